Background: an optimization exercise with open tools, aiming at small area. Do not read the settings as production practice.
At most, simulation tests tie the RTL to the original design; equivalence was not proved.
Order is by start time. A run may have started before the one above it ended, and the first run may already hold edits.
Some runs may be left out. An edit can pass the tests and still lose a function that they never use.
Function not checked in runs 2 to 4 and 7: the RTL went through the layout flow alone.
No driver is modelled on the clock port, so clocking that relies on it looks cheaper here than on a real chip.
Power and IR drop assume default switching activity.

==> design.v <==
`timescale 1ns/1ps
module sentinel_core (
    input  logic        aclk,
    input  logic        aresetn,
    input  logic [63:0] s_axis_tdata,
    input  logic        s_axis_tvalid,
    input  logic        s_axis_tlast,
    output logic        s_axis_tready,
    output logic [63:0] m_axis_tdata,
    output logic        m_axis_tvalid,
    output logic        m_axis_tlast,
    input  logic        m_axis_tready,
    input  logic [31:0] s_axil_awaddr,
    input  logic        s_axil_awvalid,
    output logic        s_axil_awready,
    input  logic [31:0] s_axil_wdata,
    input  logic        s_axil_wvalid,
    output logic        s_axil_wready,
    output logic [1:0]  s_axil_bresp,
    output logic        s_axil_bvalid,
    input  logic        s_axil_bready,
    input  logic [31:0] s_axil_araddr,
    input  logic        s_axil_arvalid,
    output logic        s_axil_arready,
    output logic [31:0] s_axil_rdata,
    output logic [1:0]  s_axil_rresp,
    output logic        s_axil_rvalid,
    input  logic        s_axil_rready
);
    logic [31:0] reg_control;
    logic [31:0] reg_limit_shadow; 
    logic [31:0] reg_violation_count;
    logic [63:0] reg_dropped_snapshot;  
    logic [39:0] active_limit; 
    logic aw_en;
    always_ff @(posedge aclk or negedge aresetn) begin
        if (!aresetn) begin
            s_axil_awready <= 0;
            s_axil_wready  <= 0;
            s_axil_bvalid  <= 0;
            s_axil_bresp   <= 0;
            reg_control    <= 1;  
            reg_limit_shadow <= 1000;  
            aw_en          <= 1;
        end else begin
            if (~s_axil_awready && s_axil_awvalid && s_axil_wvalid && aw_en) begin
                s_axil_awready <= 1;
                s_axil_wready  <= 1;
            end else begin
                s_axil_awready <= 0;
                s_axil_wready  <= 0;
            end
            if (s_axil_awready && s_axil_wready && s_axil_awvalid && s_axil_wvalid) begin
                case (s_axil_awaddr[4:0]) 
                    5'h00: reg_control      <= s_axil_wdata;
                    5'h04: reg_limit_shadow <= s_axil_wdata;
                    default: ;  
                endcase
            end
            if (s_axil_awready && s_axil_wready && s_axil_awvalid && s_axil_wvalid) begin
                s_axil_bvalid <= 1;
                s_axil_bresp  <= 2'b00;  
            end else if (s_axil_bready && s_axil_bvalid) begin
                s_axil_bvalid <= 0;
            end
        end
    end
    always_ff @(posedge aclk or negedge aresetn) begin
        if (!aresetn) begin
            s_axil_arready <= 0;
            s_axil_rvalid  <= 0;
            s_axil_rdata   <= 0;
            s_axil_rresp   <= 0;
        end else begin
            if (~s_axil_arready && s_axil_arvalid) begin
                s_axil_arready <= 1;
            end else begin
                s_axil_arready <= 0;
            end
            if (s_axil_arready && s_axil_arvalid && ~s_axil_rvalid) begin
                s_axil_rvalid <= 1;
                s_axil_rresp  <= 2'b00; 
                case (s_axil_araddr[4:0])
                    5'h00: s_axil_rdata <= reg_control;
                    5'h04: s_axil_rdata <= reg_limit_shadow;
                    5'h08: s_axil_rdata <= reg_violation_count;
                    5'h0C: s_axil_rdata <= reg_dropped_snapshot[31:0];   
                    5'h10: s_axil_rdata <= reg_dropped_snapshot[63:32];  
                    default: s_axil_rdata <= 0;
                endcase
            end else if (s_axil_rvalid && s_axil_rready) begin
                s_axil_rvalid <= 0;
            end
        end
    end
    always_ff @(posedge aclk or negedge aresetn) begin
        if (!aresetn) begin
            active_limit <= 40'd1000;
        end else begin
            if ((s_axis_tlast && s_axis_tvalid && m_axis_tready) || !s_axis_tvalid || reg_control[0] == 0) begin
                active_limit <= {8'b0, reg_limit_shadow}; 
            end
        end
    end
    logic pass_check;
    logic [63:0] data_reg;
    logic valid_reg;
    logic last_reg;
    logic violation_detected;
    logic [39:0] amount;
    logic [15:0] dest_id; 
    assign amount  = s_axis_tdata[39:0];
    assign dest_id = s_axis_tdata[55:40];
    always_comb begin
        if ((amount > active_limit) && reg_control[0]) begin
            pass_check = 1'b0; 
            violation_detected = 1'b1;
        end else begin
            pass_check = 1'b1;
            violation_detected = 1'b0;
        end
    end
    always_ff @(posedge aclk or negedge aresetn) begin
        if (!aresetn) begin
            valid_reg <= 0;
            data_reg  <= 0;
            last_reg  <= 0;
            reg_violation_count <= 0;
            reg_dropped_snapshot <= 0;
        end else begin
            if (m_axis_tready || !valid_reg) begin
                valid_reg <= s_axis_tvalid && pass_check;
                data_reg  <= s_axis_tdata;
                last_reg  <= s_axis_tlast;
                if (s_axis_tvalid && violation_detected) begin
                    reg_violation_count <= reg_violation_count + 1;
                    reg_dropped_snapshot <= s_axis_tdata;  
                end
            end
        end
    end
    assign m_axis_tvalid = valid_reg;
    assign m_axis_tdata  = data_reg;
    assign m_axis_tlast  = last_reg;
    assign s_axis_tready = m_axis_tready; 
endmodule
==> run.sh <==
#!/bin/bash
# synth_recipe.tcl (not shown) runs the flow's synth.tcl, then flattens the netlist and writes it again
# the make line also repeats each setting of config.mk as NAME=value (left out here)
make -C /OpenROAD-flow-scripts/flow DESIGN_CONFIG=/design/flow/config.mk WORK_HOME=/design/flow/orfs CLKGATE_MAP_FILE= SYNTH_SCRIPT=/design/flow/synth_recipe.tcl finish
==> config.mk <==
export PLATFORM = sky130hd
export DESIGN_NAME = sentinel_core
export DESIGN_NICKNAME = sentinel_core
export VERILOG_FILES = /design/flow/design.v
export SDC_FILE = /design/flow/constraint.sdc
export NUM_CORES = 4
export LEC_CHECK = 0
export CAP_MARGIN = 20
export CORE_MARGIN = 2
export CORE_UTILIZATION = 40
export SLEW_MARGIN = 20
==> constraint.sdc <==
create_clock -name core_clock -period 4.0 [get_ports {aclk}]
set_input_delay 0.8000 -clock core_clock [delete_from_list [all_inputs] [get_ports {aclk}]]
set_output_delay 0.8000 -clock core_clock [all_outputs]
set_load 0.01 [all_outputs]
==> flow_metrics.py, run 1 <==
metrics = {
    "status": {
        "status": "no timing/DRC/antenna violations",
    },
    "place": {
        "place_congestion": 0.7382,
        "hpwl_mm": 22.45,
        "placed_area_mm2": 0.01572,
        "io_buffers": 219,
    },
    "clocking": {
        "cts_resized": 0,
        "h-tree-depth": 2,
        "path_clk_slew_ns": 0.06,
        "cts.sinks": 294,
        "cts_made_buffers": 35,
        "hold_buffers": 0,
        "clk_latency_ns": 0.50,
        "cts_buffer_depth": 3,
        "cts_root_buf": "clkbuf_16",
        "cts_setup_buffers": 0,
        "cts_tree": "built",
    },
    "setup_path": {
        "path_class": "input pin to flop",
        "start_kind": "input pin",
        "critPathSlowestCell": "or4b_1",
        "cp_max_fo": 6,
        "r2r_slack_ns": 1.15,
        "cp.required_ns": 4.38,
        "worstRegToRegCells": 11,
        "path_common_cell": "nor2_1",
        "reg2reg_to": "reg_violation_count[21]$_DFFE_PN0P_",
        "slowest_delay_ns": 0.58,
        "rr_startpoint": "active_limit[13]$_DFFE_PN0P_",
        "critPathLaunch": "s_axis_tdata[21]",
        "crit_family": "simple AND/OR/NAND/NOR gates",
        "crit_chain": "clkdlybuf4s50_1, ha_1, a21oi_1, nor2b_1, o21ai_0, or4b_1, nor2_1, o21a_1, buf_4, nor2_1, xor2_1",
        "cp_num_buf_inv": 2,
        "cp_num_cells": 11,
        "endpoint": "reg_violation_count[21]$_DFFE_PN0P_",
        "cp-end-kind": "flop",
        "arrival_ns": 3.65,
    },
    "power_and_ir_drop": {
        "p_leak_uw": 0.007731,
        "vdd_drop_max_uv": 288.9,
        "power_density_mw_per_mm2": 436.7,
    },
    "logic_synthesis": {
        "ys_ff_latch": 294,
        "synth_top_area_share": 0.5425,
        "synth_cells": 956,
        "yosysTopAreaCell": "dfrtp_1",
        "synthArstFlopShare": 1.000,
        "synth-xor-area-share": 0.02095,
        "yosysUniqueCellTypes": 49,
        "synth.most_common_cell": "dfrtp_1",
        "yosys_warnings": 1,
        "seq_area_frac_synth": 0.5689,
        "synth-compound-area-share": 0.09084,
        "synth_mux_area_frac": 0.2033,
        "synthTopCellsByArea": "dfrtp_1 (54%), mux2_2 (14%), mux2_1 (3.3%), ha_1 (3.2%), mux2_4 (3.1%)",
        "synth_ff_type": "dfrtp_1",
        "synthSimpleGateAreaFrac": 0.05136,
        "avgSynthCellArea_um2": 13.56,
        "ys_top_cells_by_count": "dfrtp_1 (281), mux2_2 (160), a21oi_1 (43)",
        "synth_edf_count": 0,
        "netlist_area_mm2": 0.01296,
        "yosys.area_share.adder": 0.03186,
        "synth_top_family_by_area": "multiplexers",
    },
    "timing": {
        "max_freq_ghz": 0.3057,
        "slew_violations": 0,
        "worst_slew_margin_rel": 0.3155,
        "finalSetupViolations": 0,
        "tns_ns": 0,
        "tightest_slew_ns": 1.027,
        "finClkSkew_ns": 0.01238,
        "period_needed_ns": 3.271,
        "rsz0062_at_grt": "no",
        "min_period_over_period": 0.8178,
        "hold_violations": 0,
    },
    "global_route": {
        "grt_usage": 0.2056,
        "grt_pass1_vias": 9032,
        "overflow": 0,
        "grt_pass1_wl_mm": 53.61,
        "grt_max_degree": 126,
        "antenna_found_initial": 0,
    },
    "detailed_routing": {
        "vias": 8817,
        "dr.first_iter.drc_count": 657,
        "dr_wl_met2_mm": 15.75,
        "highest_layer": "met4",
        "met3_length_mm": 1.732,
        "drcViolationCount": 0,
        "dr.pass1.iters": 9,
        "wl_per_cell_um": 21.26,
        "wirelength_met1_mm": 16.24,
        "via_per_inst": 5.466,
        "wl_mm": 34.29,
        "ant_nets": 0,
    },
    "floorplan": {
        "start_util": 0.4086,
        "dieArea_mm2": 0.03386,
        "die_y_um": 184.0,
        "rows": 65,
        "core_area_mm2": 0.03172,
        "ios": 278,
        "die_w_um": 184.0,
    },
    "layout": {
        "final_net_count": 1390,
        "fill_cells": 2737,
        "diodes": 0,
        "fin_area_mm2": 0.01689,
        "area_growth_pct": 30.33,
        "drive_gt1_frac": 0.2510,
    },
    "worst_hold_path": {
        "hp-class": "input pin to asynchronous set/reset pin",
    },
    "flow_run": {
        "maxCapViolCount": 0,
    },
}
[layer usage]
| layer | vias to the layer above | track usage |
|---|---|---|
| li1 | 3983 | - |
| met2 | 255 | 0.3191 |
| met1 | 4536 | 0.3034 |
| met4 | 0 | 0.04768 |
| met5 | - | 0 |
| met3 | 43 | 0.03150 |
[final cells by class]
class / count / area, um^2 / area share
Clock inverter: 8 / 90.09 / 0.005333
Inverter: 34 / 127.6 / 0.007555
Multi-Input combinational cell: 573 / 5228 / 0.3095
Sequential cell: 294 / 7373 / 0.4365
Timing Repair Buffer: 249 / 2485 / 0.1471
Tap cell: 402 / 503.0 / 0.02978
Clock buffer: 53 / 1086 / 0.06429
[where the power goes]
group	leakage [uW]	internal (uW)	switching [uW]
Clock	0.000587	2000	1230
Combinational	0.00329	472	335
Sequential	0.00385	3220	133
[layout by cell type, fill, tap and decap left out, types with 22 or more instances in the layout]
cell / synthesis / final
mux2_4: 27 / 27
a21oi_1: 43 / 42
buf_4: 6 / 25
mux2_1: 38 / 38
a21o_1: 35 / 35
clkbuf_16: 0 / 37
a222oi_1: 32 / 32
dfrtp_1: 281 / 281
a22oi_1: 32 / 32
inv_1: 34 / 34
nand2_1: 22 / 22
ha_1: 33 / 33
mux2_2: 160 / 160
clkdlybuf4s50_1: 0 / 218
[worst reg2reg max path, delay by kind of cell, from the launching register on]
| kind | cells | cell delay (ns) |
|---|---|---|
| fa+ha+maj | 1 | 0.28 |
| buf+inv | 2 | 0.26 |
| simple gates | 4 | 1.07 |
| flops | 1 | 0.34 |
| compound gates | 3 | 0.63 |
| xor+xnor | 1 | 0.14 |
[metrics by stage]
step | setup slack, ns | hold WS (ns) | utilization | instances | power (uW)
2_1_floorplan | 1.106 | 0.4418 | - | 959 | 3744
3_3_place_gp | 0.1923 | 0.4568 | 0.4955 | 1552 | 4198
3_5_place_dp | 0.1968 | 0.4647 | 0.4955 | 1552 | 4215
4_1_cts | 0.7215 | 0.4591 | 0.5326 | 1613 | 7473
5_1_grt | 0.6097 | 0.4877 | 0.5326 | 1613 | 7696
6_report | 0.7288 | 0.3826 | 0.5326 | 1613 | 7377
[logic make-up after synthesis]
kind of cell	Yosys count
adder cells (fa/ha/maj)	33
buffers and inverters	92
AND/OR/NAND/NOR	119
AO/OA/AOI/OAI	161
multiplexers	225
other	1
XOR/XNOR	31
flip-flops	294
[how the worst min path moves through the flow]
| stage | startpoint | endpoint | cells after the start |
|---|---|---|---|
| after detailed placement | s_axil_rdata[8]$_DFFE_PN0P_ | s_axil_rdata[8]$_DFFE_PN0P_ | 1 |
| after global routing | s_axil_rdata[8]$_DFFE_PN0P_ | s_axil_rdata[8]$_DFFE_PN0P_ | 1 |
| final | aresetn | active_limit[15]$_DFFE_PN0P_ | 1 |
| after floorplan | reg_violation_count[31]$_DFFE_PN0P_ | reg_violation_count[31]$_DFFE_PN0P_ | 1 |
| after global placement | reg_violation_count[31]$_DFFE_PN0P_ | reg_violation_count[31]$_DFFE_PN0P_ | 1 |
| after CTS | aresetn | data_reg[15]$_DFFE_PN0P_ | 1 |
==> inputs of run 2 (changes only) <==
==> design.v (replaced) <==
`timescale 1ns/1ps
module sentinel_core (
    input  logic        aclk,
    input  logic        aresetn,
    input  logic [63:0] s_axis_tdata,
    input  logic        s_axis_tvalid,
    input  logic        s_axis_tlast,
    output logic        s_axis_tready,
    output logic [63:0] m_axis_tdata,
    output logic        m_axis_tvalid,
    output logic        m_axis_tlast,
    input  logic        m_axis_tready,
    input  logic [31:0] s_axil_awaddr,
    input  logic        s_axil_awvalid,
    output logic        s_axil_awready,
    input  logic [31:0] s_axil_wdata,
    input  logic        s_axil_wvalid,
    output logic        s_axil_wready,
    output logic [1:0]  s_axil_bresp,
    output logic        s_axil_bvalid,
    input  logic        s_axil_bready,
    input  logic [31:0] s_axil_araddr,
    input  logic        s_axil_arvalid,
    output logic        s_axil_arready,
    output logic [31:0] s_axil_rdata,
    output logic [1:0]  s_axil_rresp,
    output logic        s_axil_rvalid,
    input  logic        s_axil_rready
);
    localparam logic [31:0] LIMIT_RST = 32'd1000;
    logic [31:0] ctrl_q;       
    logic        ctrl_f;
    logic [31:0] shadow_q;     
    logic        shadow_f;
    logic [31:0] alim_q;       
    logic        alim_f;
    logic [31:0] vcount;
    logic [63:0] snap_q;       
    logic        snap_f;
    logic        awr;          
    logic        bvalid;
    logic        arr;
    logic        rvalid;
    logic [31:0] rdata;
    logic        valid_reg;
    logic        last_reg;
    logic [63:0] data_reg;
    wire wr      = awr & s_axil_awvalid & s_axil_wvalid;
    wire wr_ctrl = wr & (s_axil_awaddr[4:0] == 5'h00);
    wire wr_lim  = wr & (s_axil_awaddr[4:0] == 5'h04);
    always_ff @(posedge aclk or negedge aresetn) begin
        if (!aresetn) begin
            awr      <= 1'b0;
            bvalid   <= 1'b0;
            ctrl_f   <= 1'b0;
            shadow_f <= 1'b0;
        end else begin
            awr    <= ~awr & s_axil_awvalid & s_axil_wvalid;
            bvalid <= wr | (bvalid & ~s_axil_bready);
            if (wr_ctrl) ctrl_f   <= 1'b1;
            if (wr_lim)  shadow_f <= 1'b1;
        end
    end
    always_ff @(posedge aclk) begin
        if (wr_ctrl) ctrl_q   <= s_axil_wdata;
        if (wr_lim)  shadow_q <= s_axil_wdata;
    end
    wire enable = ~ctrl_f | ctrl_q[0];
    wire [4:0] ra = s_axil_araddr[4:0];
    wire ld_r  = ~rvalid;
    wire sel_c = ld_r & (ra == 5'h00);
    wire sel_l = ld_r & (ra == 5'h04);
    wire sel_v = ld_r & (ra == 5'h08);
    wire sel_s = ld_r & snap_f & (ra == 5'h0C);
    wire sel_h = ld_r & snap_f & (ra == 5'h10);
    wire [31:0] ctrl_e   = ctrl_f   ? ctrl_q   : 32'd1;
    wire [31:0] shadow_e = shadow_f ? shadow_q : LIMIT_RST;
    wire [31:0] rnext = ({32{rvalid}} & rdata)
                      | ({32{sel_c}} & ctrl_e)
                      | ({32{sel_l}} & shadow_e)
                      | ({32{sel_v}} & vcount)
                      | ({32{sel_s}} & snap_q[31:0])
                      | ({32{sel_h}} & snap_q[63:32]);
    always_ff @(posedge aclk or negedge aresetn) begin
        if (!aresetn) begin
            arr    <= 1'b0;
            rvalid <= 1'b0;
        end else begin
            arr    <= ~arr & s_axil_arvalid;
            rvalid <= (arr & s_axil_arvalid & ~rvalid) | (rvalid & ~s_axil_rready);
        end
    end
    always_ff @(posedge aclk) rdata <= rnext;
    wire upd = (s_axis_tlast & s_axis_tvalid & m_axis_tready) | ~s_axis_tvalid | ~enable;
    always_ff @(posedge aclk or negedge aresetn) begin
        if (!aresetn) alim_f <= 1'b0;
        else if (upd) alim_f <= shadow_f;
    end
    always_ff @(posedge aclk) begin
        if (upd) alim_q <= shadow_q;
    end
    wire [39:0] amount = s_axis_tdata[39:0];
    wire hi_nz   = |amount[39:32];
    wire gt_q    = hi_nz | (amount[31:0] > alim_q);
    wire gt_rst  = hi_nz | (amount[31:0] > LIMIT_RST);
    wire viol    = enable & (alim_f ? gt_q : gt_rst);
    wire ld      = m_axis_tready | ~valid_reg;
    wire snap_we = ld & s_axis_tvalid & viol;
    always_ff @(posedge aclk or negedge aresetn) begin
        if (!aresetn) begin
            valid_reg <= 1'b0;
            vcount    <= 32'd0;
            snap_f    <= 1'b0;
        end else begin
            if (ld) valid_reg <= s_axis_tvalid & ~viol;
            vcount <= vcount + {31'd0, snap_we};
            if (snap_we) snap_f <= 1'b1;
        end
    end
    always_ff @(posedge aclk) begin
        if (ld) begin
            data_reg <= s_axis_tdata;
            last_reg <= s_axis_tlast;
        end
        if (snap_we) snap_q <= s_axis_tdata;
    end
    assign s_axis_tready  = m_axis_tready;
    assign m_axis_tvalid  = valid_reg;
    assign m_axis_tdata   = data_reg;
    assign m_axis_tlast   = last_reg;
    assign s_axil_awready = awr;
    assign s_axil_wready  = awr;
    assign s_axil_bvalid  = bvalid;
    assign s_axil_bresp   = 2'b00;
    assign s_axil_arready = arr;
    assign s_axil_rvalid  = rvalid;
    assign s_axil_rdata   = rdata;
    assign s_axil_rresp   = 2'b00;
endmodule
==> flow_metrics.py, run 2 <==
metrics = {
    "status": {
        "status": "no timing/DRC/antenna violations",
    },
    "timing": {
        "min_period_over_period": 0.9415,
        "slew_violations": 0,
        "hold_violations": 0,
        "finClkSkew_ns": 0.02167,
        "max_freq_ghz": 0.2655,
        "rsz0062_at_grt": "no",
        "worst_slew_margin_rel": 0.3401,
        "period_needed_ns": 3.766,
        "tns_ns": 0,
        "tightest_slew_ns": 0.9899,
        "worst_slack_ns": 0.2341,
        "finalSetupViolations": 0,
        "whs_ns": 0.2940,
    },
    "logic_synthesis": {
        "yosys.area_share.adder": 0.03822,
        "netlist_area_mm2": 0.01113,
        "synthTopCellsByArea": "edfxtp_1 (61%), dfrtp_1 (9.2%), dfxtp_1 (5.8%), ha_1 (3.8%), a222oi_1 (3.5%)",
        "synth_ff_type": "edfxtp_1",
        "yosysUniqueCellTypes": 50,
        "synth_edf_count": 225,
        "ys_top_cells_by_count": "edfxtp_1 (225), nand2_1 (52), nand3_1 (43)",
        "synth.most_common_cell": "edfxtp_1",
        "synth_cells": 698,
        "synth_top_area_share": 0.6070,
        "synthArstFlopShare": 0.1376,
        "yosys_warnings": 1,
        "synthSimpleGateAreaFrac": 0.07992,
        "synth_top_family_by_area": "simple AND/OR/NAND/NOR gates",
        "synth-xor-area-share": 0.02361,
        "synth-compound-area-share": 0.07295,
        "yosysTopAreaCell": "edfxtp_1",
        "seq_area_frac_synth": 0.7567,
        "synth_mux_area_frac": 0.001911,
        "avgSynthCellArea_um2": 15.95,
        "ys_ff_latch": 298,
    },
    "detailed_routing": {
        "ant_nets": 0,
        "wl_per_cell_um": 20.36,
        "wl_mm": 28.47,
        "via_per_inst": 5.129,
        "drcViolationCount": 0,
        "vias": 7170,
        "dr.pass1.iters": 8,
        "dr.first_iter.drc_count": 534,
    },
    "place": {
        "io_buffers": 219,
        "place_ws_ns": -0.3077,
        "place_congestion": 0.7935,
        "placed_area_mm2": 0.01427,
        "hpwl_mm": 19.13,
    },
    "floorplan": {
        "die_w_um": 170.8,
        "die_y_um": 170.8,
        "ios": 278,
        "rows": 61,
        "start_util": 0.4040,
        "core_area_mm2": 0.02755,
        "dieArea_mm2": 0.02918,
    },
    "clocking": {
        "path_clk_slew_ns": 0.06,
        "cts_root_buf": "clkbuf_16",
        "cts_buffer_depth": 3,
        "cts_tree": "built",
        "hold_buffers": 0,
        "cts_made_buffers": 34,
        "h-tree-depth": 2,
        "cts.sinks": 298,
        "clk_latency_ns": 0.50,
    },
    "global_route": {
        "grt_pass1_wl_mm": 42.78,
        "grt_pass1_vias": 7422,
        "antenna_found_initial": 0,
        "grt_usage": 0.1981,
        "overflow": 0,
        "grt_max_degree": 67,
    },
    "flow_run": {
        "maxCapViolCount": 0,
    },
    "setup_path": {
        "crit_chain": "clkdlybuf4s50_1, ha_1, nand4_1, a2111oi_2, o31a_1, a311oi_2, buf_4, nor2_4, ha_4, nand3_1, nor2_2, nand4_1, nor2_1, nand4_1, xnor2_1",
        "crit_family": "simple AND/OR/NAND/NOR gates",
        "slowest_delay_ns": 0.46,
        "arrival_ns": 4.14,
        "cp_num_buf_inv": 2,
        "cp.required_ns": 4.38,
        "cp-end-kind": "flop",
        "cp_max_fo": 4,
        "start_kind": "input pin",
        "path_common_cell": "nand4_1",
        "path_class": "input pin to flop",
        "critPathSlowestCell": "clkdlybuf4s50_1",
    },
    "layout": {
        "diodes": 0,
        "multi_input_area_mm2": 0.002577,
        "final_common_cell": "edfxtp_1",
        "final_cell_mix": "edfxtp_1 (225), clkdlybuf4s50_1 (218), buf_4 (67), nand2_1 (51), dfrtp_1 (41)",
        "fill_cells": 2229,
        "drive_gt1_frac": 0.1480,
        "area_growth_pct": 38.19,
        "fin_area_mm2": 0.01538,
        "regArea_mm2": 0.008423,
        "final_net_count": 1199,
    },
    "power_and_ir_drop": {
        "p_leak_uw": 0.005907,
        "power_density_mw_per_mm2": 460.8,
        "power.switching_uw": 1546,
        "p_sw_frac": 0.2181,
        "seqPwrFrac": 0.505,
        "power_frac_comb": 0.078,
        "clkPwrFrac": 0.417,
        "internal_power_uw": 5541,
        "vdd_drop_max_uv": 367.8,
    },
    "worst_hold_path": {
        "hp-class": "input pin to asynchronous set/reset pin",
    },
}
run 2: cell count changes in the layout (fill, tap and decap cells not counted), moves of 10 or more:
cell	change
a21o_1	-31
a21oi_1	-31
buf_4	+42
dfrtp_1	-240
dfstp_2	-13
dfxtp_1	+32
edfxtp_1	+225
mux2_1	-38
mux2_2	-159
mux2_4	-27
nand2_1	+29
nand3_1	+29
nor3_1	-12
xor2_1	-10
run 2: worst reg2reg max path, cell delays in order (launching register included):
cell	delay (ns)
edfxtp_1	0.32
inv_1	0.05
ha_1	0.32
nand4_1	0.31
a2111oi_2	0.44
o31a_1	0.19
a311oi_2	0.06
buf_4	0.16
nor2_4	0.13
ha_4	0.16
nand3_1	0.11
nor2_2	0.27
nand4_1	0.19
nor2_1	0.22
nand4_1	0.14
xnor2_1	0.14
run 2: area by class of cell:
class	count	share of cell area
Clock inverter	16	0.005694
Inverter	37	0.009030
Timing Repair Buffer	285	0.1746
Multi-Input combinational cell	339	0.1676
Tap cell	378	0.03075
Sequential cell	298	0.5476
Clock buffer	45	0.06475
run 2: final timing paths:
kind / startpoint / endpoint / slack, ns / cells past startpoint
min: aresetn / rvalid$_DFF_PN0_ / 0.29 / 1
max in group asynchronous: aresetn / vcount[12]$_DFF_PN0_ / 3.27 / 1
min reg2reg: ctrl_q[11]$_DFFE_PP_ / rdata[11]$_DFF_P_ / 0.44 / 2
min in group core_clock: ctrl_q[11]$_DFFE_PP_ / rdata[11]$_DFF_P_ / 0.44 / 2
max: s_axis_tdata[27] / vcount[19]$_DFF_PN0_ / 0.23 / 15
max reg2reg: alim_q[27]$_DFFE_PP_ / vcount[19]$_DFF_PN0_ / 0.67 / 15
run 2: logic make-up (layout without fill, tap and decap cells):
logic type      count (synthesis)  after routing
compound gates                 97             97
mux                             2              2
xor+xnor                       30             30
simple gates                  172            172
flops                         298            298
other cells                     1              4
buf+inv                        64            383
fa+ha+maj                      34             34
run 2: metrics by stage:
step | total power (uW) | std cells | utilization
2_1_floorplan | 3811 | 701 | -
3_3_place_gp | 4185 | 1336 | 0.5181
3_5_place_dp | 4201 | 1336 | 0.5181
4_1_cts | 7160 | 1397 | 0.5574
5_1_grt | 7340 | 1398 | 0.5582
6_report | 7087 | 1398 | 0.5582
run 2: what timing repair did:
item | in CTS | in global routing
setup endpoints to repair | 0 | 4
gates resized for setup | 0 | 2
buffers inserted | 0 | 1
run 2: per-layer routing:
layer / vias to the layer above / global-route usage / share of wire
met2: 262 / 0.3383 / 0.49
li1: 3337 / - / -
met3: 44 / 0.05205 / 0.080
met5: - / 0 / 0
met1: 3527 / 0.2478 / 0.41
met4: 0 / 0.06006 / 0.021
run 2: power groups by stage:
stage / sequential (uW) / combinational, uW / clock (uW)
after floorplan: 3640 / 169 / 0
after global placement: 3640 / 547 / 0
after detailed placement: 3640 / 559 / 0
after CTS: 3580 / 563 / 3020
after global routing: 3590 / 604 / 3140
final: 3580 / 553 / 2960
==> inputs of run 3 (changes only) <==
==> flow/run.sh (new file) <==
#!/bin/bash
# Standard ORFS layout, with the port buffers made of the smallest buffer cell.
set -euo pipefail
export BUFFER_PORTS_ARGS="-buffer_cell sky130_fd_sc_hd__buf_1"
bash standard.sh finish > make_finish.log 2>&1
==> standard.sh (new file) <==
#!/bin/bash
# synth_recipe.tcl (not shown) runs the flow's synth.tcl, then flattens the netlist and writes it again
# the make line also repeats each setting of config.mk as NAME=value (left out here)
make -C /OpenROAD-flow-scripts/flow DESIGN_CONFIG=/design/flow/config.mk WORK_HOME=/design/flow/orfs CLKGATE_MAP_FILE= SYNTH_SCRIPT=/design/flow/synth_recipe.tcl "${@:-finish}"
removed: run.sh
==> flow_metrics.py, run 3 <==
metrics = {
    "floorplan": {
        "die_y_um": 170.8,
        "ios": 278,
        "start_util": 0.4040,
        "core_area_mm2": 0.02755,
        "dieArea_mm2": 0.02918,
        "rows": 61,
        "die_w_um": 170.8,
    },
    "power_and_ir_drop": {
        "power.total_uw": 7039,
        "power_density_mw_per_mm2": 509.8,
        "vdd_drop_max_uv": 356.2,
        "p_leak_uw": 0.005162,
    },
    "global_route": {
        "grt_pass1_vias": 7263,
        "grt_pass1_wl_mm": 41.39,
        "overflow": 0,
        "grt_max_degree": 67,
        "grt_usage": 0.1899,
        "antenna_found_initial": 0,
    },
    "layout": {
        "final_util": 0.5011,
        "area_growth_pct": 24.04,
        "regArea_mm2": 0.008423,
        "final_net_count": 1164,
        "stdcell_count": 1363,
        "diodes": 0,
        "drive_gt1_frac": 0.1147,
        "final_cell_mix": "edfxtp_1 (225), buf_1 (218), nand2_1 (51), dfrtp_1 (41), nand3_1 (40)",
        "fin_area_mm2": 0.01381,
        "final_common_cell": "edfxtp_1",
        "multi_input_area_mm2": 0.002564,
        "fill_cells": 2380,
    },
    "clocking": {
        "hold_buffers": 0,
        "cts_resized": 0,
        "cts.sinks": 298,
        "cts_made_buffers": 34,
        "cts_root_buf": "clkbuf_16",
        "h-tree-depth": 2,
        "path_clk_slew_ns": 0.06,
        "cts_tree": "built",
        "cts_setup_buffers": 0,
        "clk_latency_ns": 0.50,
        "cts_buffer_depth": 3,
    },
    "timing": {
        "hold_violations": 0,
        "max_freq_ghz": 0.2927,
        "finClkSkew_ns": 0.01375,
        "min_period_over_period": 0.8543,
        "worst_slack_ns": 0.5830,
        "tightest_slew_ns": 1.000,
        "period_needed_ns": 3.417,
        "slew_violations": 0,
        "worst_slew_margin_rel": 0.3333,
        "finalSetupViolations": 0,
        "rsz0062_at_grt": "no",
    },
    "detailed_routing": {
        "vias": 7009,
        "wl_per_cell_um": 20.01,
        "dr.first_iter.drc_count": 576,
        "dr.pass1.iters": 6,
        "drcViolationCount": 0,
        "ant_nets": 0,
        "via_per_inst": 5.142,
        "wl_mm": 27.28,
    },
    "logic_synthesis": {
        "seq_area_frac_synth": 0.7567,
        "synth_edf_count": 225,
        "yosys_warnings": 1,
        "synth_cells": 698,
        "avgSynthCellArea_um2": 15.95,
        "synthArstFlopShare": 0.1376,
        "ys_ff_latch": 298,
        "ys_top_cells_by_count": "edfxtp_1 (225), nand2_1 (52), nand3_1 (43)",
        "yosysTopAreaCell": "edfxtp_1",
        "synth_ff_type": "edfxtp_1",
        "synth_top_area_share": 0.6070,
        "synthTopCellsByArea": "edfxtp_1 (61%), dfrtp_1 (9.2%), dfxtp_1 (5.8%), ha_1 (3.8%), a222oi_1 (3.5%)",
        "synth.most_common_cell": "edfxtp_1",
        "yosysUniqueCellTypes": 50,
        "netlist_area_mm2": 0.01113,
    },
    "setup_path": {
        "cp_num_buf_inv": 1,
        "crit_chain": "buf_1, ha_1, nand4_1, nor4_2, a21boi_0, o31a_1, a311oi_2, nor2_4, ha_4, ha_4, nand2_4, nor2_4, and4_4, nor2b_4, xor2_1",
        "rr_startpoint": "alim_q[31]$_DFFE_PP_",
        "crit_family": "simple AND/OR/NAND/NOR gates",
        "reg2reg_to": "vcount[14]$_DFF_PN0_",
        "critPathSlowestCell": "nor4_2",
        "cp_max_fo": 5,
        "slowest_delay_ns": 0.46,
        "arrival_ns": 3.79,
        "cp.required_ns": 4.37,
        "cp-end-kind": "flop",
        "worstRegToRegCells": 15,
        "path_class": "input pin to flop",
        "start_kind": "input pin",
        "r2r_slack_ns": 0.62,
    },
    "place": {
        "placed_area_mm2": 0.01266,
        "hpwl_mm": 18.22,
        "place_ws_ns": 0.03082,
        "io_buffers": 219,
        "place_congestion": 0.8218,
        "placed_cells": 1301,
    },
    "worst_hold_path": {
        "hp-class": "input pin to asynchronous set/reset pin",
    },
    "status": {
        "status": "no timing/DRC/antenna violations",
    },
    "flow_run": {
        "maxCapViolCount": 0,
    },
}
[run 3: cell counts after synthesis]
No cell type changed its count.
[run 3: layout make-up]
cell class,count,area share
Inverter,37,0.01006
Clock buffer,49,0.07087
Clock inverter,12,0.01024
Multi-Input combinational cell,339,0.1857
Timing Repair Buffer,250,0.07884
Sequential cell,298,0.6101
Tap cell,378,0.03425
[run 3: report_power, final]
part           internal, uW  total, uW  switching, uW
logic                   147        385            238
clock network          1850       3070           1220
registers              3480       3580           99.6
[run 3: stage by stage]
step	TNS (ns)	hold WS (ns)
finish	0	0.3673
global route	0	0.4067
CTS	0	0.3873
detailed placement	0	0.4272
global placement	0	0.4252
floorplan	-2.379	0.4168
[run 3: cells by family (layout without fill, tap and decap cells)]
| family | count (synthesis) | in the layout | synth area share |
|---|---|---|---|
| adder cells (fa/ha/maj) | 34 | 34 | 0.03822 |
| multiplexers | 2 | 2 | 0.001911 |
| AND/OR/NAND/NOR | 172 | 172 | 0.07993 |
| other | 1 | 4 | 0.0003369 |
| buffers and inverters | 64 | 348 | 0.02630 |
| flip-flops | 298 | 298 | 0.7567 |
| XOR/XNOR | 30 | 30 | 0.02361 |
| AO/OA/AOI/OAI | 97 | 97 | 0.07296 |
[run 3: worst reg2reg max path, delay by kind of cell (launching register included)]
kind | cells | cell delay (ns)
and+or+nand+nor | 7 | 1.28
adders and majority gates | 3 | 0.66
AOI/OAI and AO/OA | 3 | 0.77
buffers and inverters | 1 | 0.05
xor gates and xnor gates | 1 | 0.14
DFF | 1 | 0.34
[run 3: worst max path at each step]
stage | startpoint | end | cells past startpoint
final | s_axis_tdata[30] | vcount[14]$_DFF_PN0_ | 15
after global routing | s_axis_tdata[1] | vcount[19]$_DFF_PN0_ | 15
after CTS | s_axis_tdata[30] | vcount[18]$_DFF_PN0_ | 16
after detailed placement | s_axis_tdata[30] | vcount[14]$_DFF_PN0_ | 15
after global placement | s_axis_tdata[31] | vcount[14]$_DFF_PN0_ | 15
after floorplan | s_axis_tdata[1] | vcount[16]$_DFF_PN0_ | 15
[run 3: metal layers]
layer  wire length [um]  track usage  vias up
met5                  0            0        -
met4                466      0.04716        0
met3               1852      0.03840       37
met2              13540       0.3300      247
met1              11420       0.2446     3474
li1                   -            -     3251
==> inputs of run 4 (changes only) <==
==> flow/run.sh (replaced) <==
#!/bin/bash
# Standard ORFS layout, with the port buffers made of the smallest buffer cell
# and a clock tree of small clock buffers without dummy loads.
set -euo pipefail
export BUFFER_PORTS_ARGS="-buffer_cell sky130_fd_sc_hd__buf_1"
export CTS_ARGS="-sink_clustering_enable -repair_clock_nets -dont_use_dummy_load -buf_list sky130_fd_sc_hd__clkbuf_4"
bash standard.sh finish > make_finish.log 2>&1
==> flow_metrics.py, run 4 <==
metrics = {
    "clocking": {
        "cts_setup_buffers": 0,
        "h-tree-depth": 3,
        "cts_root_buf": "clkbuf_4",
        "cts.sinks": 298,
        "hold_buffers": 0,
        "path_clk_slew_ns": 0.06,
        "clk_latency_ns": 0.65,
        "cts_buffer_depth": 3,
        "cts_tree": "built",
        "cts_made_buffers": 77,
        "cts_resized": 0,
    },
    "logic_synthesis": {
        "ys_top_cells_by_count": "edfxtp_1 (225), nand2_1 (52), nand3_1 (43)",
        "seq_area_frac_synth": 0.7567,
        "synth_ff_type": "edfxtp_1",
        "synth_cells": 698,
        "ys_ff_latch": 298,
        "yosysUniqueCellTypes": 50,
        "synthTopCellsByArea": "edfxtp_1 (61%), dfrtp_1 (9.2%), dfxtp_1 (5.8%), ha_1 (3.8%), a222oi_1 (3.5%)",
        "yosys_warnings": 1,
        "synth_top_area_share": 0.6070,
        "netlist_area_mm2": 0.01113,
        "synth_edf_count": 225,
        "synthArstFlopShare": 0.1376,
        "avgSynthCellArea_um2": 15.95,
        "synth.most_common_cell": "edfxtp_1",
        "yosysTopAreaCell": "edfxtp_1",
    },
    "floorplan": {
        "dieArea_mm2": 0.02918,
        "ios": 278,
        "die_w_um": 170.8,
        "rows": 61,
        "start_util": 0.4040,
        "core_area_mm2": 0.02755,
        "die_y_um": 170.8,
    },
    "global_route": {
        "grt_pass1_wl_mm": 41.80,
        "antenna_found_initial": 1,
        "grt_use_met2": 0.3269,
        "grt_max_degree": 67,
        "overflow": 0,
        "grt_busiest_layer": "met2",
        "met3_usage": 0.04650,
        "grtUsageMet1": 0.2422,
        "grt_pass1_vias": 7587,
        "grt_usage": 0.1928,
    },
    "detailed_routing": {
        "vias": 7177,
        "ant_nets": 0,
        "drcViolationCount": 0,
        "via_per_inst": 5.197,
        "dr.pass1.iters": 6,
        "dr.first_iter.drc_count": 622,
        "wl_per_cell_um": 19.83,
        "wl_mm": 27.39,
    },
    "place": {
        "place_congestion": 0.8218,
        "placed_cells": 1301,
        "hpwl_mm": 18.22,
        "io_buffers": 219,
        "place_ws_ns": 0.03082,
        "placed_area_mm2": 0.01266,
    },
    "power_and_ir_drop": {
        "power_frac_comb": 0.065,
        "clkPwrFrac": 0.325,
        "power_density_mw_per_mm2": 442.6,
        "seqPwrFrac": 0.610,
        "internal_power_uw": 4503,
        "vdd_drop_max_uv": 237.0,
        "power.switching_uw": 1371,
        "p_sw_frac": 0.2334,
        "p_leak_uw": 0.004975,
    },
    "layout": {
        "final_cell_mix": "edfxtp_1 (225), buf_1 (218), clkbuf_4 (77), nand2_1 (51), dfrtp_1 (41)",
        "fill_cells": 2474,
        "regArea_mm2": 0.008423,
        "multi_input_area_mm2": 0.002564,
        "drive_gt1_frac": 0.1379,
        "fin_area_mm2": 0.01327,
        "stdcell_count": 1381,
        "final_net_count": 1207,
        "area_growth_pct": 19.22,
        "final_common_cell": "edfxtp_1",
    },
    "timing": {
        "finClkSkew_ns": 0.05883,
        "period_needed_ns": 3.385,
        "rsz0062_at_grt": "no",
        "finalSetupViolations": 0,
        "max_freq_ghz": 0.2954,
        "hold_violations": 0,
        "tightest_slew_ns": 1.007,
        "slew_violations": 0,
        "worst_slack_ns": 0.6153,
        "tns_ns": 0,
        "worst_slew_margin_rel": 0.3287,
        "min_period_over_period": 0.8462,
    },
    "setup_path": {
        "path_class": "flop to flop",
        "start_kind": "flop",
        "cp_num_cells": 15,
        "slowest_delay_ns": 0.47,
        "worstRegToRegCells": 15,
        "cp_num_buf_inv": 1,
        "cp-end-kind": "flop",
        "crit_family": "simple AND/OR/NAND/NOR gates",
        "arrival_ns": 3.87,
        "critPathSlowestCell": "nor4_2",
        "crit_chain": "inv_1, ha_1, nand4_1, nor4_2, a21boi_0, o31a_1, a311oi_2, nor2_4, ha_4, ha_4, nand2_4, nor2_4, and4_4, nor2b_4, xor2_1",
        "cp.required_ns": 4.48,
        "cp_max_fo": 5,
    },
    "flow_run": {
        "maxCapViolCount": 0,
    },
    "worst_hold_path": {
        "hp-class": "input pin to asynchronous set/reset pin",
    },
    "status": {
        "status": "no timing/DRC/antenna violations",
    },
}
run 4: cell counts after synthesis:
No cell type changed its count.
run 4: through the flow:
| stage | utilization | total power [uW] | hold slack (ns) |
|---|---|---|---|
| after floorplan | - | 3811 | 0.4168 |
| after global placement | 0.4595 | 4016 | 0.4252 |
| after detailed placement | 0.4595 | 4032 | 0.4272 |
| after CTS | 0.4805 | 5963 | 0.1775 |
| after global routing | 0.4816 | 6170 | 0.2319 |
| final | 0.4816 | 5873 | 0.2397 |
run 4: cells by family after synthesis:
logic type | synth area share
AOI/OAI and AO/OA | 0.07296
muxes | 0.001911
adders and majority gates | 0.03822
DFF | 0.7567
buffers and inverters | 0.02630
and+or+nand+nor | 0.07993
xor gates and xnor gates | 0.02361
other | 0.0003369
run 4: cell type report:
type	count	share of cell area
antenna	2	0.0003771
clock buffer	77	0.04356
inverter	37	0.01047
multi-input combinational	339	0.1932
sequential	298	0.6347
tap	378	0.03564
timing repair buffer	250	0.08203
run 4: layer usage:
layer,vias to the layer above,routed length [um]
met1,3501,11340
met2,291,13480
met4,0,550
met3,51,2021
met5,-,0
li1,3334,-
run 4: power groups by stage:
stage / Sequential, uW / Clock, uW / Combinational (uW)
floorplan: 3640 / 0 / 169
global placement: 3640 / 0 / 377
detailed placement: 3640 / 0 / 390
CTS: 3580 / 1990 / 391
global route: 3600 / 2140 / 435
finish: 3580 / 1910 / 384
run 4: final timing paths:
| kind | to | slack [ns] | from |
|---|---|---|---|
| worst max-delay path | vcount[14]$_DFF_PN0_ | 0.62 | alim_q[30]$_DFFE_PP_ |
| worst min-delay path | vcount[5]$_DFF_PN0_ | 0.24 | aresetn |
| worst max register to register | vcount[14]$_DFF_PN0_ | 0.62 | alim_q[30]$_DFFE_PP_ |
| worst min register to register | rdata[1]$_DFF_P_ | 0.40 | ctrl_q[1]$_DFFE_PP_ |
| max in group asynchronous | vcount[10]$_DFF_PN0_ | 3.33 | aresetn |
| min in group core_clock | ctrl_q[3]$_DFFE_PP_ | 0.35 | s_axil_wdata[3] |
==> inputs of run 5 (changes only) <==
--- a/design.v
+++ b/design.v
@@ -73,14 +73,16 @@
     wire sel_v = ld_r & (ra == 5'h08);
     wire sel_s = ld_r & snap_f & (ra == 5'h0C);
     wire sel_h = ld_r & snap_f & (ra == 5'h10);
-    wire [31:0] ctrl_e   = ctrl_f   ? ctrl_q   : 32'd1;
-    wire [31:0] shadow_e = shadow_f ? shadow_q : LIMIT_RST;
+    wire sel_cq = sel_c & ctrl_f;
+    wire sel_lq = sel_l & shadow_f;
+    wire [31:0] rst_val = ({32{sel_c & ~ctrl_f}} & 32'd1) | ({32{sel_l & ~shadow_f}} & LIMIT_RST);
     wire [31:0] rnext = ({32{rvalid}} & rdata)
-                      | ({32{sel_c}} & ctrl_e)
-                      | ({32{sel_l}} & shadow_e)
+                      | ({32{sel_cq}} & ctrl_q)
+                      | ({32{sel_lq}} & shadow_q)
                       | ({32{sel_v}} & vcount)
                       | ({32{sel_s}} & snap_q[31:0])
-                      | ({32{sel_h}} & snap_q[63:32]);
+                      | ({32{sel_h}} & snap_q[63:32])
+                      | rst_val;
     always_ff @(posedge aclk or negedge aresetn) begin
         if (!aresetn) begin
             arr    <= 1'b0;
@@ -101,7 +103,32 @@
     end
     wire [39:0] amount = s_axis_tdata[39:0];
     wire hi_nz   = |amount[39:32];
-    wire gt_q    = hi_nz | (amount[31:0] > alim_q);
+    logic [31:0] g0, l0;
+    logic [15:0] g1, l1;
+    logic [7:0]  g2, l2;
+    logic [3:0]  g3, l3;
+    logic [1:0]  g4, l4;
+    always_comb begin
+        g0 = amount[31:0] & ~alim_q;
+        l0 = ~amount[31:0] & alim_q;
+        for (int i = 0; i < 16; i++) begin
+            g1[i] = g0[2*i+1] | (~l0[2*i+1] & g0[2*i]);
+            l1[i] = l0[2*i+1] | (~g0[2*i+1] & l0[2*i]);
+        end
+        for (int i = 0; i < 8; i++) begin
+            g2[i] = g1[2*i+1] | (~l1[2*i+1] & g1[2*i]);
+            l2[i] = l1[2*i+1] | (~g1[2*i+1] & l1[2*i]);
+        end
+        for (int i = 0; i < 4; i++) begin
+            g3[i] = g2[2*i+1] | (~l2[2*i+1] & g2[2*i]);
+            l3[i] = l2[2*i+1] | (~g2[2*i+1] & l2[2*i]);
+        end
+        for (int i = 0; i < 2; i++) begin
+            g4[i] = g3[2*i+1] | (~l3[2*i+1] & g3[2*i]);
+            l4[i] = l3[2*i+1] | (~g3[2*i+1] & l3[2*i]);
+        end
+    end
+    wire gt_q    = hi_nz | g4[1] | (~l4[1] & g4[0]);
     wire gt_rst  = hi_nz | (amount[31:0] > LIMIT_RST);
     wire viol    = enable & (alim_f ? gt_q : gt_rst);
     wire ld      = m_axis_tready | ~valid_reg;
==> flow/run.sh (replaced) <==
#!/bin/bash
# Standard ORFS layout, with the port buffers made of the smallest buffer cell
# and a clock tree of small clock buffers without dummy loads.
set -euo pipefail
export BUFFER_PORTS_ARGS="-buffer_cell sky130_fd_sc_hd__buf_1"
export CTS_ARGS="-sink_clustering_enable -repair_clock_nets -dont_use_dummy_load -buf_list sky130_fd_sc_hd__clkbuf_4 -sink_clustering_size 10 -sink_clustering_max_diameter 50"
bash standard.sh finish > make_finish.log 2>&1
==> flow_metrics.py, run 5 <==
metrics = {
    "layout": {
        "final_net_count": 1199,
        "regArea_mm2": 0.008423,
        "final_cell_mix": "edfxtp_1 (225), buf_1 (218), buf_4 (83), nand2_1 (48), dfrtp_1 (41)",
        "area_growth_pct": 19.00,
        "final_common_cell": "edfxtp_1",
        "drive_gt1_frac": 0.1483,
        "multi_input_area_mm2": 0.002467,
        "final_util": 0.4874,
        "fill_cells": 2391,
    },
    "place": {
        "io_buffers": 219,
        "place_congestion": 0.7948,
        "hpwl_mm": 19.29,
    },
    "logic_synthesis": {
        "synth_edf_count": 225,
        "synth.most_common_cell": "edfxtp_1",
        "synth_ff_type": "edfxtp_1",
        "synthTopCellsByArea": "edfxtp_1 (61%), dfrtp_1 (9.3%), dfxtp_1 (5.8%), a222oi_1 (3.4%), nand3_1 (1.9%)",
        "avgSynthCellArea_um2": 15.61,
        "seq_area_frac_synth": 0.7609,
        "yosysUniqueCellTypes": 62,
        "synth_top_area_share": 0.6104,
        "yosys_warnings": 1,
        "netlist_area_mm2": 0.01107,
        "yosysTopAreaCell": "edfxtp_1",
        "synthArstFlopShare": 0.1376,
        "ys_top_cells_by_count": "edfxtp_1 (225), nand2_1 (48), dfrtp_1 (41), nand3_1 (41), a222oi_1 (38)",
        "ys_ff_latch": 298,
        "synth_cells": 709,
    },
    "setup_path": {
        "cp_max_fo": 4,
        "critPathSlowestCell": "edfxtp_1",
        "cp-end-kind": "flop",
        "cp_num_cells": 18,
        "crit_family": "simple AND/OR/NAND/NOR gates",
        "worstRegToRegCells": 18,
        "rr_startpoint": "alim_q[29]$_DFFE_PP_",
        "arrival_ns": 4.18,
        "slowest_delay_ns": 0.40,
        "crit_chain": "nor2b_1, o21ai_0, a21oi_1, o311ai_0, a31oi_1, o211ai_1, a21oi_2, and3_4, ha_4, ha_1, nand4_1, nor2_2, nand4_1, nor2_2, nand4_1, buf_4, nor4_2, xor2_1",
        "cp.required_ns": 4.57,
        "cp_num_buf_inv": 1,
        "critPathLaunch": "alim_q[29]$_DFFE_PP_",
        "path_common_cell": "nand4_1",
        "path_class": "flop to flop",
        "start_kind": "flop",
    },
    "timing": {
        "rsz0062_at_grt": "no",
        "max_freq_ghz": 0.2771,
        "whs_ns": 0.2407,
        "finalSetupViolations": 0,
        "min_period_over_period": 0.9021,
        "slew_violations": 0,
        "hold_violations": 0,
        "finClkSkew_ns": 0.04432,
        "period_needed_ns": 3.609,
        "tightest_slew_ns": 0.9757,
        "worst_slew_margin_rel": 0.3496,
    },
    "clocking": {
        "cts_tree": "built",
        "cts.sinks": 298,
        "cts_made_buffers": 39,
        "hold_buffers": 0,
        "cts_buffer_depth": 3,
        "cts_root_buf": "clkbuf_4",
        "h-tree-depth": 2,
        "clk_latency_ns": 0.64,
        "path_clk_slew_ns": 0.11,
    },
    "global_route": {
        "grt_pass1_wl_mm": 42.19,
        "antenna_found_initial": 3,
        "grt_pass1_vias": 7211,
        "grt_usage": 0.1969,
        "grt_max_degree": 68,
        "overflow": 0,
    },
    "floorplan": {
        "dieArea_mm2": 0.02902,
        "die_y_um": 170.4,
        "rows": 60,
        "start_util": 0.4096,
        "core_area_mm2": 0.02703,
        "ios": 278,
        "die_w_um": 170.4,
    },
    "power_and_ir_drop": {
        "power.switching_uw": 1274,
        "seqPwrFrac": 0.664,
        "vdd_drop_max_uv": 220.0,
        "p_sw_frac": 0.2374,
        "p_leak_uw": 0.004835,
        "power.total_uw": 5366,
        "clkPwrFrac": 0.259,
        "power_density_mw_per_mm2": 407.4,
        "internal_power_uw": 4092,
        "power_frac_comb": 0.077,
    },
    "detailed_routing": {
        "vias": 7233,
        "dr.first_iter.drc_count": 681,
        "dr.pass1.iters": 6,
        "ant_nets": 0,
        "drcViolationCount": 0,
        "wl_mm": 28.63,
        "wl_per_cell_um": 20.91,
        "via_per_inst": 5.283,
    },
    "worst_hold_path": {
        "hp-class": "input pin to asynchronous set/reset pin",
    },
    "status": {
        "status": "no timing/DRC/antenna violations",
    },
    "flow_run": {
        "maxCapViolCount": 0,
    },
}
run 5: cell count changes in the layout (fill, tap and decap cells not counted), moves of 5 or more:
cell | previous run | this run
buf_4 | 29 | 83
clkbuf_4 | 77 | 39
ha_1 | 31 | 1
nand2b_1 | 7 | 25
nor2b_1 | 2 | 16
nand4_1 | 17 | 6
inv_1 | 37 | 29
maj3_1 | 0 | 8
nor2_1 | 10 | 17
a31oi_1 | 0 | 5
nor3_1 | 0 | 5
o21ai_0 | 3 | 8
run 5: per-stage QoR:
stage | TNS (ns) | cell area [um^2] | cells | setup WS [ns]
4_1_cts | 0 | 13160 | 1365 | 0.1217
6_report | 0 | 13170 | 1369 | 0.3915
3_3_place_gp | -2.808 | 12860 | 1326 | -0.4219
5_1_grt | 0 | 13170 | 1367 | 0.09204
2_1_floorplan | -3.264 | 11110 | 712 | -0.05036
3_5_place_dp | -2.939 | 12860 | 1326 | -0.4684
run 5: routing by layer:
metal / share of wire / track usage
met3: 0.066 / 0.04372
met4: 0.017 / 0.04980
met1: 0.43 / 0.2673
met2: 0.48 / 0.3226
met5: 0 / 0
run 5: cell families (layout without fill, tap and decap cells):
logic type | after synthesis | count (layout) | share of synthesized area
simple gates | 196 | 196 | 0.09721
other cells | 1 | 7 | 0.0003388
mux | 2 | 2 | 0.001922
fa+ha+maj | 10 | 10 | 0.009495
xor+xnor | 30 | 30 | 0.02374
buf+inv | 57 | 370 | 0.02159
flops | 298 | 298 | 0.7609
compound gates | 115 | 115 | 0.08477
run 5: worst paths after layout:
kind | endpoint | slack [ns]
setup / recovery | vcount[28]$_DFF_PN0_ | 0.39
hold / removal | vcount[31]$_DFF_PN0_ | 0.24
setup reg to reg | vcount[28]$_DFF_PN0_ | 0.39
hold reg to reg | alim_q[7]$_DFFE_PP_ | 0.44
max in group asynchronous | vcount[14]$_DFF_PN0_ | 3.31
min in group core_clock | data_reg[54]$_DFFE_PN_ | 0.35
run 5: area by class of cell:
type                            instances  area share
Timing Repair Buffer                  302      0.1098
Antenna cell                            3   0.0005699
Clock buffer                           39     0.02223
Tap cell                              341     0.03239
Sequential cell                       298      0.6394
Multi-Input combinational cell        357      0.1873
Inverter                               29    0.008264
run 5: what timing repair did:
| action | in CTS | in global routing |
|---|---|---|
| buffers inserted | 0 | 1 |
| hold endpoints to repair | 0 | 0 |
| endpoints found under the setup margin | 0 | 4 |
| gates resized for setup | 0 | 1 |
run 5: power groups by stage:
| stage | Clock [uW] | Combinational [uW] | Sequential [uW] |
|---|---|---|---|
| 2_1_floorplan | 0 | 162 | 3640 |
| 3_3_place_gp | 0 | 408 | 3630 |
| 3_5_place_dp | 0 | 418 | 3630 |
| 4_1_cts | 1450 | 419 | 3560 |
| 5_1_grt | 1560 | 456 | 3580 |
| 6_report | 1390 | 412 | 3560 |
==> inputs of run 6 (changes only) <==
--- a/config.mk
+++ b/config.mk
@@ -8,4 +8,5 @@
 export CAP_MARGIN = 20
 export CORE_MARGIN = 2
 export CORE_UTILIZATION = 40
+export GPL_TIMING_DRIVEN = 0
 export SLEW_MARGIN = 20
==> flow_metrics.py, run 6 <==
metrics = {
    "place": {
        "io_buffers": 219,
        "hpwl_mm": 20.08,
        "placed_area_mm2": 0.01249,
        "place_congestion": 0.7986,
    },
    "logic_synthesis": {
        "ys_top_cells_by_count": "edfxtp_1 (225), nand2_1 (48), dfrtp_1 (41), nand3_1 (41), a222oi_1 (38)",
        "synth_edf_count": 225,
        "synth_cells": 709,
        "yosys_warnings": 1,
        "avgSynthCellArea_um2": 15.61,
        "seq_area_frac_synth": 0.7609,
        "synthTopCellsByArea": "edfxtp_1 (61%), dfrtp_1 (9.3%), dfxtp_1 (5.8%), a222oi_1 (3.4%), nand3_1 (1.9%)",
        "synth_top_area_share": 0.6104,
        "yosysTopAreaCell": "edfxtp_1",
        "synthArstFlopShare": 0.1376,
        "synth.most_common_cell": "edfxtp_1",
        "ys_ff_latch": 298,
        "synth_ff_type": "edfxtp_1",
        "netlist_area_mm2": 0.01107,
        "yosysUniqueCellTypes": 62,
    },
    "setup_path": {
        "arrival_ns": 4.31,
        "rr_startpoint": "alim_q[9]$_DFFE_PP_",
        "reg2reg_to": "vcount[31]$_DFF_PN0_",
        "cp.required_ns": 4.56,
        "cp-end-kind": "flop",
        "worstRegToRegCells": 17,
        "path_class": "flop to flop",
        "r2r_slack_ns": 0.24,
        "start_kind": "flop",
        "cp_max_fo": 5,
    },
    "global_route": {
        "grt_usage": 0.2024,
        "overflow": 0,
        "antenna_found_initial": 4,
        "grt_pass1_vias": 7206,
        "grt_pass1_wl_mm": 43.37,
        "grt_max_degree": 71,
    },
    "floorplan": {
        "die_y_um": 170.4,
        "core_area_mm2": 0.02703,
        "die_w_um": 170.4,
        "ios": 278,
        "rows": 60,
        "dieArea_mm2": 0.02902,
        "start_util": 0.4096,
    },
    "clocking": {
        "hold_buffers": 0,
        "h-tree-depth": 2,
        "path_clk_slew_ns": 0.11,
        "cts.sinks": 298,
        "cts_buffer_depth": 3,
        "clk_latency_ns": 0.66,
        "cts_tree": "built",
        "cts_root_buf": "clkbuf_4",
        "cts_made_buffers": 38,
    },
    "layout": {
        "fill_cells": 2441,
        "fin_area_mm2": 0.01287,
        "area_growth_pct": 16.24,
        "final_net_count": 1161,
        "multi_input_area_mm2": 0.002504,
        "final_cell_mix": "edfxtp_1 (225), buf_1 (216), nand2_1 (48), dfrtp_1 (41), nand3_1 (40)",
        "drive_gt1_frac": 0.09828,
        "final_common_cell": "edfxtp_1",
        "final_util": 0.4761,
        "regArea_mm2": 0.008423,
    },
    "timing": {
        "worst_slew_margin_rel": 0.3109,
        "finClkSkew_ns": 0.06435,
        "slew_violations": 0,
        "whs_ns": 0.1302,
        "rsz0062_at_grt": "no",
        "min_period_over_period": 0.9394,
        "finalSetupViolations": 0,
        "tns_ns": 0,
        "tightest_slew_ns": 1.034,
        "period_needed_ns": 3.758,
        "hold_violations": 0,
        "max_freq_ghz": 0.2661,
    },
    "power_and_ir_drop": {
        "power.total_uw": 5340,
        "vdd_drop_max_uv": 238.9,
        "power_density_mw_per_mm2": 415.0,
        "p_leak_uw": 0.004595,
    },
    "detailed_routing": {
        "dr.first_iter.drc_count": 686,
        "ant_nets": 0,
        "wl_per_cell_um": 21.91,
        "drcViolationCount": 0,
        "vias": 7137,
        "wl_mm": 29.16,
        "dr.pass1.iters": 6,
        "via_per_inst": 5.362,
    },
    "flow_run": {
        "maxCapViolCount": 0,
    },
    "status": {
        "status": "no timing/DRC/antenna violations",
    },
    "worst_hold_path": {
        "hp-class": "input pin to asynchronous set/reset pin",
    },
}
[run 6: where the power goes]
group	internal, uW	switching [uW]	total [uW]
combinational	139	248	387
clock	440	954	1390
sequential	3470	84.4	3560
total	4050	1290	5340
[run 6: kinds of logic (layout without fill, tap and decap cells)]
| logic type | after synthesis | after routing | synth area share |
|---|---|---|---|
| mux | 2 | 2 | 0.001922 |
| flops | 298 | 298 | 0.7609 |
| compound gates | 115 | 115 | 0.08477 |
| other cells | 1 | 7 | 0.0003388 |
| buf+inv | 57 | 330 | 0.02159 |
| simple gates | 196 | 198 | 0.09721 |
| fa+ha+maj | 10 | 10 | 0.009495 |
| xor+xnor | 30 | 30 | 0.02374 |
[run 6: worst max path at each step]
stage / endpoint / depth (start not counted) / start
floorplan: ctrl_q[0]$_DFFE_PP_ / 2 / s_axil_awaddr[1]
global placement: ctrl_f$_DFFE_PN0P_ / 4 / s_axil_awaddr[1]
detailed placement: vcount[28]$_DFF_PN0_ / 18 / s_axis_tdata[29]
CTS: vcount[28]$_DFF_PN0_ / 20 / s_axis_tdata[29]
global route: vcount[28]$_DFF_PN0_ / 19 / alim_q[9]$_DFFE_PP_
finish: vcount[31]$_DFF_PN0_ / 17 / alim_q[9]$_DFFE_PP_
[run 6: per-stage QoR]
step	cells	worst slack, ns
6_report	1331	0.2423
3_3_place_gp	1272	-2.562
2_1_floorplan	712	-0.05036
4_1_cts	1327	0.1547
5_1_grt	1329	0.008053
3_5_place_dp	1282	-1.861
[run 6: layer usage]
metal / routed length [um] / global-route usage
met1: 11950 / 0.2652
met2: 14050 / 0.3358
met3: 2450 / 0.04837
met4: 704 / 0.06057
met5: 13 / 0
[run 6: what timing repair did]
item	4_1_cts	5_1_grt
gates resized for setup	1	7
gates cloned	2	0
endpoints found under the setup margin	19	5
buffers inserted	5	1
pin swaps	1	2
[run 6: cell type report]
class / instances / share of cell area
Sequential cell: 298 / 0.6546
Inverter: 29 / 0.008460
Antenna cell: 3 / 0.0005834
Tap cell: 341 / 0.03316
Buffer: 28 / 0.01011
Multi-Input combinational cell: 359 / 0.1946
Clock buffer: 38 / 0.02217
Timing Repair Buffer: 235 / 0.07633
[run 6: worst max-delay path: stages (launching register included)]
cell	delay (ns)
edfxtp_1	0.37
nor2b_1	0.15
o31ai_1	0.21
o211ai_1	0.12
or3b_4	0.26
a221oi_1	0.13
a22o_1	0.28
a21oi_2	0.14
and3_4	0.24
ha_4	0.15
and3_4	0.21
nand3_4	0.10
nor2_4	0.23
and4_4	0.30
and3_4	0.21
nand4_4	0.19
nor3_2	0.25
xor2_1	0.16
==> inputs of run 7 (changes only) <==
--- a/design.v
+++ b/design.v
@@ -34,7 +34,17 @@
     logic        shadow_f;
     logic [31:0] alim_q;       
     logic        alim_f;
-    logic [31:0] vcount;
+    logic [31:0] vcount;       
+    logic        vpend;        
+    logic [31:0] vcount_now;
+    logic [32:0] vcarry;
+    always_comb begin
+        vcarry[0] = vpend;
+        for (int i = 0; i < 32; i++) begin
+            vcount_now[i] = vcount[i] ^ vcarry[i];
+            vcarry[i+1]   = vcount[i] & vcarry[i];
+        end
+    end
     logic [63:0] snap_q;       
     logic        snap_f;
     logic        awr;          
@@ -79,7 +89,7 @@
     wire [31:0] rnext = ({32{rvalid}} & rdata)
                       | ({32{sel_cq}} & ctrl_q)
                       | ({32{sel_lq}} & shadow_q)
-                      | ({32{sel_v}} & vcount)
+                      | ({32{sel_v}} & vcount_now)
                       | ({32{sel_s}} & snap_q[31:0])
                       | ({32{sel_h}} & snap_q[63:32])
                       | rst_val;
@@ -137,10 +147,12 @@
         if (!aresetn) begin
             valid_reg <= 1'b0;
             vcount    <= 32'd0;
+            vpend     <= 1'b0;
             snap_f    <= 1'b0;
         end else begin
             if (ld) valid_reg <= s_axis_tvalid & ~viol;
-            vcount <= vcount + {31'd0, snap_we};
+            vcount <= vcount_now;
+            vpend  <= snap_we;
             if (snap_we) snap_f <= 1'b1;
         end
     end
==> flow_metrics.py, run 7 <==
metrics = {
    "status": {
        "status": "complete, but fails checks",
        "so_faults": "negative setup slack",
    },
    "logic_synthesis": {
        "synth_cells": 647,
        "synth_top_area_share": 0.6228,
        "ys_top_cells_by_count": "edfxtp_1 (225), a222oi_1 (50), dfrtp_1 (42)",
        "ys_ff_latch": 299,
        "synth_edf_count": 225,
        "synthTopCellsByArea": "edfxtp_1 (62%), dfrtp_1 (9.7%), dfxtp_1 (5.9%), a222oi_1 (4.6%), ha_1 (3.6%)",
        "synth_ff_type": "edfxtp_1",
        "yosysTopAreaCell": "edfxtp_1",
        "seq_area_frac_synth": 0.7788,
        "netlist_area_mm2": 0.01085,
        "yosys_warnings": 1,
        "synthArstFlopShare": 0.1405,
        "yosysUniqueCellTypes": 52,
        "synth.most_common_cell": "edfxtp_1",
        "avgSynthCellArea_um2": 16.77,
    },
    "clocking": {
        "path_clk_slew_ns": 0.11,
        "cts_root_buf": "clkbuf_4",
        "cts_tree": "built",
        "clk_latency_ns": 0.67,
        "cts.sinks": 299,
        "cts_made_buffers": 37,
        "cts_buffer_depth": 3,
        "hold_buffers": 0,
        "h-tree-depth": 2,
    },
    "detailed_routing": {
        "wl_mm": 26.66,
        "wl_per_cell_um": 21.17,
        "drcViolationCount": 0,
        "vias": 6728,
        "via_per_inst": 5.344,
        "dr.first_iter.drc_count": 711,
        "ant_nets": 0,
        "dr.pass1.iters": 6,
    },
    "layout": {
        "final_cell_mix": "edfxtp_1 (225), buf_1 (218), a222oi_1 (50), dfrtp_1 (42)",
        "final_net_count": 1120,
        "area_growth_pct": 20.16,
        "drive_gt1_frac": 0.1167,
        "fill_cells": 2322,
        "stdcell_count": 1259,
        "final_common_cell": "edfxtp_1",
    },
    "setup_path": {
        "start_kind": "flop",
        "path_common_cell": "ha_4",
        "cp-end-kind": "flop",
        "path_class": "flop to flop",
        "arrival_ns": 6.47,
        "cp_max_fo": 2,
        "slowest_delay_ns": 0.39,
        "cp.required_ns": 4.48,
        "critPathSlowestCell": "dfrtp_1",
    },
    "place": {
        "io_buffers": 219,
        "hpwl_mm": 19.44,
        "place_ws_ns": -1.936,
        "place_congestion": 0.7981,
        "placed_cells": 1220,
    },
    "timing": {
        "period_needed_ns": 5.990,
        "tightest_slew_ns": 0.8592,
        "finalSetupViolations": 25,
        "max_freq_ghz": 0.1670,
        "hold_violations": 0,
        "finClkSkew_ns": 0.07783,
        "slew_violations": 0,
        "min_period_over_period": 1.497,
        "worst_slack_ns": -1.990,
        "whs_ns": 0.1173,
        "worst_slew_margin_rel": 0.4219,
        "rsz0062_at_grt": "yes",
    },
    "floorplan": {
        "die_w_um": 168.7,
        "dieArea_mm2": 0.02845,
        "die_y_um": 168.7,
        "core_area_mm2": 0.02680,
        "ios": 278,
        "rows": 60,
        "start_util": 0.4048,
    },
    "power_and_ir_drop": {
        "clkPwrFrac": 0.253,
        "power_density_mw_per_mm2": 408.2,
        "p_sw_frac": 0.2319,
        "power.total_uw": 5321,
        "power.switching_uw": 1234,
        "seqPwrFrac": 0.670,
        "power_frac_comb": 0.077,
        "internal_power_uw": 4087,
        "vdd_drop_max_uv": 247.2,
        "p_leak_uw": 0.004662,
    },
    "flow_run": {
        "maxCapViolCount": 0,
    },
    "global_route": {
        "grt_pass1_vias": 6762,
        "overflow": 0,
        "grt_pass1_wl_mm": 39.23,
        "grt_max_degree": 50,
        "antenna_found_initial": 2,
        "grt_usage": 0.1858,
    },
    "worst_hold_path": {
        "hp-class": "input pin to asynchronous set/reset pin",
    },
}
run 7: changes by cell type after synthesis, sizes merged, moves of 4 or more:
cell,previous run,this run
a21oi,11,20
a222oi,38,50
a22oi,25,15
and3,8,0
ha,2,31
nand2,48,38
nand2b,26,16
nand3,42,13
nand4,7,3
nor2,21,10
xnor2,18,0
xor2,12,1
run 7: layer usage:
layer,global-route usage,vias up,share of wire
met5,0,-,0.00049
met4,0.05022,2,0.021
met3,0.04325,47,0.072
met2,0.3097,272,0.48
met1,0.2460,3306,0.43
li1,-,3101,-
run 7: path summary, 6_finish.rpt:
path	cells past startpoint	slack [ns]	to	from
worst max register to register	34	-1.99	rdata[31]$_DFF_P_	vpend$_DFF_PN0_
min in group core_clock	2	0.33	bvalid$_DFF_PN0_	s_axil_bready
worst min register to register	0	0.41	alim_q[17]$_DFFE_PP_	shadow_q[17]$_DFFE_PP_
worst min-delay path	1	0.12	vcount[6]$_DFF_PN0_	aresetn
max in group asynchronous	2	3.26	valid_reg$_DFFE_PN0N_	aresetn
worst max-delay path	34	-1.99	rdata[31]$_DFF_P_	vpend$_DFF_PN0_
run 7: cell families (layout without fill, tap and decap cells):
kind of cell / count (synthesis) / count (layout) / synth area share
xor gates and xnor gates: 1 / 1 / 0.0008075
buffers and inverters: 55 / 322 / 0.02134
AOI/OAI and AO/OA: 126 / 126 / 0.09377
and+or+nand+nor: 124 / 124 / 0.05963
other: 1 / 5 / 0.0003457
muxes: 2 / 2 / 0.001961
DFF: 299 / 299 / 0.7788
adders and majority gates: 39 / 39 / 0.04337
run 7: area by class of cell:
class                           instances  area [um^2]  area share
Sequential cell                       299         8448      0.6481
Buffer                                 27        126.4    0.009695
Clock buffer                           37        277.8     0.02131
Multi-Input combinational cell        296         2597      0.1993
Tap cell                              341        426.7     0.03273
Inverter                               28        107.6    0.008255
Timing Repair Buffer                  230         1049     0.08044
Antenna cell                            1        2.502   0.0001920
run 7: per-stage QoR:
step	instance area (um^2)	TNS (ns)	utilization
2_1_floorplan	11250	-17.35	-
3_3_place_gp	12500	-73.19	0.4665
3_5_place_dp	12740	-22.44	0.4754
4_1_cts	13030	-24.40	0.4863
5_1_grt	13040	-26.90	0.4864
6_report	13040	-23.82	0.4864
run 7: repair_timing:
action	4_1_cts	5_1_grt
buffers inserted	1	0
pin swaps	7	5
resized for setup	1	0
endpoints found under the setup margin	25	26
run 7: critical path: cells and delay by family (launching register included):
family	cells	cell delay, ns
adders and majority gates	31	4.87
DFF	1	0.39
AOI/OAI and AO/OA	1	0.29
xor gates and xnor gates	1	0.15
and+or+nand+nor	1	0.08
run 7: power groups by stage:
stage               registers (uW)  logic, uW  clock network (uW)
global route                  3580        462                1510
global placement              3630        387                   0
floorplan                     3650        173                   0
detailed placement            3630        419                   0
finish                        3560        412                1350
CTS                           3560        419                1410
==> inputs of run 8 (changes only) <==
--- a/design.v
+++ b/design.v
@@ -34,19 +34,10 @@
     logic        shadow_f;
     logic [31:0] alim_q;       
     logic        alim_f;
-    logic [31:0] vcount;       
-    logic        vpend;        
-    logic [31:0] vcount_now;
-    logic [32:0] vcarry;
-    always_comb begin
-        vcarry[0] = vpend;
-        for (int i = 0; i < 32; i++) begin
-            vcount_now[i] = vcount[i] ^ vcarry[i];
-            vcarry[i+1]   = vcount[i] & vcarry[i];
-        end
-    end
     logic [63:0] snap_q;       
     logic        snap_f;
+    logic [31:0] vcount;
+    logic        vpend;
     logic        awr;          
     logic        bvalid;
     logic        arr;
@@ -55,6 +46,22 @@
     logic        valid_reg;
     logic        last_reg;
     logic [63:0] data_reg;
+    logic [31:0] vcount_now;
+    logic [3:0]  vbyte_ones;
+    logic [3:0]  vbyte_cin;
+    logic [8:0]  vcarry [4];
+    always_comb begin
+        for (int k = 0; k < 4; k++) vbyte_ones[k] = &vcount[8*k +: 8];
+        vbyte_cin[0] = vpend;
+        for (int k = 1; k < 4; k++) vbyte_cin[k] = vbyte_cin[k-1] & vbyte_ones[k-1];
+        for (int k = 0; k < 4; k++) begin
+            vcarry[k][0] = vbyte_cin[k];
+            for (int i = 0; i < 8; i++) begin
+                vcount_now[8*k+i] = vcount[8*k+i] ^ vcarry[k][i];
+                vcarry[k][i+1]    = vcount[8*k+i] & vcarry[k][i];
+            end
+        end
+    end
     wire wr      = awr & s_axil_awvalid & s_axil_wvalid;
     wire wr_ctrl = wr & (s_axil_awaddr[4:0] == 5'h00);
     wire wr_lim  = wr & (s_axil_awaddr[4:0] == 5'h04);
--- a/config.mk
+++ b/config.mk
@@ -9,4 +9,5 @@
 export CORE_MARGIN = 2
 export CORE_UTILIZATION = 40
 export GPL_TIMING_DRIVEN = 0
+export PLACE_DENSITY = 0.75
 export SLEW_MARGIN = 20
==> flow_metrics.py, run 8 <==
metrics = {
    "status": {
        "status": "no timing/DRC/antenna violations",
    },
    "timing": {
        "rsz0062_at_grt": "no",
        "hold_violations": 0,
        "tns_ns": 0,
        "whs_ns": 0.1407,
        "worst_slew_margin_rel": 0.3303,
        "finalSetupViolations": 0,
        "tightest_slew_ns": 1.005,
        "max_freq_ghz": 0.3034,
        "slew_violations": 0,
        "min_period_over_period": 0.8240,
        "period_needed_ns": 3.296,
        "finClkSkew_ns": 0.04452,
    },
    "logic_synthesis": {
        "synth_cells": 668,
        "synth_top_area_share": 0.6138,
        "netlist_area_mm2": 0.01101,
        "seq_area_frac_synth": 0.7674,
        "avgSynthCellArea_um2": 16.48,
        "yosys_warnings": 2,
        "ys_ff_latch": 299,
        "synth.most_common_cell": "edfxtp_1",
        "yosysUniqueCellTypes": 64,
        "yosysTopAreaCell": "edfxtp_1",
        "synthTopCellsByArea": "edfxtp_1 (61%), dfrtp_1 (9.5%), dfxtp_1 (5.8%), ha_1 (3.2%), a222oi_1 (2.5%)",
        "synth_edf_count": 225,
        "synth_ff_type": "edfxtp_1",
        "synthArstFlopShare": 0.1405,
        "ys_top_cells_by_count": "edfxtp_1 (225), nand2_1 (45), dfrtp_1 (42)",
    },
    "layout": {
        "fill_cells": 2337,
        "final_util": 0.4748,
        "final_net_count": 1143,
        "final_cell_mix": "edfxtp_1 (225), buf_1 (218), nand2_1 (45), dfrtp_1 (42), clkbuf_4 (37)",
        "area_growth_pct": 16.24,
        "fin_area_mm2": 0.01280,
        "final_common_cell": "edfxtp_1",
        "stdcell_count": 1287,
        "drive_gt1_frac": 0.1018,
    },
    "clocking": {
        "hold_buffers": 0,
        "cts.sinks": 299,
        "cts_buffer_depth": 3,
        "clk_latency_ns": 0.64,
        "cts_resized": 0,
        "cts_tree": "built",
        "h-tree-depth": 2,
        "cts_made_buffers": 37,
        "path_clk_slew_ns": 0.10,
        "cts_setup_buffers": 0,
        "cts_root_buf": "clkbuf_4",
    },
    "place": {
        "placed_area_mm2": 0.01251,
        "place_congestion": 0.8532,
        "placed_cells": 1247,
        "hpwl_mm": 20.23,
        "io_buffers": 219,
    },
    "detailed_routing": {
        "dr.pass1.iters": 6,
        "wl_mm": 28.08,
        "via_per_inst": 5.413,
        "wl_per_cell_um": 21.82,
        "ant_nets": 0,
        "dr.first_iter.drc_count": 641,
        "drcViolationCount": 0,
        "vias": 6967,
    },
    "power_and_ir_drop": {
        "p_sw_frac": 0.2355,
        "vdd_drop_max_uv": 247.9,
        "power.switching_uw": 1253,
        "power_density_mw_per_mm2": 415.7,
        "internal_power_uw": 4066,
        "p_leak_uw": 0.004792,
        "clkPwrFrac": 0.254,
        "seqPwrFrac": 0.668,
        "power_frac_comb": 0.078,
    },
    "setup_path": {
        "cp.required_ns": 4.33,
        "start_kind": "flop",
        "r2r_slack_ns": 0.70,
        "arrival_ns": 3.62,
        "path_class": "flop to flop",
        "cp-end-kind": "flop",
        "cp_max_fo": 67,
    },
    "floorplan": {
        "die_w_um": 169.9,
        "ios": 278,
        "rows": 60,
        "die_y_um": 169.9,
        "dieArea_mm2": 0.02886,
        "start_util": 0.4084,
        "core_area_mm2": 0.02695,
    },
    "global_route": {
        "grt_usage": 0.1930,
        "overflow": 0,
        "grt_pass1_wl_mm": 41.63,
        "grt_max_degree": 68,
        "antenna_found_initial": 3,
        "grt_pass1_vias": 7157,
    },
    "worst_hold_path": {
        "hp-class": "input pin to asynchronous set/reset pin",
    },
    "flow_run": {
        "maxCapViolCount": 0,
    },
}
run 8: cell count changes after synthesis, moves of 4 or more:
| cell | change |
|---|---|
| a21oi_1 | -14 |
| a221o_1 | +4 |
| a222oi_1 | -23 |
| a22oi_1 | +18 |
| a31oi_1 | -4 |
| buf_2 | +8 |
| clkbuf_1 | -12 |
| inv_1 | -5 |
| maj3_2 | +5 |
| nand2_1 | +7 |
| nand3_1 | +20 |
| nand4_1 | +4 |
| nor4_1 | -4 |
| or4_1 | +4 |
run 8: kinds of logic after synthesis:
kind of cell	after synthesis	share of synthesized area
and+or+nand+nor	160	0.07684
muxes	2	0.001932
DFF	299	0.7674
AOI/OAI and AO/OA	111	0.08445
buffers and inverters	51	0.02228
other	1	0.0003407
adders and majority gates	40	0.04353
xor gates and xnor gates	4	0.003182
run 8: metal layers:
layer / share of wire / track usage / vias up
met5: 0 / 0 / -
met4: 0.038 / 0.08621 / 0
met3: 0.070 / 0.03814 / 70
met2: 0.47 / 0.3146 / 319
met1: 0.42 / 0.2520 / 3418
li1: - / - / 3160
run 8: worst paths after layout:
path | from | end | cells after the start
max in group asynchronous | aresetn | vcount[2]$_DFF_PN0_ | 2
min in group core_clock | s_axil_bready | bvalid$_DFF_PN0_ | 2
worst max-delay path | valid_reg$_DFFE_PN0N_ | snap_q[1]$_DFFE_PP_ | 10
worst max register to register | valid_reg$_DFFE_PN0N_ | snap_q[1]$_DFFE_PP_ | 10
worst min-delay path | aresetn | bvalid$_DFF_PN0_ | 1
worst min register to register | shadow_q[8]$_DFFE_PP_ | alim_q[8]$_DFFE_PP_ | 0
run 8: area by class of cell:
| type | instances | area, um^2 | area share |
|---|---|---|---|
| inverter | 25 | 93.84 | 0.007334 |
| tap | 341 | 426.7 | 0.03334 |
| timing repair buffer | 235 | 1028 | 0.08038 |
| sequential | 299 | 8448 | 0.6602 |
| multi-input combinational | 321 | 2362 | 0.1846 |
| antenna | 3 | 7.507 | 0.0005867 |
| clock buffer | 37 | 277.8 | 0.02171 |
| buffer | 26 | 151.4 | 0.01183 |
run 8: metrics by stage:
stage | worst slack, ns | total power [uW]
6_report | 0.7041 | 5319
5_1_grt | 0.4882 | 5524
4_1_cts | 0.7052 | 5364
3_5_place_dp | 0.1758 | 4037
3_3_place_gp | -2.226 | 4008
2_1_floorplan | -0.05036 | 3803
run 8: critical path: stages (launching register included):
cell       delay (ns)
dfrtp_1          0.44
nand2b_4         0.74
nand2_1          0.11
a41o_1           0.31
nor2_1           0.16
o2111ai_1        0.14
o21bai_1         0.26
o31ai_4          0.21
buf_8            0.23
buf_8            0.16
buf_8            0.16
run 8: power by group through the flow:
stage | registers, uW | clock network, uW | logic [uW]
floorplan | 3640 | 0 | 164
global placement | 3620 | 0 | 386
detailed placement | 3620 | 0 | 415
CTS | 3550 | 1400 | 415
global route | 3570 | 1500 | 455
finish | 3550 | 1350 | 415
==> inputs of run 9 (changes only) <==
--- a/config.mk
+++ b/config.mk
@@ -5,9 +5,8 @@
 export SDC_FILE = /design/flow/constraint.sdc
 export NUM_CORES = 4
 export LEC_CHECK = 0
-export CAP_MARGIN = 20
+export CAP_MARGIN = 0
 export CORE_MARGIN = 2
 export CORE_UTILIZATION = 40
 export GPL_TIMING_DRIVEN = 0
-export PLACE_DENSITY = 0.75
-export SLEW_MARGIN = 20
+export SLEW_MARGIN = 0
==> flow_metrics.py, run 9 <==
metrics = {
    "setup_path": {
        "cp-end-kind": "flop",
        "arrival_ns": 3.66,
        "path_class": "flop to flop",
        "worstRegToRegCells": 10,
        "path_common_cell": "buf_8",
        "critPathSlowestCell": "o31ai_4",
        "slowest_delay_ns": 0.74,
        "rr_startpoint": "alim_q[31]$_DFFE_PP_",
        "reg2reg_to": "snap_q[40]$_DFFE_PP_",
        "start_kind": "flop",
        "cp.required_ns": 4.34,
        "r2r_slack_ns": 0.68,
        "crit_chain": "inv_2, a211oi_1, a2111oi_2, o2111a_2, o21ai_1, nor3b_1, o31ai_4, buf_8, buf_8, buf_8",
        "cp_max_fo": 12,
    },
    "power_and_ir_drop": {
        "p_leak_uw": 0.004785,
        "vdd_drop_max_uv": 194.1,
        "power_density_mw_per_mm2": 415.6,
    },
    "timing": {
        "max_freq_ghz": 0.3015,
        "slew_violations": 0,
        "worst_slew_margin_rel": 0.3347,
        "period_needed_ns": 3.317,
        "finalSetupViolations": 0,
        "tns_ns": 0,
        "rsz0062_at_grt": "no",
        "hold_violations": 0,
        "min_period_over_period": 0.8292,
        "finClkSkew_ns": 0.05440,
        "tightest_slew_ns": 0.9979,
    },
    "clocking": {
        "cts_setup_buffers": 0,
        "cts_resized": 0,
        "clk_latency_ns": 0.65,
        "cts_made_buffers": 38,
        "cts_root_buf": "clkbuf_4",
        "path_clk_slew_ns": 0.11,
        "cts_tree": "built",
        "hold_buffers": 0,
        "h-tree-depth": 2,
        "cts.sinks": 299,
        "cts_buffer_depth": 3,
    },
    "detailed_routing": {
        "dr.pass1.iters": 6,
        "via_per_inst": 5.290,
        "drcViolationCount": 0,
        "wl_mm": 27.82,
        "ant_nets": 0,
        "vias": 6792,
        "dr.first_iter.drc_count": 463,
        "wl_per_cell_um": 21.67,
    },
    "logic_synthesis": {
        "yosysTopAreaCell": "edfxtp_1",
        "yosys_warnings": 2,
        "netlist_area_mm2": 0.01101,
        "synth.most_common_cell": "edfxtp_1",
        "synthArstFlopShare": 0.1405,
        "ys_top_cells_by_count": "edfxtp_1 (225), nand2_1 (45), dfrtp_1 (42)",
        "synth_top_area_share": 0.6138,
        "ys_ff_latch": 299,
        "avgSynthCellArea_um2": 16.48,
        "yosysUniqueCellTypes": 64,
        "synthTopCellsByArea": "edfxtp_1 (61%), dfrtp_1 (9.5%), dfxtp_1 (5.8%), ha_1 (3.2%), a222oi_1 (2.5%)",
        "seq_area_frac_synth": 0.7674,
        "synth_cells": 668,
        "synth_edf_count": 225,
        "synth_ff_type": "edfxtp_1",
    },
    "place": {
        "placed_area_mm2": 0.01250,
        "io_buffers": 219,
        "hpwl_mm": 19.95,
        "place_congestion": 0.7673,
    },
    "global_route": {
        "grt_usage": 0.1930,
        "grt_pass1_vias": 6810,
        "antenna_found_initial": 2,
        "overflow": 0,
        "grt_pass1_wl_mm": 41.21,
        "grt_max_degree": 68,
    },
    "layout": {
        "final_common_cell": "edfxtp_1",
        "area_growth_pct": 16.23,
        "multi_input_area_mm2": 0.002362,
        "fill_cells": 2427,
        "final_util": 0.4747,
        "regArea_mm2": 0.008448,
        "fin_area_mm2": 0.01279,
        "drive_gt1_frac": 0.09989,
        "final_net_count": 1141,
        "final_cell_mix": "edfxtp_1 (225), buf_1 (218), nand2_1 (45), dfrtp_1 (42), clkbuf_4 (38)",
    },
    "floorplan": {
        "ios": 278,
        "rows": 60,
        "core_area_mm2": 0.02695,
        "die_y_um": 169.9,
        "die_w_um": 169.9,
        "dieArea_mm2": 0.02886,
        "start_util": 0.4084,
    },
    "status": {
        "status": "no timing/DRC/antenna violations",
    },
    "flow_run": {
        "maxCapViolCount": 0,
    },
    "worst_hold_path": {
        "hp-class": "input pin to asynchronous set/reset pin",
    },
}
-- run 9: cell counts after synthesis --
Identical to the previous run, type by type.
-- run 9: kinds of logic after synthesis --
family	synth area share
xor gates and xnor gates	0.003182
AOI/OAI and AO/OA	0.08445
muxes	0.001932
buffers and inverters	0.02228
other	0.0003407
and+or+nand+nor	0.07684
adders and majority gates	0.04353
DFF	0.7674
-- run 9: metal layers --
layer | track usage | wire, um | vias up
met1 | 0.2592 | 12050 | 3368
met3 | 0.04977 | 1950 | 33
met4 | 0.05537 | 406 | 0
met2 | 0.3122 | 13420 | 230
met5 | 0 | 0 | -
li1 | - | - | 3161
-- run 9: area by class of cell --
cell class / count / share of cell area
sequential: 299 / 0.6603
multi-input combinational: 321 / 0.1846
timing repair buffer: 232 / 0.07989
tap: 341 / 0.03335
clock buffer: 38 / 0.02230
buffer: 26 / 0.01183
inverter: 25 / 0.007334
antenna: 2 / 0.0003912
-- run 9: worst max path at each step --
stage | from | to | slack [ns] | cells after the start
after global placement | s_axil_awaddr[1] | ctrl_f$_DFFE_PN0P_ | -2.35 | 4
after global routing | vcount[2]$_DFF_PN0_ | rdata[31]$_DFF_P_ | 0.38 | 15
final | alim_q[31]$_DFFE_PP_ | snap_q[40]$_DFFE_PP_ | 0.68 | 10
after CTS | vcount[2]$_DFF_PN0_ | rdata[31]$_DFF_P_ | 0.65 | 15
after detailed placement | s_axis_tdata[29] | snap_q[33]$_DFFE_PP_ | 0.04 | 10
after floorplan | s_axil_awaddr[1] | ctrl_q[0]$_DFFE_PP_ | -0.05 | 2
-- run 9: worst max-delay path: cells and delay by family, from the launching register on --
family	cells	cell delay [ns]
AOI/OAI and AO/OA	5	1.76
and+or+nand+nor	1	0.19
buffers and inverters	4	0.69
DFF	1	0.40
-- run 9: report_power, final --
| group | total, uW | switching [uW] | internal [uW] |
|---|---|---|---|
| clock | 1360 | 925 | 440 |
| sequential | 3550 | 60.3 | 3490 |
| combinational | 402 | 259 | 143 |
| total | 5320 | 1240 | 4070 |
-- run 9: per-stage QoR --
step / total power [uW] / hold WS [ns] / std cells / setup WS (ns)
2_1_floorplan: 3803 / 0.4207 / 671 / -0.05036
3_3_place_gp: 4010 / 0.4285 / 1231 / -2.347
3_5_place_dp: 4031 / 0.4348 / 1244 / 0.04065
4_1_cts: 5386 / 0.1155 / 1282 / 0.6528
5_1_grt: 5552 / 0.1420 / 1283 / 0.3793
6_report: 5318 / 0.1507 / 1284 / 0.6831
==> inputs of run 10 (changes only) <==
==> flow/run.sh (replaced) <==
#!/bin/bash
# Standard ORFS layout, with the port buffers made of the smallest buffer cell
# and a clock tree of small clock buffers without dummy loads.
set -euo pipefail
export BUFFER_PORTS_ARGS="-buffer_cell sky130_fd_sc_hd__buf_1"
export CTS_ARGS="-sink_clustering_enable -repair_clock_nets -dont_use_dummy_load -buf_list sky130_fd_sc_hd__clkbuf_8 -sink_clustering_size 20 -sink_clustering_max_diameter 60"
bash standard.sh finish > make_finish.log 2>&1
--- a/config.mk
+++ b/config.mk
@@ -5,8 +5,8 @@
 export SDC_FILE = /design/flow/constraint.sdc
 export NUM_CORES = 4
 export LEC_CHECK = 0
-export CAP_MARGIN = 0
+export CAP_MARGIN = 20
 export CORE_MARGIN = 2
 export CORE_UTILIZATION = 40
 export GPL_TIMING_DRIVEN = 0
-export SLEW_MARGIN = 0
+export SLEW_MARGIN = 20
==> flow_metrics.py, run 10 <==
metrics = {
    "global_route": {
        "overflow": 0,
        "grt_max_degree": 68,
        "grt_pass1_wl_mm": 40.28,
        "grt_usage": 0.1881,
        "antenna_found_initial": 2,
        "grt_pass1_vias": 6641,
    },
    "layout": {
        "final_net_count": 1128,
        "area_growth_pct": 16.31,
        "final_common_cell": "edfxtp_1",
        "drive_gt1_frac": 0.08728,
        "fill_cells": 2392,
        "final_cell_mix": "edfxtp_1 (225), buf_1 (218), nand2_1 (45), dfrtp_1 (42), a22oi_1 (33)",
    },
    "detailed_routing": {
        "ant_nets": 0,
        "wl_per_cell_um": 21.63,
        "dr.pass1.iters": 6,
        "dr.first_iter.drc_count": 643,
        "wirelength_met1_mm": 12.02,
        "highest_layer": "met4",
        "vias": 6713,
        "drcViolationCount": 0,
        "wl_mm": 27.47,
        "dr_wl_met2_mm": 13.09,
        "via_per_inst": 5.286,
        "met3_length_mm": 1.738,
    },
    "setup_path": {
        "crit_family": "compound AO/OA/AOI/OAI gates",
        "path_common_cell": "buf_8",
        "arrival_ns": 3.67,
        "slowest_delay_ns": 0.73,
        "cp_num_buf_inv": 4,
        "path_class": "input pin to flop",
        "crit_chain": "buf_1, nand2b_1, a2111oi_2, o2111a_2, o21ai_1, nor3b_1, o31ai_4, buf_8, buf_8, buf_8",
        "cp-end-kind": "flop",
        "cp.required_ns": 4.24,
        "critPathLaunch": "s_axis_tdata[29]",
        "cp_max_fo": 12,
        "critPathSlowestCell": "o31ai_4",
        "start_kind": "input pin",
        "rr_startpoint": "alim_q[31]$_DFFE_PP_",
    },
    "power_and_ir_drop": {
        "vdd_drop_max_uv": 263.6,
        "seqPwrFrac": 0.662,
        "power_frac_comb": 0.074,
        "internal_power_uw": 4147,
        "p_leak_uw": 0.004776,
        "power_density_mw_per_mm2": 418.8,
        "power.total_uw": 5362,
        "power.switching_uw": 1215,
        "clkPwrFrac": 0.264,
        "p_sw_frac": 0.2266,
    },
    "floorplan": {
        "ios": 278,
        "core_area_mm2": 0.02695,
        "start_util": 0.4084,
        "rows": 60,
        "dieArea_mm2": 0.02886,
        "die_w_um": 169.9,
        "die_y_um": 169.9,
    },
    "logic_synthesis": {
        "synthTopCellsByArea": "edfxtp_1 (61%), dfrtp_1 (9.5%), dfxtp_1 (5.8%), ha_1 (3.2%), a222oi_1 (2.5%)",
        "seq_area_frac_synth": 0.7674,
        "yosysUniqueCellTypes": 64,
        "yosysTopAreaCell": "edfxtp_1",
        "synthArstFlopShare": 0.1405,
        "avgSynthCellArea_um2": 16.48,
        "ys_top_cells_by_count": "edfxtp_1 (225), nand2_1 (45), dfrtp_1 (42)",
        "synth_top_area_share": 0.6138,
        "ys_ff_latch": 299,
        "synth.most_common_cell": "edfxtp_1",
        "synth_ff_type": "edfxtp_1",
        "synth_cells": 668,
        "netlist_area_mm2": 0.01101,
        "synth_edf_count": 225,
        "yosys_warnings": 2,
    },
    "clocking": {
        "cts.sinks": 299,
        "cts_made_buffers": 23,
        "cts_resized": 0,
        "h-tree-depth": 1,
        "cts_tree": "built",
        "path_clk_slew_ns": 0.12,
        "cts_buffer_depth": 3,
        "cts_setup_buffers": 0,
        "cts_root_buf": "clkbuf_8",
        "clk_latency_ns": 0.58,
        "hold_buffers": 0,
    },
    "timing": {
        "finalSetupViolations": 0,
        "period_needed_ns": 3.436,
        "tns_ns": 0,
        "hold_violations": 0,
        "min_period_over_period": 0.8590,
        "finClkSkew_ns": 0.07281,
        "rsz0062_at_grt": "no",
        "max_freq_ghz": 0.2910,
        "worst_slew_margin_rel": 0.3466,
        "tightest_slew_ns": 0.9802,
        "slew_violations": 0,
    },
    "place": {
        "place_congestion": 0.7673,
        "hpwl_mm": 19.94,
        "io_buffers": 219,
    },
    "worst_hold_path": {
        "hp-class": "input pin to asynchronous set/reset pin",
    },
    "status": {
        "status": "no timing/DRC/antenna violations",
    },
    "flow_run": {
        "maxCapViolCount": 0,
    },
}
## run 10: cell types whose count changed in the layout (fill, tap and decap cells not counted), sizes merged
cell	change
diode	-1
clkbuf	-15
buf	+2
## run 10: area by class of cell
class | count | area, um^2 | share of cell area
Inverter | 25 | 93.84 | 0.007329
Timing Repair Buffer | 234 | 1002 | 0.07828
Antenna cell | 1 | 2.502 | 0.0001954
Multi-Input combinational cell | 321 | 2362 | 0.1845
Tap cell | 341 | 426.7 | 0.03332
Sequential cell | 299 | 8448 | 0.6598
Clock buffer | 23 | 316.6 | 0.02472
Buffer | 26 | 151.4 | 0.01182
## run 10: power by group through the flow
stage / sequential [uW] / combinational (uW) / clock [uW]
6_report: 3550 / 398 / 1410
5_1_grt: 3570 / 449 / 1560
4_1_cts: 3550 / 407 / 1470
3_5_place_dp: 3620 / 406 / 0
3_3_place_gp: 3620 / 387 / 0
2_1_floorplan: 3640 / 164 / 0
## run 10: kinds of logic after synthesis
logic type,share of synthesized area
DFF,0.7674
and+or+nand+nor,0.07684
AOI/OAI and AO/OA,0.08445
buffers and inverters,0.02228
adders and majority gates,0.04353
xor gates and xnor gates,0.003182
muxes,0.001932
other,0.0003407
## run 10: path summary, 6_finish.rpt
path	end	slack, ns	cells after the start
hold reg to reg	alim_q[29]$_DFFE_PP_	0.40	0
min in group core_clock	alim_q[29]$_DFFE_PP_	0.40	0
max in group asynchronous	vcount[25]$_DFF_PN0_	3.15	2
setup / recovery	snap_q[1]$_DFFE_PP_	0.56	10
setup reg to reg	snap_q[1]$_DFFE_PP_	0.62	10
hold / removal	vcount[4]$_DFF_PN0_	0.21	1
## run 10: metrics by stage
step                worst slack, ns  hold slack, ns  cell area, um^2  cells    util
CTS                          0.6053          0.1903            12800   1269  0.4750
finish                       0.5638          0.2132            12800   1270  0.4751
detailed placement          0.02491          0.4358            12480   1246  0.4632
floorplan                  -0.05036          0.4207            11040    671       -
global placement             -2.347          0.4285            12290   1231  0.4560
global route                 0.4042          0.2293            12800   1270  0.4751
## run 10: worst register-to-register path, stage by stage, from the launching register on
cell and delay [ns]:
edfxtp_1 0.40, inv_2 0.09, a211oi_1 0.10, a2111oi_2 0.49, o2111a_2 0.34, o21ai_1 0.10
nor3b_1 0.19, o31ai_4 0.73, buf_8 0.25, buf_8 0.18, buf_8 0.18
## run 10: layer usage
metal  vias to the layer above  global-route usage
li1                       3116                   -
met1                      3335              0.2554
met2                       227              0.3090
met3                        35             0.04023
met4                         0             0.05054
met5                         -                   0
==> inputs of run 11 (changes only) <==
==> flow/run.sh (replaced) <==
#!/bin/bash
# Standard ORFS layout, with the port buffers made of the smallest buffer cell
# and a clock tree of small clock buffers without dummy loads.
set -euo pipefail
export BUFFER_PORTS_ARGS="-buffer_cell sky130_fd_sc_hd__buf_1"
export CTS_ARGS="-sink_clustering_enable -repair_clock_nets -dont_use_dummy_load -buf_list sky130_fd_sc_hd__clkbuf_4 -sink_clustering_size 10 -sink_clustering_max_diameter 50"
bash standard.sh finish > make_finish.log 2>&1
==> flow_metrics.py, run 11 <==
metrics = {
    "timing": {
        "max_freq_ghz": 0.3015,
        "slew_violations": 0,
        "period_needed_ns": 3.317,
        "worst_slew_margin_rel": 0.3473,
        "min_period_over_period": 0.8292,
        "whs_ns": 0.1521,
        "tightest_slew_ns": 0.9790,
        "finClkSkew_ns": 0.06202,
        "hold_violations": 0,
        "rsz0062_at_grt": "no",
        "tns_ns": 0,
        "finalSetupViolations": 0,
    },
    "setup_path": {
        "cp-end-kind": "flop",
        "slowest_delay_ns": 0.72,
        "arrival_ns": 3.67,
        "path_common_cell": "buf_8",
        "critPathSlowestCell": "o31ai_4",
        "start_kind": "flop",
        "r2r_slack_ns": 0.68,
        "cp_max_fo": 12,
        "crit_chain": "inv_2, a211oi_1, a2111oi_2, o2111a_2, o21ai_1, nor3b_1, o31ai_4, buf_8, buf_8, buf_8",
        "cp.required_ns": 4.35,
        "crit_family": "compound AO/OA/AOI/OAI gates",
        "reg2reg_to": "snap_q[35]$_DFFE_PP_",
        "rr_startpoint": "alim_q[31]$_DFFE_PP_",
        "cp_num_buf_inv": 4,
        "path_class": "flop to flop",
        "worstRegToRegCells": 10,
    },
    "flow_run": {
        "maxCapViolCount": 0,
    },
    "layout": {
        "drive_gt1_frac": 0.1018,
        "final_common_cell": "edfxtp_1",
        "final_net_count": 1143,
        "fill_cells": 2417,
        "final_util": 0.4741,
        "area_growth_pct": 16.07,
        "final_cell_mix": "edfxtp_1 (225), buf_1 (218), nand2_1 (45), dfrtp_1 (42), clkbuf_4 (38)",
        "stdcell_count": 1287,
    },
    "logic_synthesis": {
        "netlist_area_mm2": 0.01101,
        "synth_edf_count": 225,
        "synth_cells": 668,
        "synthArstFlopShare": 0.1405,
        "yosysUniqueCellTypes": 64,
        "ys_top_cells_by_count": "edfxtp_1 (225), nand2_1 (45), dfrtp_1 (42)",
        "yosysTopAreaCell": "edfxtp_1",
        "yosys_warnings": 2,
        "synth.most_common_cell": "edfxtp_1",
        "synthTopCellsByArea": "edfxtp_1 (61%), dfrtp_1 (9.5%), dfxtp_1 (5.8%), ha_1 (3.2%), a222oi_1 (2.5%)",
        "ys_ff_latch": 299,
        "synth_top_area_share": 0.6138,
        "seq_area_frac_synth": 0.7674,
        "synth_ff_type": "edfxtp_1",
        "avgSynthCellArea_um2": 16.48,
    },
    "global_route": {
        "grt_pass1_vias": 6757,
        "grt_usage": 0.1918,
        "antenna_found_initial": 4,
        "overflow": 0,
        "grt_pass1_wl_mm": 40.85,
        "grt_max_degree": 68,
    },
    "floorplan": {
        "start_util": 0.4084,
        "rows": 60,
        "die_y_um": 169.9,
        "die_w_um": 169.9,
        "ios": 278,
        "core_area_mm2": 0.02695,
        "dieArea_mm2": 0.02886,
    },
    "detailed_routing": {
        "ant_nets": 0,
        "wl_mm": 27.77,
        "vias": 6836,
        "drcViolationCount": 0,
        "wl_per_cell_um": 21.58,
        "via_per_inst": 5.312,
        "dr.pass1.iters": 6,
        "dr.first_iter.drc_count": 668,
    },
    "worst_hold_path": {
        "hp-class": "input pin to asynchronous set/reset pin",
    },
    "power_and_ir_drop": {
        "p_leak_uw": 0.004786,
        "vdd_drop_max_uv": 234.2,
        "power.switching_uw": 1242,
        "clkPwrFrac": 0.257,
        "seqPwrFrac": 0.668,
        "power_frac_comb": 0.075,
        "internal_power_uw": 4071,
        "p_sw_frac": 0.2338,
        "power_density_mw_per_mm2": 415.9,
    },
    "clocking": {
        "hold_buffers": 0,
        "cts_tree": "built",
        "cts.sinks": 299,
        "cts_made_buffers": 38,
        "cts_setup_buffers": 0,
        "cts_root_buf": "clkbuf_4",
        "h-tree-depth": 2,
        "cts_buffer_depth": 3,
        "clk_latency_ns": 0.64,
        "cts_resized": 0,
        "path_clk_slew_ns": 0.11,
    },
    "place": {
        "place_congestion": 0.7673,
        "io_buffers": 219,
        "placed_cells": 1246,
        "hpwl_mm": 19.94,
    },
    "status": {
        "status": "no timing/DRC/antenna violations",
    },
}
[run 11: kinds of logic after synthesis]
family                     after synthesis  share of synthesized area
DFF                                    299                     0.7674
and+or+nand+nor                        160                    0.07684
AOI/OAI and AO/OA                      111                    0.08445
buffers and inverters                   51                    0.02228
adders and majority gates               40                    0.04353
xor gates and xnor gates                 4                   0.003182
muxes                                    2                   0.001932
other                                    1                  0.0003407
[run 11: how the worst max path moves through the flow]
stage                         startpoint              endpoint  cells after the start
finish              alim_q[31]$_DFFE_PP_  snap_q[35]$_DFFE_PP_                     10
global route         vcount[2]$_DFF_PN0_     rdata[31]$_DFF_P_                     15
CTS                  vcount[2]$_DFF_PN0_     rdata[31]$_DFF_P_                     15
detailed placement      s_axis_tdata[29]   snap_q[1]$_DFFE_PP_                     10
global placement        s_axil_awaddr[1]    ctrl_f$_DFFE_PN0P_                      4
floorplan               s_axil_awaddr[1]   ctrl_q[0]$_DFFE_PP_                      2
[run 11: layer usage]
metal	global-route usage	vias to the layer above	part of all wire
li1	-	3165	-
met1	0.2572	3372	0.43
met2	0.3114	264	0.48
met3	0.04884	35	0.071
met4	0.05425	0	0.016
met5	0	-	0
[run 11: metrics by stage]
stage	setup slack (ns)	area [um^2]	power, uW
global placement	-2.347	12290	4010
floorplan	-0.05036	11040	3803
global route	0.4279	12780	5548
finish	0.6833	12780	5314
CTS	0.6428	12770	5379
detailed placement	0.02491	12480	4028
[run 11: final cells by class]
type / count / area [um^2] / share of cell area
Timing Repair Buffer: 234 / 1002 / 0.07844
Tap cell: 341 / 426.7 / 0.03339
Antenna cell: 3 / 7.507 / 0.0005875
Inverter: 25 / 93.84 / 0.007344
Multi-Input combinational cell: 321 / 2362 / 0.1849
Sequential cell: 299 / 8448 / 0.6612
Buffer: 26 / 151.4 / 0.01185
Clock buffer: 38 / 285.3 / 0.02233
[run 11: power groups by stage]
stage               sequential [uW]  clock [uW]  combinational [uW]
detailed placement             3620           0                 406
finish                         3550        1360                 398
global placement               3620           0                 387
CTS                            3550        1420                 407
floorplan                      3640           0                 164
global route                   3570        1530                 449
==> inputs of run 12 (changes only) <==
==> flow/run.sh (replaced) <==
#!/bin/bash
# Standard ORFS layout, with the port buffers made of the smallest buffer cell,
# a clock tree of small clock buffers without dummy loads, and the synthesis
# buffers removed at floorplan (placement-aware repair re-buffers as needed).
set -euo pipefail
export BUFFER_PORTS_ARGS="-buffer_cell sky130_fd_sc_hd__buf_1"
export CTS_ARGS="-sink_clustering_enable -repair_clock_nets -dont_use_dummy_load -buf_list sky130_fd_sc_hd__clkbuf_4 -sink_clustering_size 10 -sink_clustering_max_diameter 50"
export REMOVE_ABC_BUFFERS=1
bash standard.sh finish > make_finish.log 2>&1
==> flow_metrics.py, run 12 <==
metrics = {
    "status": {
        "status": "no timing/DRC/antenna violations",
    },
    "clocking": {
        "path_clk_slew_ns": 0.11,
        "cts_buffer_depth": 3,
        "cts_setup_buffers": 0,
        "cts_root_buf": "clkbuf_4",
        "cts_made_buffers": 38,
        "cts_tree": "built",
        "cts_resized": 0,
        "h-tree-depth": 2,
        "cts.sinks": 299,
        "clk_latency_ns": 0.65,
        "hold_buffers": 0,
    },
    "setup_path": {
        "cp_max_fo": 2,
        "critPathLaunch": "vcount[2]$_DFF_PN0_",
        "cp.required_ns": 4.49,
        "path_class": "flop to flop",
        "cp-end-kind": "flop",
        "r2r_slack_ns": 0.60,
        "rr_startpoint": "vcount[2]$_DFF_PN0_",
        "arrival_ns": 3.89,
        "start_kind": "flop",
    },
    "timing": {
        "min_period_over_period": 0.8498,
        "finalSetupViolations": 0,
        "worst_slew_margin_rel": 0.5108,
        "whs_ns": 0.08568,
        "max_freq_ghz": 0.2942,
        "rsz0062_at_grt": "no",
        "slew_violations": 0,
        "period_needed_ns": 3.399,
        "finClkSkew_ns": 0.08710,
        "hold_violations": 0,
        "tightest_slew_ns": 0.7299,
    },
    "logic_synthesis": {
        "synth_ff_type": "edfxtp_1",
        "avgSynthCellArea_um2": 16.48,
        "synth_top_area_share": 0.6138,
        "ys_ff_latch": 299,
        "synth_cells": 668,
        "yosysUniqueCellTypes": 64,
        "yosysTopAreaCell": "edfxtp_1",
        "yosys_warnings": 2,
        "synthArstFlopShare": 0.1405,
        "synth.most_common_cell": "edfxtp_1",
        "ys_top_cells_by_count": "edfxtp_1 (225), nand2_1 (45), dfrtp_1 (42)",
        "synthTopCellsByArea": "edfxtp_1 (61%), dfrtp_1 (9.5%), dfxtp_1 (5.8%), ha_1 (3.2%), a222oi_1 (2.5%)",
        "netlist_area_mm2": 0.01101,
        "seq_area_frac_synth": 0.7674,
        "synth_edf_count": 225,
    },
    "global_route": {
        "grt_usage": 0.1840,
        "overflow": 0,
        "grt_max_degree": 39,
        "antenna_found_initial": 3,
        "grt_pass1_vias": 6816,
        "grt_pass1_wl_mm": 39.75,
    },
    "detailed_routing": {
        "ant_nets": 0,
        "dr.pass1.iters": 5,
        "wl_mm": 26.68,
        "via_per_inst": 5.422,
        "dr.first_iter.drc_count": 635,
        "vias": 6891,
        "wl_per_cell_um": 20.99,
        "drcViolationCount": 0,
    },
    "power_and_ir_drop": {
        "p_sw_frac": 0.2331,
        "p_leak_uw": 0.004773,
        "seqPwrFrac": 0.669,
        "clkPwrFrac": 0.256,
        "power_density_mw_per_mm2": 413.6,
        "power_frac_comb": 0.075,
        "vdd_drop_max_uv": 188.0,
        "internal_power_uw": 4078,
        "power.switching_uw": 1240,
    },
    "layout": {
        "final_cell_mix": "edfxtp_1 (225), buf_1 (218), nand2_1 (45), dfrtp_1 (41), clkbuf_4 (38)",
        "final_util": 0.4771,
        "final_common_cell": "edfxtp_1",
        "final_net_count": 1128,
        "fill_cells": 2396,
        "area_growth_pct": 16.80,
        "stdcell_count": 1271,
        "drive_gt1_frac": 0.1013,
    },
    "floorplan": {
        "start_util": 0.4084,
        "dieArea_mm2": 0.02886,
        "die_w_um": 169.9,
        "core_area_mm2": 0.02695,
        "die_y_um": 169.9,
        "ios": 278,
        "rows": 60,
    },
    "place": {
        "place_congestion": 0.7845,
        "placed_cells": 1231,
        "hpwl_mm": 19.57,
        "io_buffers": 219,
    },
    "worst_hold_path": {
        "hp-class": "input pin to asynchronous set/reset pin",
    },
    "flow_run": {
        "maxCapViolCount": 0,
    },
}
run 12: changes by cell type in the layout (fill, tap and decap cells not counted), sizes merged:
| cell | previous run | this run |
|---|---|---|
| buf | 253 | 245 |
| clkbuf | 45 | 38 |
| diode | 3 | 2 |
run 12: worst max-delay path, stage by stage (launching register included):
cell,delay (ns)
dfrtp_1,0.37
nand4_1,0.11
nor3_1,0.40
inv_1,0.08
nor3_1,0.61
and2_1,0.25
ha_1,0.16
ha_1,0.15
ha_1,0.15
ha_1,0.15
ha_1,0.14
ha_1,0.14
ha_1,0.23
a222oi_1,0.24
nand3_1,0.10
run 12: area by class of cell:
type,count,area (um^2),share of cell area
Sequential cell,299,8449,0.6572
Multi-Input combinational cell,321,2385,0.1855
Timing Repair Buffer,245,1212,0.09430
Tap cell,341,426.7,0.03318
Clock buffer,38,285.3,0.02219
Inverter,25,93.84,0.007299
Antenna cell,2,5.005,0.0003893
run 12: path summary, 6_finish.rpt:
| kind | to | depth (start not counted) |
|---|---|---|
| max | rdata[30]$_DFF_P_ | 14 |
| min | vcount[15]$_DFF_PN0_ | 1 |
| max reg2reg | rdata[30]$_DFF_P_ | 14 |
| min reg2reg | alim_q[20]$_DFFE_PP_ | 0 |
| max in group asynchronous | rvalid$_DFF_PN0_ | 2 |
| min in group core_clock | ctrl_q[13]$_DFFE_PP_ | 1 |
run 12: logic make-up after synthesis:
kind of cell	Yosys count	synth area share
flops	299	0.7674
simple gates	160	0.07684
mux	2	0.001932
fa+ha+maj	40	0.04353
compound gates	111	0.08445
buf+inv	51	0.02228
xor+xnor	4	0.003182
other cells	1	0.0003407
run 12: power by group through the flow:
stage	clock, uW	sequential, uW	combinational [uW]
finish	1360	3560	399
global route	1550	3570	441
CTS	1430	3560	406
detailed placement	0	3630	404
global placement	0	3650	363
floorplan	0	3650	147
run 12: per-layer routing:
metal	up-vias	routed length, um	global-route usage
li1	3136	-	-
met5	-	13	0
met4	2	555	0.05277
met3	41	2022	0.04465
met1	3459	11200	0.2409
met2	253	12880	0.3068
run 12: stage by stage:
stage                     setup TNS, ns  setup slack, ns  power (uW)  cell area [um^2]
final                                 0           0.6006        5318             12860
after global routing                  0           0.3180        5563             12860
after CTS                             0           0.4717        5392             12850
after detailed placement              0           0.1900        4033             12570
after global placement          -818.59           -9.348        4010             12120
after floorplan                 -278.08           -4.259        3799             10870
==> inputs of run 13 (changes only) <==
==> flow/run.sh (replaced) <==
#!/bin/bash
# Standard ORFS layout, with the port buffers made of the smallest buffer cell
# and a clock tree of small clock buffers without dummy loads.
set -euo pipefail
export BUFFER_PORTS_ARGS="-buffer_cell sky130_fd_sc_hd__buf_1"
export CTS_ARGS="-sink_clustering_enable -repair_clock_nets -dont_use_dummy_load -buf_list sky130_fd_sc_hd__clkbuf_4 -sink_clustering_size 10 -sink_clustering_max_diameter 50"
bash standard.sh finish > make_finish.log 2>&1
--- a/config.mk
+++ b/config.mk
@@ -7,6 +7,6 @@
 export LEC_CHECK = 0
 export CAP_MARGIN = 20
 export CORE_MARGIN = 2
-export CORE_UTILIZATION = 40
+export CORE_UTILIZATION = 50
 export GPL_TIMING_DRIVEN = 0
 export SLEW_MARGIN = 20
==> flow_metrics.py, run 13 <==
metrics = {
    "status": {
        "status": "no timing/DRC/antenna violations",
    },
    "timing": {
        "max_freq_ghz": 0.2870,
        "rsz0062_at_grt": "no",
        "finClkSkew_ns": 0.04550,
        "hold_violations": 0,
        "slew_violations": 0,
        "worst_slack_ns": 0.5160,
        "tns_ns": 0,
        "min_period_over_period": 0.8710,
        "period_needed_ns": 3.484,
        "finalSetupViolations": 0,
        "worst_slew_margin_rel": 0.3478,
        "tightest_slew_ns": 0.9784,
    },
    "logic_synthesis": {
        "yosys_warnings": 2,
        "ys_ff_latch": 299,
        "synth_edf_count": 225,
        "synth_top_area_share": 0.6138,
        "yosysTopAreaCell": "edfxtp_1",
        "synth_cells": 668,
        "netlist_area_mm2": 0.01101,
        "synthTopCellsByArea": "edfxtp_1 (61%), dfrtp_1 (9.5%), dfxtp_1 (5.8%), ha_1 (3.2%), a222oi_1 (2.5%)",
        "synthArstFlopShare": 0.1405,
        "avgSynthCellArea_um2": 16.48,
        "ys_top_cells_by_count": "edfxtp_1 (225), nand2_1 (45), dfrtp_1 (42)",
        "seq_area_frac_synth": 0.7674,
        "synth_ff_type": "edfxtp_1",
        "yosysUniqueCellTypes": 64,
        "synth.most_common_cell": "edfxtp_1",
    },
    "setup_path": {
        "cp-end-kind": "flop",
        "start_kind": "flop",
        "path_class": "flop to flop",
        "reg2reg_to": "snap_q[34]$_DFFE_PP_",
        "cp.required_ns": 4.33,
        "crit_family": "compound AO/OA/AOI/OAI gates",
        "cp_num_buf_inv": 4,
        "r2r_slack_ns": 0.52,
        "worstRegToRegCells": 8,
        "cp_max_fo": 67,
        "path_common_cell": "buf_8",
        "crit_chain": "nand2b_4, nand2_1, a41o_1, o31ai_4, buf_8, buf_8, buf_6, buf_8",
        "rr_startpoint": "valid_reg$_DFFE_PN0N_",
        "critPathSlowestCell": "o31ai_4",
        "arrival_ns": 3.82,
        "slowest_delay_ns": 0.74,
    },
    "power_and_ir_drop": {
        "seqPwrFrac": 0.669,
        "p_sw_frac": 0.2366,
        "internal_power_uw": 4054,
        "p_leak_uw": 0.004781,
        "clkPwrFrac": 0.253,
        "power.total_uw": 5311,
        "power_frac_comb": 0.078,
        "power.switching_uw": 1257,
        "power_density_mw_per_mm2": 418.3,
        "vdd_drop_max_uv": 225.3,
    },
    "place": {
        "place_congestion": 0.8543,
        "hpwl_mm": 19.91,
        "place_ws_ns": -0.1881,
        "io_buffers": 219,
        "placed_area_mm2": 0.01242,
    },
    "clocking": {
        "cts_setup_buffers": 0,
        "path_clk_slew_ns": 0.11,
        "h-tree-depth": 2,
        "cts_buffer_depth": 3,
        "cts.sinks": 299,
        "clk_latency_ns": 0.64,
        "cts_resized": 0,
        "cts_made_buffers": 36,
        "cts_root_buf": "clkbuf_4",
        "cts_tree": "built",
        "hold_buffers": 0,
    },
    "detailed_routing": {
        "ant_nets": 0,
        "via_per_inst": 5.748,
        "vias": 7030,
        "drcViolationCount": 0,
        "dr.pass1.iters": 7,
        "dr.first_iter.drc_count": 628,
        "wl_per_cell_um": 22.65,
        "wl_mm": 27.70,
    },
    "floorplan": {
        "die_w_um": 152.4,
        "ios": 278,
        "start_util": 0.5076,
        "core_area_mm2": 0.02169,
        "die_y_um": 152.4,
        "rows": 54,
        "dieArea_mm2": 0.02322,
    },
    "global_route": {
        "grt_pass1_wl_mm": 42.23,
        "antenna_found_initial": 2,
        "grt_pass1_vias": 7219,
        "overflow": 0,
        "grt_usage": 0.2388,
        "grt_max_degree": 68,
    },
    "worst_hold_path": {
        "hp-class": "input pin to asynchronous set/reset pin",
    },
    "layout": {
        "final_common_cell": "edfxtp_1",
        "regArea_mm2": 0.008448,
        "drive_gt1_frac": 0.09989,
        "final_net_count": 1141,
        "final_util": 0.5855,
        "fin_area_mm2": 0.01270,
        "final_cell_mix": "edfxtp_1 (225), buf_1 (218), nand2_1 (45), dfrtp_1 (42), clkbuf_4 (36)",
        "fill_cells": 1790,
        "multi_input_area_mm2": 0.002362,
        "area_growth_pct": 15.36,
    },
    "flow_run": {
        "maxCapViolCount": 0,
    },
}
==> run 13: how the worst max path moves through the flow <==
| stage | from | to | slack (ns) | cells after the start |
|---|---|---|---|---|
| 2_1_floorplan | s_axil_awaddr[1] | ctrl_q[0]$_DFFE_PP_ | -0.05 | 2 |
| 3_3_place_gp | s_axil_awaddr[1] | ctrl_f$_DFFE_PN0P_ | -2.34 | 4 |
| 3_5_place_dp | m_axis_tready | snap_q[35]$_DFFE_PP_ | -0.19 | 9 |
| 4_1_cts | valid_reg$_DFFE_PN0N_ | snap_q[34]$_DFFE_PP_ | 0.44 | 8 |
| 5_1_grt | valid_reg$_DFFE_PN0N_ | snap_q[34]$_DFFE_PP_ | 0.33 | 8 |
| 6_report | valid_reg$_DFFE_PN0N_ | snap_q[34]$_DFFE_PP_ | 0.52 | 8 |
==> run 13: final cells by class <==
class,instances,area share
Timing Repair Buffer,234,0.08011
Tap cell,280,0.02759
Sequential cell,299,0.6653
Clock buffer,36,0.02128
Multi-Input combinational cell,321,0.1860
Buffer,26,0.01192
Inverter,25,0.007390
Antenna cell,2,0.0003941
==> run 13: stage by stage <==
| step | hold WS, ns | instances |
|---|---|---|
| global placement | 0.4336 | 1170 |
| detailed placement | 0.4340 | 1185 |
| floorplan | 0.4207 | 671 |
| global route | 0.09335 | 1223 |
| finish | 0.1052 | 1223 |
| CTS | 0.08391 | 1221 |
==> run 13: worst register-to-register path, stage by stage (launching register included) <==
cell	delay, ns
dfrtp_1	0.44
nand2b_4	0.72
nand2_1	0.15
a41o_1	0.31
o31ai_4	0.74
buf_8	0.26
buf_8	0.17
buf_6	0.20
buf_8	0.18
==> run 13: cell families (layout without fill, tap and decap cells) <==
family / Yosys count / after routing / share of synthesized area
other: 1 / 6 / 0.0003407
adders and majority gates: 40 / 40 / 0.04353
xor gates and xnor gates: 4 / 4 / 0.003182
buffers and inverters: 51 / 321 / 0.02228
and+or+nand+nor: 160 / 160 / 0.07684
muxes: 2 / 2 / 0.001932
DFF: 299 / 299 / 0.7674
AOI/OAI and AO/OA: 111 / 111 / 0.08445
==> run 13: per-layer routing <==
metal	GRT usage	vias up	share of wire
met2	0.3872	325	0.47
met3	0.05518	49	0.084
met4	0.05607	0	0.017
met5	0	-	0
li1	-	3159	-
met1	0.3329	3497	0.43
==> run 13: power groups by stage <==
stage / clock network (uW) / registers (uW) / logic [uW]
floorplan: 0 / 3640 / 164
global placement: 0 / 3620 / 388
detailed placement: 0 / 3620 / 416
CTS: 1390 / 3560 / 418
global route: 1500 / 3570 / 455
finish: 1340 / 3560 / 414
==> inputs of run 14 (changes only) <==
==> flow/run.sh (replaced) <==
#!/bin/bash
# Standard ORFS layout, with the port buffers made of the smallest buffer cell,
# a clock tree of small clock buffers without dummy loads, and gates with
# spare setup slack downsized after CTS (flow/recover_area.tcl).
set -euo pipefail
export BUFFER_PORTS_ARGS="-buffer_cell sky130_fd_sc_hd__buf_1"
export CTS_ARGS="-sink_clustering_enable -repair_clock_nets -dont_use_dummy_load -buf_list sky130_fd_sc_hd__clkbuf_4 -sink_clustering_size 10 -sink_clustering_max_diameter 50"
export POST_CTS_TCL="$PWD/flow/recover_area.tcl"
bash standard.sh finish > make_finish.log 2>&1
==> flow/recover_area.tcl (new file) <==
# After CTS: downsize gates on paths that have setup slack to spare, then
# legalize the placement again.
log_cmd estimate_parasitics -placement
log_cmd repair_timing -recover_power 100 -verbose
set result [catch { detailed_placement } msg]
if { $result != 0 } {
  error "Detailed placement after area recovery failed: $msg"
}
check_placement -verbose
--- a/config.mk
+++ b/config.mk
@@ -7,6 +7,6 @@
 export LEC_CHECK = 0
 export CAP_MARGIN = 20
 export CORE_MARGIN = 2
-export CORE_UTILIZATION = 50
+export CORE_UTILIZATION = 40
 export GPL_TIMING_DRIVEN = 0
 export SLEW_MARGIN = 20
==> flow_metrics.py, run 14 <==
metrics = {
    "status": {
        "status": "no timing/DRC/antenna violations",
    },
    "timing": {
        "tightest_slew_ns": 0.9800,
        "rsz0062_at_grt": "no",
        "whs_ns": 0.1594,
        "hold_violations": 0,
        "finalSetupViolations": 0,
        "min_period_over_period": 0.9141,
        "worst_slew_margin_rel": 0.3467,
        "max_freq_ghz": 0.2735,
        "finClkSkew_ns": 0.06024,
        "slew_violations": 0,
        "period_needed_ns": 3.656,
    },
    "detailed_routing": {
        "vias": 6808,
        "ant_nets": 0,
        "via_per_inst": 5.290,
        "dr.pass1.iters": 6,
        "wl_mm": 27.76,
        "wl_per_cell_um": 21.57,
        "dr.first_iter.drc_count": 664,
        "drcViolationCount": 0,
    },
    "layout": {
        "final_net_count": 1143,
        "stdcell_count": 1287,
        "area_growth_pct": 15.13,
        "final_util": 0.4702,
        "final_common_cell": "edfxtp_1",
        "final_cell_mix": "edfxtp_1 (225), buf_1 (206), nand2_1 (45), dfrtp_1 (42), clkbuf_4 (40)",
        "fill_cells": 2435,
        "drive_gt1_frac": 0.08484,
    },
    "floorplan": {
        "dieArea_mm2": 0.02886,
        "ios": 278,
        "die_y_um": 169.9,
        "start_util": 0.4084,
        "die_w_um": 169.9,
        "rows": 60,
        "core_area_mm2": 0.02695,
    },
    "clocking": {
        "cts_tree": "built",
        "path_clk_slew_ns": 0.11,
        "cts.sinks": 299,
        "clk_latency_ns": 0.64,
    },
    "setup_path": {
        "arrival_ns": 4.00,
        "slowest_delay_ns": 0.76,
        "path_class": "input pin to flop",
        "path_common_cell": "buf_8",
        "worstRegToRegCells": 10,
        "cp-end-kind": "flop",
        "crit_family": "compound AO/OA/AOI/OAI gates",
        "rr_startpoint": "alim_q[31]$_DFFE_PP_",
        "cp_num_buf_inv": 4,
        "crit_chain": "clkbuf_1, nand2b_1, a2111oi_0, o2111a_1, o21ai_1, nor3b_1, o31ai_4, buf_8, buf_8, buf_8",
        "critPathLaunch": "s_axis_tdata[29]",
        "cp_num_cells": 10,
        "start_kind": "input pin",
        "r2r_slack_ns": 0.35,
        "cp.required_ns": 4.34,
        "reg2reg_to": "snap_q[35]$_DFFE_PP_",
        "endpoint": "snap_q[35]$_DFFE_PP_",
        "critPathSlowestCell": "a2111oi_0",
        "cp_max_fo": 12,
    },
    "logic_synthesis": {
        "ys_ff_latch": 299,
        "seq_area_frac_synth": 0.7674,
        "synthTopCellsByArea": "edfxtp_1 (61%), dfrtp_1 (9.5%), dfxtp_1 (5.8%), ha_1 (3.2%), a222oi_1 (2.5%)",
        "yosys_warnings": 2,
        "avgSynthCellArea_um2": 16.48,
        "synthArstFlopShare": 0.1405,
        "ys_top_cells_by_count": "edfxtp_1 (225), nand2_1 (45), dfrtp_1 (42)",
        "synth_ff_type": "edfxtp_1",
        "yosysUniqueCellTypes": 64,
        "netlist_area_mm2": 0.01101,
        "synth.most_common_cell": "edfxtp_1",
        "synth_cells": 668,
        "synth_top_area_share": 0.6138,
        "yosysTopAreaCell": "edfxtp_1",
        "synth_edf_count": 225,
    },
    "global_route": {
        "grt_usage": 0.1919,
        "overflow": 0,
        "grt_pass1_wl_mm": 40.85,
        "grtUsageMet1": 0.2572,
        "grt_use_met2": 0.3114,
        "antenna_found_initial": 4,
        "grt_busiest_layer": "met2",
        "grt_max_degree": 68,
        "met3_usage": 0.04907,
        "grt_pass1_vias": 6762,
    },
    "place": {
        "placed_cells": 1246,
        "place_congestion": 0.7673,
        "io_buffers": 219,
        "hpwl_mm": 19.94,
    },
    "power_and_ir_drop": {
        "power_density_mw_per_mm2": 418.7,
        "p_leak_uw": 0.004720,
        "power.total_uw": 5306,
        "vdd_drop_max_uv": 234.4,
    },
    "worst_hold_path": {
        "hp-class": "input pin to asynchronous set/reset pin",
    },
    "flow_run": {
        "maxCapViolCount": 0,
    },
}
[run 14: cell count changes in the layout (fill, tap and decap cells not counted), sizes merged]
cell,previous run,this run
clkbuf,43,73
buf,253,225
diode,2,3
[run 14: where the power goes]
part	leakage [uW]	total (uW)	switching (uW)	internal (uW)
Sequential	0.00303	3550	60.3	3490
Clock	0.000175	1360	925	440
Combinational	0.00151	390	255	134
[run 14: cells by family after synthesis]
family,synth area share
flip-flops,0.7674
other,0.0003407
XOR/XNOR,0.003182
AO/OA/AOI/OAI,0.08445
AND/OR/NAND/NOR,0.07684
adder cells (fa/ha/maj),0.04353
buffers and inverters,0.02228
multiplexers,0.001932
[run 14: how the worst min path moves through the flow]
stage                          start             endpoint  slack [ns]  cells after the start
2_1_floorplan  shadow_q[5]$_DFFE_PP_  alim_q[5]$_DFFE_PP_        0.42                      0
3_3_place_gp   shadow_q[5]$_DFFE_PP_  alim_q[5]$_DFFE_PP_        0.43                      0
3_5_place_dp   shadow_q[6]$_DFFE_PP_  alim_q[6]$_DFFE_PP_        0.44                      0
5_1_grt                      aresetn   snap_f$_DFFE_PN0P_        0.17                      1
6_report                     aresetn  vcount[5]$_DFF_PN0_        0.16                      1
[run 14: per-stage QoR]
step	area [um^2]	worst slack (ns)	TNS (ns)
after global routing	12670	0.1168	0
after global placement	12290	-2.347	-262.76
after floorplan	11040	-0.05036	-3.230
after detailed placement	12480	0.02491	0
final	12670	0.3438	0
[run 14: routing by layer]
layer  share of wire  wire length [um]  vias to the layer above
li1                -                 -                     3165
met3           0.068              1897                       33
met1            0.43             12040                     3361
met4           0.017               467                        0
met5               0                 0                        -
met2            0.48             13350                      249
[run 14: cell type report]
type	count	area [um^2]	share of cell area
Clock buffer	38	285.3	0.02251
Multi-Input combinational cell	321	2335	0.1842
Antenna cell	3	7.507	0.0005924
Buffer	26	148.9	0.01175
Timing Repair Buffer	234	928.4	0.07326
Inverter	25	93.84	0.007404
Tap cell	341	426.7	0.03367
Sequential cell	299	8448	0.6666
==> inputs of run 15 (changes only) <==
==> flow/run.sh (replaced) <==
#!/bin/bash
# Standard ORFS layout, with the port buffers made of the smallest buffer cell,
# a clock tree of small clock buffers without dummy loads, and gates with
# spare setup slack downsized after placement repair and after CTS
# (flow/recover_area.tcl).
set -euo pipefail
export BUFFER_PORTS_ARGS="-buffer_cell sky130_fd_sc_hd__buf_1"
export CTS_ARGS="-sink_clustering_enable -repair_clock_nets -dont_use_dummy_load -buf_list sky130_fd_sc_hd__clkbuf_4 -sink_clustering_size 10 -sink_clustering_max_diameter 50"
export POST_RESIZE_TCL="$PWD/flow/recover_area.tcl"
export POST_CTS_TCL="$PWD/flow/recover_area.tcl"
bash standard.sh finish > make_finish.log 2>&1
==> flow_metrics.py, run 15 <==
metrics = {
    "logic_synthesis": {
        "synth-compound-area-share": 0.08445,
        "synthArstFlopShare": 0.1405,
        "netlist_area_mm2": 0.01101,
        "yosysUniqueCellTypes": 64,
        "yosysTopAreaCell": "edfxtp_1",
        "synthTopCellsByArea": "edfxtp_1 (61%), dfrtp_1 (9.5%), dfxtp_1 (5.8%), ha_1 (3.2%), a222oi_1 (2.5%)",
        "ys_ff_latch": 299,
        "synth_top_family_by_area": "compound AO/OA/AOI/OAI gates",
        "synth_edf_count": 225,
        "synthSimpleGateAreaFrac": 0.07684,
        "synth-xor-area-share": 0.003183,
        "avgSynthCellArea_um2": 16.48,
        "synth_mux_area_frac": 0.001932,
        "synth_ff_type": "edfxtp_1",
        "seq_area_frac_synth": 0.7674,
        "ys_top_cells_by_count": "edfxtp_1 (225), nand2_1 (45), dfrtp_1 (42)",
        "yosys.area_share.adder": 0.04353,
        "synth_cells": 668,
        "synth.most_common_cell": "edfxtp_1",
        "yosys_warnings": 2,
        "synth_top_area_share": 0.6138,
    },
    "timing": {
        "finClkSkew_ns": 0.06115,
        "finalSetupViolations": 0,
        "hold_violations": 0,
        "worst_slack_ns": 0.3783,
        "whs_ns": 0.1423,
        "rsz0062_at_grt": "no",
        "tightest_slew_ns": 0.9774,
        "slew_violations": 0,
        "period_needed_ns": 3.622,
        "worst_slew_margin_rel": 0.3484,
        "min_period_over_period": 0.9054,
        "max_freq_ghz": 0.2761,
    },
    "global_route": {
        "grt_pass1_vias": 6661,
        "overflow": 0,
        "grt_pass1_wl_mm": 40.57,
        "grt_max_degree": 68,
        "grt_usage": 0.1905,
        "antenna_found_initial": 3,
    },
    "setup_path": {
        "arrival_ns": 3.85,
        "path_class": "input pin to flop",
        "cp.required_ns": 4.23,
        "cp-end-kind": "flop",
        "r2r_slack_ns": 0.39,
        "cp_max_fo": 13,
        "start_kind": "input pin",
    },
    "power_and_ir_drop": {
        "vdd_drop_max_uv": 255.7,
        "p_leak_uw": 0.004710,
        "seqPwrFrac": 0.668,
        "internal_power_uw": 4064,
        "power.switching_uw": 1253,
        "p_sw_frac": 0.2357,
        "clkPwrFrac": 0.259,
        "power_frac_comb": 0.073,
        "power.total_uw": 5317,
        "power_density_mw_per_mm2": 420.0,
    },
    "detailed_routing": {
        "dr.pass1.iters": 6,
        "via_per_inst": 5.323,
        "wl_per_cell_um": 21.56,
        "drcViolationCount": 0,
        "wl_mm": 27.73,
        "dr.first_iter.drc_count": 608,
        "vias": 6846,
        "ant_nets": 0,
    },
    "clocking": {
        "clk_latency_ns": 0.65,
        "cts.sinks": 299,
        "cts_tree": "built",
        "path_clk_slew_ns": 0.11,
    },
    "place": {
        "placed_area_mm2": 0.01237,
        "place_ws_ns": 0.005283,
        "hpwl_mm": 19.86,
        "place_congestion": 0.7673,
        "io_buffers": 219,
    },
    "layout": {
        "area_growth_pct": 15.01,
        "final_net_count": 1143,
        "fill_cells": 2444,
        "final_cell_mix": "edfxtp_1 (225), buf_1 (206), nand2_1 (45), dfrtp_1 (42), clkbuf_4 (40)",
        "drive_gt1_frac": 0.08271,
        "fin_area_mm2": 0.01266,
        "final_common_cell": "edfxtp_1",
    },
    "floorplan": {
        "die_y_um": 169.9,
        "rows": 60,
        "ios": 278,
        "start_util": 0.4084,
        "core_area_mm2": 0.02695,
        "dieArea_mm2": 0.02886,
        "die_w_um": 169.9,
    },
    "flow_run": {
        "maxCapViolCount": 0,
    },
    "status": {
        "status": "no timing/DRC/antenna violations",
    },
    "worst_hold_path": {
        "hp-class": "input pin to asynchronous set/reset pin",
    },
}
## run 15: cell counts after synthesis
No cell type changed its count.
## run 15: metrics by stage
stage | util | TNS [ns] | cells
6_report | 0.4698 | 0 | 1286
5_1_grt | 0.4698 | 0 | 1286
3_5_place_dp | 0.4590 | 0 | 1246
3_3_place_gp | 0.4560 | -262.76 | 1231
2_1_floorplan | - | -3.230 | 671
## run 15: worst paths after layout
kind / endpoint / from / cells after the start
worst max-delay path: snap_q[10]$_DFFE_PP_ / s_axis_tdata[29] / 8
worst min-delay path: vcount[1]$_DFF_PN0_ / aresetn / 1
worst max register to register: snap_q[10]$_DFFE_PP_ / alim_q[31]$_DFFE_PP_ / 8
worst min register to register: rdata[27]$_DFF_P_ / snap_q[59]$_DFFE_PP_ / 2
max in group asynchronous: vcount[17]$_DFF_PN0_ / aresetn / 2
min in group core_clock: rvalid$_DFF_PN0_ / s_axil_rready / 2
## run 15: cell type report
class	count	area [um^2]	share of cell area
diodes	2	5.005	0.0003953
well taps	341	426.7	0.03370
repair buffers	234	913.4	0.07214
clock buffers	38	285.3	0.02253
multi-input cells	321	2341	0.1849
plain buffers	26	147.6	0.01166
flip-flops and latches	299	8448	0.6673
inverters	25	93.84	0.007412
## run 15: logic make-up (layout without fill, tap and decap cells)
family	count (synthesis)	in the layout
compound gates	111	111
xor+xnor	4	4
fa+ha+maj	40	40
buf+inv	51	323
flops	299	299
mux	2	2
other cells	1	6
simple gates	160	160
## run 15: routing by layer
metal	wire length, um	global-route usage
met5	0	0
met3	2001	0.04884
met4	493	0.05277
met2	13070	0.3043
met1	12160	0.2600
## run 15: worst max-delay path: stages
cell and delay [ns]:
clkbuf_1 0.33, nand2b_1 0.17, a2111oi_2 0.44, o2111a_1 0.34, o21ai_0 0.13, nor3b_1 0.20
o31ai_4 0.71, clkbuf_1 0.72
## run 15: power groups by stage
| stage | registers (uW) | logic (uW) | clock network, uW |
|---|---|---|---|
| 6_report | 3550 | 389 | 1380 |
| 5_1_grt | 3570 | 437 | 1520 |
| 3_5_place_dp | 3620 | 396 | 0 |
| 3_3_place_gp | 3620 | 387 | 0 |
| 2_1_floorplan | 3640 | 164 | 0 |
==> inputs of run 16 (changes only) <==
==> flow/run.sh (replaced) <==
#!/bin/bash
# Standard ORFS layout, with the port buffers made of the smallest buffer cell,
# a clock tree of small clock buffers without dummy loads, placement repair
# kept to small buffers (flow/small_bufs.tcl), and gates with spare setup
# slack downsized after CTS (flow/recover_area.tcl).
set -euo pipefail
export BUFFER_PORTS_ARGS="-buffer_cell sky130_fd_sc_hd__buf_1"
export CTS_ARGS="-sink_clustering_enable -repair_clock_nets -dont_use_dummy_load -buf_list sky130_fd_sc_hd__clkbuf_4 -sink_clustering_size 10 -sink_clustering_max_diameter 50"
export PRE_RESIZE_TCL="$PWD/flow/small_bufs.tcl"
export POST_CTS_TCL="$PWD/flow/recover_area.tcl"
bash standard.sh finish > make_finish.log 2>&1
==> flow/small_bufs.tcl (new file) <==
# Keep placement repair to the smaller buffers: it then builds buffer trees
# of small cells instead of single large ones.
set_dont_use [get_lib_cells {sky130_fd_sc_hd__buf_6 sky130_fd_sc_hd__buf_8 sky130_fd_sc_hd__buf_12 sky130_fd_sc_hd__buf_16 sky130_fd_sc_hd__bufbuf_8 sky130_fd_sc_hd__bufbuf_16}]
==> flow_metrics.py, run 16 <==
metrics = {
    "power_and_ir_drop": {
        "power_density_mw_per_mm2": 420.4,
        "power_frac_comb": 0.073,
        "vdd_drop_max_uv": 207.9,
        "p_leak_uw": 0.004703,
        "clkPwrFrac": 0.259,
        "seqPwrFrac": 0.668,
        "internal_power_uw": 4063,
        "power.switching_uw": 1253,
        "p_sw_frac": 0.2357,
        "power.total_uw": 5315,
    },
    "place": {
        "placed_area_mm2": 0.01240,
        "place_ws_ns": 0.05714,
        "place_congestion": 0.7673,
        "hpwl_mm": 19.90,
        "io_buffers": 219,
    },
    "detailed_routing": {
        "drcViolationCount": 0,
        "dr.first_iter.drc_count": 613,
        "wl_per_cell_um": 21.50,
        "wl_mm": 27.63,
        "via_per_inst": 5.298,
        "ant_nets": 0,
        "vias": 6808,
        "dr.pass1.iters": 5,
    },
    "logic_synthesis": {
        "synth_cells": 668,
        "yosysTopAreaCell": "edfxtp_1",
        "ys_ff_latch": 299,
        "avgSynthCellArea_um2": 16.48,
        "synthArstFlopShare": 0.1405,
        "yosysUniqueCellTypes": 64,
        "synth_top_area_share": 0.6138,
        "synth.most_common_cell": "edfxtp_1",
        "synth_edf_count": 225,
        "seq_area_frac_synth": 0.7674,
        "synth_ff_type": "edfxtp_1",
        "ys_top_cells_by_count": "edfxtp_1 (225), nand2_1 (45), dfrtp_1 (42)",
        "synthTopCellsByArea": "edfxtp_1 (61%), dfrtp_1 (9.5%), dfxtp_1 (5.8%), ha_1 (3.2%), a222oi_1 (2.5%)",
        "netlist_area_mm2": 0.01101,
        "yosys_warnings": 2,
    },
    "status": {
        "status": "no timing/DRC/antenna violations",
    },
    "floorplan": {
        "die_y_um": 169.9,
        "rows": 60,
        "dieArea_mm2": 0.02886,
        "ios": 278,
        "core_area_mm2": 0.02695,
        "die_w_um": 169.9,
        "start_util": 0.4084,
    },
    "clocking": {
        "cts_tree": "built",
        "path_clk_slew_ns": 0.11,
        "clk_latency_ns": 0.65,
        "cts.sinks": 299,
    },
    "layout": {
        "fill_cells": 2440,
        "drive_gt1_frac": 0.08484,
        "final_cell_mix": "edfxtp_1 (225), buf_1 (205), nand2_1 (45), dfrtp_1 (42), clkbuf_4 (39)",
        "area_growth_pct": 14.86,
        "final_common_cell": "edfxtp_1",
        "fin_area_mm2": 0.01264,
        "final_net_count": 1143,
        "final_util": 0.4691,
    },
    "global_route": {
        "antenna_found_initial": 2,
        "grt_max_degree": 68,
        "overflow": 0,
        "grt_pass1_wl_mm": 40.49,
        "grt_usage": 0.1906,
        "grt_pass1_vias": 6654,
    },
    "timing": {
        "tns_ns": 0,
        "finClkSkew_ns": 0.04433,
        "min_period_over_period": 0.8510,
        "finalSetupViolations": 0,
        "worst_slack_ns": 0.5962,
        "slew_violations": 0,
        "tightest_slew_ns": 0.9901,
        "hold_violations": 0,
        "max_freq_ghz": 0.2938,
        "period_needed_ns": 3.404,
        "rsz0062_at_grt": "no",
        "worst_slew_margin_rel": 0.3399,
    },
    "setup_path": {
        "start_kind": "flop",
        "cp.required_ns": 4.23,
        "worstRegToRegCells": 8,
        "cp-end-kind": "flop",
        "cp_max_fo": 67,
        "path_class": "flop to flop",
        "arrival_ns": 3.64,
    },
    "worst_hold_path": {
        "hp-class": "input pin to asynchronous set/reset pin",
    },
    "flow_run": {
        "maxCapViolCount": 0,
    },
}
run 16: path summary, 6_finish.rpt:
| check | startpoint | endpoint | slack (ns) |
|---|---|---|---|
| min in group core_clock | s_axil_bready | bvalid$_DFF_PN0_ | 0.32 |
| worst min-delay path | aresetn | vcount[1]$_DFF_PN0_ | 0.14 |
| worst max register to register | valid_reg$_DFFE_PN0N_ | snap_q[59]$_DFFE_PP_ | 0.60 |
| worst max-delay path | valid_reg$_DFFE_PN0N_ | snap_q[59]$_DFFE_PP_ | 0.60 |
| worst min register to register | ctrl_q[27]$_DFFE_PP_ | rdata[27]$_DFF_P_ | 0.41 |
| max in group asynchronous | aresetn | vcount[20]$_DFF_PN0_ | 2.80 |
run 16: routing by layer:
| metal | share of wire | wire [um] | global-route usage |
|---|---|---|---|
| met5 | 0 | 0 | 0 |
| met4 | 0.014 | 393 | 0.04534 |
| met3 | 0.077 | 2134 | 0.04977 |
| met2 | 0.47 | 13110 | 0.3084 |
| met1 | 0.43 | 11990 | 0.2593 |
run 16: per-stage QoR:
step / hold WS, ns / instances
after detailed placement: 0.4358 / 1246
after global placement: 0.4285 / 1231
final: 0.1398 / 1285
after floorplan: 0.4207 / 671
after global routing: 0.1607 / 1285
run 16: area by class of cell:
cell class / instances / area (um^2) / share of cell area
flip-flops and latches: 299 / 8448 / 0.6682
multi-input cells: 321 / 2342 / 0.1853
repair buffers: 234 / 897.1 / 0.07095
well taps: 341 / 426.7 / 0.03375
clock buffers: 38 / 285.3 / 0.02256
plain buffers: 26 / 147.6 / 0.01168
inverters: 25 / 93.84 / 0.007422
diodes: 1 / 2.502 / 0.0001979
run 16: critical path: stages, from the launching register on:
cell and delay, ns:
dfrtp_1 0.44, nand2b_4 0.74, nand2_1 0.11, a41o_1 0.30, nor2_1 0.15, o2111ai_1 0.12
o21bai_1 0.25, o31ai_4 0.20, clkbuf_1 0.68
run 16: logic make-up (layout without fill, tap and decap cells):
kind of cell	after synthesis	in the layout	share of synthesized area
xor+xnor	4	4	0.003182
compound gates	111	111	0.08445
fa+ha+maj	40	40	0.04353
simple gates	160	160	0.07684
buf+inv	51	323	0.02228
other cells	1	5	0.0003407
flops	299	299	0.7674
mux	2	2	0.001932
run 16: power by group through the flow:
| stage | Combinational, uW | Sequential (uW) | Clock [uW] |
|---|---|---|---|
| final | 386 | 3550 | 1380 |
| after detailed placement | 396 | 3620 | 0 |
| after global placement | 387 | 3620 | 0 |
| after floorplan | 164 | 3640 | 0 |
| after global routing | 437 | 3570 | 1540 |
==> inputs of run 17 (changes only) <==
==> flow/run.sh (replaced) <==
#!/bin/bash
# Standard ORFS layout (standard.sh), changed only in how it sizes:
#  - port buffers made of the smallest buffer cell,
#  - a clock tree of small clock buffers without dummy loads,
#  - placement repair kept to small buffers (flow/small_bufs.tcl),
#  - gates with spare setup slack downsized after placement repair and after
#    CTS (flow/recover_area.tcl).
# make's output goes to make_finish.log; each ORFS step keeps its own log
# under orfs/logs/.
set -euo pipefail
export BUFFER_PORTS_ARGS="-buffer_cell sky130_fd_sc_hd__buf_1"
export CTS_ARGS="-sink_clustering_enable -repair_clock_nets -dont_use_dummy_load -buf_list sky130_fd_sc_hd__clkbuf_4 -sink_clustering_size 10 -sink_clustering_max_diameter 50"
export PRE_RESIZE_TCL="$PWD/flow/small_bufs.tcl"
export POST_RESIZE_TCL="$PWD/flow/recover_area.tcl"
export POST_CTS_TCL="$PWD/flow/recover_area.tcl"
bash standard.sh finish > make_finish.log 2>&1
==> flow_metrics.py, run 17 <==
metrics = {
    "status": {
        "status": "no timing/DRC/antenna violations",
    },
    "setup_path": {
        "path_common_cell": "buf_4",
        "rr_startpoint": "alim_q[31]$_DFFE_PP_",
        "crit_family": "compound AO/OA/AOI/OAI gates",
        "critPathSlowestCell": "a2111oi_0",
        "cp.required_ns": 4.30,
        "slowest_delay_ns": 0.70,
        "cp-end-kind": "flop",
        "cp_num_cells": 9,
        "arrival_ns": 3.91,
        "reg2reg_to": "snap_q[10]$_DFFE_PP_",
        "worstRegToRegCells": 9,
        "start_kind": "flop",
        "critPathLaunch": "alim_q[31]$_DFFE_PP_",
        "cp_max_fo": 13,
        "path_class": "flop to flop",
        "cp_num_buf_inv": 3,
        "r2r_slack_ns": 0.39,
        "endpoint": "snap_q[10]$_DFFE_PP_",
        "crit_chain": "inv_1, a211oi_1, a2111oi_0, o2111a_1, o21ai_0, nor3b_1, o31ai_4, buf_4, buf_4",
    },
    "timing": {
        "hold_violations": 0,
        "period_needed_ns": 3.605,
        "min_period_over_period": 0.9014,
        "rsz0062_at_grt": "no",
        "tightest_slew_ns": 0.9983,
        "finClkSkew_ns": 0.03537,
        "finalSetupViolations": 0,
        "slew_violations": 0,
        "worst_slack_ns": 0.3946,
        "max_freq_ghz": 0.2774,
        "whs_ns": 0.1686,
        "tns_ns": 0,
        "worst_slew_margin_rel": 0.3345,
    },
    "power_and_ir_drop": {
        "p_leak_uw": 0.004701,
        "power_frac_comb": 0.073,
        "seqPwrFrac": 0.671,
        "p_sw_frac": 0.2346,
        "clkPwrFrac": 0.256,
        "power_density_mw_per_mm2": 419.0,
        "vdd_drop_max_uv": 227.0,
        "power.switching_uw": 1241,
        "internal_power_uw": 4051,
    },
    "detailed_routing": {
        "ant_nets": 0,
        "wl_mm": 27.62,
        "drcViolationCount": 0,
        "dr.first_iter.drc_count": 593,
        "dr.pass1.iters": 9,
        "wl_per_cell_um": 21.51,
        "via_per_inst": 5.340,
        "vias": 6857,
    },
    "floorplan": {
        "die_w_um": 169.9,
        "dieArea_mm2": 0.02886,
        "start_util": 0.4084,
        "rows": 60,
        "ios": 278,
        "core_area_mm2": 0.02695,
        "die_y_um": 169.9,
    },
    "logic_synthesis": {
        "synthTopCellsByArea": "edfxtp_1 (61%), dfrtp_1 (9.5%), dfxtp_1 (5.8%), ha_1 (3.2%), a222oi_1 (2.5%)",
        "ys_top_cells_by_count": "edfxtp_1 (225), nand2_1 (45), dfrtp_1 (42)",
        "synthArstFlopShare": 0.1405,
        "synth_edf_count": 225,
        "ys_ff_latch": 299,
        "synth.most_common_cell": "edfxtp_1",
        "yosys_warnings": 2,
        "seq_area_frac_synth": 0.7674,
        "avgSynthCellArea_um2": 16.48,
        "synth_ff_type": "edfxtp_1",
        "netlist_area_mm2": 0.01101,
        "yosysTopAreaCell": "edfxtp_1",
        "synth_top_area_share": 0.6138,
        "synth_cells": 668,
        "yosysUniqueCellTypes": 64,
    },
    "worst_hold_path": {
        "hp-class": "input pin to asynchronous set/reset pin",
    },
    "global_route": {
        "grt_max_degree": 68,
        "grt_pass1_vias": 6715,
        "grt_usage": 0.1901,
        "overflow": 0,
        "antenna_found_initial": 2,
        "grt_pass1_wl_mm": 40.52,
    },
    "layout": {
        "drive_gt1_frac": 0.08174,
        "final_util": 0.4686,
        "fill_cells": 2421,
        "final_cell_mix": "edfxtp_1 (225), buf_1 (205), nand2_1 (45), dfrtp_1 (42), clkbuf_4 (39)",
        "area_growth_pct": 14.73,
        "stdcell_count": 1284,
        "final_common_cell": "edfxtp_1",
        "final_net_count": 1142,
    },
    "clocking": {
        "path_clk_slew_ns": 0.11,
        "cts_tree": "built",
        "cts.sinks": 299,
        "clk_latency_ns": 0.63,
    },
    "flow_run": {
        "maxCapViolCount": 0,
    },
    "place": {
        "place_ws_ns": 0.02664,
        "placed_cells": 1246,
        "io_buffers": 219,
        "place_congestion": 0.7673,
        "hpwl_mm": 19.88,
    },
}
[run 17: cell type report]
cell class | instances | area, um^2 | share of cell area
antenna | 1 | 2.502 | 0.0001981
buffer | 26 | 147.6 | 0.01169
clock buffer | 37 | 277.8 | 0.02199
multi-input combinational | 321 | 2335 | 0.1849
inverter | 25 | 93.84 | 0.007430
sequential | 299 | 8448 | 0.6689
timing repair buffer | 234 | 898.4 | 0.07113
tap | 341 | 426.7 | 0.03378
[run 17: metrics by stage]
step | power, uW | area (um^2)
floorplan | 3803 | 11040
finish | 5292 | 12630
global route | 5510 | 12630
global placement | 4010 | 12290
detailed placement | 4014 | 12350
[run 17: worst min-delay path by stage]
stage | slack [ns] | to | from
5_1_grt | 0.17 | vcount[5]$_DFF_PN0_ | aresetn
3_5_place_dp | 0.44 | alim_q[17]$_DFFE_PP_ | shadow_q[17]$_DFFE_PP_
2_1_floorplan | 0.42 | alim_q[5]$_DFFE_PP_ | shadow_q[5]$_DFFE_PP_
6_report | 0.17 | vcount[5]$_DFF_PN0_ | aresetn
3_3_place_gp | 0.43 | alim_q[5]$_DFFE_PP_ | shadow_q[5]$_DFFE_PP_
[run 17: power by group through the flow]
stage	Sequential [uW]	Combinational [uW]	Clock, uW
after detailed placement	3620	392	0
after global placement	3620	387	0
after global routing	3570	433	1510
final	3550	384	1360
after floorplan	3640	164	0
[run 17: metal layers]
metal / wire [um] / share of wire / GRT usage
met1: 12180 / 0.44 / 0.2614
met5: 0 / 0 / 0
met3: 1888 / 0.068 / 0.04302
met4: 547 / 0.020 / 0.05648
met2: 13000 / 0.47 / 0.3043
[run 17: logic make-up (layout without fill, tap and decap cells)]
| family | after synthesis | after routing | share of synthesized area |
|---|---|---|---|
| buffers and inverters | 51 | 322 | 0.02228 |
| other | 1 | 5 | 0.0003407 |
| DFF | 299 | 299 | 0.7674 |
| and+or+nand+nor | 160 | 160 | 0.07684 |
| xor gates and xnor gates | 4 | 4 | 0.003182 |
| AOI/OAI and AO/OA | 111 | 111 | 0.08445 |
| adders and majority gates | 40 | 40 | 0.04353 |
| muxes | 2 | 2 | 0.001932 |
==> inputs of run 18 (changes only) <==
--- a/design.v
+++ b/design.v
@@ -120,32 +120,13 @@
     end
     wire [39:0] amount = s_axis_tdata[39:0];
     wire hi_nz   = |amount[39:32];
-    logic [31:0] g0, l0;
-    logic [15:0] g1, l1;
-    logic [7:0]  g2, l2;
-    logic [3:0]  g3, l3;
-    logic [1:0]  g4, l4;
+    logic [32:0] gc;
     always_comb begin
-        g0 = amount[31:0] & ~alim_q;
-        l0 = ~amount[31:0] & alim_q;
-        for (int i = 0; i < 16; i++) begin
-            g1[i] = g0[2*i+1] | (~l0[2*i+1] & g0[2*i]);
-            l1[i] = l0[2*i+1] | (~g0[2*i+1] & l0[2*i]);
-        end
-        for (int i = 0; i < 8; i++) begin
-            g2[i] = g1[2*i+1] | (~l1[2*i+1] & g1[2*i]);
-            l2[i] = l1[2*i+1] | (~g1[2*i+1] & l1[2*i]);
-        end
-        for (int i = 0; i < 4; i++) begin
-            g3[i] = g2[2*i+1] | (~l2[2*i+1] & g2[2*i]);
-            l3[i] = l2[2*i+1] | (~g2[2*i+1] & l2[2*i]);
-        end
-        for (int i = 0; i < 2; i++) begin
-            g4[i] = g3[2*i+1] | (~l3[2*i+1] & g3[2*i]);
-            l4[i] = l3[2*i+1] | (~g3[2*i+1] & l3[2*i]);
-        end
+        gc[0] = 1'b0;
+        for (int i = 0; i < 32; i++)
+            gc[i+1] = (amount[i] & ~alim_q[i]) | (amount[i] & gc[i]) | (~alim_q[i] & gc[i]);
     end
-    wire gt_q    = hi_nz | g4[1] | (~l4[1] & g4[0]);
+    wire gt_q    = hi_nz | gc[32];
     wire gt_rst  = hi_nz | (amount[31:0] > LIMIT_RST);
     wire viol    = enable & (alim_f ? gt_q : gt_rst);
     wire ld      = m_axis_tready | ~valid_reg;
==> flow_metrics.py, run 18 <==
metrics = {
    "status": {
        "status": "no timing/DRC/antenna violations",
    },
    "layout": {
        "drive_gt1_frac": 0.07952,
        "final_cell_mix": "edfxtp_1 (225), buf_1 (204), a222oi_1 (57), dfrtp_1 (42), clkbuf_4 (40)",
        "fin_area_mm2": 0.01252,
        "final_common_cell": "edfxtp_1",
        "fill_cells": 2420,
        "area_growth_pct": 14.64,
        "final_net_count": 1118,
    },
    "global_route": {
        "overflow": 0,
        "grt_usage": 0.1891,
        "grt_pass1_wl_mm": 39.91,
        "antenna_found_initial": 1,
        "grt_pass1_vias": 6790,
        "grt_max_degree": 46,
    },
    "setup_path": {
        "cp_num_buf_inv": 2,
        "reg2reg_to": "snap_q[36]$_DFFE_PP_",
        "cp.required_ns": 4.24,
        "arrival_ns": 3.86,
        "worstRegToRegCells": 7,
        "cp_max_fo": 45,
        "slowest_delay_ns": 0.84,
        "cp-end-kind": "flop",
        "path_class": "flop to flop",
        "crit_family": "buffers and inverters",
        "r2r_slack_ns": 0.39,
        "critPathSlowestCell": "clkbuf_1",
        "start_kind": "flop",
        "cp_num_cells": 7,
        "rr_startpoint": "valid_reg$_DFFE_PN0N_",
        "crit_chain": "nand2b_4, buf_4, nand3_1, a31oi_1, a2111oi_0, nor2_4, clkbuf_1",
    },
    "worst_hold_path": {
        "hp-class": "input pin to asynchronous set/reset pin",
    },
    "timing": {
        "max_freq_ghz": 0.2767,
        "worst_slew_margin_rel": 0.2944,
        "whs_ns": 0.2375,
        "rsz0062_at_grt": "no",
        "min_period_over_period": 0.9036,
        "period_needed_ns": 3.614,
        "finalSetupViolations": 0,
        "slew_violations": 0,
        "tightest_slew_ns": 1.058,
        "hold_violations": 0,
        "finClkSkew_ns": 0.07334,
    },
    "floorplan": {
        "start_util": 0.4065,
        "core_area_mm2": 0.02688,
        "die_y_um": 169.3,
        "ios": 278,
        "die_w_um": 169.3,
        "dieArea_mm2": 0.02865,
        "rows": 60,
    },
    "logic_synthesis": {
        "avgSynthCellArea_um2": 16.99,
        "seq_area_frac_synth": 0.7733,
        "synth_top_area_share": 0.6185,
        "synthArstFlopShare": 0.1405,
        "synth_edf_count": 225,
        "yosys_warnings": 2,
        "yosysUniqueCellTypes": 62,
        "ys_ff_latch": 299,
        "synth.most_common_cell": "edfxtp_1",
        "yosysTopAreaCell": "edfxtp_1",
        "ys_top_cells_by_count": "edfxtp_1 (225), a222oi_1 (57), dfrtp_1 (42)",
        "synthTopCellsByArea": "edfxtp_1 (62%), dfrtp_1 (9.6%), dfxtp_1 (5.9%), a222oi_1 (5.2%), ha_1 (3.2%)",
        "synth_ff_type": "edfxtp_1",
        "synth_cells": 643,
        "netlist_area_mm2": 0.01092,
    },
    "detailed_routing": {
        "ant_nets": 0,
        "dr.pass1.iters": 6,
        "wl_mm": 27.33,
        "via_per_inst": 5.422,
        "drcViolationCount": 0,
        "vias": 6832,
        "wl_per_cell_um": 21.69,
        "dr.first_iter.drc_count": 739,
    },
    "power_and_ir_drop": {
        "power.total_uw": 5286,
        "p_leak_uw": 0.004696,
        "vdd_drop_max_uv": 244.9,
        "power_density_mw_per_mm2": 422.1,
    },
    "flow_run": {
        "maxCapViolCount": 0,
    },
    "clocking": {
        "cts.sinks": 299,
        "clk_latency_ns": 0.65,
        "path_clk_slew_ns": 0.11,
        "cts_tree": "built",
    },
    "place": {
        "hpwl_mm": 20.05,
        "io_buffers": 219,
        "placed_area_mm2": 0.01223,
        "place_congestion": 0.8184,
    },
}
==> run 18: through the flow <==
step	cells	worst slack, ns	setup TNS, ns	util
5_1_grt	1260	0.1306	0	0.4660
2_1_floorplan	646	-0.05036	-3.230	-
3_5_place_dp	1220	0.1735	0	0.4550
6_report	1260	0.3856	0	0.4660
3_3_place_gp	1206	-2.016	-198.95	0.4537
==> run 18: kinds of logic (layout without fill, tap and decap cells) <==
family,after synthesis,in the layout,synth area share
other,1,5,0.0003433
AOI/OAI and AO/OA,117,117,0.09495
adders and majority gates,34,34,0.03791
buffers and inverters,57,329,0.02417
and+or+nand+nor,130,130,0.06517
muxes,1,1,0.0009163
xor gates and xnor gates,4,4,0.003207
DFF,299,299,0.7733
==> run 18: final cells by class <==
type                            instances  area [um^2]  share of cell area
Tap cell                              341        426.7             0.03407
Multi-Input combinational cell        290         2211              0.1765
Inverter                               32        120.1            0.009591
Antenna cell                            1        2.502           0.0001998
Buffer                                 25        126.4             0.01009
Sequential cell                       299         8448              0.6746
Clock buffer                           38        285.3             0.02278
Timing Repair Buffer                  234        903.4             0.07213
==> run 18: worst max-delay path by stage <==
stage | start | to | slack, ns
finish | valid_reg$_DFFE_PN0N_ | snap_q[36]$_DFFE_PP_ | 0.39
global route | valid_reg$_DFFE_PN0N_ | snap_q[35]$_DFFE_PP_ | 0.13
detailed placement | s_axis_tdata[23] | snap_q[44]$_DFFE_PP_ | 0.17
global placement | s_axil_awaddr[1] | shadow_f$_DFFE_PN0P_ | -2.02
floorplan | s_axil_awaddr[1] | ctrl_q[0]$_DFFE_PP_ | -0.05
==> run 18: worst reg2reg max path: stages (launching register included) <==
cell and delay (ns):
dfrtp_1 0.45, nand2b_4 0.32, buf_4 0.60, nand3_1 0.20, a31oi_1 0.23, a2111oi_0 0.15, nor2_4 0.44, clkbuf_1 0.84
==> run 18: power by group <==
group / internal (uW) / total, uW / leakage (uW) / switching, uW
logic: 124 / 380 / 0.00149 / 255
registers: 3490 / 3540 / 0.00303 / 55.1
clock network: 440 / 1370 / 0.000175 / 926
total: 4050 / 5290 / 0.00470 / 1240
==> run 18: layer usage <==
layer / part of all wire / vias to the layer above / track usage
met5: 0 / - / 0
met4: 0.028 / 0 / 0.06020
met3: 0.077 / 58 / 0.04268
met2: 0.47 / 306 / 0.3070
met1: 0.42 / 3329 / 0.2546
li1: - / 3139 / -
==> inputs of run 19 (changes only) <==
==> flow/run.sh (replaced) <==
#!/bin/bash
# The standard ORFS layout (standard.sh), changed only in how it sizes:
#  - synthesis: synth_recipe.tcl unchanged, but ABC maps the logic for area
#    (flow/synth_area.tcl, flow/abc_area.script),
#  - port buffers made of the smallest buffer cell,
#  - a clock tree of small clock buffers without dummy loads,
#  - placement repair kept to small buffers (flow/small_bufs.tcl),
#  - gates with spare setup slack downsized after placement repair and after
#    CTS (flow/recover_area.tcl).
# make's output goes to make_finish.log; each ORFS step keeps its own log
# under orfs/logs/.
set -euo pipefail
export FLOW_SYNTH_TCL="$PWD/synth_recipe.tcl"
export AREA_ABC_SCRIPT="$PWD/flow/abc_area.script"
export BUFFER_PORTS_ARGS="-buffer_cell sky130_fd_sc_hd__buf_1"
export CTS_ARGS="-sink_clustering_enable -repair_clock_nets -dont_use_dummy_load -buf_list sky130_fd_sc_hd__clkbuf_4 -sink_clustering_size 10 -sink_clustering_max_diameter 50"
export PRE_RESIZE_TCL="$PWD/flow/small_bufs.tcl"
export POST_RESIZE_TCL="$PWD/flow/recover_area.tcl"
export POST_CTS_TCL="$PWD/flow/recover_area.tcl"
bash standard.sh SYNTH_SCRIPT="$PWD/flow/synth_area.tcl" finish > make_finish.log 2>&1
==> flow/abc_area.script (new file) <==
&get -n
&st
&syn2
&dch -f
&nf -a
&put
topo
stime -c
==> flow/synth_area.tcl (new file) <==
# The standard synthesis (synth_recipe.tcl, sourced unchanged), with one
# change: ABC maps the combinational logic for area (flow/abc_area.script)
# instead of ORFS's delay-driven script. The flip-flops are mapped by
# dfflibmap before ABC runs, so they are exactly the standard synthesis's.
proc abc {args} {
  set i [lsearch -exact $args -script]
  if { $i >= 0 } { lset args [expr {$i + 1}] $::env(AREA_ABC_SCRIPT) }
  yosys abc {*}$args
}
source $::env(FLOW_SYNTH_TCL)
==> flow_metrics.py, run 19 <==
metrics = {
    "status": {
        "so_faults": "negative setup slack",
        "status": "complete, but fails checks",
    },
    "global_route": {
        "grt_max_degree": 46,
        "grt_usage": 0.1835,
        "grt_pass1_wl_mm": 38.72,
        "overflow": 0,
        "antenna_found_initial": 1,
        "grt_pass1_vias": 6690,
    },
    "logic_synthesis": {
        "yosysUniqueCellTypes": 35,
        "synth_ff_type": "edfxtp_1",
        "yosys_warnings": 2,
        "synth_edf_count": 225,
        "synthTopCellsByArea": "edfxtp_1 (65%), dfrtp_1 (10%), dfxtp_1 (6.1%), a222oi_1 (6.0%), ha_1 (3.4%)",
        "synth_top_area_share": 0.6461,
        "avgSynthCellArea_um2": 18.09,
        "synthArstFlopShare": 0.1405,
        "ys_ff_latch": 299,
        "synth_cells": 578,
        "netlist_area_mm2": 0.01046,
        "ys_top_cells_by_count": "edfxtp_1 (225), a222oi_1 (63), nand2_1 (48)",
        "yosysTopAreaCell": "edfxtp_1",
        "seq_area_frac_synth": 0.8078,
        "synth.most_common_cell": "edfxtp_1",
    },
    "clocking": {
        "clk_latency_ns": 0.63,
        "cts.sinks": 299,
        "cts_tree": "built",
        "path_clk_slew_ns": 0.11,
    },
    "detailed_routing": {
        "dr.first_iter.drc_count": 634,
        "dr.pass1.iters": 6,
        "wl_mm": 25.61,
        "wl_per_cell_um": 21.41,
        "drcViolationCount": 0,
        "vias": 6520,
        "via_per_inst": 5.452,
        "ant_nets": 0,
    },
    "setup_path": {
        "path_common_cell": "o221ai_1",
        "cp_num_buf_inv": 2,
        "crit_chain": "buf_1, nand2b_4, a221oi_2, o2bb2ai_1, a221oi_1, o221ai_1, a222oi_1, o221ai_1, a222oi_1, o221ai_1, a222oi_1, o221ai_1, a222oi_1, o221ai_1, a222oi_1, o221ai_1, a222oi_1, o221ai_1, a21oi_2, nor2_4, buf_12",
        "critPathSlowestCell": "a222oi_1",
        "cp.required_ns": 4.31,
        "arrival_ns": 5.92,
        "crit_family": "compound AO/OA/AOI/OAI gates",
        "start_kind": "input pin",
        "cp_max_fo": 21,
        "path_class": "input pin to flop",
        "slowest_delay_ns": 0.43,
        "cp-end-kind": "flop",
    },
    "layout": {
        "final_net_count": 1060,
        "multi_input_area_mm2": 0.001928,
        "fill_cells": 2316,
        "drive_gt1_frac": 0.09186,
        "final_cell_mix": "edfxtp_1 (225), buf_1 (215), a222oi_1 (63), nand2_1 (48), dfrtp_1 (42)",
        "area_growth_pct": 17.21,
        "final_common_cell": "edfxtp_1",
        "regArea_mm2": 0.008448,
    },
    "place": {
        "hpwl_mm": 17.58,
        "io_buffers": 219,
        "place_congestion": 0.7647,
    },
    "worst_hold_path": {
        "hp-class": "input pin to asynchronous set/reset pin",
    },
    "power_and_ir_drop": {
        "p_leak_uw": 0.004522,
        "power.switching_uw": 1279,
        "power_frac_comb": 0.079,
        "seqPwrFrac": 0.671,
        "vdd_drop_max_uv": 254.8,
        "clkPwrFrac": 0.251,
        "power_density_mw_per_mm2": 436.4,
        "p_sw_frac": 0.2392,
        "internal_power_uw": 4070,
    },
    "timing": {
        "slew_violations": 0,
        "whs_ns": 0.2075,
        "finalSetupViolations": 67,
        "hold_violations": 0,
        "worst_slew_margin_rel": 0.3748,
        "tns_ns": -103.96,
        "finClkSkew_ns": 0.06558,
        "worst_slack_ns": -1.605,
        "max_freq_ghz": 0.1784,
        "period_needed_ns": 5.605,
        "tightest_slew_ns": 0.9378,
        "min_period_over_period": 1.401,
        "rsz0062_at_grt": "yes",
    },
    "floorplan": {
        "ios": 278,
        "rows": 59,
        "start_util": 0.4047,
        "die_w_um": 165.7,
        "dieArea_mm2": 0.02745,
        "core_area_mm2": 0.02584,
        "die_y_um": 165.7,
    },
    "flow_run": {
        "maxCapViolCount": 0,
    },
}
run 19: changes by cell type after synthesis, sizes merged, moves of 6 or more:
cell	delta
a221oi	+7
a222oi	+6
a22oi	-12
buf	-12
clkbuf	-7
clkinv	+31
inv	-32
maj3	-6
nand2	+11
nand2b	-8
nand3	-6
nor2b	-7
o21ai	-9
run 19: cell type report:
| class | instances | area share |
|---|---|---|
| tap | 335 | 0.03420 |
| antenna | 1 | 0.0002042 |
| timing repair buffer | 242 | 0.08310 |
| inverter | 31 | 0.009596 |
| multi-input combinational | 245 | 0.1573 |
| sequential | 299 | 0.6893 |
| clock buffer | 37 | 0.02266 |
| buffer | 6 | 0.003675 |
run 19: worst reg2reg max path, cell delays in order, from the launching register on:
cell	delay, ns
edfxtp_1	0.41
nand2b_4	0.06
a221oi_2	0.23
o2bb2ai_1	0.12
a221oi_1	0.29
o221ai_1	0.19
a222oi_1	0.39
o221ai_1	0.17
a222oi_1	0.43
o221ai_1	0.21
a222oi_1	0.42
o221ai_1	0.17
a222oi_1	0.37
o221ai_1	0.17
a222oi_1	0.39
o221ai_1	0.17
a222oi_1	0.36
o221ai_1	0.19
a21oi_2	0.26
nor2_4	0.11
buf_12	0.18
run 19: final timing paths:
path	startpoint	slack (ns)	depth (start not counted)	to
max	s_axis_tdata[1]	-1.61	21	snap_q[23]$_DFFE_PP_
min	aresetn	0.21	1	vcount[3]$_DFF_PN0_
max reg2reg	alim_q[1]$_DFFE_PP_	-1.60	20	snap_q[23]$_DFFE_PP_
min reg2reg	shadow_q[5]$_DFFE_PP_	0.44	0	alim_q[5]$_DFFE_PP_
max in group asynchronous	aresetn	2.77	2	vcount[13]$_DFF_PN0_
min in group core_clock	s_axil_rready	0.34	2	rvalid$_DFF_PN0_
run 19: cell families after synthesis:
kind of cell | synth area share
compound gates | 0.08950
xor+xnor | 0.003350
flops | 0.8078
fa+ha+maj | 0.03350
simple gates | 0.04894
buf+inv | 0.01543
mux | 0.001077
other cells | 0.0003586
run 19: metal layers:
| metal | GRT usage | vias to the layer above | share of wire |
|---|---|---|---|
| li1 | - | 2954 | - |
| met1 | 0.2425 | 3262 | 0.43 |
| met2 | 0.3105 | 265 | 0.50 |
| met3 | 0.03560 | 39 | 0.059 |
| met4 | 0.05331 | 0 | 0.018 |
| met5 | 0 | - | 0 |
run 19: per-stage QoR:
stage	setup WS [ns]	std cells	instance area [um^2]	power [uW]	util
finish	-1.605	1196	12260	5349	0.4744
detailed placement	-2.657	1153	11870	4075	0.4592
floorplan	-0.9244	581	10500	3829	-
global placement	-2.603	1135	11750	4059	0.4546
global route	-1.929	1196	12260	5584	0.4744
run 19: power groups by stage:
stage / registers (uW) / clock network (uW) / logic [uW]
final: 3590 / 1340 / 420
after global routing: 3610 / 1520 / 463
after detailed placement: 3660 / 0 / 418
after global placement: 3690 / 0 / 365
after floorplan: 3680 / 0 / 144
==> inputs of run 20 (changes only) <==
--- a/design.v
+++ b/design.v
@@ -120,13 +120,32 @@
     end
     wire [39:0] amount = s_axis_tdata[39:0];
     wire hi_nz   = |amount[39:32];
-    logic [32:0] gc;
+    logic [31:0] g0, l0;
+    logic [15:0] g1, l1;
+    logic [7:0]  g2, l2;
+    logic [3:0]  g3, l3;
+    logic [1:0]  g4, l4;
     always_comb begin
-        gc[0] = 1'b0;
-        for (int i = 0; i < 32; i++)
-            gc[i+1] = (amount[i] & ~alim_q[i]) | (amount[i] & gc[i]) | (~alim_q[i] & gc[i]);
+        g0 = amount[31:0] & ~alim_q;
+        l0 = ~amount[31:0] & alim_q;
+        for (int i = 0; i < 16; i++) begin
+            g1[i] = g0[2*i+1] | (~l0[2*i+1] & g0[2*i]);
+            l1[i] = l0[2*i+1] | (~g0[2*i+1] & l0[2*i]);
+        end
+        for (int i = 0; i < 8; i++) begin
+            g2[i] = g1[2*i+1] | (~l1[2*i+1] & g1[2*i]);
+            l2[i] = l1[2*i+1] | (~g1[2*i+1] & l1[2*i]);
+        end
+        for (int i = 0; i < 4; i++) begin
+            g3[i] = g2[2*i+1] | (~l2[2*i+1] & g2[2*i]);
+            l3[i] = l2[2*i+1] | (~g2[2*i+1] & l2[2*i]);
+        end
+        for (int i = 0; i < 2; i++) begin
+            g4[i] = g3[2*i+1] | (~l3[2*i+1] & g3[2*i]);
+            l4[i] = l3[2*i+1] | (~g3[2*i+1] & l3[2*i]);
+        end
     end
-    wire gt_q    = hi_nz | gc[32];
+    wire gt_q    = hi_nz | g4[1] | (~l4[1] & g4[0]);
     wire gt_rst  = hi_nz | (amount[31:0] > LIMIT_RST);
     wire viol    = enable & (alim_f ? gt_q : gt_rst);
     wire ld      = m_axis_tready | ~valid_reg;
==> flow_metrics.py, run 20 <==
metrics = {
    "detailed_routing": {
        "wl_mm": 26.08,
        "drcViolationCount": 0,
        "vias": 6762,
        "wl_per_cell_um": 20.83,
        "dr.first_iter.drc_count": 604,
        "ant_nets": 0,
        "dr.pass1.iters": 6,
        "via_per_inst": 5.401,
    },
    "setup_path": {
        "cp.required_ns": 4.23,
        "start_kind": "input pin",
        "path_class": "input pin to flop",
        "arrival_ns": 3.76,
        "cp-end-kind": "flop",
        "cp_max_fo": 13,
    },
    "timing": {
        "rsz0062_at_grt": "no",
        "min_period_over_period": 0.8834,
        "slew_violations": 0,
        "period_needed_ns": 3.534,
        "finalSetupViolations": 0,
        "whs_ns": 0.2413,
        "finClkSkew_ns": 0.06647,
        "max_freq_ghz": 0.2830,
        "hold_violations": 0,
        "worst_slew_margin_rel": 0.3730,
        "tightest_slew_ns": 0.9333,
    },
    "power_and_ir_drop": {
        "power.total_uw": 5409,
        "vdd_drop_max_uv": 243.0,
        "power_density_mw_per_mm2": 432.6,
        "p_leak_uw": 0.004581,
    },
    "logic_synthesis": {
        "seq_area_frac_synth": 0.7871,
        "synth_cells": 627,
        "yosysTopAreaCell": "edfxtp_1",
        "synthArstFlopShare": 0.1405,
        "synth_top_area_share": 0.6295,
        "yosys_warnings": 2,
        "synthTopCellsByArea": "edfxtp_1 (63%), dfrtp_1 (9.8%), dfxtp_1 (6.0%), a222oi_1 (5.3%), ha_1 (3.3%)",
        "netlist_area_mm2": 0.01073,
        "ys_ff_latch": 299,
        "synth.most_common_cell": "edfxtp_1",
        "ys_top_cells_by_count": "edfxtp_1 (225), a222oi_1 (57), dfrtp_1 (42), nand2_1 (42), nand2b_1 (36)",
        "yosysUniqueCellTypes": 34,
        "synth_edf_count": 225,
        "synth_ff_type": "edfxtp_1",
        "avgSynthCellArea_um2": 17.12,
    },
    "place": {
        "place_congestion": 0.7370,
        "io_buffers": 219,
        "hpwl_mm": 18.59,
    },
    "layout": {
        "final_net_count": 1113,
        "drive_gt1_frac": 0.07338,
        "fill_cells": 2323,
        "area_growth_pct": 16.50,
        "final_cell_mix": "edfxtp_1 (225), buf_1 (208), a222oi_1 (57), nand2_1 (42), dfrtp_1 (42)",
        "final_common_cell": "edfxtp_1",
    },
    "global_route": {
        "grt_usage": 0.1845,
        "grt_pass1_vias": 6789,
        "overflow": 0,
        "grt_max_degree": 66,
        "grt_pass1_wl_mm": 39.34,
        "antenna_found_initial": 5,
    },
    "status": {
        "status": "no timing/DRC/antenna violations",
    },
    "worst_hold_path": {
        "hp-class": "input pin to asynchronous set/reset pin",
    },
    "clocking": {
        "cts_tree": "built",
        "path_clk_slew_ns": 0.10,
        "cts.sinks": 299,
        "clk_latency_ns": 0.63,
    },
    "floorplan": {
        "start_util": 0.4095,
        "die_w_um": 167.8,
        "dieArea_mm2": 0.02816,
        "die_y_um": 167.8,
        "core_area_mm2": 0.02621,
        "ios": 278,
        "rows": 59,
    },
    "flow_run": {
        "maxCapViolCount": 0,
    },
}
==> run 20: changes by cell type in the layout (fill, tap and decap cells not counted), sizes merged, moves of 8 or more <==
cell,before,now
nand2b,4,36
o21ai,2,23
clkbuf,53,69
clkinv,31,15
nor2b,5,21
buf,232,220
a21oi,4,15
a31oi,0,10
o22ai,8,0
==> run 20: metal layers <==
metal / vias up / GRT usage / share of wire
li1: 3127 / - / -
met1: 3274 / 0.2488 / 0.42
met2: 298 / 0.2939 / 0.46
met3: 59 / 0.04748 / 0.088
met4: 4 / 0.06163 / 0.028
met5: - / 0 / 0.0010
==> run 20: final timing paths <==
path	start	endpoint	slack, ns	depth (start not counted)
setup / recovery	s_axis_tdata[3]	snap_q[6]$_DFFE_PP_	0.47	10
hold / removal	aresetn	rvalid$_DFF_PN0_	0.24	1
setup reg to reg	alim_q[1]$_DFFE_PP_	snap_q[6]$_DFFE_PP_	0.47	9
hold reg to reg	ctrl_q[5]$_DFFE_PP_	rdata[5]$_DFF_P_	0.44	2
max in group asynchronous	aresetn	vcount[10]$_DFF_PN0_	2.82	3
min in group core_clock	s_axil_rready	rvalid$_DFF_PN0_	0.32	2
==> run 20: worst max-delay path, stage by stage <==
cell	delay (ns)
buf_1	0.21
nand2b_1	0.17
o2111ai_1	0.19
a221oi_1	0.43
o221ai_1	0.20
a221oi_1	0.32
o31ai_1	0.22
nor3_4	0.34
buf_4	0.31
clkbuf_1	0.56
==> run 20: area by class of cell <==
class	count	area [um^2]	area share
antenna	4	10.01	0.0008006
buffer	6	45.04	0.003603
clock buffer	39	292.8	0.02342
inverter	16	63.81	0.005104
multi-input combinational	309	2233	0.1786
sequential	299	8448	0.6757
tap	335	419.2	0.03352
timing repair buffer	244	991.0	0.07926
==> run 20: stage by stage <==
stage                     cells  TNS [ns]  utilization  setup WS, ns  area (um^2)
final                      1252         0       0.4771        0.4664        12500
after global routing       1250         0       0.4769        0.2423        12500
after detailed placement   1207    -1.556       0.4631       -0.1309        12140
after global placement     1184   -375.89       0.4578        -2.708        12000
after floorplan             630    -3.315            -      -0.05195        10760
==> run 20: logic make-up after synthesis <==
| family | Yosys count | synth area share |
|---|---|---|
| buffers and inverters | 22 | 0.009792 |
| AND/OR/NAND/NOR | 148 | 0.07368 |
| other | 1 | 0.0003494 |
| AO/OA/AOI/OAI | 125 | 0.09315 |
| XOR/XNOR | 4 | 0.003264 |
| adder cells (fa/ha/maj) | 28 | 0.03264 |
| flip-flops | 299 | 0.7871 |
==> run 20: power by group <==
group	switching, uW	internal (uW)
Clock	918	450
Combinational	292	149
Sequential	87.7	3510
==> inputs of run 21 (changes only) <==
--- a/design.v
+++ b/design.v
@@ -120,32 +120,31 @@
     end
     wire [39:0] amount = s_axis_tdata[39:0];
     wire hi_nz   = |amount[39:32];
-    logic [31:0] g0, l0;
-    logic [15:0] g1, l1;
-    logic [7:0]  g2, l2;
-    logic [3:0]  g3, l3;
-    logic [1:0]  g4, l4;
+    logic [7:0] bg, bl;
+    logic [3:0] g1, l1;
+    logic [1:0] g2, l2;
     always_comb begin
-        g0 = amount[31:0] & ~alim_q;
-        l0 = ~amount[31:0] & alim_q;
-        for (int i = 0; i < 16; i++) begin
-            g1[i] = g0[2*i+1] | (~l0[2*i+1] & g0[2*i]);
-            l1[i] = l0[2*i+1] | (~g0[2*i+1] & l0[2*i]);
+        for (int k = 0; k < 8; k++) begin
+            logic cg, cl;
+            cg = 1'b0;
+            cl = 1'b0;
+            for (int i = 4*k; i < 4*k + 4; i++) begin
+                cg = (amount[i] & ~alim_q[i]) | (amount[i] & cg) | (~alim_q[i] & cg);
+                cl = (~amount[i] & alim_q[i]) | (~amount[i] & cl) | (alim_q[i] & cl);
+            end
+            bg[k] = cg;
+            bl[k] = cl;
         end
-        for (int i = 0; i < 8; i++) begin
+        for (int i = 0; i < 4; i++) begin
+            g1[i] = bg[2*i+1] | (~bl[2*i+1] & bg[2*i]);
+            l1[i] = bl[2*i+1] | (~bg[2*i+1] & bl[2*i]);
+        end
+        for (int i = 0; i < 2; i++) begin
             g2[i] = g1[2*i+1] | (~l1[2*i+1] & g1[2*i]);
             l2[i] = l1[2*i+1] | (~g1[2*i+1] & l1[2*i]);
         end
-        for (int i = 0; i < 4; i++) begin
-            g3[i] = g2[2*i+1] | (~l2[2*i+1] & g2[2*i]);
-            l3[i] = l2[2*i+1] | (~g2[2*i+1] & l2[2*i]);
-        end
-        for (int i = 0; i < 2; i++) begin
-            g4[i] = g3[2*i+1] | (~l3[2*i+1] & g3[2*i]);
-            l4[i] = l3[2*i+1] | (~g3[2*i+1] & l3[2*i]);
-        end
     end
-    wire gt_q    = hi_nz | g4[1] | (~l4[1] & g4[0]);
+    wire gt_q    = hi_nz | g2[1] | (~l2[1] & g2[0]);
     wire gt_rst  = hi_nz | (amount[31:0] > LIMIT_RST);
     wire viol    = enable & (alim_f ? gt_q : gt_rst);
     wire ld      = m_axis_tready | ~valid_reg;
==> flow_metrics.py, run 21 <==
metrics = {
    "layout": {
        "drive_gt1_frac": 0.08159,
        "final_util": 0.4779,
        "fin_area_mm2": 0.01252,
        "area_growth_pct": 16.94,
        "final_common_cell": "edfxtp_1",
        "final_cell_mix": "edfxtp_1 (225), buf_1 (211), a222oi_1 (57), nand2_1 (44), dfrtp_1 (42)",
        "multi_input_area_mm2": 0.002197,
        "fill_cells": 2322,
        "stdcell_count": 1243,
        "final_net_count": 1107,
        "regArea_mm2": 0.008448,
    },
    "detailed_routing": {
        "drcViolationCount": 0,
        "dr.first_iter.drc_count": 732,
        "dr.pass1.iters": 6,
        "ant_nets": 0,
        "wl_per_cell_um": 21.33,
        "wl_mm": 26.51,
        "via_per_inst": 5.442,
        "vias": 6765,
    },
    "power_and_ir_drop": {
        "power_frac_comb": 0.081,
        "p_leak_uw": 0.004590,
        "vdd_drop_max_uv": 233.5,
        "p_sw_frac": 0.2420,
        "power.switching_uw": 1309,
        "clkPwrFrac": 0.255,
        "seqPwrFrac": 0.663,
        "internal_power_uw": 4098,
        "power_density_mw_per_mm2": 431.7,
    },
    "place": {
        "hpwl_mm": 18.82,
        "io_buffers": 219,
        "placed_cells": 1199,
        "place_congestion": 0.7233,
        "placed_area_mm2": 0.01214,
    },
    "global_route": {
        "grt_pass1_vias": 6904,
        "grt_usage": 0.1881,
        "grt_pass1_wl_mm": 39.94,
        "antenna_found_initial": 4,
        "grt_max_degree": 68,
        "overflow": 0,
    },
    "logic_synthesis": {
        "synth_ff_type": "edfxtp_1",
        "synth_edf_count": 225,
        "synth_top_family_by_area": "compound AO/OA/AOI/OAI gates",
        "synth-xor-area-share": 0.003271,
        "yosys.area_share.adder": 0.03738,
        "synthArstFlopShare": 0.1405,
        "synthTopCellsByArea": "edfxtp_1 (63%), dfrtp_1 (9.8%), dfxtp_1 (6.0%), a222oi_1 (5.3%), ha_1 (3.3%)",
        "synth.most_common_cell": "edfxtp_1",
        "synthSimpleGateAreaFrac": 0.06834,
        "ys_top_cells_by_count": "edfxtp_1 (225), a222oi_1 (57), nand2_1 (44)",
        "synth-compound-area-share": 0.08925,
        "netlist_area_mm2": 0.01071,
        "synth_cells": 618,
        "avgSynthCellArea_um2": 17.33,
        "synth_mux_area_frac": 0.001051,
        "yosys_warnings": 2,
        "yosysTopAreaCell": "edfxtp_1",
        "yosysUniqueCellTypes": 46,
        "synth_top_area_share": 0.6308,
        "ys_ff_latch": 299,
        "seq_area_frac_synth": 0.7888,
    },
    "setup_path": {
        "cp-end-kind": "flop",
        "critPathSlowestCell": "nor3b_4",
        "crit_chain": "clkbuf_1, clkinv_1, o311ai_0, a31oi_1, o21ai_0, o221ai_1, a31oi_1, nor3b_4, buf_4, buf_4, buf_4",
        "cp.required_ns": 4.32,
        "arrival_ns": 3.97,
        "path_class": "input pin to flop",
        "start_kind": "input pin",
        "r2r_slack_ns": 0.36,
        "path_common_cell": "buf_4",
        "cp_max_fo": 13,
        "slowest_delay_ns": 0.53,
    },
    "floorplan": {
        "ios": 278,
        "die_y_um": 167.6,
        "start_util": 0.4087,
        "die_w_um": 167.6,
        "core_area_mm2": 0.02621,
        "dieArea_mm2": 0.02810,
        "rows": 59,
    },
    "timing": {
        "rsz0062_at_grt": "no",
        "hold_violations": 0,
        "slew_violations": 0,
        "whs_ns": 0.08206,
        "tightest_slew_ns": 1.113,
        "worst_slew_margin_rel": 0.2525,
        "max_freq_ghz": 0.2737,
        "finalSetupViolations": 0,
        "tns_ns": 0,
        "period_needed_ns": 3.654,
        "finClkSkew_ns": 0.09336,
        "min_period_over_period": 0.9136,
    },
    "flow_run": {
        "maxCapViolCount": 0,
    },
    "clocking": {
        "clk_latency_ns": 0.66,
        "cts.sinks": 299,
        "path_clk_slew_ns": 0.11,
        "cts_tree": "built",
    },
    "worst_hold_path": {
        "hp-class": "input pin to asynchronous set/reset pin",
    },
    "status": {
        "status": "no timing/DRC/antenna violations",
    },
}
==> run 21: changes by cell type after synthesis, moves of 2 or more <==
cell,previous run,this run
nand2b_1,36,19
o21ai_0,23,6
a31oi_1,10,4
clkinv_1,16,21
maj3_1,0,5
nor2_1,6,11
a21bo_1,4,0
o311ai_0,0,3
a311oi_1,0,2
nand2_1,42,44
o2111ai_1,2,0
o22ai_1,0,2
o311a_1,0,2
==> run 21: critical path, delay by kind of cell <==
| kind | cells | cell delay [ns] |
|---|---|---|
| buf+inv | 5 | 1.24 |
| simple gates | 1 | 0.53 |
| compound gates | 5 | 1.37 |
==> run 21: area by class of cell <==
class                   instances  area share
multi-input cells             295      0.1754
flip-flops and latches        299      0.6745
repair buffers                247     0.08282
well taps                     335     0.03347
plain buffers                   6    0.003596
inverters                      21    0.006593
diodes                          1   0.0001998
clock buffers                  39     0.02338
==> run 21: per-layer routing <==
| metal | wire [um] | vias to the layer above | share of wire | track usage |
|---|---|---|---|---|
| met4 | 697 | 6 | 0.026 | 0.06276 |
| met5 | 39 | - | 0.0015 | 0 |
| li1 | - | 3107 | - | - |
| met1 | 11390 | 3320 | 0.43 | 0.2507 |
| met3 | 1846 | 61 | 0.070 | 0.04325 |
| met2 | 12540 | 271 | 0.47 | 0.3065 |
==> run 21: power by group through the flow <==
stage	sequential, uW	combinational, uW	clock, uW
floorplan	3680	159	0
global placement	3680	394	0
detailed placement	3660	438	0
global route	3610	487	1560
finish	3590	440	1380
==> run 21: final timing paths <==
kind	from	to	depth (start not counted)
worst min register to register	shadow_q[23]$_DFFE_PP_	alim_q[23]$_DFFE_PP_	0
min in group core_clock	s_axis_tdata[51]	snap_q[51]$_DFFE_PP_	1
worst max-delay path	s_axis_tdata[24]	snap_q[18]$_DFFE_PP_	11
max in group asynchronous	aresetn	arr$_DFF_PN0_	3
worst max register to register	alim_q[0]$_DFFE_PP_	snap_q[18]$_DFFE_PP_	11
worst min-delay path	aresetn	vcount[19]$_DFF_PN0_	1
==> run 21: through the flow <==
stage	power, uW	worst slack [ns]
after global placement	4079	-2.939
final	5407	0.3457
after global routing	5657	0.05970
after floorplan	3836	-0.05195
after detailed placement	4095	-0.3479
==> run 21: cell families after synthesis <==
logic type / count (synthesis)
other: 1
xor gates and xnor gates: 4
DFF: 299
adders and majority gates: 33
and+or+nand+nor: 141
buffers and inverters: 27
AOI/OAI and AO/OA: 112
muxes: 1
==> inputs of run 22 (changes only) <==
--- a/flow/run.sh
+++ b/flow/run.sh
@@ -4,7 +4,9 @@
 #    (flow/synth_area.tcl, flow/abc_area.script),
 #  - port buffers made of the smallest buffer cell,
 #  - a clock tree of small clock buffers without dummy loads,
-#  - placement repair kept to small buffers (flow/small_bufs.tcl),
+#  - no timing repair at floorplan (there are no synthesis buffers to remove),
+#  - placement and global-route repair kept to small buffers
+#    (flow/small_bufs.tcl),
 #  - gates with spare setup slack downsized after placement repair and after
 #    CTS (flow/recover_area.tcl).
 # make's output goes to make_finish.log; each ORFS step keeps its own log
@@ -14,7 +16,9 @@
 export AREA_ABC_SCRIPT="$PWD/flow/abc_area.script"
 export BUFFER_PORTS_ARGS="-buffer_cell sky130_fd_sc_hd__buf_1"
 export CTS_ARGS="-sink_clustering_enable -repair_clock_nets -dont_use_dummy_load -buf_list sky130_fd_sc_hd__clkbuf_4 -sink_clustering_size 10 -sink_clustering_max_diameter 50"
+export REMOVE_ABC_BUFFERS=1
 export PRE_RESIZE_TCL="$PWD/flow/small_bufs.tcl"
+export PRE_GLOBAL_ROUTE_TCL="$PWD/flow/small_bufs.tcl"
 export POST_RESIZE_TCL="$PWD/flow/recover_area.tcl"
 export POST_CTS_TCL="$PWD/flow/recover_area.tcl"
 bash standard.sh SYNTH_SCRIPT="$PWD/flow/synth_area.tcl" finish > make_finish.log 2>&1
==> flow_metrics.py, run 22 <==
metrics = {
    "status": {
        "status": "no timing/DRC/antenna violations",
    },
    "setup_path": {
        "crit_family": "simple AND/OR/NAND/NOR gates",
        "cp-end-kind": "flop",
        "path_class": "flop to flop",
        "cp.required_ns": 4.27,
        "cp_max_fo": 9,
        "crit_chain": "nand2b_1, maj3_1, o21ai_0, a21oi_1, nor3_1, o221ai_1, a31oi_1, nor3b_4, buf_2, clkbuf_1",
        "slowest_delay_ns": 0.53,
        "r2r_slack_ns": 0.38,
        "critPathSlowestCell": "nor3b_4",
        "arrival_ns": 3.89,
        "start_kind": "flop",
        "cp_num_buf_inv": 2,
    },
    "timing": {
        "worst_slew_margin_rel": 0.2788,
        "max_freq_ghz": 0.2764,
        "hold_violations": 0,
        "rsz0062_at_grt": "no",
        "tightest_slew_ns": 1.074,
        "finalSetupViolations": 0,
        "tns_ns": 0,
        "slew_violations": 0,
        "finClkSkew_ns": 0.05731,
        "worst_slack_ns": 0.3822,
        "min_period_over_period": 0.9044,
        "period_needed_ns": 3.618,
    },
    "logic_synthesis": {
        "synth_top_area_share": 0.6308,
        "yosys_warnings": 2,
        "synthArstFlopShare": 0.1405,
        "ys_ff_latch": 299,
        "avgSynthCellArea_um2": 17.33,
        "synth_ff_type": "edfxtp_1",
        "synth_cells": 618,
        "seq_area_frac_synth": 0.7888,
        "yosysUniqueCellTypes": 46,
        "synth.most_common_cell": "edfxtp_1",
        "synth_edf_count": 225,
        "ys_top_cells_by_count": "edfxtp_1 (225), a222oi_1 (57), nand2_1 (44)",
        "netlist_area_mm2": 0.01071,
        "synthTopCellsByArea": "edfxtp_1 (63%), dfrtp_1 (9.8%), dfxtp_1 (6.0%), a222oi_1 (5.3%), ha_1 (3.3%)",
        "yosysTopAreaCell": "edfxtp_1",
    },
    "floorplan": {
        "die_w_um": 167.6,
        "start_util": 0.4087,
        "ios": 278,
        "core_area_mm2": 0.02621,
        "die_y_um": 167.6,
        "dieArea_mm2": 0.02810,
        "rows": 59,
    },
    "detailed_routing": {
        "drcViolationCount": 0,
        "wl_mm": 25.61,
        "dr.pass1.iters": 5,
        "vias": 6669,
        "via_per_inst": 5.383,
        "ant_nets": 0,
        "wl_per_cell_um": 20.67,
        "dr.first_iter.drc_count": 608,
    },
    "layout": {
        "final_util": 0.4753,
        "final_common_cell": "edfxtp_1",
        "final_cell_mix": "edfxtp_1 (225), buf_1 (209), a222oi_1 (57), nand2_1 (44), dfrtp_1 (42)",
        "final_net_count": 1102,
        "fin_area_mm2": 0.01246,
        "area_growth_pct": 16.31,
        "drive_gt1_frac": 0.07428,
    },
    "power_and_ir_drop": {
        "internal_power_uw": 4078,
        "power_density_mw_per_mm2": 431.6,
        "seqPwrFrac": 0.666,
        "clkPwrFrac": 0.255,
        "p_sw_frac": 0.2416,
        "power.switching_uw": 1299,
        "vdd_drop_max_uv": 254.9,
        "p_leak_uw": 0.004560,
        "power.total_uw": 5377,
        "power_frac_comb": 0.079,
    },
    "flow_run": {
        "maxCapViolCount": 0,
    },
    "place": {
        "place_ws_ns": -0.4439,
        "hpwl_mm": 18.13,
        "place_congestion": 0.7227,
        "placed_area_mm2": 0.01207,
        "io_buffers": 219,
    },
    "worst_hold_path": {
        "hp-class": "input pin to asynchronous set/reset pin",
    },
    "clocking": {
        "clk_latency_ns": 0.64,
        "cts_tree": "built",
        "cts.sinks": 299,
        "path_clk_slew_ns": 0.11,
    },
    "global_route": {
        "grt_usage": 0.1823,
        "antenna_found_initial": 1,
        "grt_pass1_vias": 6797,
        "grt_max_degree": 68,
        "overflow": 0,
        "grt_pass1_wl_mm": 39.06,
    },
}
[run 22: cell types whose count changed in the layout (fill, tap and decap cells not counted), sizes merged]
| cell | previous run | this run |
|---|---|---|
| diode | 1 | 2 |
| buf | 226 | 219 |
| clkbuf | 66 | 68 |
[run 22: through the flow]
stage | hold slack (ns) | std cells
after floorplan | 0.4182 | 615
after global placement | 0.4213 | 1169
after detailed placement | 0.4315 | 1195
after global routing | 0.05430 | 1239
final | 0.09467 | 1239
[run 22: cells by family (layout without fill, tap and decap cells)]
family,count (synthesis),in the layout,synth area share
AOI/OAI and AO/OA,112,112,0.08925
xor gates and xnor gates,4,4,0.003271
adders and majority gates,33,33,0.03738
buffers and inverters,27,308,0.01157
DFF,299,299,0.7888
muxes,1,1,0.001051
other,1,6,0.0003501
and+or+nand+nor,141,141,0.06834
[run 22: final timing paths]
path / end / depth (start not counted) / from
worst max-delay path: snap_q[27]$_DFFE_PP_ / 10 / alim_q[0]$_DFFE_PP_
worst min-delay path: vcount[23]$_DFF_PN0_ / 1 / aresetn
worst max register to register: snap_q[27]$_DFFE_PP_ / 10 / alim_q[0]$_DFFE_PP_
worst min register to register: rdata[24]$_DFF_P_ / 2 / snap_q[24]$_DFFE_PP_
max in group asynchronous: vcount[26]$_DFF_PN0_ / 3 / aresetn
min in group core_clock: bvalid$_DFF_PN0_ / 2 / s_axil_bready
[run 22: per-layer routing]
| metal | vias to the layer above | global-route usage | routed length [um] |
|---|---|---|---|
| li1 | 3095 | - | - |
| met3 | 47 | 0.04018 | 1744 |
| met2 | 272 | 0.2879 | 11780 |
| met5 | - | 0 | 0 |
| met4 | 0 | 0.05747 | 591 |
| met1 | 3255 | 0.2537 | 11490 |
[run 22: power groups by stage]
stage               clock network [uW]  logic, uW  registers, uW
floorplan                            0        151           3680
global placement                     0        383           3680
detailed placement                   0        424           3650
global route                      1570        469           3600
finish                            1370        422           3580
[run 22: cell type report]
cell class | count | area [um^2]
diodes | 2 | 5.005
inverters | 21 | 82.58
clock buffers | 38 | 285.3
multi-input cells | 295 | 2183
repair buffers | 249 | 1033
fillers | 2341 | 13750
well taps | 335 | 419.2
flip-flops and latches | 299 | 8448
==> inputs of run 23 (changes only) <==
--- a/design.v
+++ b/design.v
@@ -120,31 +120,13 @@
     end
     wire [39:0] amount = s_axis_tdata[39:0];
     wire hi_nz   = |amount[39:32];
-    logic [7:0] bg, bl;
-    logic [3:0] g1, l1;
-    logic [1:0] g2, l2;
+    logic [32:0] gc;
     always_comb begin
-        for (int k = 0; k < 8; k++) begin
-            logic cg, cl;
-            cg = 1'b0;
-            cl = 1'b0;
-            for (int i = 4*k; i < 4*k + 4; i++) begin
-                cg = (amount[i] & ~alim_q[i]) | (amount[i] & cg) | (~alim_q[i] & cg);
-                cl = (~amount[i] & alim_q[i]) | (~amount[i] & cl) | (alim_q[i] & cl);
-            end
-            bg[k] = cg;
-            bl[k] = cl;
-        end
-        for (int i = 0; i < 4; i++) begin
-            g1[i] = bg[2*i+1] | (~bl[2*i+1] & bg[2*i]);
-            l1[i] = bl[2*i+1] | (~bg[2*i+1] & bl[2*i]);
-        end
-        for (int i = 0; i < 2; i++) begin
-            g2[i] = g1[2*i+1] | (~l1[2*i+1] & g1[2*i]);
-            l2[i] = l1[2*i+1] | (~g1[2*i+1] & l1[2*i]);
-        end
+        gc[0] = 1'b0;
+        for (int i = 0; i < 32; i++)
+            gc[i+1] = (amount[i] & ~alim_q[i]) | (amount[i] & gc[i]) | (~alim_q[i] & gc[i]);
     end
-    wire gt_q    = hi_nz | g2[1] | (~l2[1] & g2[0]);
+    wire gt_q    = hi_nz | gc[32];
     wire gt_rst  = hi_nz | (amount[31:0] > LIMIT_RST);
     wire viol    = enable & (alim_f ? gt_q : gt_rst);
     wire ld      = m_axis_tready | ~valid_reg;
==> flow/run.sh (replaced) <==
#!/bin/bash
# The standard ORFS layout (standard.sh), changed only in how it sizes:
#  - synthesis: synth_recipe.tcl unchanged, but ABC maps the logic for area
#    (flow/synth_area.tcl, flow/abc_area.script),
#  - port buffers made of the smallest buffer cell,
#  - a clock tree of small clock buffers without dummy loads,
#  - placement repair kept to small buffers (flow/small_bufs.tcl),
#  - gates with spare setup slack downsized after placement repair and after
#    CTS (flow/recover_area.tcl).
# make's output goes to make_finish.log; each ORFS step keeps its own log
# under orfs/logs/.
set -euo pipefail
export FLOW_SYNTH_TCL="$PWD/synth_recipe.tcl"
export AREA_ABC_SCRIPT="$PWD/flow/abc_area.script"
export BUFFER_PORTS_ARGS="-buffer_cell sky130_fd_sc_hd__buf_1"
export CTS_ARGS="-sink_clustering_enable -repair_clock_nets -dont_use_dummy_load -buf_list sky130_fd_sc_hd__clkbuf_4 -sink_clustering_size 10 -sink_clustering_max_diameter 50"
export PRE_RESIZE_TCL="$PWD/flow/small_bufs.tcl"
export POST_RESIZE_TCL="$PWD/flow/recover_area.tcl"
export POST_CTS_TCL="$PWD/flow/recover_area.tcl"
bash standard.sh SYNTH_SCRIPT="$PWD/flow/synth_area.tcl" finish > make_finish.log 2>&1
==> flow/abc_area.script (replaced) <==
&get -n
&st
&syn2
&if -g -K 6
&synch2
&nf -R 50
&put
topo
stime -c
==> flow_metrics.py, run 23 <==
metrics = {
    "status": {
        "status": "complete, but fails checks",
        "so_faults": "negative setup slack",
    },
    "logic_synthesis": {
        "synth_top_family_by_area": "compound AO/OA/AOI/OAI gates",
        "synth_ff_type": "edfxtp_1",
        "synth-xor-area-share": 0.003310,
        "yosysUniqueCellTypes": 41,
        "synth-compound-area-share": 0.08061,
        "avgSynthCellArea_um2": 17.82,
        "synthTopCellsByArea": "edfxtp_1 (64%), dfrtp_1 (9.9%), dfxtp_1 (6.1%), a222oi_1 (4.9%), ha_1 (3.3%)",
        "ys_ff_latch": 299,
        "netlist_area_mm2": 0.01059,
        "seq_area_frac_synth": 0.7981,
        "yosys.area_share.adder": 0.04823,
        "yosys_warnings": 2,
        "synth.most_common_cell": "edfxtp_1",
        "synthArstFlopShare": 0.1405,
        "yosysTopAreaCell": "edfxtp_1",
        "synth_edf_count": 225,
        "synth_mux_area_frac": 0.002009,
        "synthSimpleGateAreaFrac": 0.05284,
        "synth_cells": 594,
        "synth_top_area_share": 0.6383,
        "ys_top_cells_by_count": "edfxtp_1 (225), a222oi_1 (52), dfrtp_1 (42)",
    },
    "setup_path": {
        "cp_num_buf_inv": 3,
        "cp_max_fo": 5,
        "cp-end-kind": "flop",
        "path_common_cell": "maj3_2",
        "r2r_slack_ns": -3.22,
        "slowest_delay_ns": 0.38,
        "cp.required_ns": 4.34,
        "path_class": "flop to flop",
        "start_kind": "flop",
        "crit_family": "adder cells",
        "arrival_ns": 7.56,
        "critPathSlowestCell": "edfxtp_1",
    },
    "layout": {
        "fin_area_mm2": 0.01264,
        "final_net_count": 1086,
        "final_common_cell": "edfxtp_1",
        "area_growth_pct": 19.46,
        "drive_gt1_frac": 0.1185,
        "final_cell_mix": "edfxtp_1 (225), buf_1 (209), a222oi_1 (52), dfrtp_1 (42), nand2_1 (40)",
    },
    "flow_run": {
        "maxCapViolCount": 0,
    },
    "worst_hold_path": {
        "hp-class": "input pin to asynchronous set/reset pin",
    },
    "timing": {
        "min_period_over_period": 1.804,
        "worst_slack_ns": -3.216,
        "period_needed_ns": 7.216,
        "hold_violations": 0,
        "worst_slew_margin_rel": 0.2479,
        "rsz0062_at_grt": "yes",
        "whs_ns": 0.2012,
        "max_freq_ghz": 0.1386,
        "tightest_slew_ns": 1.125,
        "finalSetupViolations": 67,
        "slew_violations": 0,
        "finClkSkew_ns": 0.05627,
    },
    "detailed_routing": {
        "vias": 6672,
        "dr.first_iter.drc_count": 615,
        "wl_per_cell_um": 21.71,
        "ant_nets": 0,
        "wl_mm": 26.55,
        "dr.pass1.iters": 5,
        "via_per_inst": 5.455,
        "drcViolationCount": 0,
    },
    "place": {
        "io_buffers": 219,
        "placed_area_mm2": 0.01199,
        "hpwl_mm": 17.72,
        "place_ws_ns": -4.561,
        "place_congestion": 0.7640,
    },
    "power_and_ir_drop": {
        "p_leak_uw": 0.004668,
        "power_density_mw_per_mm2": 420.3,
        "vdd_drop_max_uv": 248.8,
        "power.total_uw": 5315,
    },
    "clocking": {
        "path_clk_slew_ns": 0.11,
        "cts_tree": "built",
        "cts.sinks": 299,
        "clk_latency_ns": 0.63,
    },
    "global_route": {
        "grt_pass1_vias": 6734,
        "overflow": 0,
        "grt_usage": 0.1865,
        "grt_pass1_wl_mm": 39.61,
        "grt_max_degree": 44,
        "antenna_found_initial": 1,
    },
    "floorplan": {
        "die_y_um": 166.7,
        "die_w_um": 166.7,
        "ios": 278,
        "start_util": 0.4074,
        "core_area_mm2": 0.02598,
        "dieArea_mm2": 0.02778,
        "rows": 59,
    },
}
-- run 23: cell count changes after synthesis, moves of 4 or more --
cell	delta
nand2_1	-4
nor3_1	-4
a21oi_1	-12
nor2_1	+5
maj3_1	+11
nand2b_1	-12
clkinv_1	+8
a222oi_1	-5
nor2b_1	-18
a22oi_1	+14
-- run 23: routing by layer --
layer | GRT usage | vias to the layer above | share of wire
met3 | 0.03992 | 49 | 0.072
li1 | - | 3016 | -
met4 | 0.05210 | 0 | 0.023
met5 | 0 | - | 0
met1 | 0.2464 | 3314 | 0.42
met2 | 0.3135 | 293 | 0.48
-- run 23: worst paths after layout --
check	start	end	depth (start not counted)
hold reg to reg	snap_q[60]$_DFFE_PP_	rdata[28]$_DFF_P_	2
hold / removal	aresetn	vcount[2]$_DFF_PN0_	1
max in group asynchronous	aresetn	vcount[16]$_DFF_PN0_	2
setup / recovery	alim_q[0]$_DFFE_PP_	snap_q[54]$_DFFE_PP_	29
setup reg to reg	alim_q[0]$_DFFE_PP_	snap_q[54]$_DFFE_PP_	29
min in group core_clock	s_axil_rready	rvalid$_DFF_PN0_	2
-- run 23: through the flow --
step           setup TNS [ns]    util  cells
5_1_grt               -225.05  0.4866   1223
2_1_floorplan         -236.43       -    597
3_5_place_dp          -295.38  0.4616   1167
6_report              -210.64  0.4866   1223
3_3_place_gp          -401.02  0.4578   1151
-- run 23: cells by family (layout without fill, tap and decap cells) --
logic type / after synthesis / in the layout
other: 1 / 6
XOR/XNOR: 4 / 4
buffers and inverters: 35 / 323
AND/OR/NAND/NOR: 113 / 114
AO/OA/AOI/OAI: 96 / 96
flip-flops: 299 / 299
multiplexers: 2 / 2
adder cells (fa/ha/maj): 44 / 44
-- run 23: layout make-up --
cell class	count	area (um^2)
diodes	2	5.005
clock buffers	37	277.8
fillers	2286	13340
repair buffers	251	1211
plain buffers	6	45.04
multi-input cells	264	2128
flip-flops and latches	299	8448
well taps	335	419.2
inverters	29	110.1
-- run 23: worst reg2reg max path, delay by kind of cell, from the launching register on --
kind                       cells  cell delay (ns)
buffers and inverters          3             0.41
and+or+nand+nor                4             0.55
DFF                            1             0.38
adders and majority gates     13             3.97
AOI/OAI and AO/OA              9             1.63
-- run 23: report_power, final --
part           internal, uW  leakage, uW  total [uW]  switching [uW]
Sequential             3480      0.00303        3550            65.6
Clock                   429     0.000170        1360             933
Combinational           152      0.00147         403             251
==> inputs of run 24 (changes only) <==
--- a/design.v
+++ b/design.v
@@ -120,13 +120,32 @@
     end
     wire [39:0] amount = s_axis_tdata[39:0];
     wire hi_nz   = |amount[39:32];
-    logic [32:0] gc;
+    logic [31:0] g0, l0;
+    logic [15:0] g1, l1;
+    logic [7:0]  g2, l2;
+    logic [3:0]  g3, l3;
+    logic [1:0]  g4, l4;
     always_comb begin
-        gc[0] = 1'b0;
-        for (int i = 0; i < 32; i++)
-            gc[i+1] = (amount[i] & ~alim_q[i]) | (amount[i] & gc[i]) | (~alim_q[i] & gc[i]);
+        g0 = amount[31:0] & ~alim_q;
+        l0 = ~amount[31:0] & alim_q;
+        for (int i = 0; i < 16; i++) begin
+            g1[i] = g0[2*i+1] | (~l0[2*i+1] & g0[2*i]);
+            l1[i] = l0[2*i+1] | (~g0[2*i+1] & l0[2*i]);
+        end
+        for (int i = 0; i < 8; i++) begin
+            g2[i] = g1[2*i+1] | (~l1[2*i+1] & g1[2*i]);
+            l2[i] = l1[2*i+1] | (~g1[2*i+1] & l1[2*i]);
+        end
+        for (int i = 0; i < 4; i++) begin
+            g3[i] = g2[2*i+1] | (~l2[2*i+1] & g2[2*i]);
+            l3[i] = l2[2*i+1] | (~g2[2*i+1] & l2[2*i]);
+        end
+        for (int i = 0; i < 2; i++) begin
+            g4[i] = g3[2*i+1] | (~l3[2*i+1] & g3[2*i]);
+            l4[i] = l3[2*i+1] | (~g3[2*i+1] & l3[2*i]);
+        end
     end
-    wire gt_q    = hi_nz | gc[32];
+    wire gt_q    = hi_nz | g4[1] | (~l4[1] & g4[0]);
     wire gt_rst  = hi_nz | (amount[31:0] > LIMIT_RST);
     wire viol    = enable & (alim_f ? gt_q : gt_rst);
     wire ld      = m_axis_tready | ~valid_reg;
--- a/flow/run.sh
+++ b/flow/run.sh
@@ -4,7 +4,9 @@
 #    (flow/synth_area.tcl, flow/abc_area.script),
 #  - port buffers made of the smallest buffer cell,
 #  - a clock tree of small clock buffers without dummy loads,
-#  - placement repair kept to small buffers (flow/small_bufs.tcl),
+#  - no timing repair at floorplan (there are no synthesis buffers to remove),
+#  - placement and global-route repair kept to small buffers
+#    (flow/small_bufs.tcl),
 #  - gates with spare setup slack downsized after placement repair and after
 #    CTS (flow/recover_area.tcl).
 # make's output goes to make_finish.log; each ORFS step keeps its own log
@@ -14,7 +16,9 @@
 export AREA_ABC_SCRIPT="$PWD/flow/abc_area.script"
 export BUFFER_PORTS_ARGS="-buffer_cell sky130_fd_sc_hd__buf_1"
 export CTS_ARGS="-sink_clustering_enable -repair_clock_nets -dont_use_dummy_load -buf_list sky130_fd_sc_hd__clkbuf_4 -sink_clustering_size 10 -sink_clustering_max_diameter 50"
+export REMOVE_ABC_BUFFERS=1
 export PRE_RESIZE_TCL="$PWD/flow/small_bufs.tcl"
+export PRE_GLOBAL_ROUTE_TCL="$PWD/flow/small_bufs.tcl"
 export POST_RESIZE_TCL="$PWD/flow/recover_area.tcl"
 export POST_CTS_TCL="$PWD/flow/recover_area.tcl"
 bash standard.sh SYNTH_SCRIPT="$PWD/flow/synth_area.tcl" finish > make_finish.log 2>&1
==> flow/abc_area.script (replaced) <==
&get -n
&st
&syn2
&dch -f
&nf -a
&put
topo
stime -c
==> flow_metrics.py, run 24 <==
metrics = {
    "logic_synthesis": {
        "synth_edf_count": 225,
        "synth_top_area_share": 0.6295,
        "synth.most_common_cell": "edfxtp_1",
        "yosysTopAreaCell": "edfxtp_1",
        "yosysUniqueCellTypes": 34,
        "avgSynthCellArea_um2": 17.12,
        "synthTopCellsByArea": "edfxtp_1 (63%), dfrtp_1 (9.8%), dfxtp_1 (6.0%), a222oi_1 (5.3%), ha_1 (3.3%)",
        "netlist_area_mm2": 0.01073,
        "synthArstFlopShare": 0.1405,
        "seq_area_frac_synth": 0.7871,
        "synth_ff_type": "edfxtp_1",
        "yosys_warnings": 2,
        "ys_top_cells_by_count": "edfxtp_1 (225), a222oi_1 (57), dfrtp_1 (42), nand2_1 (42), nand2b_1 (36)",
        "ys_ff_latch": 299,
        "synth_cells": 627,
    },
    "clocking": {
        "cts_tree": "built",
        "clk_latency_ns": 0.63,
        "cts.sinks": 299,
        "path_clk_slew_ns": 0.11,
    },
    "setup_path": {
        "cp.required_ns": 4.27,
        "slowest_delay_ns": 0.48,
        "critPathSlowestCell": "nor3_4",
        "cp_max_fo": 10,
        "arrival_ns": 4.01,
        "cp-end-kind": "flop",
        "cp_num_buf_inv": 3,
        "start_kind": "flop",
        "crit_family": "compound AO/OA/AOI/OAI gates",
        "crit_chain": "nor2b_1, o2111ai_1, a221oi_1, o221ai_1, a221oi_1, o31ai_1, nor3_4, buf_2, buf_2, clkbuf_1",
        "path_class": "flop to flop",
    },
    "place": {
        "io_buffers": 219,
        "place_congestion": 0.7646,
        "hpwl_mm": 18.57,
        "placed_area_mm2": 0.01211,
        "place_ws_ns": -0.4304,
        "placed_cells": 1206,
    },
    "detailed_routing": {
        "met3_length_mm": 1.943,
        "wl_per_cell_um": 20.74,
        "wl_mm": 25.82,
        "via_per_inst": 5.429,
        "dr_wl_met2_mm": 12.05,
        "ant_nets": 0,
        "highest_layer": "met4",
        "vias": 6759,
        "wirelength_met1_mm": 11.35,
        "dr.first_iter.drc_count": 649,
        "dr.pass1.iters": 8,
        "drcViolationCount": 0,
    },
    "floorplan": {
        "dieArea_mm2": 0.02816,
        "die_y_um": 167.8,
        "start_util": 0.4095,
        "rows": 59,
        "ios": 278,
        "die_w_um": 167.8,
        "core_area_mm2": 0.02621,
    },
    "layout": {
        "final_net_count": 1109,
        "stdcell_count": 1245,
        "fin_area_mm2": 0.01242,
        "drive_gt1_frac": 0.06711,
        "final_common_cell": "edfxtp_1",
        "area_growth_pct": 15.76,
        "final_cell_mix": "edfxtp_1 (225), buf_1 (209), a222oi_1 (57), nand2_1 (42), dfrtp_1 (42)",
    },
    "global_route": {
        "grt_pass1_vias": 6891,
        "antenna_found_initial": 1,
        "grt_usage": 0.1822,
        "overflow": 0,
        "grt_max_degree": 66,
        "grt_pass1_wl_mm": 38.89,
    },
    "timing": {
        "max_freq_ghz": 0.2676,
        "min_period_over_period": 0.9342,
        "rsz0062_at_grt": "no",
        "slew_violations": 0,
        "hold_violations": 0,
        "worst_slew_margin_rel": 0.2529,
        "finClkSkew_ns": 0.04516,
        "finalSetupViolations": 0,
        "period_needed_ns": 3.737,
        "worst_slack_ns": 0.2631,
        "whs_ns": 0.1209,
        "tightest_slew_ns": 1.121,
    },
    "power_and_ir_drop": {
        "power_density_mw_per_mm2": 432.8,
        "power.total_uw": 5377,
        "vdd_drop_max_uv": 248.4,
        "p_leak_uw": 0.004540,
    },
    "status": {
        "status": "no timing/DRC/antenna violations",
    },
    "worst_hold_path": {
        "hp-class": "input pin to asynchronous set/reset pin",
    },
    "flow_run": {
        "maxCapViolCount": 0,
    },
}
## run 24: cell types whose count changed in the layout (fill, tap and decap cells not counted), moves of 9 or more
cell,change
clkinv_1,-13
a22oi_1,-15
a31oi_1,+10
nor2b_1,+17
nand2b_1,+32
maj3_2,-13
clkbuf_1,+10
o21ai_0,+20
nor2_1,-9
a21oi_1,+14
## run 24: where the power goes
part           switching, uW  internal [uW]  total [uW]  leakage (uW)
registers               93.5           3510        3600       0.00303
clock network            921            429        1350      0.000170
logic                    279            143         423       0.00134
## run 24: worst paths after layout
| kind | start | end | slack, ns | cells after the start |
|---|---|---|---|---|
| min in group core_clock | s_axil_rready | rvalid$_DFF_PN0_ | 0.32 | 2 |
| worst min-delay path | aresetn | vcount[31]$_DFF_PN0_ | 0.12 | 1 |
| worst max-delay path | alim_q[1]$_DFFE_PP_ | snap_q[40]$_DFFE_PP_ | 0.26 | 10 |
| worst min register to register | shadow_q[15]$_DFFE_PP_ | alim_q[15]$_DFFE_PP_ | 0.41 | 0 |
| worst max register to register | alim_q[1]$_DFFE_PP_ | snap_q[40]$_DFFE_PP_ | 0.26 | 10 |
| max in group asynchronous | aresetn | vcount[2]$_DFF_PN0_ | 2.79 | 2 |
## run 24: final cells by class
| cell class | count | area, um^2 |
|---|---|---|
| Multi-Input combinational cell | 309 | 2230 |
| Timing Repair Buffer | 248 | 983.4 |
| Fill cell | 2318 | 13780 |
| Inverter | 16 | 63.81 |
| Tap cell | 335 | 419.2 |
| Clock buffer | 37 | 277.8 |
| Sequential cell | 299 | 8448 |
| Antenna cell | 1 | 2.502 |
## run 24: metal layers
metal	global-route usage	vias up
li1	-	3100
met3	0.04067	43
met4	0.04423	0
met2	0.2959	269
met5	0	-
met1	0.2515	3347
## run 24: cell families after synthesis
family | synth area share
XOR/XNOR | 0.003264
AND/OR/NAND/NOR | 0.07368
buffers and inverters | 0.009792
flip-flops | 0.7871
adder cells (fa/ha/maj) | 0.03264
AO/OA/AOI/OAI | 0.09315
other | 0.0003494
## run 24: stage by stage
stage / utilization / TNS, ns
2_1_floorplan: - / -187.04
3_3_place_gp: 0.4556 / -709.96
3_5_place_dp: 0.4620 / -12.53
5_1_grt: 0.4741 / 0
6_report: 0.4741 / 0
==> inputs of run 25 (changes only) <==
==> flow/small_bufs.tcl (replaced) <==
# Keep repair to the smaller buffers: it then builds buffer trees of small
# cells instead of single large ones.
set_dont_use [get_lib_cells {sky130_fd_sc_hd__buf_6 sky130_fd_sc_hd__buf_8 sky130_fd_sc_hd__buf_12 sky130_fd_sc_hd__buf_16 sky130_fd_sc_hd__bufbuf_8 sky130_fd_sc_hd__bufbuf_16 sky130_fd_sc_hd__clkbuf_8 sky130_fd_sc_hd__clkbuf_16}]
==> flow_metrics.py, run 25 <==
metrics = {
    "status": {
        "status": "no timing/DRC/antenna violations",
    },
    "global_route": {
        "overflow": 0,
        "grt_pass1_vias": 6891,
        "antenna_found_initial": 1,
        "grt_usage": 0.1822,
        "grt_max_degree": 66,
        "grt_pass1_wl_mm": 38.89,
    },
    "setup_path": {
        "start_kind": "flop",
        "arrival_ns": 4.01,
        "crit_family": "compound AO/OA/AOI/OAI gates",
        "slowest_delay_ns": 0.48,
        "cp_num_buf_inv": 3,
        "path_class": "flop to flop",
        "cp_max_fo": 10,
        "cp.required_ns": 4.27,
        "critPathSlowestCell": "nor3_4",
        "crit_chain": "nor2b_1, o2111ai_1, a221oi_1, o221ai_1, a221oi_1, o31ai_1, nor3_4, buf_2, buf_2, clkbuf_1",
        "cp-end-kind": "flop",
    },
    "floorplan": {
        "ios": 278,
        "die_w_um": 167.8,
        "dieArea_mm2": 0.02816,
        "die_y_um": 167.8,
        "start_util": 0.4095,
        "rows": 59,
        "core_area_mm2": 0.02621,
    },
    "detailed_routing": {
        "wl_per_cell_um": 20.73,
        "vias": 6747,
        "dr.pass1.iters": 8,
        "drcViolationCount": 0,
        "via_per_inst": 5.419,
        "dr.first_iter.drc_count": 642,
        "ant_nets": 0,
        "wl_mm": 25.81,
    },
    "place": {
        "hpwl_mm": 18.57,
        "place_ws_ns": -0.4304,
        "place_congestion": 0.7646,
        "io_buffers": 219,
    },
    "timing": {
        "tightest_slew_ns": 1.116,
        "finalSetupViolations": 0,
        "worst_slew_margin_rel": 0.2557,
        "hold_violations": 0,
        "slew_violations": 0,
        "worst_slack_ns": 0.2630,
        "finClkSkew_ns": 0.04674,
        "whs_ns": 0.1209,
        "rsz0062_at_grt": "no",
        "period_needed_ns": 3.737,
        "min_period_over_period": 0.9342,
        "max_freq_ghz": 0.2676,
    },
    "layout": {
        "drive_gt1_frac": 0.06711,
        "fill_cells": 2319,
        "area_growth_pct": 15.60,
        "final_cell_mix": "edfxtp_1 (225), buf_1 (209), a222oi_1 (57), nand2_1 (42), dfrtp_1 (42)",
        "final_net_count": 1109,
        "multi_input_area_mm2": 0.002230,
        "final_common_cell": "edfxtp_1",
        "regArea_mm2": 0.008448,
    },
    "logic_synthesis": {
        "synth_mux_area_frac": 0,
        "synth-compound-area-share": 0.09315,
        "synth_top_family_by_area": "compound AO/OA/AOI/OAI gates",
        "synthArstFlopShare": 0.1405,
        "synth_edf_count": 225,
        "synth_ff_type": "edfxtp_1",
        "ys_ff_latch": 299,
        "synth.most_common_cell": "edfxtp_1",
        "yosys.area_share.adder": 0.03264,
        "netlist_area_mm2": 0.01073,
        "yosysUniqueCellTypes": 34,
        "seq_area_frac_synth": 0.7871,
        "synth_cells": 627,
        "yosysTopAreaCell": "edfxtp_1",
        "ys_top_cells_by_count": "edfxtp_1 (225), a222oi_1 (57), dfrtp_1 (42), nand2_1 (42), nand2b_1 (36)",
        "synthTopCellsByArea": "edfxtp_1 (63%), dfrtp_1 (9.8%), dfxtp_1 (6.0%), a222oi_1 (5.3%), ha_1 (3.3%)",
        "synth-xor-area-share": 0.003264,
        "yosys_warnings": 2,
        "synth_top_area_share": 0.6295,
        "synthSimpleGateAreaFrac": 0.07368,
        "avgSynthCellArea_um2": 17.12,
    },
    "clocking": {
        "cts_tree": "built",
        "path_clk_slew_ns": 0.11,
        "cts.sinks": 299,
        "clk_latency_ns": 0.63,
    },
    "power_and_ir_drop": {
        "power_density_mw_per_mm2": 433.2,
        "vdd_drop_max_uv": 247.7,
        "p_leak_uw": 0.004530,
    },
    "flow_run": {
        "maxCapViolCount": 0,
    },
    "worst_hold_path": {
        "hp-class": "input pin to asynchronous set/reset pin",
    },
}
## run 25: cell count changes in the layout (fill, tap and decap cells not counted)
cell,previous run,this run
clkbuf_16,1,0
buf_4,5,6
## run 25: cell type report
type	instances	share of cell area
antenna	1	0.0002017
clock buffer	37	0.02239
inverter	16	0.005143
multi-input combinational	309	0.1797
sequential	299	0.6809
tap	335	0.03378
timing repair buffer	248	0.07785
## run 25: power breakdown
| part | total (uW) | switching (uW) | leakage, uW | internal [uW] |
|---|---|---|---|---|
| sequential | 3600 | 93.5 | 0.00303 | 3510 |
| combinational | 422 | 279 | 0.00133 | 143 |
| clock | 1350 | 920 | 0.000170 | 429 |
## run 25: routing by layer
layer,wire length [um],share of wire,global-route usage
met1,11370,0.44,0.2515
met2,12050,0.47,0.2959
met3,1919,0.074,0.04067
met4,475,0.018,0.04423
met5,0,0,0
## run 25: cell families (layout without fill, tap and decap cells)
kind of cell	after synthesis	after routing
simple gates	148	148
compound gates	125	125
buf+inv	22	301
other cells	1	5
fa+ha+maj	28	28
flops	299	299
xor+xnor	4	4
## run 25: metrics by stage
step / total power [uW] / util / setup TNS (ns) / cells / cell area [um^2]
global placement: 4092 / 0.4556 / -709.96 / 1178 / 11940
floorplan: 3855 / - / -187.04 / 624 / 10700
detailed placement: 4103 / 0.4620 / -12.53 / 1206 / 12110
global route: 5621 / 0.4734 / 0 / 1245 / 12410
finish: 5375 / 0.4734 / 0 / 1245 / 12410
## run 25: worst paths after layout
kind / slack, ns / end / cells after the start / from
setup / recovery: 0.26 / snap_q[40]$_DFFE_PP_ / 10 / alim_q[1]$_DFFE_PP_
max in group asynchronous: 2.79 / vcount[2]$_DFF_PN0_ / 2 / aresetn
setup reg to reg: 0.26 / snap_q[40]$_DFFE_PP_ / 10 / alim_q[1]$_DFFE_PP_
hold / removal: 0.12 / vcount[31]$_DFF_PN0_ / 1 / aresetn
min in group core_clock: 0.32 / rvalid$_DFF_PN0_ / 2 / s_axil_rready
hold reg to reg: 0.41 / alim_q[15]$_DFFE_PP_ / 0 / shadow_q[15]$_DFFE_PP_
## run 25: worst register-to-register path, cell delays in order (launching register included)
cell	delay (ns)
edfxtp_1	0.41
nor2b_1	0.13
o2111ai_1	0.19
a221oi_1	0.43
o221ai_1	0.19
a221oi_1	0.30
o31ai_1	0.25
nor3_4	0.48
buf_2	0.35
buf_2	0.30
clkbuf_1	0.36
==> inputs of run 26 (changes only) <==
--- a/design.v
+++ b/design.v
@@ -120,32 +120,31 @@
     end
     wire [39:0] amount = s_axis_tdata[39:0];
     wire hi_nz   = |amount[39:32];
-    logic [31:0] g0, l0;
-    logic [15:0] g1, l1;
-    logic [7:0]  g2, l2;
-    logic [3:0]  g3, l3;
-    logic [1:0]  g4, l4;
+    logic [7:0] bg, bl;
+    logic [3:0] g1, l1;
+    logic [1:0] g2, l2;
     always_comb begin
-        g0 = amount[31:0] & ~alim_q;
-        l0 = ~amount[31:0] & alim_q;
-        for (int i = 0; i < 16; i++) begin
-            g1[i] = g0[2*i+1] | (~l0[2*i+1] & g0[2*i]);
-            l1[i] = l0[2*i+1] | (~g0[2*i+1] & l0[2*i]);
+        for (int k = 0; k < 8; k++) begin
+            logic cg, cl;
+            cg = 1'b0;
+            cl = 1'b0;
+            for (int i = 4*k; i < 4*k + 4; i++) begin
+                cg = (amount[i] & ~alim_q[i]) | (amount[i] & cg) | (~alim_q[i] & cg);
+                cl = (~amount[i] & alim_q[i]) | (~amount[i] & cl) | (alim_q[i] & cl);
+            end
+            bg[k] = cg;
+            bl[k] = cl;
         end
-        for (int i = 0; i < 8; i++) begin
+        for (int i = 0; i < 4; i++) begin
+            g1[i] = bg[2*i+1] | (~bl[2*i+1] & bg[2*i]);
+            l1[i] = bl[2*i+1] | (~bg[2*i+1] & bl[2*i]);
+        end
+        for (int i = 0; i < 2; i++) begin
             g2[i] = g1[2*i+1] | (~l1[2*i+1] & g1[2*i]);
             l2[i] = l1[2*i+1] | (~g1[2*i+1] & l1[2*i]);
         end
-        for (int i = 0; i < 4; i++) begin
-            g3[i] = g2[2*i+1] | (~l2[2*i+1] & g2[2*i]);
-            l3[i] = l2[2*i+1] | (~g2[2*i+1] & l2[2*i]);
-        end
-        for (int i = 0; i < 2; i++) begin
-            g4[i] = g3[2*i+1] | (~l3[2*i+1] & g3[2*i]);
-            l4[i] = l3[2*i+1] | (~g3[2*i+1] & l3[2*i]);
-        end
     end
-    wire gt_q    = hi_nz | g4[1] | (~l4[1] & g4[0]);
+    wire gt_q    = hi_nz | g2[1] | (~l2[1] & g2[0]);
     wire gt_rst  = hi_nz | (amount[31:0] > LIMIT_RST);
     wire viol    = enable & (alim_f ? gt_q : gt_rst);
     wire ld      = m_axis_tready | ~valid_reg;
--- a/flow/run.sh
+++ b/flow/run.sh
@@ -15,7 +15,7 @@
 export FLOW_SYNTH_TCL="$PWD/synth_recipe.tcl"
 export AREA_ABC_SCRIPT="$PWD/flow/abc_area.script"
 export BUFFER_PORTS_ARGS="-buffer_cell sky130_fd_sc_hd__buf_1"
-export CTS_ARGS="-sink_clustering_enable -repair_clock_nets -dont_use_dummy_load -buf_list sky130_fd_sc_hd__clkbuf_4 -sink_clustering_size 10 -sink_clustering_max_diameter 50"
+export CTS_ARGS='-sink_clustering_enable -repair_clock_nets -dont_use_dummy_load -buf_list {sky130_fd_sc_hd__clkbuf_2 sky130_fd_sc_hd__clkbuf_4} -sink_clustering_size 10 -sink_clustering_max_diameter 50'
 export REMOVE_ABC_BUFFERS=1
 export PRE_RESIZE_TCL="$PWD/flow/small_bufs.tcl"
 export PRE_GLOBAL_ROUTE_TCL="$PWD/flow/small_bufs.tcl"
==> flow_metrics.py, run 26 <==
metrics = {
    "logic_synthesis": {
        "synthTopCellsByArea": "edfxtp_1 (63%), dfrtp_1 (9.8%), dfxtp_1 (6.0%), a222oi_1 (5.3%), ha_1 (3.3%)",
        "yosysTopAreaCell": "edfxtp_1",
        "avgSynthCellArea_um2": 17.33,
        "synth_edf_count": 225,
        "synth_ff_type": "edfxtp_1",
        "ys_ff_latch": 299,
        "synthArstFlopShare": 0.1405,
        "synth_top_area_share": 0.6308,
        "yosysUniqueCellTypes": 46,
        "yosys_warnings": 2,
        "synth_cells": 618,
        "seq_area_frac_synth": 0.7888,
        "netlist_area_mm2": 0.01071,
        "synth.most_common_cell": "edfxtp_1",
        "ys_top_cells_by_count": "edfxtp_1 (225), a222oi_1 (57), nand2_1 (44)",
    },
    "setup_path": {
        "r2r_slack_ns": 0.38,
        "worstRegToRegCells": 10,
        "cp.required_ns": 4.27,
        "cp-end-kind": "flop",
        "start_kind": "flop",
        "rr_startpoint": "alim_q[0]$_DFFE_PP_",
        "crit_chain": "nand2b_1, maj3_1, o21ai_0, a21oi_1, nor3_1, o221ai_1, a31oi_1, nor3b_4, buf_2, clkbuf_1",
        "endpoint": "snap_q[27]$_DFFE_PP_",
        "critPathLaunch": "alim_q[0]$_DFFE_PP_",
        "reg2reg_to": "snap_q[27]$_DFFE_PP_",
        "cp_max_fo": 9,
        "arrival_ns": 3.89,
        "critPathSlowestCell": "nor3b_4",
        "slowest_delay_ns": 0.53,
        "path_class": "flop to flop",
    },
    "timing": {
        "tightest_slew_ns": 1.087,
        "worst_slew_margin_rel": 0.2699,
        "hold_violations": 0,
        "tns_ns": 0,
        "slew_violations": 0,
        "max_freq_ghz": 0.2763,
        "finalSetupViolations": 0,
        "period_needed_ns": 3.619,
        "finClkSkew_ns": 0.05701,
        "whs_ns": 0.09437,
        "rsz0062_at_grt": "no",
        "min_period_over_period": 0.9048,
    },
    "power_and_ir_drop": {
        "p_leak_uw": 0.004533,
        "vdd_drop_max_uv": 254.8,
        "power_density_mw_per_mm2": 433.2,
    },
    "clocking": {
        "cts.sinks": 299,
        "cts_tree": "built",
        "path_clk_slew_ns": 0.11,
        "clk_latency_ns": 0.64,
    },
    "global_route": {
        "grt_usage": 0.1823,
        "overflow": 0,
        "antenna_found_initial": 1,
        "grt_pass1_vias": 6797,
        "grt_pass1_wl_mm": 39.06,
        "grt_max_degree": 68,
    },
    "layout": {
        "stdcell_count": 1239,
        "final_common_cell": "edfxtp_1",
        "final_net_count": 1102,
        "final_cell_mix": "edfxtp_1 (225), buf_1 (209), a222oi_1 (57), nand2_1 (44), dfrtp_1 (42)",
        "area_growth_pct": 15.82,
        "drive_gt1_frac": 0.07428,
        "fill_cells": 2347,
    },
    "worst_hold_path": {
        "hp-class": "input pin to asynchronous set/reset pin",
    },
    "detailed_routing": {
        "drcViolationCount": 0,
        "dr.pass1.iters": 8,
        "via_per_inst": 5.382,
        "ant_nets": 0,
        "dr.first_iter.drc_count": 572,
        "vias": 6668,
        "wl_per_cell_um": 20.67,
        "wl_mm": 25.61,
    },
    "floorplan": {
        "core_area_mm2": 0.02621,
        "rows": 59,
        "die_w_um": 167.6,
        "ios": 278,
        "start_util": 0.4087,
        "dieArea_mm2": 0.02810,
        "die_y_um": 167.6,
    },
    "place": {
        "hpwl_mm": 18.13,
        "placed_cells": 1195,
        "place_congestion": 0.7227,
        "io_buffers": 219,
    },
    "status": {
        "status": "no timing/DRC/antenna violations",
    },
    "flow_run": {
        "maxCapViolCount": 0,
    },
}
run 26: cell count changes after synthesis, moves of 2 or more:
cell       delta
a21bo_1       -4
nand2b_1     -17
clkinv_1      +5
nor2_1        +5
a311oi_1      +2
a31oi_1       -6
o21ai_0      -17
nand2_1       +2
o311a_1       +2
o22ai_1       +2
o2111ai_1     -2
o311ai_0      +3
maj3_1        +5
run 26: layout make-up:
class | instances | area (um^2) | area share
timing repair buffer | 249 | 980.9 | 0.07908
multi-input combinational | 295 | 2183 | 0.1760
tap | 335 | 419.2 | 0.03379
antenna | 2 | 5.005 | 0.0004035
inverter | 21 | 82.58 | 0.006657
clock buffer | 38 | 285.3 | 0.02300
sequential | 299 | 8448 | 0.6811
run 26: where the power goes:
part / switching, uW / internal [uW] / total, uW
logic: 277 / 143 / 420
clock network: 933 / 440 / 1370
registers: 87.7 / 3490 / 3580
total: 1300 / 4080 / 5370
run 26: critical path, delay by kind of cell (launching register included):
| family | cells | cell delay, ns |
|---|---|---|
| buffers and inverters | 2 | 0.68 |
| DFF | 1 | 0.36 |
| AOI/OAI and AO/OA | 4 | 0.85 |
| and+or+nand+nor | 3 | 1.02 |
| adders and majority gates | 1 | 0.35 |
run 26: logic make-up (layout without fill, tap and decap cells):
family,after synthesis,after routing,synth area share
fa+ha+maj,33,33,0.03738
buf+inv,27,308,0.01157
compound gates,112,112,0.08925
simple gates,141,141,0.06834
mux,1,1,0.001051
other cells,1,6,0.0003501
xor+xnor,4,4,0.003271
flops,299,299,0.7888
run 26: per-stage QoR:
stage	total power, uW	util	setup WS, ns	cell area [um^2]
after floorplan	3832	-	-3.410	10680
after global placement	4068	0.4548	-8.154	11920
after detailed placement	4075	0.4605	-0.4439	12070
after global routing	5633	0.4733	0.007276	12400
final	5373	0.4733	0.3808	12400
run 26: routing by layer:
layer  global-route usage  share of wire
met5                    0              0
met2               0.2879           0.46
met3              0.04018          0.072
met4              0.05747          0.023
met1               0.2537           0.45
run 26: worst min-delay path by stage:
| stage | startpoint | to | slack [ns] | depth (start not counted) |
|---|---|---|---|---|
| 3_5_place_dp | ctrl_q[6]$_DFFE_PP_ | rdata[6]$_DFF_P_ | 0.43 | 2 |
| 3_3_place_gp | ctrl_q[9]$_DFFE_PP_ | rdata[9]$_DFF_P_ | 0.42 | 2 |
| 2_1_floorplan | ctrl_q[3]$_DFFE_PP_ | rdata[3]$_DFF_P_ | 0.42 | 2 |
| 6_report | aresetn | vcount[23]$_DFF_PN0_ | 0.09 | 1 |
| 5_1_grt | aresetn | vcount[23]$_DFF_PN0_ | 0.05 | 1 |
==> inputs of run 27 (changes only) <==
--- a/flow/run.sh
+++ b/flow/run.sh
@@ -15,7 +15,7 @@
 export FLOW_SYNTH_TCL="$PWD/synth_recipe.tcl"
 export AREA_ABC_SCRIPT="$PWD/flow/abc_area.script"
 export BUFFER_PORTS_ARGS="-buffer_cell sky130_fd_sc_hd__buf_1"
-export CTS_ARGS='-sink_clustering_enable -repair_clock_nets -dont_use_dummy_load -buf_list {sky130_fd_sc_hd__clkbuf_2 sky130_fd_sc_hd__clkbuf_4} -sink_clustering_size 10 -sink_clustering_max_diameter 50'
+export CTS_ARGS="-sink_clustering_enable -repair_clock_nets -dont_use_dummy_load -buf_list sky130_fd_sc_hd__clkbuf_4 -sink_clustering_size 10 -sink_clustering_max_diameter 50"
 export REMOVE_ABC_BUFFERS=1
 export PRE_RESIZE_TCL="$PWD/flow/small_bufs.tcl"
 export PRE_GLOBAL_ROUTE_TCL="$PWD/flow/small_bufs.tcl"
==> flow_metrics.py, run 27 <==
metrics = {
    "logic_synthesis": {
        "synth_cells": 618,
        "ys_top_cells_by_count": "edfxtp_1 (225), a222oi_1 (57), nand2_1 (44)",
        "synth_edf_count": 225,
        "yosysUniqueCellTypes": 46,
        "synth_top_area_share": 0.6308,
        "netlist_area_mm2": 0.01071,
        "seq_area_frac_synth": 0.7888,
        "avgSynthCellArea_um2": 17.33,
        "synth_ff_type": "edfxtp_1",
        "synth.most_common_cell": "edfxtp_1",
        "ys_ff_latch": 299,
        "synthTopCellsByArea": "edfxtp_1 (63%), dfrtp_1 (9.8%), dfxtp_1 (6.0%), a222oi_1 (5.3%), ha_1 (3.3%)",
        "synthArstFlopShare": 0.1405,
        "yosys_warnings": 2,
        "yosysTopAreaCell": "edfxtp_1",
    },
    "power_and_ir_drop": {
        "p_leak_uw": 0.004533,
        "vdd_drop_max_uv": 254.8,
        "clkPwrFrac": 0.256,
        "seqPwrFrac": 0.666,
        "power_frac_comb": 0.078,
        "power.switching_uw": 1298,
        "p_sw_frac": 0.2415,
        "power_density_mw_per_mm2": 433.2,
        "internal_power_uw": 4076,
    },
    "layout": {
        "final_net_count": 1102,
        "area_growth_pct": 15.82,
        "drive_gt1_frac": 0.07428,
        "final_common_cell": "edfxtp_1",
        "stdcell_count": 1239,
        "final_cell_mix": "edfxtp_1 (225), buf_1 (209), a222oi_1 (57), nand2_1 (44), dfrtp_1 (42)",
    },
    "global_route": {
        "grt_pass1_vias": 6797,
        "grt_use_met2": 0.2879,
        "met3_usage": 0.04018,
        "grt_pass1_wl_mm": 39.06,
        "grt_busiest_layer": "met2",
        "grtUsageMet1": 0.2537,
        "grt_usage": 0.1823,
        "grt_max_degree": 68,
        "overflow": 0,
        "antenna_found_initial": 1,
    },
    "clocking": {
        "cts.sinks": 299,
        "path_clk_slew_ns": 0.11,
        "clk_latency_ns": 0.64,
        "cts_tree": "built",
    },
    "timing": {
        "max_freq_ghz": 0.2763,
        "hold_violations": 0,
        "worst_slew_margin_rel": 0.2699,
        "period_needed_ns": 3.619,
        "rsz0062_at_grt": "no",
        "whs_ns": 0.09437,
        "finalSetupViolations": 0,
        "min_period_over_period": 0.9048,
        "slew_violations": 0,
        "finClkSkew_ns": 0.05701,
        "tightest_slew_ns": 1.087,
    },
    "setup_path": {
        "crit_family": "simple AND/OR/NAND/NOR gates",
        "slowest_delay_ns": 0.53,
        "critPathSlowestCell": "nor3b_4",
        "cp_num_buf_inv": 2,
        "cp.required_ns": 4.27,
        "path_class": "flop to flop",
        "cp_max_fo": 9,
        "start_kind": "flop",
        "arrival_ns": 3.89,
        "cp-end-kind": "flop",
        "crit_chain": "nand2b_1, maj3_1, o21ai_0, a21oi_1, nor3_1, o221ai_1, a31oi_1, nor3b_4, buf_2, clkbuf_1",
    },
    "worst_hold_path": {
        "hp-class": "input pin to asynchronous set/reset pin",
    },
    "floorplan": {
        "start_util": 0.4087,
        "die_y_um": 167.6,
        "die_w_um": 167.6,
        "core_area_mm2": 0.02621,
        "rows": 59,
        "dieArea_mm2": 0.02810,
        "ios": 278,
    },
    "detailed_routing": {
        "wl_per_cell_um": 20.67,
        "dr.first_iter.drc_count": 572,
        "ant_nets": 0,
        "via_per_inst": 5.382,
        "wl_mm": 25.61,
        "dr.pass1.iters": 8,
        "drcViolationCount": 0,
        "vias": 6668,
    },
    "place": {
        "io_buffers": 219,
        "place_congestion": 0.7227,
        "hpwl_mm": 18.13,
        "placed_cells": 1195,
    },
    "flow_run": {
        "maxCapViolCount": 0,
    },
    "status": {
        "status": "no timing/DRC/antenna violations",
    },
}
==> run 27: cell counts in the layout (fill, tap and decap cells not counted) <==
No cell type changed its count.
==> run 27: cell type report <==
cell class	count	area (um^2)
timing repair buffer	249	980.9
inverter	21	82.58
sequential	299	8448
tap	335	419.2
multi-input combinational	295	2183
clock buffer	38	285.3
antenna	2	5.005
fill	2347	13800
==> run 27: cell families after synthesis <==
| logic type | count (synthesis) | synth area share |
|---|---|---|
| XOR/XNOR | 4 | 0.003271 |
| multiplexers | 1 | 0.001051 |
| other | 1 | 0.0003501 |
| flip-flops | 299 | 0.7888 |
| adder cells (fa/ha/maj) | 33 | 0.03738 |
| buffers and inverters | 27 | 0.01157 |
| AND/OR/NAND/NOR | 141 | 0.06834 |
| AO/OA/AOI/OAI | 112 | 0.08925 |
==> run 27: power by group through the flow <==
stage | clock network, uW | logic (uW) | registers, uW
detailed placement | 0 | 424 | 3650
floorplan | 0 | 151 | 3680
finish | 1370 | 420 | 3580
global route | 1570 | 466 | 3600
global placement | 0 | 383 | 3680
==> run 27: per-layer routing <==
metal	vias to the layer above	routed length, um
met4	0	595
met3	47	1832
li1	3094	-
met2	281	11770
met5	-	0
met1	3246	11410
==> run 27: final timing paths <==
check,end,slack [ns],depth (start not counted),start
max in group asynchronous,vcount[26]$_DFF_PN0_,2.98,3,aresetn
worst max-delay path,snap_q[27]$_DFFE_PP_,0.38,10,alim_q[0]$_DFFE_PP_
worst max register to register,snap_q[27]$_DFFE_PP_,0.38,10,alim_q[0]$_DFFE_PP_
worst min register to register,rdata[24]$_DFF_P_,0.43,2,snap_q[24]$_DFFE_PP_
worst min-delay path,vcount[23]$_DFF_PN0_,0.09,1,aresetn
min in group core_clock,bvalid$_DFF_PN0_,0.35,2,s_axil_bready
==> run 27: through the flow <==
step	setup slack (ns)	utilization	power, uW	TNS, ns	area [um^2]
floorplan	-3.410	-	3832	-223.18	10680
global placement	-8.154	0.4548	4068	-759.72	11920
detailed placement	-0.4439	0.4605	4075	-15.74	12070
global route	0.007276	0.4733	5633	0	12400
finish	0.3808	0.4733	5373	0	12400
==> inputs of run 28 (changes only) <==
--- a/config.mk
+++ b/config.mk
@@ -7,6 +7,6 @@
 export LEC_CHECK = 0
 export CAP_MARGIN = 20
 export CORE_MARGIN = 2
-export CORE_UTILIZATION = 40
+export CORE_UTILIZATION = 55
 export GPL_TIMING_DRIVEN = 0
 export SLEW_MARGIN = 20
==> flow_metrics.py, run 28 <==
metrics = {
    "clocking": {
        "cts_tree": "built",
        "cts.sinks": 299,
        "clk_latency_ns": 0.63,
        "path_clk_slew_ns": 0.11,
    },
    "power_and_ir_drop": {
        "power_density_mw_per_mm2": 436.4,
        "vdd_drop_max_uv": 299.8,
        "clkPwrFrac": 0.252,
        "power.switching_uw": 1306,
        "power_frac_comb": 0.082,
        "internal_power_uw": 4068,
        "seqPwrFrac": 0.666,
        "p_sw_frac": 0.2430,
        "p_leak_uw": 0.004520,
    },
    "layout": {
        "area_growth_pct": 14.98,
        "stdcell_count": 1168,
        "final_common_cell": "edfxtp_1",
        "final_net_count": 1102,
        "drive_gt1_frac": 0.07095,
        "final_util": 0.6390,
        "final_cell_mix": "edfxtp_1 (225), buf_1 (212), a222oi_1 (57), nand2_1 (44), dfrtp_1 (42)",
    },
    "floorplan": {
        "ios": 278,
        "start_util": 0.5558,
        "dieArea_mm2": 0.02061,
        "die_y_um": 143.5,
        "rows": 51,
        "die_w_um": 143.5,
        "core_area_mm2": 0.01927,
    },
    "worst_hold_path": {
        "hp-class": "input pin to asynchronous set/reset pin",
    },
    "logic_synthesis": {
        "seq_area_frac_synth": 0.7888,
        "synth_ff_type": "edfxtp_1",
        "synth_edf_count": 225,
        "synthTopCellsByArea": "edfxtp_1 (63%), dfrtp_1 (9.8%), dfxtp_1 (6.0%), a222oi_1 (5.3%), ha_1 (3.3%)",
        "synth_cells": 618,
        "yosys_warnings": 2,
        "ys_ff_latch": 299,
        "yosysUniqueCellTypes": 46,
        "synthSimpleGateAreaFrac": 0.06834,
        "synth_mux_area_frac": 0.001051,
        "synth.most_common_cell": "edfxtp_1",
        "ys_top_cells_by_count": "edfxtp_1 (225), a222oi_1 (57), nand2_1 (44)",
        "avgSynthCellArea_um2": 17.33,
        "synth-compound-area-share": 0.08925,
        "netlist_area_mm2": 0.01071,
        "yosysTopAreaCell": "edfxtp_1",
        "yosys.area_share.adder": 0.03738,
        "synth_top_family_by_area": "compound AO/OA/AOI/OAI gates",
        "synthArstFlopShare": 0.1405,
        "synth_top_area_share": 0.6308,
        "synth-xor-area-share": 0.003271,
    },
    "detailed_routing": {
        "wl_mm": 25.42,
        "via_per_inst": 5.873,
        "wirelength_met1_mm": 11.17,
        "met3_length_mm": 1.874,
        "ant_nets": 0,
        "dr.first_iter.drc_count": 706,
        "vias": 6860,
        "wl_per_cell_um": 21.76,
        "dr_wl_met2_mm": 11.89,
        "drcViolationCount": 0,
        "highest_layer": "met4",
        "dr.pass1.iters": 10,
    },
    "setup_path": {
        "reg2reg_to": "snap_q[52]$_DFFE_PP_",
        "arrival_ns": 4.06,
        "cp-end-kind": "flop",
        "cp_max_fo": 9,
        "r2r_slack_ns": 0.22,
        "cp.required_ns": 4.27,
        "worstRegToRegCells": 11,
        "path_class": "input pin to flop",
        "start_kind": "input pin",
        "rr_startpoint": "alim_q[0]$_DFFE_PP_",
    },
    "global_route": {
        "antenna_found_initial": 1,
        "grt_max_degree": 64,
        "grt_pass1_wl_mm": 38.36,
        "grt_usage": 0.2489,
        "grt_pass1_vias": 6903,
        "overflow": 0,
    },
    "status": {
        "status": "no timing/DRC/antenna violations",
    },
    "timing": {
        "hold_violations": 0,
        "rsz0062_at_grt": "no",
        "min_period_over_period": 0.9488,
        "finalSetupViolations": 0,
        "worst_slack_ns": 0.2048,
        "period_needed_ns": 3.795,
        "max_freq_ghz": 0.2635,
        "finClkSkew_ns": 0.05907,
        "tightest_slew_ns": 1.094,
        "whs_ns": 0.2369,
        "slew_violations": 0,
        "worst_slew_margin_rel": 0.2705,
        "tns_ns": 0,
    },
    "flow_run": {
        "maxCapViolCount": 0,
    },
    "place": {
        "hpwl_mm": 17.65,
        "place_congestion": 0.7656,
        "place_ws_ns": -0.4942,
        "placed_cells": 1127,
        "io_buffers": 219,
    },
}
==> run 28: cell counts after synthesis <==
No cell type changed its count.
==> run 28: power groups by stage <==
stage / combinational, uW / clock [uW] / sequential (uW)
3_3_place_gp: 385 / 0 / 3690
3_5_place_dp: 436 / 0 / 3650
2_1_floorplan: 151 / 0 / 3680
6_report: 440 / 1350 / 3580
5_1_grt: 482 / 1500 / 3600
==> run 28: logic make-up after synthesis <==
logic type	after synthesis
other	1
multiplexers	1
XOR/XNOR	4
buffers and inverters	27
flip-flops	299
adder cells (fa/ha/maj)	33
AND/OR/NAND/NOR	141
AO/OA/AOI/OAI	112
==> run 28: cell type report <==
cell class	instances	area, um^2
Multi-Input combinational cell	295	2193
Tap cell	265	331.6
Fill cell	1472	6957
Timing Repair Buffer	250	980.9
Antenna cell	1	2.502
Sequential cell	299	8448
Inverter	21	80.08
Clock buffer	37	277.8
==> run 28: critical path, stage by stage <==
cell      delay, ns
buf_1          0.21
nand2b_1       0.12
maj3_1         0.36
o21ai_0        0.21
a21oi_1        0.15
nor3_1         0.27
o221ai_1       0.17
a31oi_1        0.42
nor3b_4        0.45
buf_2          0.32
buf_2          0.28
clkbuf_2       0.28
==> run 28: worst max-delay path by stage <==
stage | slack (ns) | endpoint | depth (start not counted) | startpoint
2_1_floorplan | -3.41 | vpend$_DFF_PN0_ | 8 | s_axis_tdata[13]
3_3_place_gp | -7.88 | vpend$_DFF_PN0_ | 9 | s_axis_tdata[0]
3_5_place_dp | -0.49 | snap_q[52]$_DFFE_PP_ | 12 | s_axis_tdata[0]
5_1_grt | 0.03 | rdata[15]$_DFF_P_ | 8 | rvalid$_DFF_PN0_
6_report | 0.20 | snap_q[52]$_DFFE_PP_ | 12 | s_axis_tdata[0]
==> run 28: per-layer routing <==
metal | vias up | global-route usage
li1 | 3086 | -
met2 | 298 | 0.3957
met1 | 3438 | 0.3548
met4 | 0 | 0.06656
met5 | - | 0
met3 | 38 | 0.05198
==> run 28: per-stage QoR <==
| step | cell area [um^2] | total power (uW) |
|---|---|---|
| 2_1_floorplan | 10680 | 3832 |
| 3_3_place_gp | 11830 | 4075 |
| 3_5_place_dp | 11990 | 4083 |
| 5_1_grt | 12310 | 5584 |
| 6_report | 12310 | 5375 |
==> inputs of run 29 (changes only) <==
--- a/config.mk
+++ b/config.mk
@@ -7,6 +7,6 @@
 export LEC_CHECK = 0
 export CAP_MARGIN = 20
 export CORE_MARGIN = 2
-export CORE_UTILIZATION = 55
+export CORE_UTILIZATION = 50
 export GPL_TIMING_DRIVEN = 0
 export SLEW_MARGIN = 20
==> flow_metrics.py, run 29 <==
metrics = {
    "clocking": {
        "cts_tree": "built",
        "cts.sinks": 299,
        "path_clk_slew_ns": 0.11,
        "clk_latency_ns": 0.64,
    },
    "logic_synthesis": {
        "synthTopCellsByArea": "edfxtp_1 (63%), dfrtp_1 (9.8%), dfxtp_1 (6.0%), a222oi_1 (5.3%), ha_1 (3.3%)",
        "yosysUniqueCellTypes": 46,
        "ys_ff_latch": 299,
        "synth_edf_count": 225,
        "synth_cells": 618,
        "synth.most_common_cell": "edfxtp_1",
        "ys_top_cells_by_count": "edfxtp_1 (225), a222oi_1 (57), nand2_1 (44)",
        "synthArstFlopShare": 0.1405,
        "synth_ff_type": "edfxtp_1",
        "avgSynthCellArea_um2": 17.33,
        "yosysTopAreaCell": "edfxtp_1",
        "seq_area_frac_synth": 0.7888,
        "netlist_area_mm2": 0.01071,
        "synth_top_area_share": 0.6308,
        "yosys_warnings": 2,
    },
    "power_and_ir_drop": {
        "power_density_mw_per_mm2": 433.5,
        "power.total_uw": 5335,
        "p_leak_uw": 0.004524,
        "vdd_drop_max_uv": 271.7,
    },
    "timing": {
        "finalSetupViolations": 0,
        "worst_slew_margin_rel": 0.3209,
        "finClkSkew_ns": 0.03666,
        "tightest_slew_ns": 1.011,
        "worst_slack_ns": 0.2500,
        "period_needed_ns": 3.750,
        "min_period_over_period": 0.9375,
        "slew_violations": 0,
        "max_freq_ghz": 0.2667,
        "tns_ns": 0,
        "hold_violations": 0,
    },
    "place": {
        "place_ws_ns": -0.4898,
        "hpwl_mm": 17.94,
        "io_buffers": 219,
        "place_congestion": 0.7681,
    },
    "detailed_routing": {
        "vias": 6836,
        "wl_mm": 25.13,
        "ant_nets": 0,
        "wl_per_cell_um": 21.30,
        "via_per_inst": 5.793,
        "drcViolationCount": 0,
        "dr.pass1.iters": 5,
        "dr.first_iter.drc_count": 608,
    },
    "floorplan": {
        "ios": 278,
        "dieArea_mm2": 0.02261,
        "start_util": 0.5095,
        "die_y_um": 150.4,
        "core_area_mm2": 0.02102,
        "rows": 53,
        "die_w_um": 150.4,
    },
    "layout": {
        "area_growth_pct": 14.91,
        "final_util": 0.5854,
        "final_cell_mix": "edfxtp_1 (225), buf_1 (216), a222oi_1 (57), nand2_1 (44), dfrtp_1 (42)",
        "final_common_cell": "edfxtp_1",
        "drive_gt1_frac": 0.06969,
        "final_net_count": 1104,
    },
    "setup_path": {
        "cp_max_fo": 8,
        "start_kind": "flop",
        "cp.required_ns": 4.31,
        "arrival_ns": 4.06,
        "worstRegToRegCells": 12,
        "reg2reg_to": "snap_q[46]$_DFFE_PP_",
        "rr_startpoint": "alim_q[0]$_DFFE_PP_",
        "path_class": "flop to flop",
        "cp-end-kind": "flop",
        "r2r_slack_ns": 0.25,
    },
    "worst_hold_path": {
        "hp-class": "input pin to asynchronous set/reset pin",
    },
    "global_route": {
        "antenna_found_initial": 2,
        "grt_pass1_vias": 7011,
        "grt_max_degree": 65,
        "overflow": 0,
        "grt_pass1_wl_mm": 38.09,
        "grt_usage": 0.2242,
    },
    "flow_run": {
        "maxCapViolCount": 0,
    },
    "status": {
        "status": "no timing/DRC/antenna violations",
    },
}
==> run 29: cell counts after synthesis <==
Identical to the previous run, type by type.
==> run 29: final cells by class <==
cell class              count  area, um^2
flip-flops and latches    299        8448
fillers                  1718        8715
clock buffers              36       270.3
repair buffers            253       988.4
diodes                      1       2.502
multi-input cells         295        2173
inverters                  21       80.08
well taps                 275       344.1
==> run 29: routing by layer <==
metal | up-vias | GRT usage | share of wire
met5 | - | 0 | 0.00052
met4 | 2 | 0.07217 | 0.022
met3 | 49 | 0.04758 | 0.079
met2 | 299 | 0.3602 | 0.47
met1 | 3391 | 0.3086 | 0.42
li1 | 3095 | - | -
==> run 29: worst max path at each step <==
stage	start	cells past startpoint	slack [ns]	to
global placement	s_axis_tdata[1]	9	-7.81	vpend$_DFF_PN0_
detailed placement	s_axis_tdata[1]	13	-0.49	snap_q[46]$_DFFE_PP_
global route	alim_q[0]$_DFFE_PP_	12	-0.009	snap_q[46]$_DFFE_PP_
floorplan	s_axis_tdata[13]	8	-3.41	vpend$_DFF_PN0_
finish	alim_q[0]$_DFFE_PP_	12	0.25	snap_q[46]$_DFFE_PP_
==> run 29: kinds of logic (layout without fill, tap and decap cells) <==
| family | Yosys count | after routing | share of synthesized area |
|---|---|---|---|
| flops | 299 | 299 | 0.7888 |
| simple gates | 141 | 141 | 0.06834 |
| compound gates | 112 | 112 | 0.08925 |
| fa+ha+maj | 33 | 33 | 0.03738 |
| buf+inv | 27 | 310 | 0.01157 |
| xor+xnor | 4 | 4 | 0.003271 |
| other cells | 1 | 5 | 0.0003501 |
| mux | 1 | 1 | 0.001051 |
==> run 29: metrics by stage <==
stage | area, um^2 | instances | hold slack (ns)
2_1_floorplan | 10680 | 615 | 0.4182
3_3_place_gp | 11840 | 1109 | 0.4271
3_5_place_dp | 12000 | 1138 | 0.4306
5_1_grt | 12310 | 1180 | 0.1155
6_report | 12310 | 1180 | 0.1232
==> run 29: worst max-delay path, stage by stage (launching register included) <==
cell and delay, ns:
edfxtp_1 0.37, nand2b_1 0.15, maj3_1 0.37, o21ai_0 0.18, a21oi_1 0.15, nor3_1 0.23
o221ai_1 0.16, a31oi_1 0.31, nor3b_4 0.36, buf_2 0.28, buf_2 0.28, buf_2 0.28
clkbuf_2 0.28
==> run 29: power breakdown <==
group	internal, uW	switching [uW]
Sequential	3490	85.2
Combinational	145	290
Clock	417	904
==> inputs of run 30 (changes only) <==
--- a/flow/run.sh
+++ b/flow/run.sh
@@ -8,7 +8,8 @@
 #  - placement and global-route repair kept to small buffers
 #    (flow/small_bufs.tcl),
 #  - gates with spare setup slack downsized after placement repair and after
-#    CTS (flow/recover_area.tcl).
+#    CTS (flow/recover_area.tcl), and again after global routing (ORFS's
+#    own RECOVER_POWER step).
 # make's output goes to make_finish.log; each ORFS step keeps its own log
 # under orfs/logs/.
 set -euo pipefail
@@ -21,4 +22,5 @@
 export PRE_GLOBAL_ROUTE_TCL="$PWD/flow/small_bufs.tcl"
 export POST_RESIZE_TCL="$PWD/flow/recover_area.tcl"
 export POST_CTS_TCL="$PWD/flow/recover_area.tcl"
+export RECOVER_POWER=100
 bash standard.sh SYNTH_SCRIPT="$PWD/flow/synth_area.tcl" finish > make_finish.log 2>&1
==> flow_metrics.py, run 30 <==
metrics = {
    "detailed_routing": {
        "dr.first_iter.drc_count": 601,
        "ant_nets": 0,
        "drcViolationCount": 0,
        "vias": 6822,
        "dr.pass1.iters": 8,
        "wl_mm": 25.16,
        "via_per_inst": 5.781,
        "wl_per_cell_um": 21.32,
    },
    "global_route": {
        "met3_usage": 0.04758,
        "grt_max_degree": 65,
        "grt_pass1_vias": 7011,
        "grtUsageMet1": 0.3086,
        "antenna_found_initial": 2,
        "grt_pass1_wl_mm": 38.09,
        "overflow": 0,
        "grt_use_met2": 0.3602,
        "grt_usage": 0.2242,
        "grt_busiest_layer": "met2",
    },
    "setup_path": {
        "cp-end-kind": "flop",
        "path_common_cell": "buf_2",
        "crit_chain": "nand2b_1, maj3_1, o21ai_0, a21oi_1, nor3_1, o221ai_1, a31oi_1, nor3b_4, buf_2, buf_2, buf_2, clkbuf_2",
        "path_class": "flop to flop",
        "critPathLaunch": "alim_q[0]$_DFFE_PP_",
        "slowest_delay_ns": 0.38,
        "rr_startpoint": "alim_q[0]$_DFFE_PP_",
        "crit_family": "buffers and inverters",
        "cp_max_fo": 8,
        "start_kind": "flop",
        "cp.required_ns": 4.31,
        "critPathSlowestCell": "edfxtp_1",
        "arrival_ns": 4.05,
        "cp_num_buf_inv": 4,
    },
    "timing": {
        "tightest_slew_ns": 1.972,
        "max_freq_ghz": 0.2672,
        "finalSetupViolations": 0,
        "period_needed_ns": 3.742,
        "min_period_over_period": 0.9355,
        "slew_violations": 33,
        "hold_violations": 0,
        "worst_slack_ns": 0.2581,
        "finClkSkew_ns": 0.03602,
        "worst_slew_margin_rel": -0.3149,
    },
    "logic_synthesis": {
        "yosys_warnings": 2,
        "yosysTopAreaCell": "edfxtp_1",
        "synth_ff_type": "edfxtp_1",
        "synthTopCellsByArea": "edfxtp_1 (63%), dfrtp_1 (9.8%), dfxtp_1 (6.0%), a222oi_1 (5.3%), ha_1 (3.3%)",
        "avgSynthCellArea_um2": 17.33,
        "yosysUniqueCellTypes": 46,
        "ys_top_cells_by_count": "edfxtp_1 (225), a222oi_1 (57), nand2_1 (44)",
        "ys_ff_latch": 299,
        "synth.most_common_cell": "edfxtp_1",
        "synth_top_area_share": 0.6308,
        "synthArstFlopShare": 0.1405,
        "synth_cells": 618,
        "synth_edf_count": 225,
        "seq_area_frac_synth": 0.7888,
        "netlist_area_mm2": 0.01071,
    },
    "place": {
        "place_ws_ns": -0.4898,
        "place_congestion": 0.7681,
        "hpwl_mm": 17.94,
        "io_buffers": 219,
    },
    "clocking": {
        "clk_latency_ns": 0.64,
        "path_clk_slew_ns": 0.10,
        "cts_tree": "built",
        "cts.sinks": 299,
    },
    "worst_hold_path": {
        "hp-class": "input pin to flop",
        "min_from": "s_axil_rready",
    },
    "floorplan": {
        "start_util": 0.5095,
        "ios": 278,
        "core_area_mm2": 0.02102,
        "dieArea_mm2": 0.02261,
        "die_y_um": 150.4,
        "die_w_um": 150.4,
        "rows": 53,
    },
    "power_and_ir_drop": {
        "p_leak_uw": 0.004512,
        "power.total_uw": 5338,
        "power_density_mw_per_mm2": 434.1,
        "vdd_drop_max_uv": 270.0,
    },
    "layout": {
        "final_cell_mix": "edfxtp_1 (225), buf_1 (213), a222oi_1 (57), nand2_1 (44), dfrtp_1 (42)",
        "drive_gt1_frac": 0.06527,
        "area_growth_pct": 14.81,
        "final_common_cell": "edfxtp_1",
        "final_net_count": 1104,
        "fill_cells": 1722,
    },
    "flow_run": {
        "maxCapViolCount": 1,
    },
    "status": {
        "so_faults": "max-capacitance violations, max-slew violations",
        "status": "complete, but fails checks",
    },
}
[run 30: changes by cell type in the layout (fill, tap and decap cells not counted), sizes merged]
cell | previous run | this run
buf | 229 | 224
clkbuf | 60 | 65
[run 30: final timing paths]
path	to	slack, ns	cells past startpoint
worst max-delay path	snap_q[46]$_DFFE_PP_	0.26	12
worst min-delay path	rvalid$_DFF_PN0_	0.33	2
worst max register to register	snap_q[46]$_DFFE_PP_	0.26	12
worst min register to register	alim_q[20]$_DFFE_PP_	0.44	0
max in group asynchronous	vcount[13]$_DFF_PN0_	1.73	2
min in group asynchronous	vcount[30]$_DFF_PN0_	0.37	1
[run 30: logic make-up (layout without fill, tap and decap cells)]
logic type / count (synthesis) / after routing / synth area share
flip-flops: 299 / 299 / 0.7888
AND/OR/NAND/NOR: 141 / 141 / 0.06834
AO/OA/AOI/OAI: 112 / 112 / 0.08925
adder cells (fa/ha/maj): 33 / 33 / 0.03738
buffers and inverters: 27 / 310 / 0.01157
XOR/XNOR: 4 / 4 / 0.003271
other: 1 / 5 / 0.0003501
multiplexers: 1 / 1 / 0.001051
[run 30: metrics by stage]
step / area [um^2] / instances / setup TNS (ns) / hold WS, ns / utilization
6_report: 12300 / 1180 / 0 / 0.3330 / 0.5850
5_1_grt: 12300 / 1180 / -0.009670 / 0.3018 / 0.5850
3_5_place_dp: 12000 / 1138 / -7.064 / 0.4306 / 0.5707
3_3_place_gp: 11840 / 1109 / -737.26 / 0.4271 / 0.5634
2_1_floorplan: 10680 / 615 / -223.18 / 0.4182 / -
[run 30: routing by layer]
metal | vias up | share of wire
li1 | 3099 | -
met3 | 48 | 0.074
met5 | - | 0.00052
met4 | 2 | 0.021
met2 | 294 | 0.48
met1 | 3379 | 0.42
[run 30: where the power goes]
group | internal [uW] | total (uW) | leakage, uW | switching, uW
Combinational | 145 | 437 | 0.00132 | 292
Clock | 417 | 1320 | 0.000166 | 905
Sequential | 3490 | 3580 | 0.00303 | 85.2
Total | 4060 | 5340 | 0.00451 | 1280
[run 30: final cells by class]
type	count	area [um^2]	area share
sequential	299	8448	0.6870
multi-input combinational	295	2173	0.1767
timing repair buffer	253	978.4	0.07957
tap	275	344.1	0.02798
clock buffer	36	270.3	0.02198
inverter	21	80.08	0.006512
antenna	1	2.502	0.0002035
==> inputs of run 31 (changes only) <==
--- a/flow/run.sh
+++ b/flow/run.sh
@@ -8,8 +8,7 @@
 #  - placement and global-route repair kept to small buffers
 #    (flow/small_bufs.tcl),
 #  - gates with spare setup slack downsized after placement repair and after
-#    CTS (flow/recover_area.tcl), and again after global routing (ORFS's
-#    own RECOVER_POWER step).
+#    CTS (flow/recover_area.tcl).
 # make's output goes to make_finish.log; each ORFS step keeps its own log
 # under orfs/logs/.
 set -euo pipefail
@@ -22,5 +21,4 @@
 export PRE_GLOBAL_ROUTE_TCL="$PWD/flow/small_bufs.tcl"
 export POST_RESIZE_TCL="$PWD/flow/recover_area.tcl"
 export POST_CTS_TCL="$PWD/flow/recover_area.tcl"
-export RECOVER_POWER=100
 bash standard.sh SYNTH_SCRIPT="$PWD/flow/synth_area.tcl" finish > make_finish.log 2>&1
--- a/config.mk
+++ b/config.mk
@@ -9,4 +9,5 @@
 export CORE_MARGIN = 2
 export CORE_UTILIZATION = 50
 export GPL_TIMING_DRIVEN = 0
+export PLACE_DENSITY = 0.7
 export SLEW_MARGIN = 20
==> flow_metrics.py, run 31 <==
metrics = {
    "status": {
        "status": "no timing/DRC/antenna violations",
    },
    "detailed_routing": {
        "dr.first_iter.drc_count": 651,
        "ant_nets": 0,
        "drcViolationCount": 0,
        "wl_per_cell_um": 20.91,
        "vias": 6718,
        "via_per_inst": 5.713,
        "dr.pass1.iters": 6,
        "wl_mm": 24.60,
    },
    "layout": {
        "drive_gt1_frac": 0.07111,
        "final_cell_mix": "edfxtp_1 (225), buf_1 (213), a222oi_1 (57), nand2_1 (44), dfrtp_1 (42)",
        "final_net_count": 1100,
        "area_growth_pct": 15.02,
        "final_common_cell": "edfxtp_1",
    },
    "logic_synthesis": {
        "avgSynthCellArea_um2": 17.33,
        "ys_ff_latch": 299,
        "synthArstFlopShare": 0.1405,
        "synth_top_area_share": 0.6308,
        "yosys_warnings": 2,
        "yosysTopAreaCell": "edfxtp_1",
        "synth_cells": 618,
        "synth_ff_type": "edfxtp_1",
        "yosysUniqueCellTypes": 46,
        "synth_edf_count": 225,
        "synthTopCellsByArea": "edfxtp_1 (63%), dfrtp_1 (9.8%), dfxtp_1 (6.0%), a222oi_1 (5.3%), ha_1 (3.3%)",
        "seq_area_frac_synth": 0.7888,
        "synth.most_common_cell": "edfxtp_1",
        "netlist_area_mm2": 0.01071,
        "ys_top_cells_by_count": "edfxtp_1 (225), a222oi_1 (57), nand2_1 (44)",
    },
    "timing": {
        "min_period_over_period": 0.9251,
        "period_needed_ns": 3.700,
        "tns_ns": 0,
        "tightest_slew_ns": 1.064,
        "finalSetupViolations": 0,
        "slew_violations": 0,
        "hold_violations": 0,
        "rsz0062_at_grt": "no",
        "finClkSkew_ns": 0.06183,
        "max_freq_ghz": 0.2702,
        "worst_slew_margin_rel": 0.2909,
    },
    "setup_path": {
        "critPathLaunch": "s_axis_tdata[24]",
        "cp_max_fo": 8,
        "path_class": "input pin to flop",
        "reg2reg_to": "snap_q[20]$_DFFE_PP_",
        "start_kind": "input pin",
        "rr_startpoint": "alim_q[25]$_DFFE_PP_",
        "cp-end-kind": "flop",
        "arrival_ns": 3.95,
        "cp.required_ns": 4.25,
        "r2r_slack_ns": 0.32,
        "worstRegToRegCells": 10,
    },
    "floorplan": {
        "die_w_um": 150.4,
        "die_y_um": 150.4,
        "start_util": 0.5095,
        "ios": 278,
        "rows": 53,
        "dieArea_mm2": 0.02261,
        "core_area_mm2": 0.02102,
    },
    "global_route": {
        "grt_pass1_wl_mm": 36.87,
        "grt_pass1_vias": 6542,
        "grtUsageMet1": 0.3083,
        "antenna_found_initial": 2,
        "grt_busiest_layer": "met2",
        "grt_max_degree": 68,
        "met3_usage": 0.04455,
        "grt_usage": 0.2181,
        "overflow": 0,
        "grt_use_met2": 0.3484,
    },
    "place": {
        "io_buffers": 219,
        "place_congestion": 0.7597,
        "hpwl_mm": 17.44,
    },
    "clocking": {
        "cts.sinks": 299,
        "path_clk_slew_ns": 0.11,
        "clk_latency_ns": 0.63,
        "cts_tree": "built",
    },
    "power_and_ir_drop": {
        "vdd_drop_max_uv": 271.0,
        "p_leak_uw": 0.004516,
        "power.total_uw": 5358,
        "power_density_mw_per_mm2": 434.9,
    },
    "worst_hold_path": {
        "hp-class": "input pin to asynchronous set/reset pin",
    },
    "flow_run": {
        "maxCapViolCount": 0,
    },
}
==> run 31: per-layer routing <==
layer | part of all wire | vias to the layer above
li1 | - | 3082
met1 | 0.43 | 3294
met2 | 0.47 | 304
met3 | 0.079 | 36
met4 | 0.018 | 2
met5 | 0.00049 | -
==> run 31: area by class of cell <==
type | count | area [um^2]
antenna | 1 | 2.502
clock buffer | 37 | 277.8
fill | 1670 | 8702
inverter | 21 | 82.58
multi-input combinational | 295 | 2198
sequential | 299 | 8448
tap | 275 | 344.1
timing repair buffer | 248 | 965.9
==> run 31: worst max path at each step <==
stage                                       to  slack (ns)  cells after the start
final                     snap_q[20]$_DFFE_PP_        0.30                     11
after global routing      snap_q[20]$_DFFE_PP_        0.04                     10
after detailed placement  snap_q[53]$_DFFE_PP_       -0.53                     11
after global placement         vpend$_DFF_PN0_       -7.93                      8
after floorplan                vpend$_DFF_PN0_       -3.41                      8
==> run 31: worst max-delay path, cell delays in order <==
cell      delay [ns]
buf_1           0.21
clkinv_1        0.12
o311ai_0        0.37
a31oi_1         0.13
o21ai_0         0.43
o221ai_1        0.23
a31oi_2         0.37
nor3b_4         0.44
buf_2           0.31
buf_2           0.26
buf_2           0.28
==> run 31: per-stage QoR <==
stage / util / instances / setup WS [ns] / cell area (um^2) / hold slack [ns]
2_1_floorplan: - / 615 / -3.410 / 10680 / 0.4182
3_3_place_gp: 0.5634 / 1109 / -7.925 / 11840 / 0.4222
3_5_place_dp: 0.5708 / 1136 / -0.5343 / 12000 / 0.4276
5_1_grt: 0.5860 / 1176 / 0.03853 / 12320 / 0.1597
6_report: 0.5860 / 1176 / 0.2997 / 12320 / 0.1595
==> run 31: cell families (layout without fill, tap and decap cells) <==
logic type               after synthesis  count (layout)  synth area share
adder cells (fa/ha/maj)               33              33           0.03738
XOR/XNOR                               4               4          0.003271
AO/OA/AOI/OAI                        112             112           0.08925
AND/OR/NAND/NOR                      141             141           0.06834
other                                  1               5         0.0003501
flip-flops                           299             299            0.7888
multiplexers                           1               1          0.001051
buffers and inverters                 27             306           0.01157
==> run 31: report_power, final <==
group	internal (uW)	switching, uW	total [uW]
sequential	3490	94.3	3590
clock	429	918	1350
combinational	144	280	424

==> port drivers added, routing unchanged <==
In the flow no input, the clock included, has a driving cell. The finished layouts below were timed again as built, in two steps. Step 1, drivers: a clkbuf_16 drives aclk and a buf_2 each remaining input, both assumed. Step 2 also shifts input and output timing later by t, the mid clock arrival at the registers, as if the neighbouring blocks saw the same clock. Slacks: no drivers / after step 1 / after step 2; pairs: no drivers / after step 1.
run | t, ns | setup slack, ns | worst hold slack (ns) | worst register clock-pin slew, ns | worst slew at a driven data input, ns
run 1 | 0.546 | 0.729 / 0.751 / 0.204 | 0.383 / 0.383 / 0.474 | 0.06 / 0.06 | 0.09
run 2 | 0.535 | 0.234 / 0.255 / -0.280 | 0.294 / 0.273 / 0.440 | 0.06 / 0.06 | 0.06
run 3 | 0.542 | 0.583 / 0.608 / 0.066 | 0.367 / 0.346 / 0.440 | 0.06 / 0.06 | 0.06
run 4 | 0.667 | 0.615 / 0.615 / 0.028 | 0.240 / 0.223 / 0.403 | 0.07 / 0.07 | 0.07
run 5 | 0.661 | 0.391 / 0.391 / -0.205 | 0.241 / 0.223 / 0.439 | 0.11 / 0.11 | 0.07
run 6 | 0.673 | 0.242 / 0.242 / -0.421 | 0.130 / 0.121 / 0.446 | 0.11 / 0.11 | 0.07
run 7 | 0.663 | -1.990 / -1.990 / -1.990 | 0.117 / 0.103 / 0.408 | 0.11 / 0.11 | 0.07
run 8 | 0.657 | 0.704 / 0.704 / 0.164 | 0.141 / 0.125 / 0.452 | 0.11 / 0.11 | 0.08
run 9 | 0.657 | 0.683 / 0.683 / 0.035 | 0.151 / 0.143 / 0.391 | 0.11 / 0.11 | 0.07
run 10 | 0.585 | 0.564 / 0.574 / -0.010 | 0.213 / 0.200 / 0.402 | 0.12 / 0.12 | 0.07
run 11 | 0.651 | 0.683 / 0.683 / 0.049 | 0.152 / 0.144 / 0.413 | 0.11 / 0.11 | 0.07
run 12 | 0.644 | 0.601 / 0.601 / 0.181 | 0.086 / 0.073 / 0.429 | 0.11 / 0.11 | 0.08
run 13 | 0.667 | 0.516 / 0.516 / -0.109 | 0.105 / 0.081 / 0.442 | 0.11 / 0.11 | 0.07
run 14 | 0.643 | 0.344 / 0.346 / -0.293 | 0.159 / 0.152 / 0.413 | 0.11 / 0.11 | 0.07
run 15 | 0.660 | 0.378 / 0.386 / -0.275 | 0.142 / 0.137 / 0.417 | 0.11 / 0.11 | 0.08
run 16 | 0.661 | 0.596 / 0.596 / -0.038 | 0.140 / 0.133 / 0.406 | 0.11 / 0.11 | 0.07
run 17 | 0.651 | 0.395 / 0.395 / -0.235 | 0.169 / 0.163 / 0.450 | 0.11 / 0.11 | 0.08
run 18 | 0.661 | 0.386 / 0.386 / -0.177 | 0.238 / 0.242 / 0.427 | 0.11 / 0.11 | 0.07
run 19 | 0.633 | -1.605 / -1.604 / -2.230 | 0.207 / 0.193 / 0.443 | 0.12 / 0.12 | 0.06
run 20 | 0.645 | 0.466 / 0.468 / -0.157 | 0.241 / 0.253 / 0.440 | 0.11 / 0.11 | 0.07
run 21 | 0.654 | 0.346 / 0.356 / -0.289 | 0.082 / 0.066 / 0.444 | 0.11 / 0.11 | 0.07
run 22 | 0.655 | 0.382 / 0.382 / -0.228 | 0.095 / 0.091 / 0.431 | 0.12 / 0.12 | 0.06
run 23 | 0.644 | -3.216 / -3.216 / -3.794 | 0.201 / 0.203 / 0.425 | 0.11 / 0.11 | 0.07
run 24 | 0.651 | 0.263 / 0.263 / -0.380 | 0.121 / 0.110 / 0.410 | 0.11 / 0.11 | 0.07
run 25 | 0.651 | 0.263 / 0.263 / -0.379 | 0.121 / 0.110 / 0.410 | 0.11 / 0.11 | 0.07
run 26 | 0.655 | 0.381 / 0.381 / -0.218 | 0.094 / 0.091 / 0.428 | 0.12 / 0.12 | 0.06
run 27 | 0.655 | 0.381 / 0.381 / -0.218 | 0.094 / 0.091 / 0.428 | 0.12 / 0.12 | 0.06
run 28 | 0.644 | 0.205 / 0.213 / -0.431 | 0.237 / 0.227 / 0.439 | 0.11 / 0.11 | 0.07
run 29 | 0.667 | 0.250 / 0.250 / -0.336 | 0.123 / 0.108 / 0.438 | 0.11 / 0.11 | 0.07
run 30 | 0.663 | 0.258 / 0.258 / -0.337 | 0.333 / 0.321 / 0.438 | 0.11 / 0.11 | 0.07
run 31 | 0.635 | 0.300 / 0.312 / -0.323 | 0.160 / 0.151 / 0.402 | 0.11 / 0.11 | 0.07
The setup slack of run 6, which loses most, moves by 0.000 ns with the drivers and by -0.663 ns with both steps.
